From an optimization exercise on the open Yosys and OpenROAD flow, aimed at small area, a short achievable clock period and few clock cycles per item; shortcuts taken in it are not production practice.
RTL that was checked went through simulation tests only; none was proved equivalent to the original.
Runs are listed by start time; runs that overlapped did not see each other's results, and the first one shown may already differ from the original design.
Some runs may be left out. An edit can pass the tests and still lose a function that they never use.
No functional check of the RTL was part of runs 1 to 6, 10 to 12, 15, 16 and 27.

## flow/constraint.sdc

```tcl
create_clock -name core_clock -period 10.0 [get_ports {CLOCK_50}]
set_input_delay 2.0000 -clock core_clock [delete_from_list [all_inputs] [get_ports {CLOCK_50}]]
set_output_delay 2.0000 -clock core_clock [all_outputs]
set_load 0.01 [all_outputs]
```

## flow/config.mk

```make
export PLATFORM = sky130hd
export DESIGN_NAME = SHA256_controller
export DESIGN_NICKNAME = SHA256_controller
export VERILOG_FILES = /design/flow/design.v
export SDC_FILE = /design/flow/constraint.sdc
export NUM_CORES = 4
export LEC_CHECK = 0
export CAP_MARGIN = 20
export CORE_MARGIN = 2
export CORE_UTILIZATION = 40
export SLEW_MARGIN = 20
```

## flow/run.sh

```bash
#!/bin/bash
# synth_recipe.tcl (not shown) runs the flow's synth.tcl, then flattens the netlist and writes it again
# the make line also repeats each setting of config.mk as NAME=value (left out here)
make -C /OpenROAD-flow-scripts/flow DESIGN_CONFIG=/design/flow/config.mk WORK_HOME=/design/flow/orfs CLKGATE_MAP_FILE= SYNTH_SCRIPT=/design/flow/synth_recipe.tcl finish
```

## flow/design.v

```verilog
module sigma0 (input [31:0] in, output [31:0] out);
	logic [31:0] shift_right;
	assign shift_right = in >> 3;
	assign out = {in[6:0], in[31:7]} ^ {in[17:0], in[31:18]} ^ shift_right;
endmodule
module sigma1 (input [31:0] in, output [31:0] out);
	logic [31:0] shift_right;
	assign shift_right = in >> 10;
	assign out = {in[16:0], in[31:17]} ^ {in[18:0], in[31:19]} ^ shift_right;
endmodule
module SIGMA0 (input [31:0] in, output [31:0] out);
	assign out = {in[1:0], in[31:2]} ^ {in[12:0], in[31:13]} ^ {in[21:0], in[31:22]};
endmodule
module SIGMA1 (input [31:0] in, output [31:0] out);
	assign out = {in[5:0], in[31:6]} ^ {in[10:0], in[31:11]} ^ {in[24:0], in[31:25]};
endmodule
module choice (input [31:0] in0, in1, in2, output [31:0] out);
	assign out = (~in0 & in2) | (in0 & in1);
endmodule
module majority (input [31:0] in0, in1, in2, output [31:0] out);
	assign out = in0 & (in1 | in2) | (in1 & in2);
endmodule
module SHA256_core (
	input clk,
	input [255:0] init,
	input [511:0] value,
	input start,
	output [255:0] result
);
	localparam SHA256_constants = {
		32'h428a2f98, 32'h71374491, 32'hb5c0fbcf, 32'he9b5dba5, 32'h3956c25b, 32'h59f111f1, 32'h923f82a4, 32'hab1c5ed5,
		32'hd807aa98, 32'h12835b01, 32'h243185be, 32'h550c7dc3, 32'h72be5d74, 32'h80deb1fe, 32'h9bdc06a7, 32'hc19bf174,
		32'he49b69c1, 32'hefbe4786, 32'h0fc19dc6, 32'h240ca1cc, 32'h2de92c6f, 32'h4a7484aa, 32'h5cb0a9dc, 32'h76f988da,
		32'h983e5152, 32'ha831c66d, 32'hb00327c8, 32'hbf597fc7, 32'hc6e00bf3, 32'hd5a79147, 32'h06ca6351, 32'h14292967,
		32'h27b70a85, 32'h2e1b2138, 32'h4d2c6dfc, 32'h53380d13, 32'h650a7354, 32'h766a0abb, 32'h81c2c92e, 32'h92722c85,
		32'ha2bfe8a1, 32'ha81a664b, 32'hc24b8b70, 32'hc76c51a3, 32'hd192e819, 32'hd6990624, 32'hf40e3585, 32'h106aa070,
		32'h19a4c116, 32'h1e376c08, 32'h2748774c, 32'h34b0bcb5, 32'h391c0cb3, 32'h4ed8aa4a, 32'h5b9cca4f, 32'h682e6ff3,
		32'h748f82ee, 32'h78a5636f, 32'h84c87814, 32'h8cc70208, 32'h90befffa, 32'ha4506ceb, 32'hbef9a3f7, 32'hc67178f2
	};
	logic [511:0] W_reg;
	logic [511:0] next_W;
	logic [255:0] hash_val_reg;
	logic [255:0] next_hash_val;
	logic [7:0] index;
	always_ff @(posedge clk) begin
		if (start) begin
			index <= 'd0;
			hash_val_reg <= init;
			W_reg <= value;
		end
		else if (index < 64) begin
			index <= index + 8'd1;
			W_reg <= next_W;
			hash_val_reg <= next_hash_val;
		end
	end
	logic [31:0] new_W_entry, s1, s0;
	sigma1 sig1(W_reg[511-14*32:512-(14+1)*32], s1);
	sigma0 sig0(W_reg[511-1*32:512-(1+1)*32], s0);
	assign new_W_entry = s1 + W_reg[511-9*32:512-(9+1)*32] + s0 + W_reg[511-0*32:512-(0+1)*32];
	assign next_W = {W_reg[479:0], new_W_entry};
	logic [31:0] T1, T2, S1, S0, ch, maj;
	SIGMA1 SIG1(hash_val_reg[255-4*32:256-(4+1)*32], S1);
	SIGMA0 SIG0(hash_val_reg[255-0*32:256-(0+1)*32], S0);
	majority maj0(hash_val_reg[255-0*32:256-(0+1)*32], hash_val_reg[255-1*32:256-(1+1)*32], hash_val_reg[255-2*32:256-(2+1)*32], maj);
	choice ch0(hash_val_reg[255-4*32:256-(4+1)*32], hash_val_reg[255-5*32:256-(5+1)*32], hash_val_reg[255-6*32:256-(6+1)*32], ch);
	assign T1 = S1 + ch + hash_val_reg[255-7*32:256-(7+1)*32] + SHA256_constants[2047-index*32-:32] + W_reg[511-0*32:512-(0+1)*32];
	assign T2 = S0 + maj;
	logic [31:0] new_hash_entry, modified_e_entry;
	assign new_hash_entry = T1 + T2;
	assign modified_e_entry = hash_val_reg[255-3*32:256-(3+1)*32] + T1;
	assign next_hash_val = {new_hash_entry, hash_val_reg[255:160], modified_e_entry, hash_val_reg[127:32]};
	genvar i;
	generate
		for (i = 0; i < 8; i++) begin : OUTPUT_LOOP
			assign result[32*(i+1)-1:32*i] = hash_val_reg[32*(i+1)-1:32*i] + init[32*(i+1)-1:32*i];
		end
	endgenerate
endmodule
module SHA256_controller
	#(parameter num_cores=1)	 
(
	input CLOCK_50,
	input calculate,
	input [95:0] data,
	input [255:0] midstate,
	input [255:0] target,
	output reg [31:0] good_nonce,
	output reg done
);
	localparam START = 4'd0, INIT = 4'd1, HASH1 = 4'd2, HASH1_READ = 4'd3, HASH2 = 4'd4, HASH2_READ=4'd5, SEND=4'd6;
	logic [4:0] next_state, current_state;
	logic [255:0] hash1;
	assign hash1 = 256'h8000000000000000000000000000000000000000000000000000000000000100;
	logic SHA256_start;
	logic [511:0] value_source [num_cores-1:0];
	logic [255:0] init_source [num_cores-1:0];
	logic [255:0] hash_result[num_cores-1:0];
	logic [255:0] hash_result_reversed[num_cores-1:0];
	logic [255:0] desired_target;
	logic [6:0] timer;
	logic timer_enable;
	always_ff @(posedge CLOCK_50) begin
		if (timer_enable && timer > 7'd0)
			timer <= timer - 7'd1;
		else
			timer <= 7'd64;
	end
	wire found_nonce;
	reg done_send;
	always_ff @(posedge CLOCK_50)
		if (current_state == START)
			done <= 1'b0;
		else if (done_send == 1'b1)
			done <= done_send;
	always_comb begin
		case (current_state)
			START:
				next_state = INIT;
			INIT:
				next_state = HASH1;
			HASH1:
				if (timer == 'd0)
					next_state = HASH1_READ;
				else
					next_state = HASH1;
			HASH1_READ:
				next_state = HASH2;
			HASH2:
				if (timer == 'd0)
					next_state = HASH2_READ;
				else
					next_state = HASH2;
			HASH2_READ:
				if (found_nonce)
					next_state = SEND;
				else
					next_state = INIT;
			SEND:
				if (done_send)
					next_state = INIT;
				else
					next_state = SEND;
			default:
				next_state = START;
		endcase
	end
	always_ff @(posedge CLOCK_50 or posedge calculate)
		if (calculate)
			current_state <= START;
		else
			current_state <= next_state;
	genvar i;
	generate
		for (i = 0; i < num_cores; i++) begin : SHA256_CORE_LOOP
			SHA256_core mycore1 (
				.clk(CLOCK_50),
				.init(init_source[i]),
				.value(value_source[i]),
				.start(SHA256_start),
				.result(hash_result[i])
			);
		end
	endgenerate
	assign SHA256_start = current_state != HASH2_READ && current_state != SEND &&
				(current_state == INIT || current_state == HASH1_READ || timer == 'd64);
	assign timer_enable = (current_state == HASH1 || current_state == HASH2);
	logic [31:0] nonce;
	always @(posedge CLOCK_50) begin
		if (current_state == HASH2_READ)
			nonce <= nonce + num_cores;
		else if (current_state == START)
			nonce <= 'h913914e3;
	end
	logic [31:0] nonce_values [num_cores-1:0];
	generate
		for (i = 0; i < num_cores; i++) begin : NONCE_LOOP
			assign nonce_values[i] = nonce + i;
		end
	endgenerate
	always_ff@(posedge CLOCK_50)
		if (current_state == INIT)
			desired_target <= target;
	generate
		for (i = 0; i < num_cores; i++) begin : SOURCES_LOOP
			always_ff@(posedge CLOCK_50) begin
				if (current_state == INIT) begin
					init_source[i] <= midstate;
					value_source[i] <= {data, nonce_values[i][7:0], nonce_values[i][15:8], nonce_values[i][23:16], nonce_values[i][31:24], 8'b10000000, 312'b0, 64'd640};
				end
				else if (current_state == HASH1_READ) begin
					init_source[i] <= 256'h6a09e667bb67ae853c6ef372a54ff53a510e527f9b05688c1f83d9ab5be0cd19;
					value_source[i] <= {hash_result[i], hash1};
				end
			end
		end
	endgenerate
	genvar j;
	generate
		for (i = 0; i < num_cores; i++) begin: REVERSR_RESULT_LOOP
			for (j = 0; j < 32; j++) begin: REVERSE_RESULT_PER_BIT_LOOP
				assign hash_result_reversed[i][8*j+:8] = hash_result[i][255-8*j-:8];
			end
		end
	endgenerate
	logic [num_cores-1:0] satisfactory_results;
	generate
		for (i = 0; i < num_cores; i++) begin: RESULT_LOOP
			always_comb begin
				satisfactory_results[i] <= 0;
				if (hash_result_reversed[i] < desired_target)
					satisfactory_results[i] <= 1;
			end
		end
	endgenerate
	assign found_nonce = |satisfactory_results;
	integer index;
	always_ff @(posedge CLOCK_50) begin
		if (current_state == SEND) begin
			if (satisfactory_results[index] == 'd1) begin
				good_nonce <= nonce - num_cores + index;
				done_send <= 'd1;
			end
			else begin
				index <= index + 1;
				done_send <= 'd0;
			end
		end
		else begin
			index <= 0;
			done_send <= 'd0;
		end
	end
endmodule
```

==> flow_summary.ini, run 1 <==
[worst_setup_path]
cp_common_cell = buf_4
r2r_cells = 36
critPathLaunchType = register
reg2reg_from = SHA256_CORE_LOOP[0].mycore1.index[3]
worstPathMaxFanout = 21
cp.required_ns = 10.57
ff2ff_setup_slack_ns = 0.78
crit_type = register to register
regToRegEndpoint = SHA256_CORE_LOOP[0].mycore1.hash_val_reg[252]
cpMaxStageDelayCell = fa_1
arrival_ns = 9.79
max_stage_delay_ns = 0.51
end_kind = register

[route]
dr_wl_met3_mm = 28.14
route.detailed.drc = 0
route.top_layer_used = met5
wl_per_cell_um = 28.35
initialDrtViolationCount = 8711
wl_met2_mm = 174.7
dr.pass1.iters = 6
vias_per_cell = 5.653
vias = 76100
wl_met1_mm = 159.3
ant_nets = 0
drt-total-wl_mm = 381.6

[synthesis]
synth_cells = 9437
syn-cell-area_um2 = 98060
synth_seq_cells = 1654
syn_area_per_cell_um2 = 10.39
ys_warn_count = 11
synth_flop_cell = edfxtp_1
synth-async-reset-ratio_pct = 0.1814
synth_edf_count = 1472
synth.distinct_cells = 91
synth_nets = 10940
ys_seq_area_share_pct = 48.81

[clock_network]
cts_root_buf = clkbuf_16
ctsResizeCount = 0
cts_tree = done
cts_setup_buffers = 0
clk_pin_slew_worst_paths_ns = 0.06
cts_hold_buffers = 0
htree_num_levels = 4
cts_buffers = 185
cts.path.max_buffers = 3
cts_num_sinks = 1654
clock_latency_ns = 0.89

[layout]
regArea_um2 = 47870
fillers = 22470
layout_commonest_cell = nand2_1
drive_gt1_share_pct = 5.919
most-common-layout-cells = nand2_1 (1668), edfxtp_1 (1472), ha_1 (694)
fin_area_um2 = 115200
multi_input_area_um2 = 46330
synthToLayoutAreaGrowth_pct = 17.52
largest_register_ffs = 512
nNetsFinal = 11600

[min_path]
hold_class = register to register
worstHoldEndpoint = value_source[0][321]
hold_start = value_source[0][321]
min_path_cells = 2

[place]
dpl_cell_area_um2 = 109100
gp_congestion = 0.9771
dp_slack_ns = 0.8141
portBuffers = 642
hpwl_mm = 296.9

[die]
coreArea_um2 = 243500
die_h_um = 499.1
num_rows = 181
ioPinCount = 643
initial_utilization_pct = 40.28
die_width_um = 499.1
dieArea_um2 = 249100

[sta]
setup_viol = 0
relSlewSlack_pct = 7.443
fin_skew_ns = 0.04993
drv_slew = 0
worst_slack_ns = 0.7849
grt_setup_unrepaired = false
min_period_ns = 9.215
tns_ns = 0
fmax_mhz = 108.5
finalHoldViolations = 0
finalCritPeriodShare_pct = 92.15
worst_slew_pin_slew_ns = 1.388

[grt]
grt_usage_pct = 29.88
grt_pass1_vias = 74370
grt_max_degree = 230
grt-ovfl-total = 0
grt_pass1_wl_mm = 535.3
antenna_found_initial = 16

[status]
status = no timing/DRC/antenna violations

[run]
drv_cap = 0
==> worst max path at each step <==
| stage | from | end | slack, ns | cells past startpoint |
|---|---|---|---|---|
| 3_5_place_dp | SHA256_CORE_LOOP[0].mycore1.index[3] | SHA256_CORE_LOOP[0].mycore1.hash_val_reg[252] | 0.81 | 35 |
| 6_report | SHA256_CORE_LOOP[0].mycore1.index[3] | SHA256_CORE_LOOP[0].mycore1.hash_val_reg[252] | 0.78 | 36 |
| 3_3_place_gp | SHA256_CORE_LOOP[0].mycore1.index[3] | SHA256_CORE_LOOP[0].mycore1.hash_val_reg[255] | 0.69 | 36 |
| 2_1_floorplan | current_state[2] | nonce[0] | 0.06 | 6 |
| 4_1_cts | SHA256_CORE_LOOP[0].mycore1.index[3] | SHA256_CORE_LOOP[0].mycore1.hash_val_reg[252] | 0.73 | 36 |
| 5_1_grt | SHA256_CORE_LOOP[0].mycore1.index[3] | SHA256_CORE_LOOP[0].mycore1.hash_val_reg[252] | 0.28 | 35 |
==> critical path: cells and delay by family (launching register included) <==
kind,cells,cell delay (ns)
buffers and inverters,9,1.26
adder cells (fa/ha/maj),6,2.54
XOR/XNOR,2,0.42
AO/OA/AOI/OAI,13,2.75
AND/OR/NAND/NOR,6,1.50
flip-flops,1,0.45
==> metal layers <==
layer,vias to the layer above,global-route usage [%]
li1,34520,-
met1,37570,40.29
met2,3433,47.64
met3,571,4.209
met4,2,13.72
met5,-,0
==> kinds of logic after synthesis <==
group | Yosys count | share of synthesized area [%]
and+or+nand+nor | 3318 | 15.35
AOI/OAI and AO/OA | 1696 | 11.35
DFF | 1654 | 48.81
buffers and inverters | 1050 | 4.022
adders and majority gates | 914 | 13.10
xor gates and xnor gates | 680 | 6.073
muxes | 125 | 1.303
==> Yosys cell counts (141+ instances only) <==
| master | instances | share of area (%) |
|---|---|---|
| a21o_1 | 231 | 1.8 |
| or3_1 | 171 | 1.1 |
| ha_1 | 694 | 8.9 |
| nand2_1 | 1669 | 6.4 |
| xnor2_1 | 521 | 4.7 |
| inv_1 | 634 | 2.4 |
| o21ai_0 | 296 | 1.5 |
| dfxtp_1 | 179 | 3.7 |
| nor2_1 | 532 | 2.0 |
| a21oi_1 | 490 | 2.5 |
| xor2_1 | 159 | 1.4 |
| edfxtp_1 | 1472 | 45 |
| fa_1 | 196 | 4.0 |
| clkbuf_1 | 389 | 1.5 |
| a22o_1 | 141 | 1.3 |
| and2_1 | 242 | 1.5 |
| and3_1 | 159 | 1.0 |
==> cell type report <==
| type | count | share of cell area, % |
|---|---|---|
| sequential | 1654 | 41.54 |
| timing repair buffer | 884 | 7.352 |
| clock buffer | 225 | 4.239 |
| antenna | 5 | 0.01086 |
| clock inverter | 121 | 1.091 |
| multi-input combinational | 6733 | 40.21 |
| inverter | 638 | 2.087 |
| tap | 3202 | 3.477 |
==> per-stage QoR <==
step	cells	hold slack, ns	util (%)
final	13460	0.4450	47.34
after global routing	13460	0.4524	47.33
after CTS	13460	0.4426	47.33
after detailed placement	13110	0.4341	44.81
after global placement	13110	0.4242	44.81
after floorplan	9437	0.4133	-
Power of run 1 is not shown: default switching activity piles up to over one toggle a cycle in this logic, so the estimate is an artifact.
==> run 2, diff against run 1 <==
==> flow/design.v (replaced) <==
module sigma0 (input [31:0] in, output [31:0] out);
	assign out = {in[6:0], in[31:7]} ^ {in[17:0], in[31:18]} ^ (in >> 3);
endmodule
module sigma1 (input [31:0] in, output [31:0] out);
	assign out = {in[16:0], in[31:17]} ^ {in[18:0], in[31:19]} ^ (in >> 10);
endmodule
module SIGMA0 (input [31:0] in, output [31:0] out);
	assign out = {in[1:0], in[31:2]} ^ {in[12:0], in[31:13]} ^ {in[21:0], in[31:22]};
endmodule
module SIGMA1 (input [31:0] in, output [31:0] out);
	assign out = {in[5:0], in[31:6]} ^ {in[10:0], in[31:11]} ^ {in[24:0], in[31:25]};
endmodule
module choice (input [31:0] in0, in1, in2, output [31:0] out);
	assign out = (in0 & in1) | (~in0 & in2);
endmodule
module majority (input [31:0] in0, in1, in2, output [31:0] out);
	assign out = (in0 & in1) | (in0 & in2) | (in1 & in2);
endmodule
module sha256_k (input [5:0] idx, output logic [31:0] k);
	always_comb
		case (idx)
			6'd0: k = 32'h428a2f98; 6'd1: k = 32'h71374491; 6'd2: k = 32'hb5c0fbcf; 6'd3: k = 32'he9b5dba5;
			6'd4: k = 32'h3956c25b; 6'd5: k = 32'h59f111f1; 6'd6: k = 32'h923f82a4; 6'd7: k = 32'hab1c5ed5;
			6'd8: k = 32'hd807aa98; 6'd9: k = 32'h12835b01; 6'd10: k = 32'h243185be; 6'd11: k = 32'h550c7dc3;
			6'd12: k = 32'h72be5d74; 6'd13: k = 32'h80deb1fe; 6'd14: k = 32'h9bdc06a7; 6'd15: k = 32'hc19bf174;
			6'd16: k = 32'he49b69c1; 6'd17: k = 32'hefbe4786; 6'd18: k = 32'h0fc19dc6; 6'd19: k = 32'h240ca1cc;
			6'd20: k = 32'h2de92c6f; 6'd21: k = 32'h4a7484aa; 6'd22: k = 32'h5cb0a9dc; 6'd23: k = 32'h76f988da;
			6'd24: k = 32'h983e5152; 6'd25: k = 32'ha831c66d; 6'd26: k = 32'hb00327c8; 6'd27: k = 32'hbf597fc7;
			6'd28: k = 32'hc6e00bf3; 6'd29: k = 32'hd5a79147; 6'd30: k = 32'h06ca6351; 6'd31: k = 32'h14292967;
			6'd32: k = 32'h27b70a85; 6'd33: k = 32'h2e1b2138; 6'd34: k = 32'h4d2c6dfc; 6'd35: k = 32'h53380d13;
			6'd36: k = 32'h650a7354; 6'd37: k = 32'h766a0abb; 6'd38: k = 32'h81c2c92e; 6'd39: k = 32'h92722c85;
			6'd40: k = 32'ha2bfe8a1; 6'd41: k = 32'ha81a664b; 6'd42: k = 32'hc24b8b70; 6'd43: k = 32'hc76c51a3;
			6'd44: k = 32'hd192e819; 6'd45: k = 32'hd6990624; 6'd46: k = 32'hf40e3585; 6'd47: k = 32'h106aa070;
			6'd48: k = 32'h19a4c116; 6'd49: k = 32'h1e376c08; 6'd50: k = 32'h2748774c; 6'd51: k = 32'h34b0bcb5;
			6'd52: k = 32'h391c0cb3; 6'd53: k = 32'h4ed8aa4a; 6'd54: k = 32'h5b9cca4f; 6'd55: k = 32'h682e6ff3;
			6'd56: k = 32'h748f82ee; 6'd57: k = 32'h78a5636f; 6'd58: k = 32'h84c87814; 6'd59: k = 32'h8cc70208;
			6'd60: k = 32'h90befffa; 6'd61: k = 32'ha4506ceb; 6'd62: k = 32'hbef9a3f7; default: k = 32'hc67178f2;
		endcase
endmodule
module SHA256_core (
	input clk,
	input ld1,
	input ld2,
	input [5:0] rnd,
	input [255:0] midstate,
	input [95:0] data,
	input [31:0] n,
	output [255:0] state
);
	localparam [255:0] IV = 256'h6a09e667bb67ae853c6ef372a54ff53a510e527f9b05688c1f83d9ab5be0cd19;
	logic [31:0] a, b, c, d, e, f, g, h;
	logic [31:0] w [0:15];
	assign state = {a, b, c, d, e, f, g, h};
	logic [31:0] k, s0w, s1w, S0, S1, ch, mj, t1, t2, wn;
	sha256_k kr(rnd, k);
	sigma0 sg0(w[1], s0w);
	sigma1 sg1(w[14], s1w);
	SIGMA0 SG0(a, S0);
	SIGMA1 SG1(e, S1);
	choice chs(e, f, g, ch);
	majority mjs(a, b, c, mj);
	assign wn = s1w + w[9] + s0w + w[0];
	assign t1 = h + S1 + ch + k + w[0];
	assign t2 = S0 + mj;
	always_ff @(posedge clk) begin
		if (ld1) begin
			{a, b, c, d, e, f, g, h} <= midstate;
			w[0] <= data[95:64];
			w[1] <= data[63:32];
			w[2] <= data[31:0];
			w[3] <= {n[7:0], n[15:8], n[23:16], n[31:24]};
			w[4] <= 32'h80000000;
			for (int j = 5; j < 15; j++) w[j] <= 32'd0;
			w[15] <= 32'd640;
		end else if (ld2) begin
			{a, b, c, d, e, f, g, h} <= IV;
			w[0] <= a + midstate[255:224];
			w[1] <= b + midstate[223:192];
			w[2] <= c + midstate[191:160];
			w[3] <= d + midstate[159:128];
			w[4] <= e + midstate[127:96];
			w[5] <= f + midstate[95:64];
			w[6] <= g + midstate[63:32];
			w[7] <= h + midstate[31:0];
			w[8] <= 32'h80000000;
			for (int j = 9; j < 15; j++) w[j] <= 32'd0;
			w[15] <= 32'd256;
		end else begin
			h <= g; g <= f; f <= e; e <= d + t1;
			d <= c; c <= b; b <= a; a <= t1 + t2;
			for (int j = 0; j < 15; j++) w[j] <= w[j+1];
			w[15] <= wn;
		end
	end
endmodule
module SHA256_controller (
	input CLOCK_50,
	input calculate,
	input [95:0] data,
	input [255:0] midstate,
	input [255:0] target,
	output [31:0] good_nonce,
	output reg done
);
	localparam [255:0] IV = 256'h6a09e667bb67ae853c6ef372a54ff53a510e527f9b05688c1f83d9ab5be0cd19;
	localparam [1:0] LD1 = 2'd0, RUN1 = 2'd1, LD2 = 2'd2, RUN2 = 2'd3;
	logic [1:0] st;
	logic first;        
	logic [5:0] rnd;
	logic [31:0] nonce;  
	logic [255:0] state;
	logic [31:0] nonce_next;
	assign nonce_next = nonce + 32'd1;
	SHA256_core core (
		.clk(CLOCK_50),
		.ld1(st == LD1),
		.ld2(st == LD2),
		.rnd(rnd),
		.midstate(midstate),
		.data(data),
		.n(nonce_next),
		.state(state)
	);
	logic [255:0] h2, v;
	logic found;
	always_comb begin
		for (int j = 0; j < 8; j++)
			h2[32*j +: 32] = state[32*j +: 32] + IV[32*j +: 32];
		for (int j = 0; j < 32; j++)
			v[8*j +: 8] = h2[255-8*j -: 8];
	end
	assign found = !first && (v < target);
	always_ff @(posedge CLOCK_50 or posedge calculate)
		if (calculate) begin
			st <= LD1;
			first <= 1'b1;
			rnd <= 6'd0;
			nonce <= 32'h913914e2;
			done <= 1'b0;
		end else if (!done) begin
			case (st)
				LD1: begin
					first <= 1'b0;
					if (found)
						done <= 1'b1;
					else begin
						nonce <= nonce_next;
						st <= RUN1;
					end
				end
				RUN1: begin
					rnd <= rnd + 6'd1;
					if (rnd == 6'd63) st <= LD2;
				end
				LD2: st <= RUN2;
				RUN2: begin
					rnd <= rnd + 6'd1;
					if (rnd == 6'd63) st <= LD1;
				end
			endcase
		end
	assign good_nonce = nonce;
endmodule
==> run 2 against run 1 <==
  * Largest cell class is now multi-input combinational cells
  * Synthesized cell count fell by 19%
  * Die area shrank 35%
  * Wire length fell by 21%
  * Hold slack got worse by 0.028 ns
  * Register-to-register slack improved by 0.54 ns
  * Clock skew is 0.031 ns higher
  * Still clean on timing, DRC and antenna
  * Sequential cell count is 844 lower
  * Design area fell by 33%
  * Final cell count fell by 23%
  * Critical path type unchanged
  * Worst setup slack improved by 0.54 ns
  * Maximum frequency grew 6.2%
  * Highest routed layer unchanged
==> flow_summary.ini, run 2 <==
[clock_network]
cts_hold_buffers = 0
clk_pin_slew_worst_paths_ns = 0.07
cts_tree = done
htree_num_levels = 3
ctsResizeCount = 0
cts.path.max_buffers = 3
cts_root_buf = clkbuf_16
cts_setup_buffers = 0
clock_latency_ns = 0.78
cts_num_sinks = 810
cts_buffers = 94

[worst_setup_path]
worstPathMaxFanout = 12
crit_type = register to register
cpMaxStageDelayCell = fa_1
max_stage_delay_ns = 0.52
critical_path_buf_inv_count = 3
arrival_ns = 9.27
cp_common_cell = fa_1
end_kind = register
cp.required_ns = 10.59
ff2ff_setup_slack_ns = 1.32
critPathTopFamily = compound AO/OA/AOI/OAI gates
critPathLaunchType = register

[sta]
min_period_ns = 8.677
drv_slew = 0
fin_skew_ns = 0.08093
finalCritPeriodShare_pct = 86.77
grt_setup_unrepaired = false
worst_slew_pin_slew_ns = 1.195
relSlewSlack_pct = 20.31
finalHoldViolations = 0
setup_viol = 0
fmax_mhz = 115.2
tns_ns = 0

[synthesis]
yosysTopAreaCell = dfxtp_1
synth_seq_cells = 810
synth_top_area_share_pct = 24.08
ys_seq_area_share_pct = 25.75
synth_cells = 7620
synth.distinct_cells = 91
synth_nets = 9086
synth_edf_count = 0
synth_area_leaders = dfxtp_1 (24%), ha_1 (13%), xnor2_1 (8.0%)
syn-cell-area_um2 = 63860
synth-async-reset-ratio_pct = 5.185
syn_area_per_cell_um2 = 8.380
ys_top_cells_by_count = dfxtp_1 (768), inv_1 (671), ha_1 (661), xnor2_1 (584), nand2_1 (550)
ys_warn_count = 5
yosysMostFrequentCell = dfxtp_1
synth_flop_cell = dfxtp_1

[route]
vias_per_cell = 5.822
dr.pass1.iters = 6
route.detailed.drc = 0
initialDrtViolationCount = 6197
wl_per_cell_um = 29.01
ant_nets = 0
vias = 60550
drt-total-wl_mm = 301.7

[layout]
largest_register_ffs = 512
drive_gt1_share_pct = 5.205
fillers = 15270
nNetsFinal = 9705
multi_input_area_um2 = 43760
synthToLayoutAreaGrowth_pct = 20.20
layout_commonest_cell = dfxtp_1
most-common-layout-cells = dfxtp_1 (768), inv_1 (670), ha_1 (659)
regArea_um2 = 16450
fin_util_pct = 48.47

[grt]
grt_pass1_vias = 58410
grt-ovfl-total = 0
antenna_found_initial = 10
grt_usage_pct = 35.96
grt_max_degree = 176
grt_pass1_wl_mm = 420.4

[min_path]
hold_class = register to register

[status]
status = no timing/DRC/antenna violations

[run]
drv_cap = 0

[place]
portBuffers = 642
hpwl_mm = 246.3
gp_congestion = 1.037

[die]
coreArea_um2 = 158400
ioPinCount = 643
dieArea_um2 = 162900
num_rows = 146
initial_utilization_pct = 40.32
die_width_um = 403.6
die_h_um = 403.6
-- run 2: cell types whose count changed after synthesis, moves of 89 or more --
cell      previous run  this run
nand2_1           1669       550
dfxtp_1            179       768
clkbuf_1           389       264
o21ai_0            296       435
and3_1             159        53
edfxtp_1          1472         0
xor2_1             159       248
o22a_1               2        93
or3_1              171        34
-- run 2: final timing paths --
path / startpoint / endpoint / depth (start not counted)
min: core.w[7][29] / core.w[6][29] / 2
min reg2reg: core.w[7][29] / core.w[6][29] / 2
max in group asynchronous: calculate / nonce[0] / 3
min in group asynchronous: calculate / nonce[27] / 3
max: rnd[2] / core.a[30] / 31
max reg2reg: rnd[2] / core.a[30] / 31
-- run 2: kinds of logic after synthesis --
| kind of cell | after synthesis | synth area share [%] |
|---|---|---|
| compound gates | 1957 | 20.04 |
| fa+ha+maj | 886 | 19.53 |
| simple gates | 2001 | 14.98 |
| mux | 152 | 2.441 |
| flops | 810 | 25.75 |
| buf+inv | 981 | 5.808 |
| xor+xnor | 833 | 11.45 |
-- run 2: through the flow --
step | hold WS (ns) | setup WS (ns) | std cells | area [um^2]
2_1_floorplan | 0.4014 | 1.839 | 7620 | 63860
6_report | 0.4169 | 1.323 | 10400 | 76760
4_1_cts | 0.4069 | 1.361 | 10390 | 76730
5_1_grt | 0.4290 | 0.6938 | 10400 | 76750
3_3_place_gp | 0.4064 | 1.573 | 10210 | 73250
3_5_place_dp | 0.4097 | 1.550 | 10220 | 73260
-- run 2: area by class of cell --
class	count	share of cell area, %
Antenna cell	10	0.03260
Clock buffer	119	3.384
Clock inverter	57	1.149
Inverter	674	3.306
Multi-Input combinational cell	5829	57.01
Sequential cell	810	21.43
Tap cell	2072	3.377
Timing Repair Buffer	830	10.30
-- run 2: worst min-delay path: stages, from the launching register on --
cell     delay, ns
dfxtp_1       0.30
nand2_1       0.04
o21ai_0       0.07
-- run 2: layer usage --
layer	vias to the layer above	GRT usage, %	share of wire (%)
met2	2951	55.28	43
met3	637	6.283	8.5
met4	2	22.51	7.1
met5	-	0	0.0043
met1	29290	46.71	41
li1	27670	-	-
Power of run 2 is left out for the same reason.
==> run 3, diff against run 2 <==
--- a/flow/design.v
+++ b/flow/design.v
@@ -39,2 +39,6 @@
 endmodule
+module csa (input [31:0] x, y, z, output [31:0] s, c);
+	assign s = x ^ y ^ z;
+	assign c = {(x[30:0] & y[30:0]) | (x[30:0] & z[30:0]) | (y[30:0] & z[30:0]), 1'b0};
+endmodule
 module SHA256_core (
@@ -43,3 +47,8 @@
 	input ld2,
+	input ffw,           
+	input ffc,           
+	input [1:0] cr,      
+	input ph2,           
 	input [5:0] rnd,
+	input [1:0] c,
 	input [255:0] midstate,
@@ -47,12 +56,13 @@
 	input [31:0] n,
-	output [255:0] state
+	input [255:0] target,
+	output e_lt, e_eq,    
+	output a_lt, a_eq     
 );
 	localparam [255:0] IV = 256'h6a09e667bb67ae853c6ef372a54ff53a510e527f9b05688c1f83d9ab5be0cd19;
-	logic [31:0] a, b, c, d, e, f, g, h;
+	localparam [31:0] K0 = 32'h428a2f98;
+	localparam [31:0] IV7K0 = 32'h5be0cd19 + 32'h428a2f98;
+	logic [31:0] a, b, cc, d, e, f, g, h;
 	logic [31:0] w [0:15];
-	assign state = {a, b, c, d, e, f, g, h};
-	logic [31:0] k, s0w, s1w, S0, S1, ch, mj, t1, t2, wn;
-	sha256_k kr(rnd, k);
-	sigma0 sg0(w[1], s0w);
-	sigma1 sg1(w[14], s1w);
+	logic [31:0] pre_s, pre_c;
+	logic [31:0] S0, S1, ch, mj;
 	SIGMA0 SG0(a, S0);
@@ -60,9 +70,64 @@
 	choice chs(e, f, g, ch);
-	majority mjs(a, b, c, mj);
-	assign wn = s1w + w[9] + s0w + w[0];
-	assign t1 = h + S1 + ch + k + w[0];
-	assign t2 = S0 + mj;
+	majority mjs(a, b, cc, mj);
+	logic [31:0] eu, ev, ep, eq, er, es, e_new;
+	csa ce1(pre_s, pre_c, d, eu, ev);
+	csa ce2(S1, ch, eu, ep, eq);
+	csa ce3(ep, eq, ev, er, es);
+	assign e_new = er + es;
+	logic [31:0] a1s, a1c, a2s, a2c, a3s, a3c, a4s, a4c, a_new;
+	csa ca1(S1, ch, pre_s, a1s, a1c);
+	csa ca2(S0, mj, pre_c, a2s, a2c);
+	csa ca3(a1s, a1c, a2s, a3s, a3c);
+	csa ca4(a3s, a3c, a2c, a4s, a4c);
+	assign a_new = a4s + a4c;
+	logic [31:0] s0w, s1w, wu, wv, wx, wy, wn;
+	sigma0 sg0(w[1], s0w);
+	sigma1 sg1(w[14], s1w);
+	csa cw1(s1w, w[9], s0w, wu, wv);
+	csa cw2(wu, wv, w[0], wx, wy);
+	assign wn = wx + wy;
+	logic [5:0] rnd1;
+	logic [31:0] kn, pn_s, pn_c;
+	assign rnd1 = rnd + 6'd1;
+	sha256_k kr(rnd1, kn);
+	csa cp(g, kn, w[1], pn_s, pn_c);
+	logic [31:0] opa, ope, ffa, ffe, ta, te, xa, xe;
+	always_comb begin
+		case (c)
+			2'd0: begin opa = ph2 ? IV[159:128] : midstate[159:128]; ope = ph2 ? IV[31:0]  : midstate[31:0]; end
+			2'd1: begin opa = ph2 ? IV[191:160] : midstate[191:160]; ope = ph2 ? IV[63:32] : midstate[63:32]; end
+			2'd2: begin opa = ph2 ? IV[223:192] : midstate[223:192]; ope = ph2 ? IV[95:64] : midstate[95:64]; end
+			default: begin opa = ph2 ? IV[255:224] : midstate[255:224]; ope = ph2 ? IV[127:96] : midstate[127:96]; end
+		endcase
+		case (cr)
+			2'd0: begin ta = target[127:96]; te = target[255:224]; end
+			2'd1: begin ta = target[95:64];  te = target[223:192]; end
+			2'd2: begin ta = target[63:32];  te = target[191:160]; end
+			default: begin ta = target[31:0]; te = target[159:128]; end
+		endcase
+	end
+	assign ffa = a + opa;
+	assign ffe = e + ope;
+	assign xa = {w[6][7:0], w[6][15:8], w[6][23:16], w[6][31:24]};
+	assign xe = {w[10][7:0], w[10][15:8], w[10][23:16], w[10][31:24]};
+	assign e_lt = xe < te;
+	assign e_eq = xe == te;
+	assign a_lt = xa < ta;
+	assign a_eq = xa == ta;
 	always_ff @(posedge clk) begin
 		if (ld1) begin
-			{a, b, c, d, e, f, g, h} <= midstate;
+			{a, b, cc, d, e, f, g, h} <= midstate;
+			{pre_s, pre_c} <= {midstate[31:0] ^ K0 ^ data[95:64],
+			                   ((midstate[30:0] & K0[30:0]) | (midstate[30:0] & data[94:64]) | (K0[30:0] & data[94:64])), 1'b0};
+		end else if (ld2) begin
+			{a, b, cc, d, e, f, g, h} <= IV;
+			{pre_s, pre_c} <= {ffa ^ IV7K0, (ffa[30:0] & IV7K0[30:0]), 1'b0};
+		end else begin
+			h <= g; g <= f; f <= e; e <= e_new;
+			d <= cc; cc <= b; b <= a; a <= a_new;
+			{pre_s, pre_c} <= {pn_s, pn_c};
+		end
+		for (int j = 0; j < 15; j++) w[j] <= w[j+1];
+		w[15] <= wn;
+		if (ld1) begin
 			w[0] <= data[95:64];
@@ -75,11 +140,2 @@
 		end else if (ld2) begin
-			{a, b, c, d, e, f, g, h} <= IV;
-			w[0] <= a + midstate[255:224];
-			w[1] <= b + midstate[223:192];
-			w[2] <= c + midstate[191:160];
-			w[3] <= d + midstate[159:128];
-			w[4] <= e + midstate[127:96];
-			w[5] <= f + midstate[95:64];
-			w[6] <= g + midstate[63:32];
-			w[7] <= h + midstate[31:0];
 			w[8] <= 32'h80000000;
@@ -87,7 +143,14 @@
 			w[15] <= 32'd256;
-		end else begin
-			h <= g; g <= f; f <= e; e <= d + t1;
-			d <= c; c <= b; b <= a; a <= t1 + t2;
-			for (int j = 0; j < 15; j++) w[j] <= w[j+1];
-			w[15] <= wn;
+		end
+		if (ffw) begin
+			case (c)
+				2'd0: begin w[6] <= ffa; w[10] <= ffe; end
+				2'd1: begin w[4] <= ffa; w[8]  <= ffe; end
+				2'd2: begin w[2] <= ffa; w[6]  <= ffe; end
+				default: begin w[0] <= ffa; w[4] <= ffe; end
+			endcase
+		end
+		if (ffc) begin
+			w[6] <= ffa;
+			w[10] <= ffe;
 		end
@@ -104,11 +167,15 @@
 );
-	localparam [255:0] IV = 256'h6a09e667bb67ae853c6ef372a54ff53a510e527f9b05688c1f83d9ab5be0cd19;
-	localparam [1:0] LD1 = 2'd0, RUN1 = 2'd1, LD2 = 2'd2, RUN2 = 2'd3;
-	logic [1:0] st;
-	logic first;        
+	localparam [2:0] LD1 = 3'd0, H1 = 3'd1, LD2 = 3'd2, H2 = 3'd3, CMP = 3'd4, FOUND = 3'd5;
+	logic [2:0] st;
 	logic [5:0] rnd;
-	logic [31:0] nonce;  
-	logic [255:0] state;
+	logic [31:0] nonce;   
 	logic [31:0] nonce_next;
+	logic [1:0] c, cr;
+	logic e_lt, e_eq, a_lt, a_eq;
+	logic adec, alt;      
+	logic chk;            
 	assign nonce_next = nonce + 32'd1;
+	assign c = rnd[1:0] - 2'd1;
+	assign cr = rnd[1:0] - 2'd2;
+	assign chk = (st == H2 && rnd >= 6'd62) || st == CMP;
 	SHA256_core core (
@@ -117,3 +184,8 @@
 		.ld2(st == LD2),
+		.ffw((st == H1 && rnd >= 6'd61) || st == LD2),
+		.ffc((st == H2 && rnd >= 6'd61) || (st == CMP && rnd[0] == 1'b0)),
+		.cr(cr),
+		.ph2(st == H2 || st == CMP),
 		.rnd(rnd),
+		.c(c),
 		.midstate(midstate),
@@ -121,13 +193,15 @@
 		.n(nonce_next),
-		.state(state)
+		.target(target),
+		.e_lt(e_lt), .e_eq(e_eq), .a_lt(a_lt), .a_eq(a_eq)
 	);
-	logic [255:0] h2, v;
-	logic found;
-	always_comb begin
-		for (int j = 0; j < 8; j++)
-			h2[32*j +: 32] = state[32*j +: 32] + IV[32*j +: 32];
-		for (int j = 0; j < 32; j++)
-			v[8*j +: 8] = h2[255-8*j -: 8];
-	end
-	assign found = !first && (v < target);
+	always_ff @(posedge CLOCK_50)
+		if (st == LD1 || st == LD2)
+			rnd <= 6'd0;
+		else
+			rnd <= rnd + 6'd1;
+	always_ff @(posedge CLOCK_50)
+		if (cr == 2'd0 || !adec) begin
+			adec <= !a_eq;
+			alt <= a_lt;
+		end
 	always_ff @(posedge CLOCK_50 or posedge calculate)
@@ -135,28 +209,24 @@
 			st <= LD1;
-			first <= 1'b1;
-			rnd <= 6'd0;
 			nonce <= 32'h913914e2;
 			done <= 1'b0;
-		end else if (!done) begin
+		end else
 			case (st)
 				LD1: begin
-					first <= 1'b0;
-					if (found)
-						done <= 1'b1;
-					else begin
-						nonce <= nonce_next;
-						st <= RUN1;
-					end
+					nonce <= nonce_next;
+					st <= H1;
 				end
-				RUN1: begin
-					rnd <= rnd + 6'd1;
-					if (rnd == 6'd63) st <= LD2;
+				H1: if (rnd == 6'd63) st <= LD2;
+				LD2: st <= H2;
+				H2, CMP: if (chk) begin
+					if (!e_eq || cr == 2'd3) begin
+						if (e_lt || (e_eq && (adec ? alt : a_lt))) begin
+							st <= FOUND;
+							done <= 1'b1;
+						end else
+							st <= LD1;
+					end else if (rnd == 6'd63)
+						st <= CMP;
 				end
-				LD2: st <= RUN2;
-				RUN2: begin
-					rnd <= rnd + 6'd1;
-					if (rnd == 6'd63) st <= LD1;
-				end
+				default: ;
 			endcase
-		end
 	assign good_nonce = nonce;
==> run 3 against run 2 <==
  * Core utilization increased by 0.33 points
  * Maximum frequency increased by 25%
  * Hold slack got worse by 0.0012 ns
  * Still clean on timing, DRC and antenna
  * Clock skew decreased by 0.046 ns
  * Synthesized cell count decreased by 18%
  * Die area decreased by 16%
  * Critical path type unchanged
  * Final cell count decreased by 18%
  * Via count decreased by 15%
==> flow_summary.ini, run 3 <==
[status]
status = no timing/DRC/antenna violations

[clock_network]
ctsResizeCount = 0
cts.path.max_buffers = 3
cts_tree = done
clk_pin_slew_worst_paths_ns = 0.07
htree_num_levels = 3
cts_root_buf = clkbuf_16
cts_setup_buffers = 0
cts_hold_buffers = 0
cts_num_sinks = 843
cts_buffers = 95
clock_latency_ns = 0.72

[grt]
grt_usage_pct = 38.50
grt_pass1_wl_mm = 373.0
antenna_found_initial = 23
grt-ovfl-total = 0
grt_max_degree = 250
grt_pass1_vias = 48960

[route]
vias_per_cell = 6.084
dr.pass1.iters = 9
drt-total-wl_mm = 273.2
route.detailed.drc = 0
ant_nets = 0
vias = 51730
wl_per_cell_um = 32.13
initialDrtViolationCount = 7264

[synthesis]
syn_area_per_cell_um2 = 8.579
synth_top_area_share_pct = 30.03
synth_edf_count = 2
ys_seq_area_share_pct = 31.85
yosysMostFrequentCell = dfxtp_1
synth_nets = 7420
synth_flop_cell = dfxtp_1
synth_cells = 6256
synth.distinct_cells = 84
ys_top_cells_by_count = dfxtp_1 (805), nand2_1 (646), o21ai_0 (535), clkbuf_1 (404), nor2_1 (386)
synth_seq_cells = 843
ys_warn_count = 5
yosysTopAreaCell = dfxtp_1
syn-cell-area_um2 = 53670
synth_area_leaders = dfxtp_1 (30%), fa_1 (10%), ha_1 (6.4%)
synth-async-reset-ratio_pct = 4.270

[sta]
min_period_ns = 6.941
drv_slew = 0
setup_viol = 0
worst_slew_pin_slew_ns = 1.410
finalCritPeriodShare_pct = 69.41
tns_ns = 0
relSlewSlack_pct = 6.009
fin_skew_ns = 0.03445
grt_setup_unrepaired = false
finalHoldViolations = 0
fmax_mhz = 144.1

[place]
gp_congestion = 1.055
portBuffers = 642
placed_cells = 8318
hpwl_mm = 216.5

[worst_setup_path]
crit_type = register to register
critPathLaunchType = register
r2r_cells = 18
arrival_ns = 7.57
worstPathMaxFanout = 40
cp.required_ns = 10.63
end_kind = register

[layout]
layout_commonest_cell = dfxtp_1
synthToLayoutAreaGrowth_pct = 21.18
largest_register_ffs = 512
layout.cells.non_filler = 8503
most-common-layout-cells = dfxtp_1 (804), nand2_1 (643), clkdlybuf4s50_1 (642)
fillers = 12830
nNetsFinal = 7811
drive_gt1_share_pct = 5.115

[die]
coreArea_um2 = 133300
die_width_um = 370.3
initial_utilization_pct = 40.26
num_rows = 134
ioPinCount = 643
dieArea_um2 = 137100
die_h_um = 370.3

[min_path]
min_path_cells = 1
hold_class = register to register

[run]
drv_cap = 0
-- run 3: cell types whose count changed after synthesis, sizes merged, moves of 131 or more --
cell	delta
xnor2	-260
a21oi	-131
inv	-312
clkbuf	+141
nor2	-157
ha	-386
-- run 3: cell type report --
type	instances	area (um^2)	share of cell area [%]
multi-input combinational	4602	33750	51.90
clock inverter	58	789.5	1.214
antenna	10	25.02	0.03848
timing repair buffer	744	7242	11.13
tap	1768	2212	3.401
clock buffer	117	2560	3.936
inverter	361	1358	2.087
sequential	843	17100	26.29
-- run 3: cells by family (layout without fill, tap and decap cells) --
kind of cell / after synthesis / in the layout / share of synthesized area [%]
AO/OA/AOI/OAI: 1809 / 1809 / 21.99
AND/OR/NAND/NOR: 1700 / 1700 / 14.70
flip-flops: 843 / 843 / 31.85
buffers and inverters: 811 / 1280 / 5.688
adder cells (fa/ha/maj): 566 / 566 / 17.04
XOR/XNOR: 485 / 485 / 7.915
multiplexers: 42 / 42 / 0.8183
other: 0 / 10 / 0
-- run 3: path summary, 6_finish.rpt --
kind	start	endpoint	slack [ns]
max	rnd[0]	core.w[4][23]	3.06
min	core.w[15][30]	core.w[14][30]	0.42
max reg2reg	rnd[0]	core.w[4][23]	3.06
min reg2reg	core.w[15][30]	core.w[14][30]	0.42
max in group asynchronous	calculate	st[1]	7.46
min in group asynchronous	calculate	nonce[13]	1.82
-- run 3: layer usage --
metal,GRT usage (%),share of wire (%)
met1,49.06,38
met2,57.76,42
met3,9.312,11
met4,25.61,8.1
met5,0,0.043
-- run 3: per-stage QoR --
stage | hold slack (ns) | cell area (um^2) | utilization (%) | worst slack, ns
2_1_floorplan | 0.3988 | 53670 | - | 4.686
3_3_place_gp | 0.4065 | 61640 | 46.25 | 3.253
3_5_place_dp | 0.4060 | 61650 | 46.25 | 3.122
4_1_cts | 0.4201 | 65000 | 48.76 | 3.077
5_1_grt | 0.4272 | 65020 | 48.78 | 3.091
6_report | 0.4157 | 65040 | 48.79 | 3.059
-- run 3: critical path, stage by stage, from the launching register on --
cell and delay, ns:
dfxtp_2 0.31, buf_4 0.27, inv_1 0.17, ha_4 0.52, clkinv_1 0.70, nor2_2 0.45
buf_4 0.43, a221oi_1 0.13, o21ai_0 0.32, ha_1 0.34, o21a_1 0.20, o2111ai_1 0.25
and3b_1 0.23, o2111ai_1 0.59, a41oi_1 0.32, a31oi_1 0.88, buf_4 0.28, a221oi_1 0.09
a211oi_1 0.27
Power of run 3 is left out for the same reason.
==> run 4, diff against run 3 <==
--- a/flow/config.mk
+++ b/flow/config.mk
@@ -9,3 +9,4 @@
 export CORE_MARGIN = 2
-export CORE_UTILIZATION = 40
+export CORE_UTILIZATION = 65
+export SETUP_SLACK_MARGIN = 4.5
 export SLEW_MARGIN = 20
==> run 4 against run 3 <==
  * Sequential share of layout area grew 0.19 points
  * Worst setup slack improved by 1.3 ns
  * Die area down 38%
  * First-iteration DRC count increased by 55%
  * Hold slack improved by 0.0077 ns
  * Global-route usage up 22 points
  * Critical path type unchanged
  * Highest routed layer unchanged
==> flow_summary.ini, run 4 <==
[synthesis]
synth-async-reset-ratio_pct = 4.270
synth_nets = 7420
synth_flop_cell = dfxtp_1
yosysTopAreaCell = dfxtp_1
synth_cells = 6256
syn_area_per_cell_um2 = 8.579
ys_top_cells_by_count = dfxtp_1 (805), nand2_1 (646), o21ai_0 (535), clkbuf_1 (404), nor2_1 (386)
synth_seq_cells = 843
synth_area_leaders = dfxtp_1 (30%), fa_1 (10%), ha_1 (6.4%)
ys_seq_area_share_pct = 31.85
ys_warn_count = 5
synth_top_area_share_pct = 30.03
syn-cell-area_um2 = 53670
synth_edf_count = 2
yosysMostFrequentCell = dfxtp_1
synth.distinct_cells = 84

[worst_setup_path]
worstPathMaxFanout = 87
critPathLaunchType = register
cp.required_ns = 10.61
end_kind = register
r2r_cells = 17
ff2ff_setup_slack_ns = 4.34
cp-startpoint = rnd[1]
crit_type = register to register
reg2reg_from = rnd[1]
arrival_ns = 6.27

[die]
coreArea_um2 = 81980
initial_utilization_pct = 65.47
die_h_um = 291.3
die_width_um = 291.3
dieArea_um2 = 84880
num_rows = 105
ioPinCount = 643

[clock_network]
htree_num_levels = 3
cts_root_buf = clkbuf_16
clock_latency_ns = 0.70
cts_tree = done
cts.path.max_buffers = 3
clk_pin_slew_worst_paths_ns = 0.08
cts_hold_buffers = 0
cts_num_sinks = 843
cts_buffers = 87

[sta]
fin_skew_ns = 0.05333
finalCritPeriodShare_pct = 56.64
finalHoldViolations = 0
tns_ns = 0
min_period_ns = 5.664
relSlewSlack_pct = 11.72
grt_setup_unrepaired = true
fmax_mhz = 176.6
drv_slew = 0
setup_viol = 0
worst_slew_pin_slew_ns = 1.319

[route]
dr.pass1.iters = 14
route.detailed.drc = 0
vias = 56450
wl_per_cell_um = 33.93
drt-total-wl_mm = 265.9
initialDrtViolationCount = 11230
ant_nets = 0
vias_per_cell = 7.204

[layout]
drive_gt1_share_pct = 6.292
nNetsFinal = 7816
synthToLayoutAreaGrowth_pct = 20.51
layout_commonest_cell = dfxtp_1
most-common-layout-cells = dfxtp_1 (782), clkdlybuf4s50_1 (641), nand2_1 (640)
largest_register_ffs = 512
layout.cells.non_filler = 7836
fin_util_pct = 78.89
fillers = 5280

[place]
hpwl_mm = 192.8
portBuffers = 642
gp_congestion = 1.136
placed_cells = 7608

[grt]
grt_pass1_vias = 52900
grt_usage_pct = 60.41
grt_max_degree = 256
grt-ovfl-total = 0
grt_pass1_wl_mm = 369.9
antenna_found_initial = 43

[min_path]
hold_start = core.w[13][16]
hold_class = register to register
min_path_cells = 1

[run]
drv_cap = 0

[status]
status = no timing/DRC/antenna violations
-- run 4: layer usage --
| metal | share of wire (%) | vias up | track usage (%) | wire (um) |
|---|---|---|---|---|
| met3 | 18 | 1936 | 30.95 | 47400 |
| met5 | 0.11 | - | 0.6807 | 294 |
| met2 | 38 | 5862 | 81.31 | 101100 |
| met4 | 14 | 16 | 60.37 | 35890 |
| li1 | - | 22570 | - | - |
| met1 | 31 | 26060 | 66.97 | 81190 |
-- run 4: what timing repair did --
item | 4_1_cts | 5_1_grt
hold endpoints to repair | 0 | 0
buffers inserted | 11 | 9
gates cloned | 0 | 1
pin swaps | 4 | 7
gates resized for setup | 50 | 84
endpoints found under the setup margin | 160 | 134
-- run 4: critical path, cell delays in order, from the launching register on --
cell and delay, ns:
dfxtp_2 0.48, buf_6 0.28, ha_4 0.19, buf_4 0.44, buf_12 0.40, a222oi_1 0.18, nand2_1 0.20, o21ai_0 0.34
ha_1 0.32, a21oi_1 0.15, nor2b_1 0.06, o21ai_0 0.14, a21oi_1 0.09, o31ai_1 0.55, a41oi_1 0.42, or4b_2 0.82
o31ai_1 0.14, o21bai_1 0.16
-- run 4: cells by family (layout without fill, tap and decap cells) --
family	Yosys count	in the layout	share of synthesized area, %
other	0	43	0
AND/OR/NAND/NOR	1700	1701	14.70
adder cells (fa/ha/maj)	566	566	17.04
AO/OA/AOI/OAI	1809	1809	21.99
buffers and inverters	811	1277	5.688
XOR/XNOR	485	485	7.915
flip-flops	843	843	31.85
multiplexers	42	42	0.8183
-- run 4: worst paths after layout --
| path | to |
|---|---|
| setup / recovery | st[0] |
| hold / removal | core.w[12][16] |
| setup reg to reg | st[0] |
| hold reg to reg | core.w[12][16] |
| max in group asynchronous | st[1] |
| min in group asynchronous | nonce[22] |
-- run 4: area by class of cell --
type                            instances  area, um^2  share of cell area (%)
Inverter                              361        1373                   2.122
Clock buffer                          122        2510                   3.881
Sequential cell                       843       17130                   26.48
Clock inverter                         38       536.8                  0.8299
Antenna cell                           43       107.6                  0.1664
Timing Repair Buffer                  756        7472                   11.55
Tap cell                             1070        1339                   2.070
Multi-Input combinational cell       4603       34210                   52.90
-- run 4: through the flow --
| stage | instance area (um^2) | hold WS, ns | setup WS (ns) |
|---|---|---|---|
| 5_1_grt | 64610 | 0.4253 | 4.400 |
| 4_1_cts | 64070 | 0.4147 | 4.448 |
| 3_3_place_gp | 60670 | 0.4032 | 3.579 |
| 2_1_floorplan | 53670 | 0.3988 | 4.686 |
| 6_report | 64680 | 0.4233 | 4.336 |
| 3_5_place_dp | 60670 | 0.4067 | 3.574 |
Power of run 4 is left out for the same reason.
==> run 5, diff against run 4 <==
--- a/flow/config.mk
+++ b/flow/config.mk
@@ -9,3 +9,3 @@
 export CORE_MARGIN = 2
-export CORE_UTILIZATION = 65
+export CORE_UTILIZATION = 40
 export SETUP_SLACK_MARGIN = 4.5
==> run 5 against run 4 <==
  * Synthesized cell count unchanged
  * Design area increased by 1.7%
  * Still clean on timing, DRC and antenna
  * Worst setup slack improved by 0.15 ns
  * Critical path type is now primary input to register
  * Final cell count increased by 8.8%
  * Non-clock buffer count increased by 12
  * Global-route usage decreased by 22 points
==> flow_summary.ini, run 5 <==
[layout]
layout_commonest_cell = dfxtp_1
most-common-layout-cells = dfxtp_1 (779), nand2_1 (642), clkdlybuf4s50_1 (642)
synthToLayoutAreaGrowth_pct = 22.60
drive_gt1_share_pct = 6.667
fin_util_pct = 49.36
fin_area_um2 = 65800
nNetsFinal = 7836
fillers = 12780
largest_register_ffs = 512

[route]
vias_per_cell = 6.111
route.detailed.drc = 0
wl_per_cell_um = 32.30
vias = 52120
route.top_layer_used = met5
ant_nets = 0
wl_met1_mm = 104.9
initialDrtViolationCount = 7301
drt-total-wl_mm = 275.5
dr_wl_met3_mm = 31.30
wl_met2_mm = 116.8
dr.pass1.iters = 8

[synthesis]
syn-cell-area_um2 = 53670
yosysMostFrequentCell = dfxtp_1
synth_seq_cells = 843
ys_warn_count = 5
yosysTopAreaCell = dfxtp_1
synth_top_area_share_pct = 30.03
synth_area_leaders = dfxtp_1 (30%), fa_1 (10%), ha_1 (6.4%)
synth_edf_count = 2
synth-async-reset-ratio_pct = 4.270
synth_flop_cell = dfxtp_1
ys_seq_area_share_pct = 31.85
ys_top_cells_by_count = dfxtp_1 (805), nand2_1 (646), o21ai_0 (535), clkbuf_1 (404), nor2_1 (386)
synth_cells = 6256
synth_nets = 7420
syn_area_per_cell_um2 = 8.579
synth.distinct_cells = 84

[worst_setup_path]
critPathLaunchType = primary input
cp_cell_sequence = clkdlybuf4s50_1, nor2_1, nor2_1, a221oi_1, a21oi_1, ha_1, nand2_1, or4_1, a21o_1, nand3_1, xor2_2, a221oi_1, nor3_1
end_kind = register
max_stage_delay_ns = 0.54
crit_type = primary input to register
cpMaxStageDelayCell = or4_1
arrival_ns = 6.16
worstPathMaxFanout = 6
cp.required_ns = 10.64

[sta]
worst_slew_pin_slew_ns = 1.406
drv_slew = 0
finalCritPeriodShare_pct = 55.15
finalHoldViolations = 0
fin_skew_ns = 0.04378
grt_setup_unrepaired = false
setup_viol = 0
fmax_mhz = 181.3
worst_slack_ns = 4.485
min_period_ns = 5.515
tns_ns = 0
relSlewSlack_pct = 6.274

[die]
die_h_um = 370.3
die_width_um = 370.3
coreArea_um2 = 133300
initial_utilization_pct = 40.26
ioPinCount = 643
num_rows = 134
dieArea_um2 = 137100

[grt]
grt-ovfl-total = 0
grt_max_degree = 250
antenna_found_initial = 27
grt_pass1_vias = 49240
grt_pass1_wl_mm = 375.0
grt_usage_pct = 38.74

[place]
dp_slack_ns = 3.122
dpl_cell_area_um2 = 61650
hpwl_mm = 216.5
portBuffers = 642
gp_congestion = 1.055

[clock_network]
cts_root_buf = clkbuf_16
cts_buffers = 95
cts.path.max_buffers = 3
cts_num_sinks = 843
clk_pin_slew_worst_paths_ns = 0.07
cts_tree = done
htree_num_levels = 3
clock_latency_ns = 0.73

[run]
drv_cap = 0

[min_path]
hold_class = register to register

[status]
status = no timing/DRC/antenna violations
## run 5: timing repair
action	in CTS	in global routing
hold buffers	0	0
gates resized for setup	78	38
endpoints found under the setup margin	219	143
pin swaps	5	2
buffers inserted	17	7
gates cloned	0	1
## run 5: cell families after synthesis
logic type	count (synthesis)	share of synthesized area (%)
AO/OA/AOI/OAI	1809	21.99
XOR/XNOR	485	7.915
adder cells (fa/ha/maj)	566	17.04
buffers and inverters	811	5.688
flip-flops	843	31.85
multiplexers	42	0.8183
AND/OR/NAND/NOR	1700	14.70
## run 5: area by class of cell
class	count	area [um^2]	area share, %
antenna	11	27.53	0.04184
clock buffer	117	2560	3.891
clock inverter	58	789.5	1.200
inverter	361	1369	2.080
multi-input combinational	4603	34180	51.95
sequential	843	17130	26.03
tap	1768	2212	3.362
timing repair buffer	768	7528	11.44
## run 5: worst paths after layout
path,from,to,slack (ns),cells after the start
min in group asynchronous,calculate,nonce[15],1.82,2
worst min-delay path,core.w[15][27],core.w[14][27],0.42,1
worst max-delay path,midstate[217],core.w[4][29],4.48,13
worst max register to register,rnd[0],core.w[0][1],4.51,15
worst min register to register,core.w[15][27],core.w[14][27],0.42,1
max in group asynchronous,calculate,st[1],7.45,2
## run 5: metal layers
| layer | global-route usage [%] | vias up |
|---|---|---|
| met1 | 49.42 | 25240 |
| li1 | - | 22570 |
| met2 | 57.93 | 3601 |
| met5 | 0 | - |
| met3 | 9.094 | 696 |
| met4 | 26.47 | 16 |
## run 5: worst max-delay path, delay by kind of cell
kind            cells  cell delay [ns]
fa+ha+maj           1             0.45
xor+xnor            1             0.54
compound gates      4             0.90
simple gates        6             1.78
buf+inv             1             0.47
## run 5: stage by stage
step / hold slack, ns / cells
final: 0.4169 / 8529
after detailed placement: 0.4060 / 8318
after global placement: 0.4065 / 8318
after global routing: 0.4272 / 8521
after CTS: 0.4201 / 8510
after floorplan: 0.3988 / 6256
Power of run 5 is left out for the same reason.
==> run 6, diff against run 5 <==
--- a/flow/design.v
+++ b/flow/design.v
@@ -48,7 +48,10 @@
 	input ffw,           
-	input ffc,           
+	input ffce,          
+	input ffca,          
+	input ph2,           
+	input [3:0] csel,    
 	input [1:0] cr,      
-	input ph2,           
+	input [1:0] wsel,    
+	input [3:0] k,
 	input [5:0] rnd,
-	input [1:0] c,
 	input [255:0] midstate,
@@ -88,2 +91,23 @@
 	assign wn = wx + wy;
+	logic [31:0] bw, w15;
+	always_comb begin
+		bw = 32'd0;
+		if (wsel[0])
+			case (k)
+				4'd0: bw = data[95:64];
+				4'd1: bw = data[63:32];
+				4'd2: bw = data[31:0];
+				4'd3: bw = {n[7:0], n[15:8], n[23:16], n[31:24]};
+				4'd4: bw = 32'h80000000;
+				4'd15: bw = 32'd640;
+				default: bw = 32'd0;
+			endcase
+		else
+			case (k)
+				4'd8: bw = 32'h80000000;
+				4'd15: bw = 32'd256;
+				default: bw = 32'd0;
+			endcase
+	end
+	assign w15 = (wsel == 2'd0) ? wn : bw;
 	logic [5:0] rnd1;
@@ -95,8 +119,10 @@
 	always_comb begin
-		case (c)
-			2'd0: begin opa = ph2 ? IV[159:128] : midstate[159:128]; ope = ph2 ? IV[31:0]  : midstate[31:0]; end
-			2'd1: begin opa = ph2 ? IV[191:160] : midstate[191:160]; ope = ph2 ? IV[63:32] : midstate[63:32]; end
-			2'd2: begin opa = ph2 ? IV[223:192] : midstate[223:192]; ope = ph2 ? IV[95:64] : midstate[95:64]; end
-			default: begin opa = ph2 ? IV[255:224] : midstate[255:224]; ope = ph2 ? IV[127:96] : midstate[127:96]; end
-		endcase
+		opa = ({32{csel[0]}} & (ph2 ? IV[159:128] : midstate[159:128]))
+		    | ({32{csel[1]}} & (ph2 ? IV[191:160] : midstate[191:160]))
+		    | ({32{csel[2]}} & (ph2 ? IV[223:192] : midstate[223:192]))
+		    | ({32{csel[3]}} & (ph2 ? IV[255:224] : midstate[255:224]));
+		ope = ({32{csel[0]}} & (ph2 ? IV[31:0]   : midstate[31:0]))
+		    | ({32{csel[1]}} & (ph2 ? IV[63:32]  : midstate[63:32]))
+		    | ({32{csel[2]}} & (ph2 ? IV[95:64]  : midstate[95:64]))
+		    | ({32{csel[3]}} & (ph2 ? IV[127:96] : midstate[127:96]));
 		case (cr)
@@ -111,3 +137,3 @@
 	assign xa = {w[6][7:0], w[6][15:8], w[6][23:16], w[6][31:24]};
-	assign xe = {w[10][7:0], w[10][15:8], w[10][23:16], w[10][31:24]};
+	assign xe = {w[0][7:0], w[0][15:8], w[0][23:16], w[0][31:24]};
 	assign e_lt = xe < te;
@@ -123,3 +149,4 @@
 			{a, b, cc, d, e, f, g, h} <= IV;
-			{pre_s, pre_c} <= {ffa ^ IV7K0, (ffa[30:0] & IV7K0[30:0]), 1'b0};
+			{pre_s, pre_c} <= {a ^ midstate[255:224] ^ IV7K0,
+			                   ((a[30:0] & midstate[254:224]) | (a[30:0] & IV7K0[30:0]) | (midstate[254:224] & IV7K0[30:0])), 1'b0};
 		end else begin
@@ -130,28 +157,11 @@
 		for (int j = 0; j < 15; j++) w[j] <= w[j+1];
-		w[15] <= wn;
-		if (ld1) begin
-			w[0] <= data[95:64];
-			w[1] <= data[63:32];
-			w[2] <= data[31:0];
-			w[3] <= {n[7:0], n[15:8], n[23:16], n[31:24]};
-			w[4] <= 32'h80000000;
-			for (int j = 5; j < 15; j++) w[j] <= 32'd0;
-			w[15] <= 32'd640;
-		end else if (ld2) begin
-			w[8] <= 32'h80000000;
-			for (int j = 9; j < 15; j++) w[j] <= 32'd0;
-			w[15] <= 32'd256;
-		end
+		w[15] <= w15;
 		if (ffw) begin
-			case (c)
-				2'd0: begin w[6] <= ffa; w[10] <= ffe; end
-				2'd1: begin w[4] <= ffa; w[8]  <= ffe; end
-				2'd2: begin w[2] <= ffa; w[6]  <= ffe; end
-				default: begin w[0] <= ffa; w[4] <= ffe; end
-			endcase
-		end
-		if (ffc) begin
-			w[6] <= ffa;
-			w[10] <= ffe;
-		end
+			if (csel[0]) begin w[6] <= ffa; w[10] <= ffe; end
+			if (csel[1]) begin w[4] <= ffa; w[8]  <= ffe; end
+			if (csel[2]) begin w[2] <= ffa; w[6]  <= ffe; end
+			if (csel[3]) begin w[0] <= ffa; w[4]  <= ffe; end
+		end
+		if (ffce) w[0] <= ffe;
+		if (ffca) w[6] <= ffa;
 	end
@@ -167,15 +177,32 @@
 );
-	localparam [2:0] LD1 = 3'd0, H1 = 3'd1, LD2 = 3'd2, H2 = 3'd3, CMP = 3'd4, FOUND = 3'd5;
-	logic [2:0] st;
-	logic [5:0] rnd;
-	logic [31:0] nonce;   
-	logic [31:0] nonce_next;
-	logic [1:0] c, cr;
+	localparam [2:0] RELOAD = 3'd0, LD1 = 3'd1, H1 = 3'd2, LD2 = 3'd3, H2 = 3'd4, CMP = 3'd5, FOUND = 3'd6;
+	logic [2:0] st, st_n;
+	logic [5:0] rnd, rnd_n;
+	logic [31:0] nonce;    
+	logic slow, slow_n;
+	logic done_n;
+	logic [1:0] cr;
 	logic e_lt, e_eq, a_lt, a_eq;
-	logic adec, alt;      
-	logic chk;            
-	assign nonce_next = nonce + 32'd1;
-	assign c = rnd[1:0] - 2'd1;
+	logic adec, alt;       
+	logic chk, fin, found;
+	logic [3:0] csel;      
+	logic ph2;             
+	logic [1:0] wsel;
+	logic [3:0] k;
 	assign cr = rnd[1:0] - 2'd2;
 	assign chk = (st == H2 && rnd >= 6'd62) || st == CMP;
+	assign fin = !e_eq || cr == 2'd3;
+	assign found = e_lt || (e_eq && (adec ? alt : a_lt));
+	always_comb begin
+		if (st == RELOAD || (st == H2 && !slow && rnd >= 6'd48) || st == LD1) begin
+			wsel = 2'd1;
+			k = rnd[3:0];
+		end else if ((st == H1 && rnd >= 6'd57) || st == LD2) begin
+			wsel = 2'd2;
+			k = (st == LD2) ? 4'd15 : rnd[3:0] - 4'd1;
+		end else begin
+			wsel = 2'd0;
+			k = rnd[3:0];
+		end
+	end
 	SHA256_core core (
@@ -185,10 +212,13 @@
 		.ffw((st == H1 && rnd >= 6'd61) || st == LD2),
-		.ffc((st == H2 && rnd >= 6'd61) || (st == CMP && rnd[0] == 1'b0)),
+		.ffce((st == H2 && rnd >= 6'd61) || (st == CMP && rnd == 6'd0)),
+		.ffca(slow && ((st == H2 && rnd >= 6'd61) || (st == CMP && rnd == 6'd0))),
+		.ph2(ph2),
+		.csel(csel),
 		.cr(cr),
-		.ph2(st == H2 || st == CMP),
+		.wsel(wsel),
+		.k(k),
 		.rnd(rnd),
-		.c(c),
 		.midstate(midstate),
 		.data(data),
-		.n(nonce_next),
+		.n(slow ? nonce : nonce + 32'd1),
 		.target(target),
@@ -196,8 +226,68 @@
 	);
-	always_ff @(posedge CLOCK_50)
-		if (st == LD1 || st == LD2)
-			rnd <= 6'd0;
-		else
-			rnd <= rnd + 6'd1;
-	always_ff @(posedge CLOCK_50)
+	always_comb begin
+		st_n = st;
+		slow_n = slow;
+		done_n = 1'b0;
+		rnd_n = rnd + 6'd1;
+		case (st)
+			RELOAD: if (rnd == 6'd62) st_n = LD1;
+			LD1: begin
+				st_n = H1;
+				rnd_n = 6'd0;
+			end
+			H1: if (rnd == 6'd63) st_n = LD2;
+			LD2: begin
+				st_n = H2;
+				rnd_n = 6'd0;
+			end
+			H2, CMP: if (chk) begin
+				if (!slow) begin
+					if (!e_eq) begin
+						if (e_lt) begin
+							st_n = FOUND;
+							done_n = 1'b1;
+						end else
+							st_n = LD1;
+					end else begin
+						st_n = RELOAD;
+						slow_n = 1'b1;
+						rnd_n = 6'd48;
+					end
+				end else if (fin) begin
+					if (found) begin
+						st_n = FOUND;
+						done_n = 1'b1;
+					end else begin
+						st_n = RELOAD;
+						slow_n = 1'b0;
+						rnd_n = 6'd48;
+					end
+				end else if (rnd == 6'd63)
+					st_n = CMP;
+			end
+			default: ;
+		endcase
+	end
+	always_ff @(posedge CLOCK_50 or posedge calculate)
+		if (calculate) begin
+			st <= RELOAD;
+			rnd <= 6'd48;
+			slow <= 1'b0;
+			nonce <= 32'h913914e2;
+			done <= 1'b0;
+		end else begin
+			st <= st_n;
+			rnd <= rnd_n;
+			slow <= slow_n;
+			if (done_n) done <= 1'b1;
+			if (st == LD1 && !slow) nonce <= nonce + 32'd1;
+		end
+	always_ff @(posedge CLOCK_50) begin
+		ph2 <= st_n == H2 || st_n == CMP;
+		case (rnd_n[1:0])
+			2'd1: csel <= 4'b0001;
+			2'd2: csel <= 4'b0010;
+			2'd3: csel <= 4'b0100;
+			default: csel <= 4'b1000;
+		endcase
 		if (cr == 2'd0 || !adec) begin
@@ -206,27 +296,3 @@
 		end
-	always_ff @(posedge CLOCK_50 or posedge calculate)
-		if (calculate) begin
-			st <= LD1;
-			nonce <= 32'h913914e2;
-			done <= 1'b0;
-		end else
-			case (st)
-				LD1: begin
-					nonce <= nonce_next;
-					st <= H1;
-				end
-				H1: if (rnd == 6'd63) st <= LD2;
-				LD2: st <= H2;
-				H2, CMP: if (chk) begin
-					if (!e_eq || cr == 2'd3) begin
-						if (e_lt || (e_eq && (adec ? alt : a_lt))) begin
-							st <= FOUND;
-							done <= 1'b1;
-						end else
-							st <= LD1;
-					end else if (rnd == 6'd63)
-						st <= CMP;
-				end
-				default: ;
-			endcase
+	end
 	assign good_nonce = nonce;
--- a/flow/config.mk
+++ b/flow/config.mk
@@ -10,3 +10,3 @@
 export CORE_UTILIZATION = 40
-export SETUP_SLACK_MARGIN = 4.5
+export SETUP_SLACK_MARGIN = 5.0
 export SLEW_MARGIN = 20
==> run 6 against run 5 <==
  * Worst setup slack improved by 0.29 ns
  * Non-clock buffer count up 120
  * Core utilization up 1.9 points
  * Area after synthesis is 0.35% higher
  * Maximum frequency rose by 5.6%
  * Still clean on timing, DRC and antenna
  * Wire length fell by 4.1%
  * Critical path depth up 4
  * First-iteration DRC count shrank 8.7%
  * Register-to-register slack gained 0.27 ns
  * Sequential cell count up 6
==> flow_summary.ini, run 6 <==
[status]
status = no timing/DRC/antenna violations

[min_path]
min_path_cells = 0
hold_class = register to register

[clock_network]
cts_buffers = 93
htree_num_levels = 3
cts.path.max_buffers = 3
cts_tree = done
cts_num_sinks = 849
clk_pin_slew_worst_paths_ns = 0.07
cts_root_buf = clkbuf_16
clock_latency_ns = 0.70
cts_hold_buffers = 0

[worst_setup_path]
worstPathMaxFanout = 7
cp-startpoint = core.e[12]
ff2ff_setup_slack_ns = 4.78
endpoint = core.a[30]
cpMaxStageDelayCell = dfxtp_2
arrival_ns = 5.77
end_kind = register
max_stage_delay_ns = 0.55
r2r_cells = 17
critPathLaunchType = register
cp_cell_sequence = o21a_1, inv_1, fa_1, inv_1, fa_1, inv_1, fa_1, ha_2, a21oi_1, o21bai_1, a311o_1, o41a_1, a41o_1, or4_4, a31oi_4, xor2_1, o21ai_1
cp.required_ns = 10.55
crit_type = register to register
reg2reg_from = core.e[12]
regToRegEndpoint = core.a[30]

[grt]
grt_pass1_wl_mm = 360.6
grt-ovfl-total = 0
antenna_found_initial = 14
grt_pass1_vias = 48410
grt_max_degree = 182
grt_usage_pct = 36.90

[die]
dieArea_um2 = 137600
ioPinCount = 643
num_rows = 134
die_h_um = 370.9
coreArea_um2 = 133600
die_width_um = 370.9
initial_utilization_pct = 40.31

[sta]
tns_ns = 0
setup_viol = 0
relSlewSlack_pct = 20.34
finalHoldViolations = 0
drv_slew = 0
min_period_ns = 5.222
finalCritPeriodShare_pct = 52.22
worst_slew_pin_slew_ns = 1.195
fmax_mhz = 191.5
worst_slack_ns = 4.778
fin_skew_ns = 0.02624
grt_setup_unrepaired = true

[place]
placed_cells = 8362
dp_slack_ns = 3.440
gp_congestion = 1.049
dpl_cell_area_um2 = 61970
hpwl_mm = 205.3
portBuffers = 642

[layout]
fin_area_um2 = 68560
layout_commonest_cell = nand2_1
regArea_um2 = 17380
fillers = 12570
synthToLayoutAreaGrowth_pct = 27.30
nNetsFinal = 8039
largest_register_ffs = 512
drive_gt1_share_pct = 12.06
most-common-layout-cells = nand2_1 (785), dfxtp_1 (755), clkdlybuf4s50_1 (583)
multi_input_area_um2 = 35270
layout.cells.non_filler = 8671

[synthesis]
synth_cells = 6281
syn-cell-area_um2 = 53860
synth_flop_cell = dfxtp_1
syn_area_per_cell_um2 = 8.575
ys_warn_count = 5
ys_seq_area_share_pct = 32.03
synth_nets = 7502
synth_top_area_share_pct = 29.89
synth_area_leaders = dfxtp_1 (30%), fa_1 (11%), ha_1 (7.0%)
ys_top_cells_by_count = dfxtp_1 (804), nand2_1 (791), o21ai_0 (545), inv_1 (494), clkbuf_1 (390)
yosysMostFrequentCell = dfxtp_1
synth.distinct_cells = 89
yosysTopAreaCell = dfxtp_1
synth_edf_count = 2
synth_seq_cells = 849
synth-async-reset-ratio_pct = 5.065

[route]
wl_per_cell_um = 30.45
ant_nets = 0
dr.pass1.iters = 9
vias = 51840
vias_per_cell = 5.978
drt-total-wl_mm = 264.1
route.detailed.drc = 0
initialDrtViolationCount = 6669

[run]
drv_cap = 0
[run 6: cell types whose count changed in the layout (fill, tap and decap cells not counted), sizes merged, moves of 59 or more]
cell,previous run,this run
and2,238,12
buf,126,247
a22o,87,2
o22a,98,1
clkdlybuf4s50,642,583
nand2,647,791
nand3b,26,95
inv,367,499
a31oi,107,41
o21ai,540,602
[run 6: cells by family (layout without fill, tap and decap cells)]
family          count (synthesis)  count (layout)  synth area share (%)
other cells                     0              10                     0
mux                            54              54                 1.113
simple gates                 1609            1609                 13.35
flops                         849             849                 32.03
compound gates               1717            1717                 20.20
buf+inv                       943            1555                 6.626
fa+ha+maj                     643             643                 19.10
xor+xnor                      466             466                 7.592
[run 6: worst max-delay path, delay by kind of cell, from the launching register on]
kind	cells	cell delay, ns
xor+xnor	1	0.16
flops	1	0.55
simple gates	1	0.44
fa+ha+maj	4	1.83
buf+inv	3	0.21
compound gates	8	1.91
[run 6: layout make-up]
type | count | share of cell area, %
inverters | 497 | 2.745
flip-flops and latches | 849 | 25.35
repair buffers | 888 | 12.53
clock buffers | 126 | 3.889
multi-input cells | 4489 | 51.45
clock inverters | 44 | 0.7756
well taps | 1768 | 3.227
diodes | 10 | 0.03650
[run 6: how the worst min path moves through the flow]
stage / startpoint / end / slack [ns]
global placement: core.w[15][27] / core.w[14][27] / 0.31
floorplan: core.w[12][0] / core.w[11][0] / 0.31
global route: core.w[2][16] / core.w[1][16] / 0.33
CTS: core.w[15][25] / core.w[14][25] / 0.32
finish: core.w[8][20] / core.w[7][20] / 0.32
detailed placement: core.w[13][21] / core.w[12][21] / 0.31
[run 6: per-layer routing]
metal	global-route usage, %	vias to the layer above	share of wire [%]
met5	0	-	0.025
met1	48.23	25250	39
met2	55.30	3203	43
li1	-	22720	-
met4	23.97	6	7.8
met3	7.498	655	11
[run 6: repair_timing]
item / CTS / global route
pin swaps: 82 / 154
endpoints found under the setup margin: 194 / 124
endpoints found under the hold margin: 0 / 0
gates cloned: 0 / 2
gates resized for setup: 296 / 299
buffers inserted: 53 / 74
[run 6: stage by stage]
stage / util [%] / hold WS, ns
5_1_grt: 51.30 / 0.3262
6_report: 51.31 / 0.3212
4_1_cts: 49.93 / 0.3236
3_5_place_dp: 46.38 / 0.3121
2_1_floorplan: - / 0.3096
3_3_place_gp: 46.36 / 0.3095
Power of run 6 is left out for the same reason.
==> run 7, diff against run 6 <==
==> flow/design.v (replaced) <==
module sigma0 (input [31:0] in, output [31:0] out);
	assign out = {in[6:0], in[31:7]} ^ {in[17:0], in[31:18]} ^ (in >> 3);
endmodule
module sigma1 (input [31:0] in, output [31:0] out);
	assign out = {in[16:0], in[31:17]} ^ {in[18:0], in[31:19]} ^ (in >> 10);
endmodule
module SIGMA0 (input [31:0] in, output [31:0] out);
	assign out = {in[1:0], in[31:2]} ^ {in[12:0], in[31:13]} ^ {in[21:0], in[31:22]};
endmodule
module SIGMA1 (input [31:0] in, output [31:0] out);
	assign out = {in[5:0], in[31:6]} ^ {in[10:0], in[31:11]} ^ {in[24:0], in[31:25]};
endmodule
module choice (input [31:0] in0, in1, in2, output [31:0] out);
	assign out = (in0 & in1) | (~in0 & in2);
endmodule
module majority (input [31:0] in0, in1, in2, output [31:0] out);
	assign out = (in0 & in1) | (in0 & in2) | (in1 & in2);
endmodule
module sha256_k_next (input [5:0] idx, output logic [31:0] k);
	always_comb
		case (idx)
			6'd0: k = 32'h71374491;
			6'd1: k = 32'hb5c0fbcf;
			6'd2: k = 32'he9b5dba5;
			6'd3: k = 32'h3956c25b;
			6'd4: k = 32'h59f111f1;
			6'd5: k = 32'h923f82a4;
			6'd6: k = 32'hab1c5ed5;
			6'd7: k = 32'hd807aa98;
			6'd8: k = 32'h12835b01;
			6'd9: k = 32'h243185be;
			6'd10: k = 32'h550c7dc3;
			6'd11: k = 32'h72be5d74;
			6'd12: k = 32'h80deb1fe;
			6'd13: k = 32'h9bdc06a7;
			6'd14: k = 32'hc19bf174;
			6'd15: k = 32'he49b69c1;
			6'd16: k = 32'hefbe4786;
			6'd17: k = 32'h0fc19dc6;
			6'd18: k = 32'h240ca1cc;
			6'd19: k = 32'h2de92c6f;
			6'd20: k = 32'h4a7484aa;
			6'd21: k = 32'h5cb0a9dc;
			6'd22: k = 32'h76f988da;
			6'd23: k = 32'h983e5152;
			6'd24: k = 32'ha831c66d;
			6'd25: k = 32'hb00327c8;
			6'd26: k = 32'hbf597fc7;
			6'd27: k = 32'hc6e00bf3;
			6'd28: k = 32'hd5a79147;
			6'd29: k = 32'h06ca6351;
			6'd30: k = 32'h14292967;
			6'd31: k = 32'h27b70a85;
			6'd32: k = 32'h2e1b2138;
			6'd33: k = 32'h4d2c6dfc;
			6'd34: k = 32'h53380d13;
			6'd35: k = 32'h650a7354;
			6'd36: k = 32'h766a0abb;
			6'd37: k = 32'h81c2c92e;
			6'd38: k = 32'h92722c85;
			6'd39: k = 32'ha2bfe8a1;
			6'd40: k = 32'ha81a664b;
			6'd41: k = 32'hc24b8b70;
			6'd42: k = 32'hc76c51a3;
			6'd43: k = 32'hd192e819;
			6'd44: k = 32'hd6990624;
			6'd45: k = 32'hf40e3585;
			6'd46: k = 32'h106aa070;
			6'd47: k = 32'h19a4c116;
			6'd48: k = 32'h1e376c08;
			6'd49: k = 32'h2748774c;
			6'd50: k = 32'h34b0bcb5;
			6'd51: k = 32'h391c0cb3;
			6'd52: k = 32'h4ed8aa4a;
			6'd53: k = 32'h5b9cca4f;
			6'd54: k = 32'h682e6ff3;
			6'd55: k = 32'h748f82ee;
			6'd56: k = 32'h78a5636f;
			6'd57: k = 32'h84c87814;
			6'd58: k = 32'h8cc70208;
			6'd59: k = 32'h90befffa;
			6'd60: k = 32'ha4506ceb;
			6'd61: k = 32'hbef9a3f7;
			6'd62: k = 32'hc67178f2;
			default: k = 32'h428a2f98;
		endcase
endmodule
module csa (input [31:0] x, y, z, output [31:0] s, c);
	assign s = x ^ y ^ z;
	assign c = {(x[30:0] & y[30:0]) | (x[30:0] & z[30:0]) | (y[30:0] & z[30:0]), 1'b0};
endmodule
module csa1 (input [31:0] x, y, z, output [31:0] s, c);
	assign s = x ^ y ^ z;
	assign c = {(x[30:0] & y[30:0]) | (x[30:0] & z[30:0]) | (y[30:0] & z[30:0]), 1'b1};
endmodule
module SHA256_core (
	input clk,
	input ld,
	input ld0,
	input ph2,            
	input lpre2,          
	input [3:0] ffe_w,    
	input [3:0] ffa_w,    
	input [3:0] esel,     
	input [3:0] asel,     
	input oph2,           
	input park_d,         
	input park_w,         
	input cmp_d,          
	input [1:0] cr,       
	input [1:0] ca,       
	input [1:0] wsel,     
	input [3:0] k,
	input [5:0] rnd,      
	input [255:0] midstate,
	input [95:0] data,
	input [31:0] n,
	input [255:0] target,
	output e_lt, e_eq,    
	output a_lt, a_eq     
);
	localparam [255:0] IV = 256'h6a09e667bb67ae853c6ef372a54ff53a510e527f9b05688c1f83d9ab5be0cd19;
	localparam [31:0] K0 = 32'h428a2f98;
	localparam [31:0] C2 = 32'h5be0cd19 + 32'h428a2f98 + 32'ha54ff53a;
	logic [31:0] a, b, c, d, e, f, g;
	logic [31:0] w [0:15];
	logic [31:0] pre_s, pre_c;
	logic [31:0] S0, S1, ch, mj;
	SIGMA0 SG0(a, S0);
	SIGMA1 SG1(e, S1);
	choice chs(e, f, g, ch);
	majority mjs(a, b, c, mj);
	logic [31:0] e1s, e1c, e2s, e2c, e_new;
	csa ce1(S1, ch, pre_s, e1s, e1c);
	csa ce2(e1s, e1c, pre_c, e2s, e2c);
	assign e_new = e2s + e2c;
	logic [31:0] a1s, a1c, a2s, a2c, a_new;
	csa  ca1(S0, mj, e, a1s, a1c);
	csa1 ca2(a1s, a1c, ~d, a2s, a2c);
	assign a_new = a2s + a2c;
	logic [31:0] s0w, s1w, wu, wv, wx, wy, wn;
	sigma0 sg0(w[1], s0w);
	sigma1 sg1(w[14], s1w);
	csa cw1(s1w, w[9], s0w, wu, wv);
	csa cw2(wu, wv, w[0], wx, wy);
	assign wn = wx + wy;
	logic [31:0] bw, w15;
	always_comb begin
		bw = 32'd0;
		if (wsel[0])
			case (k)
				4'd0: bw = data[95:64];
				4'd1: bw = data[63:32];
				4'd2: bw = data[31:0];
				4'd3: bw = {n[7:0], n[15:8], n[23:16], n[31:24]};
				4'd4: bw = 32'h80000000;
				4'd15: bw = 32'd640;
				default: bw = 32'd0;
			endcase
		else
			case (k)
				4'd8: bw = 32'h80000000;
				4'd15: bw = 32'd256;
				default: bw = 32'd0;
			endcase
	end
	assign w15 = (wsel == 2'd0) ? wn : bw;
	logic [31:0] kn, p1s, p1c, pn_s, pn_c;
	sha256_k_next kr(rnd, kn);
	csa cp1(g, kn, w[1], p1s, p1c);
	csa cp2(p1s, p1c, b, pn_s, pn_c);
	logic [31:0] l1s, l1c, q1s, q1c;
	csa cl1(midstate[31:0], K0, data[95:64], l1s, l1c);
	csa cl2(l1s, l1c, midstate[159:128], q1s, q1c);
	logic [31:0] opa, ope, opr_a, opr_e, ffa, ffe, ta, te, xa, xe, xd;
	always_comb begin
		ope = ({32{esel[0]}} & (oph2 ? IV[31:0]   : midstate[31:0]))
		    | ({32{esel[1]}} & (oph2 ? IV[63:32]  : midstate[63:32]))
		    | ({32{esel[2]}} & (oph2 ? IV[95:64]  : midstate[95:64]))
		    | ({32{esel[3]}} & (oph2 ? IV[127:96] : midstate[127:96]));
		opa = ({32{asel[0]}} & (oph2 ? IV[159:128] : midstate[159:128]))
		    | ({32{asel[1]}} & (oph2 ? IV[191:160] : midstate[191:160]))
		    | ({32{asel[2]}} & (oph2 ? IV[223:192] : midstate[223:192]))
		    | ({32{asel[3]}} & (oph2 ? IV[255:224] : midstate[255:224]));
		case (cr)
			2'd0: te = target[255:224];
			2'd1: te = target[223:192];
			2'd2: te = target[191:160];
			default: te = target[159:128];
		endcase
		case (ca)
			2'd0: ta = target[127:96];
			2'd1: ta = target[95:64];
			2'd2: ta = target[63:32];
			default: ta = target[31:0];
		endcase
	end
	always_ff @(posedge clk) begin
		opr_a <= opa;
		opr_e <= ope;
	end
	assign ffa = a + opr_a;
	assign ffe = e + opr_e;
	assign xd = cmp_d ? d : w[0];
	assign xe = {xd[7:0], xd[15:8], xd[23:16], xd[31:24]};
	assign xa = {w[6][7:0], w[6][15:8], w[6][23:16], w[6][31:24]};
	assign e_lt = xe < te;
	assign e_eq = xe == te;
	assign a_lt = xa < ta;
	assign a_eq = xa == ta;
	logic [255:0] lv;
	assign lv = ph2 ? IV : midstate;
	always_ff @(posedge clk) begin
		if (ld) begin
			{e, f, g} <= lv[127:32];
			{a, b, c} <= lv[223:128];
			if (lpre2)
				{pre_s, pre_c} <= {a ^ opr_a ^ C2, (a[30:0] & opr_a[30:0]) | (a[30:0] & C2[30:0]) | (opr_a[30:0] & C2[30:0]), 1'b0};
			else
				{pre_s, pre_c} <= {q1s, q1c};
		end else begin
			g <= f; f <= e; e <= e_new;
			c <= b; b <= a; a <= ld0 ? lv[255:224] : a_new;
			{pre_s, pre_c} <= {pn_s, pn_c};
		end
		d <= park_d ? ffe : c;
		for (int j = 0; j < 15; j++) w[j] <= w[j+1];
		w[15] <= w15;
		if (ffe_w[0]) w[11] <= ffe;
		if (ffe_w[1]) w[9]  <= ffe;
		if (ffe_w[2]) w[7]  <= ffe;
		if (ffe_w[3]) w[5]  <= ffe;
		if (ffa_w[0]) w[6]  <= ffa;
		if (ffa_w[1]) w[4]  <= ffa;
		if (ffa_w[2]) w[2]  <= ffa;
		if (ffa_w[3]) w[0]  <= ffa;
		if (park_w) begin
			w[0] <= ffe;
			w[6] <= ffa;
		end
	end
endmodule
module SHA256_controller (
	input CLOCK_50,
	input calculate,
	input [95:0] data,
	input [255:0] midstate,
	input [255:0] target,
	output [31:0] good_nonce,
	output reg done
);
	localparam [1:0] RELOAD = 2'd0, H1 = 2'd1, H2 = 2'd2, FOUND = 2'd3;
	logic [1:0] st;
	logic [6:0] rnd, rnd_n;
	logic [31:0] nonce;    
	logic slow;            
	logic e_lt, e_eq, a_lt, a_eq;
	logic edec, elt, adec, alt;
	logic dec;             
	logic acted;           
	logic r_lt, r_eq;
	logic [1:0] cr, ca;
	logic ld, ld0, ph2, lpre2, oph2, park_d, park_w;
	logic [3:0] ffe_w, ffa_w, esel, esel_n, asel_n, k;
	logic [1:0] wsel;
	logic [6:0] r60, r61, r62;
	assign r60 = rnd - 7'd60;
	assign r61 = rnd - 7'd61;
	assign r62 = rnd - 7'd62;
	always_comb begin
		rnd_n = rnd + 7'd1;
		case (st)
			RELOAD: if (rnd == 7'd61) rnd_n = 7'd0;
			H1: if (rnd == 7'd65) rnd_n = 7'd0;
			H2: if (!slow && rnd == 7'd61) rnd_n = 7'd0;
			    else if (slow && rnd == 7'd67) rnd_n = 7'd46;
			default: ;
		endcase
	end
	always_comb begin
		ld = 1'b0; ld0 = 1'b0; ph2 = 1'b0; lpre2 = 1'b0; oph2 = 1'b0;
		park_d = 1'b0; park_w = 1'b0;
		ffe_w = 4'd0; ffa_w = 4'd0;
		esel = 4'd0; esel_n = 4'd0; asel_n = 4'd0;
		wsel = 2'd0; k = rnd[3:0];
		if (rnd >= 7'd61 && rnd <= 7'd64) esel[r61[1:0]] = 1'b1;
		if (rnd >= 7'd60 && rnd <= 7'd63) esel_n[r60[1:0]] = 1'b1;
		if (rnd >= 7'd61 && rnd <= 7'd64) asel_n[r61[1:0]] = 1'b1;
		case (st)
			RELOAD: begin
				wsel = 2'd1;
				k = rnd[3:0] - 4'd14;
				if (rnd == 7'd61) ld = 1'b1;
			end
			H1: begin
				if (rnd == 7'd0) ld0 = 1'b1;
				if (rnd >= 7'd58) begin
					wsel = 2'd2;
					k = rnd[3:0] - 4'd2;
				end
				if (rnd >= 7'd61 && rnd <= 7'd64) ffe_w = esel;
				if (rnd >= 7'd62 && rnd <= 7'd65) ffa_w[r62[1:0]] = 1'b1;
				if (rnd == 7'd65) begin
					ld = 1'b1;
					ph2 = 1'b1;
					lpre2 = 1'b1;
				end
			end
			H2: begin
				oph2 = 1'b1;
				ph2 = 1'b1;
				if (rnd == 7'd0) ld0 = 1'b1;
				if (!slow) begin
					if (rnd >= 7'd46) begin
						wsel = 2'd1;
						k = rnd[3:0] - 4'd14;
					end
					if (rnd == 7'd61) begin
						park_d = 1'b1;
						ld = 1'b1;
						ph2 = 1'b0;
					end
				end else if (rnd >= 7'd61)
					park_w = 1'b1;
			end
			default: ;
		endcase
	end
	SHA256_core core (
		.clk(CLOCK_50),
		.ld(ld), .ld0(ld0), .ph2(ph2), .lpre2(lpre2),
		.ffe_w(ffe_w), .ffa_w(ffa_w), .esel(esel_n), .asel(asel_n), .oph2(oph2),
		.park_d(park_d), .park_w(park_w), .cmp_d(dec), .cr(cr), .ca(ca),
		.wsel(wsel), .k(k), .rnd(rnd[5:0]),
		.midstate(midstate), .data(data),
		.n(st == RELOAD ? nonce : nonce + 32'd1),
		.target(target),
		.e_lt(e_lt), .e_eq(e_eq), .a_lt(a_lt), .a_eq(a_eq)
	);
	always_ff @(posedge CLOCK_50) begin
		dec <= st == H2 && !slow && rnd == 7'd61;
		cr <= (st == H2 && !slow && rnd == 7'd61) ? 2'd0 : rnd_n[1:0] - 2'd2;   
		ca <= rnd_n[1:0] + 2'd1;                                               
		acted <= dec;
		r_lt <= e_lt;
		r_eq <= e_eq;
		if (rnd == 7'd62 || (!edec && rnd <= 7'd65)) begin
			edec <= !e_eq;
			elt <= e_lt;
		end
		if (rnd == 7'd63 || (!adec && rnd <= 7'd66)) begin
			adec <= !a_eq;
			alt <= a_lt;
		end
	end
	always_ff @(posedge CLOCK_50 or posedge calculate)
		if (calculate) begin
			st <= RELOAD;
			rnd <= 7'd46;
			slow <= 1'b0;
			nonce <= 32'h913914e3;
			done <= 1'b0;
		end else begin
			rnd <= rnd_n;
			case (st)
				RELOAD: if (rnd == 7'd61) st <= H1;
				H1: begin
					if (acted) begin
						if (!r_eq) begin
							if (r_lt) begin
								st <= FOUND;
								done <= 1'b1;
							end else
								nonce <= nonce + 32'd1;
						end else begin
							st <= RELOAD;
							slow <= 1'b1;
						end
					end
					if (rnd == 7'd65) st <= H2;
				end
				H2: begin
					if (!slow && rnd == 7'd61) st <= H1;
					if (slow && rnd == 7'd67) begin
						if (edec ? elt : alt) begin
							st <= FOUND;
							done <= 1'b1;
						end else begin
							st <= RELOAD;
							slow <= 1'b0;
							nonce <= nonce + 32'd1;
						end
					end
				end
				default: ;
			endcase
		end
	assign good_nonce = nonce;
endmodule
==> flow/flow/run.sh (new file) <==
#!/bin/bash
# The standard layout (standard.sh: standard synthesis, floorplan, place,
# CTS, route, finish), with the port buffers made from buf_1 cells instead of
# the default choice.  make's full output goes to make.log in this folder;
# ORFS keeps each step's own log under orfs/logs.
set -euo pipefail
bash standard.sh BUFFER_PORTS_ARGS="-buffer_cell sky130_fd_sc_hd__buf_1" finish > make.log 2>&1
==> flow/standard.sh (new file) <==
#!/bin/bash
# synth_recipe.tcl (not shown) runs the flow's synth.tcl, then flattens the netlist and writes it again
# the make line also repeats each setting of config.mk as NAME=value (left out here)
make -C /OpenROAD-flow-scripts/flow DESIGN_CONFIG=/design/flow/config.mk WORK_HOME=/design/flow/orfs CLKGATE_MAP_FILE= SYNTH_SCRIPT=/design/flow/synth_recipe.tcl "${@:-finish}"
removed: flow/run.sh
==> run 7 against run 6 <==
  * Via count shrank 3.4%
  * Area after synthesis rose by 2.8%
  * Register-to-register slack improved by 0.37 ns
  * Highest routed layer unchanged
==> flow_summary.ini, run 7 <==
[grt]
grt_pass1_vias = 47000
grt_max_degree = 167
grt_usage_pct = 35.58
grt_pass1_wl_mm = 355.7
antenna_found_initial = 15
grt-ovfl-total = 0

[sta]
worst_slack_ns = 5.153
drv_slew = 0
tns_ns = 0
fmax_mhz = 206.3
finalCritPeriodShare_pct = 48.47
worst_slew_pin_slew_ns = 1.272
relSlewSlack_pct = 14.56
finalHoldViolations = 0
grt_setup_unrepaired = true
setup_viol = 0
fin_skew_ns = 0.06581
whs_ns = 0.3027
min_period_ns = 4.847

[route]
vias_per_cell = 5.867
ant_nets = 0
dr.pass1.iters = 8
vias = 50070
wl_per_cell_um = 30.32
drt-total-wl_mm = 258.7
route.detailed.drc = 0
initialDrtViolationCount = 6674

[worst_setup_path]
crit_type = register to register
end_kind = register
cpMaxStageDelayCell = dfstp_4
arrival_ns = 5.48
cp_cell_sequence = ha_1, a21o_1, a311oi_4, or2_4, o311ai_4, nand2b_1, nor3_4, buf_16, a222oi_1, o21ai_0, a22o_1
worstPathMaxFanout = 25
max_stage_delay_ns = 0.84
cp.required_ns = 10.63
critPathLaunchType = register

[layout]
synthToLayoutAreaGrowth_pct = 13.84
drive_gt1_share_pct = 8.424
nNetsFinal = 7830
largest_register_ffs = 512
layout.cells.non_filler = 8534
regArea_um2 = 18720
multi_input_area_um2 = 33230
layout_commonest_cell = dfxtp_1
fillers = 13500
most-common-layout-cells = dfxtp_1 (833), o21ai_0 (665), buf_1 (642)

[synthesis]
synth_flop_cell = dfxtp_1
ys_seq_area_share_pct = 33.68
synth.distinct_cells = 109
syn-cell-area_um2 = 55380
synth_nets = 7406
synth_top_area_share_pct = 31.48
yosysTopAreaCell = dfxtp_1
synth_cells = 6222
ys_warn_count = 5
synth-async-reset-ratio_pct = 4.684
syn_area_per_cell_um2 = 8.901
ys_top_cells_by_count = dfxtp_1 (871), o21ai_0 (670), nand2_1 (636), inv_1 (582), clkbuf_1 (351)
yosysMostFrequentCell = dfxtp_1
synth_area_leaders = dfxtp_1 (31%), fa_1 (10%), ha_1 (6.7%)
synth_edf_count = 4
synth_seq_cells = 918

[die]
die_h_um = 376.1
num_rows = 136
dieArea_um2 = 141500
die_width_um = 376.1
initial_utilization_pct = 40.28
coreArea_um2 = 137500
ioPinCount = 643

[run]
drv_cap = 0

[clock_network]
cts_tree = done
cts_buffers = 102
cts_hold_buffers = 0
clk_pin_slew_worst_paths_ns = 0.07
cts.path.max_buffers = 3
cts_num_sinks = 918
htree_num_levels = 3
clock_latency_ns = 0.76
cts_root_buf = clkbuf_16

[place]
dp_slack_ns = 4.660
portBuffers = 642
placed_cells = 8331
hpwl_mm = 208.5
gp_congestion = 1.035

[min_path]
hold_class = register to register

[status]
status = no timing/DRC/antenna violations
## run 7: cell count changes in the layout (fill, tap and decap cells not counted), moves of 93 or more
cell,before,now
buf_1,0,642
buf_4,208,77
clkdlybuf4s50_1,583,0
inv_1,488,581
nand2_1,785,627
nand3b_1,95,2
o21ai_0,478,665
## run 7: final timing paths
kind,start,to,slack [ns],cells past startpoint
max,rnd[1],core.w[15][4],5.15,11
min in group asynchronous,calculate,nonce[3],1.40,3
max in group asynchronous,calculate,rnd[4],8.16,3
min,core.w[15][30],core.w[14][30],0.30,0
min reg2reg,core.w[15][30],core.w[14][30],0.30,0
max reg2reg,rnd[1],core.w[15][4],5.15,11
## run 7: metal layers
metal / share of wire, % / global-route usage, % / vias to the layer above
li1: - / - / 22100
met1: 41 / 47.81 / 24360
met2: 41 / 50.52 / 3028
met3: 11 / 9.429 / 566
met4: 7.3 / 22.35 / 12
met5: 0.033 / 0.03431 / -
## run 7: logic make-up after synthesis
family / Yosys count / share of synthesized area (%)
mux: 179 / 5.027
xor+xnor: 457 / 7.240
fa+ha+maj: 606 / 17.33
simple gates: 1430 / 11.47
buf+inv: 992 / 6.870
flops: 918 / 33.68
compound gates: 1640 / 18.38
## run 7: through the flow
stage | cell area, um^2 | util [%]
finish | 63050 | 45.86
global route | 63030 | 45.84
CTS | 62840 | 45.70
detailed placement | 59240 | 43.09
global placement | 59170 | 43.04
floorplan | 55380 | -
## run 7: area by class of cell
class | count | area share, %
inverters | 585 | 3.489
flip-flops and latches | 918 | 29.69
repair buffers | 726 | 4.925
diodes | 9 | 0.03572
clock inverters | 55 | 1.042
well taps | 1794 | 3.560
clock buffers | 134 | 4.558
multi-input cells | 4313 | 52.70
## run 7: timing repair
action / CTS / global route
cloned: 1 / 0
pin swaps: 1 / 4
resized for setup: 24 / 44
buffers inserted: 2 / 1
endpoints found under the setup margin: 33 / 70
## run 7: critical path: cells and delay by family, from the launching register on
kind	cells	cell delay [ns]
AO/OA/AOI/OAI	6	2.06
adder cells (fa/ha/maj)	1	0.63
buffers and inverters	1	0.21
flip-flops	1	0.84
AND/OR/NAND/NOR	3	0.97
Testbench counts for the RTL of run 7, summed over its fixed seeds: cycles 1,043,776, nonces 8,126.
Power of run 7 is not shown: the default activity estimate is doubtful for this run.
==> run 8, diff against run 7 <==
==> flow/run.sh (new file) <==
#!/bin/bash
# synth_recipe.tcl (not shown) runs the flow's synth.tcl, then flattens the netlist and writes it again
# the make line also repeats each setting of config.mk as NAME=value (left out here)
make -C /OpenROAD-flow-scripts/flow DESIGN_CONFIG=/design/flow/config.mk WORK_HOME=/design/flow/orfs CLKGATE_MAP_FILE= SYNTH_SCRIPT=/design/flow/synth_recipe.tcl finish
removed: flow/flow/run.sh
removed: flow/standard.sh
==> run 8 against run 7 <==
  * Core utilization up 2.9 points
  * Non-clock buffer count up 2
  * Sequential share of layout area down 1.8 points
  * Highest routed layer unchanged
  * Maximum frequency down 1.1%
  * Sequential cell count unchanged
  * Count of clock-buffer cells in the layout down 6
  * Clock skew up 0.013 ns
  * Final cell count down 0.14%
  * Worst setup slack worse by 0.054 ns
==> flow_summary.ini, run 8 <==
[sta]
drv_slew = 0
worst_slew_pin_slew_ns = 1.253
fmax_mhz = 204.0
grt_setup_unrepaired = false
min_period_ns = 4.901
fin_skew_ns = 0.07859
setup_viol = 0
relSlewSlack_pct = 15.85
tns_ns = 0
finalHoldViolations = 0
finalCritPeriodShare_pct = 49.01

[synthesis]
yosysMostFrequentCell = dfxtp_1
synth_nets = 7406
ys_top_cells_by_count = dfxtp_1 (871), o21ai_0 (670), nand2_1 (636), inv_1 (582), clkbuf_1 (351)
synth.distinct_cells = 109
synth_seq_cells = 918
syn_area_per_cell_um2 = 8.901
synth_top_area_share_pct = 31.48
ys_seq_area_share_pct = 33.68
synth-async-reset-ratio_pct = 4.684
yosysTopAreaCell = dfxtp_1
synth_edf_count = 4
syn-cell-area_um2 = 55380
synth_cells = 6222
synth_flop_cell = dfxtp_1
synth_area_leaders = dfxtp_1 (31%), fa_1 (10%), ha_1 (6.7%)
ys_warn_count = 5

[route]
ant_nets = 0
initialDrtViolationCount = 6462
route.detailed.drc = 0
dr.pass1.iters = 8
drt-total-wl_mm = 261.4
wl_per_cell_um = 30.68
vias = 50330
vias_per_cell = 5.906

[place]
portBuffers = 642
dpl_cell_area_um2 = 63310
gp_congestion = 1.030
hpwl_mm = 210.8

[worst_setup_path]
reg2reg_from = core.a[27]
worstPathMaxFanout = 6
regToRegEndpoint = core.a[29]
arrival_ns = 5.49
crit_type = register to register
r2r_cells = 16
cp.required_ns = 10.59
critical_path_buf_inv_count = 2
cp_cell_sequence = xnor2_1, xnor2_1, fa_1, inv_1, fa_1, inv_1, ha_1, o21ai_0, or4b_4, a21oi_2, a31oi_1, o311ai_2, nand2_1, o21ai_1, xnor2_1, a22oi_1
cpMaxStageDelayCell = dfxtp_1
cp_common_cell = xnor2_1
max_stage_delay_ns = 0.63
critPathLaunchType = register
ff2ff_setup_slack_ns = 5.10
critPathTopFamily = adder cells
end_kind = register

[die]
initial_utilization_pct = 40.28
num_rows = 136
die_width_um = 376.1
dieArea_um2 = 141500
ioPinCount = 643
die_h_um = 376.1
coreArea_um2 = 137500

[clock_network]
cts_num_sinks = 918
cts_buffers = 98
htree_num_levels = 3
cts_hold_buffers = 0
cts_root_buf = clkbuf_16
cts_tree = done
clk_pin_slew_worst_paths_ns = 0.06
cts.path.max_buffers = 3
clock_latency_ns = 0.75

[layout]
layout_commonest_cell = dfxtp_1
nNetsFinal = 7827
fin_area_um2 = 67070
fin_util_pct = 48.78
synthToLayoutAreaGrowth_pct = 21.10
largest_register_ffs = 512
drive_gt1_share_pct = 8.018
most-common-layout-cells = dfxtp_1 (844), o21ai_0 (664), clkdlybuf4s50_1 (642)

[min_path]
hold_start = core.w[4][15]
hold_class = register to register
worstHoldEndpoint = core.w[3][15]
min_path_cells = 0

[status]
status = no timing/DRC/antenna violations

[grt]
grt_max_degree = 175
grt-ovfl-total = 0
grt_pass1_vias = 47500
antenna_found_initial = 17
grt_pass1_wl_mm = 359.2
grt_usage_pct = 35.83

[run]
drv_cap = 0
## run 8: cell counts after synthesis
No cell type changed its count.
## run 8: metal layers
| layer | GRT usage, % | vias up | part of all wire (%) |
|---|---|---|---|
| li1 | - | 22070 | - |
| met1 | 47.88 | 24390 | 40 |
| met2 | 51.17 | 3250 | 41 |
| met3 | 9.657 | 605 | 11 |
| met4 | 22.29 | 16 | 7.4 |
| met5 | 0 | - | 0.050 |
## run 8: area by class of cell
type | count | area (um^2)
antenna | 6 | 15.01
clock buffer | 128 | 2766
clock inverter | 51 | 810.8
fill | 13040 | 70420
inverter | 585 | 2196
multi-input combinational | 4312 | 33160
sequential | 918 | 18710
tap | 1794 | 2245
timing repair buffer | 728 | 7169
## run 8: logic make-up after synthesis
group | Yosys count | share of synthesized area [%]
buffers and inverters | 992 | 6.870
multiplexers | 179 | 5.027
flip-flops | 918 | 33.68
AO/OA/AOI/OAI | 1640 | 18.38
adder cells (fa/ha/maj) | 606 | 17.33
XOR/XNOR | 457 | 7.240
AND/OR/NAND/NOR | 1430 | 11.47
## run 8: timing repair
item / in CTS / in global routing
gates resized for setup: 19 / 26
setup buffers: 0 / 1
endpoints found under the setup margin: 5 / 35
gates cloned: 0 / 1
pin swaps: 0 / 2
## run 8: worst max-delay path by stage
stage	from	endpoint	slack [ns]	depth (start not counted)
global placement	target[177]	edec	3.53	7
detailed placement	core.e[10]	core.e[31]	4.78	14
global route	core.w[1][8]	core.w[15][31]	4.97	18
floorplan	core.a[2]	core.a[29]	5.78	17
finish	core.a[27]	core.a[29]	5.10	16
CTS	core.e[14]	core.e[31]	5.00	17
## run 8: worst register-to-register path, stage by stage (launching register included)
cell,delay (ns)
dfxtp_1,0.63
xnor2_1,0.16
xnor2_1,0.24
fa_1,0.53
inv_1,0.05
fa_1,0.47
inv_1,0.04
ha_1,0.35
o21ai_0,0.18
or4b_4,0.60
a21oi_2,0.24
a31oi_1,0.25
o311ai_2,0.38
nand2_1,0.14
o21ai_1,0.18
xnor2_1,0.20
a22oi_1,0.11
## run 8: per-stage QoR
step           std cells  hold WS (ns)  setup slack, ns
3_3_place_gp        8329        0.3096            3.532
2_1_floorplan       6222        0.3096            5.778
3_5_place_dp        8334        0.3121            4.781
6_report            8522        0.3106            5.099
5_1_grt             8516        0.3278            4.975
4_1_cts             8513        0.3042            4.999
Power of run 8 is not shown: the default activity estimate is doubtful for this run.
==> run 9, diff against run 8 <==
==> flow/flow/run.sh (new file) <==
#!/bin/bash
# The standard layout (standard.sh: standard synthesis, floorplan, place,
# CTS, route, finish), with the port buffers made from buf_1 cells instead of
# the default choice.  make's full output goes to make.log in this folder;
# ORFS keeps each step's own log under orfs/logs.
set -euo pipefail
bash standard.sh BUFFER_PORTS_ARGS="-buffer_cell sky130_fd_sc_hd__buf_1" finish > make.log 2>&1
==> flow/standard.sh (new file) <==
#!/bin/bash
# synth_recipe.tcl (not shown) runs the flow's synth.tcl, then flattens the netlist and writes it again
# the make line also repeats each setting of config.mk as NAME=value (left out here)
make -C /OpenROAD-flow-scripts/flow DESIGN_CONFIG=/design/flow/config.mk WORK_HOME=/design/flow/orfs CLKGATE_MAP_FILE= SYNTH_SCRIPT=/design/flow/synth_recipe.tcl "${@:-finish}"
--- a/flow/config.mk
+++ b/flow/config.mk
@@ -10,2 +10,4 @@
 export CORE_UTILIZATION = 40
+export CTS_BUF_LIST = sky130_fd_sc_hd__clkbuf_8
+export CTS_CLUSTER_SIZE = 40
 export SETUP_SLACK_MARGIN = 5.0
removed: flow/run.sh
==> run 9 against run 8 <==
  * Still clean
  * Core utilization fell by 3.1 points
  * Clock skew rose by 0.0080 ns
  * Highest routed layer unchanged
  * Area after synthesis did not move
  * Global-route usage barely moved
  * Largest cell class unchanged
  * Final cell count rose by 1.2%
  * Wire length fell by 0.55%
  * Non-clock buffer count rose by 1
  * Sequential cell count did not move
  * Die area did not move
==> flow_summary.ini, run 9 <==
[worst_setup_path]
cp.required_ns = 10.79
cp_cell_sequence = inv_1, ha_1, inv_1, nor2_1, o21ai_0, nand2_1, a221oi_1, a21oi_1, fa_1, inv_1, fa_1, nand2_1, o21ai_0
critPathTopFamily = adder cells
arrival_ns = 5.67
end_kind = register
critPathLaunchType = register
critical_path_buf_inv_count = 3
max_stage_delay_ns = 0.77
cpMaxStageDelayCell = a21oi_1
crit_type = register to register
cp_common_cell = inv_1
worstPathMaxFanout = 25

[synthesis]
ys_seq_area_share_pct = 33.68
synth_cells = 6222
synth_area_leaders = dfxtp_1 (31%), fa_1 (10%), ha_1 (6.7%)
syn_area_per_cell_um2 = 8.901
synth_edf_count = 4
synth_flop_cell = dfxtp_1
synth_nets = 7406
ys_warn_count = 5
synth_seq_cells = 918
synth_top_area_share_pct = 31.48
syn-cell-area_um2 = 55380
yosysTopAreaCell = dfxtp_1
synth.distinct_cells = 109
yosysMostFrequentCell = dfxtp_1
ys_top_cells_by_count = dfxtp_1 (871), o21ai_0 (670), nand2_1 (636), inv_1 (582), clkbuf_1 (351)
synth-async-reset-ratio_pct = 4.684

[clock_network]
clk_pin_slew_worst_paths_ns = 0.07
cts_tree = done
htree_num_levels = 4
cts_root_buf = clkbuf_8
cts.path.max_buffers = 3
cts_num_sinks = 918
cts_buffers = 162
clock_latency_ns = 0.96

[layout]
regArea_um2 = 18720
drive_gt1_share_pct = 9.146
largest_register_ffs = 512
nNetsFinal = 7893
synthToLayoutAreaGrowth_pct = 13.43
multi_input_area_um2 = 33210
most-common-layout-cells = dfxtp_1 (833), o21ai_0 (665), buf_1 (642)
layout_commonest_cell = dfxtp_1
fillers = 13620

[sta]
tns_ns = 0
fin_skew_ns = 0.08655
grt_setup_unrepaired = true
finalCritPeriodShare_pct = 48.83
fmax_mhz = 204.8
finalHoldViolations = 0
relSlewSlack_pct = 18.07
min_period_ns = 4.883
setup_viol = 0
drv_slew = 0
worst_slew_pin_slew_ns = 1.220

[grt]
antenna_found_initial = 21
grt_usage_pct = 35.82
grt_pass1_vias = 47560
grt_max_degree = 167
grt_pass1_wl_mm = 357.3
grt-ovfl-total = 0

[place]
hpwl_mm = 208.5
gp_congestion = 1.035
portBuffers = 642

[die]
dieArea_um2 = 141500
die_width_um = 376.1
coreArea_um2 = 137500
die_h_um = 376.1
num_rows = 136
ioPinCount = 643
initial_utilization_pct = 40.28

[min_path]
hold_class = register to register

[route]
vias = 50640
initialDrtViolationCount = 6578
dr.pass1.iters = 7
route.detailed.drc = 0
vias_per_cell = 5.871
ant_nets = 0
drt-total-wl_mm = 260.0
wl_per_cell_um = 30.14

[run]
drv_cap = 0

[status]
status = no timing/DRC/antenna violations
run 9: worst paths after layout:
check | slack, ns | end | cells after the start | from
max | 5.12 | core.pre_s[19] | 13 | rnd[1]
min | 0.30 | core.w[14][31] | 0 | core.w[15][31]
max reg2reg | 5.12 | core.pre_s[19] | 13 | rnd[1]
min reg2reg | 0.30 | core.w[14][31] | 0 | core.w[15][31]
max in group asynchronous | 8.33 | slow | 3 | calculate
min in group asynchronous | 1.21 | nonce[13] | 3 | calculate
run 9: kinds of logic after synthesis:
family | synth area share, %
buffers and inverters | 6.870
and+or+nand+nor | 11.47
adders and majority gates | 17.33
AOI/OAI and AO/OA | 18.38
xor gates and xnor gates | 7.240
DFF | 33.68
muxes | 5.027
run 9: layout make-up:
cell class              instances  share of cell area, %
multi-input cells            4313                  52.86
flip-flops and latches        918                  29.80
repair buffers                729                  4.979
clock buffers                 201                  4.403
well taps                    1794                  3.573
inverters                     585                  3.501
clock inverters                77                 0.8405
diodes                          9                0.03585
run 9: worst register-to-register path, delay by kind of cell (launching register included):
kind,cells,cell delay (ns)
fa+ha+maj,3,1.65
simple gates,3,0.79
compound gates,4,1.11
flops,1,0.58
buf+inv,3,0.64
run 9: timing repair:
item | in CTS | in global routing
hold endpoints to repair | 0 | 0
pin swaps | 1 | 3
cloned | 1 | 0
hold buffers | 0 | 0
setup buffers | 2 | 4
endpoints found under the setup margin | 31 | 65
gates resized for setup | 25 | 39
run 9: metal layers:
metal / wire (um) / vias up / share of wire, % / track usage, %
met5: 65 / - / 0.025 / 0
met4: 18900 / 10 / 7.3 / 22.56
met3: 30290 / 561 / 12 / 10.18
met2: 105800 / 3210 / 41 / 50.86
met1: 105000 / 24620 / 40 / 47.66
li1: - / 22240 / - / -
run 9: per-stage QoR:
stage | std cells | setup WS (ns) | cell area (um^2) | hold WS, ns | util, %
2_1_floorplan | 6222 | 5.778 | 55380 | 0.3096 | -
3_3_place_gp | 8328 | 4.312 | 59170 | 0.3098 | 43.04
4_1_cts | 8612 | 4.962 | 62610 | 0.2989 | 45.53
6_report | 8626 | 5.117 | 62820 | 0.3039 | 45.69
5_1_grt | 8619 | 4.984 | 62810 | 0.2997 | 45.68
3_5_place_dp | 8331 | 4.660 | 59240 | 0.3121 | 43.09
Power of run 9 is not shown: the default activity estimate is doubtful for this run.
==> run 10, diff against run 9 <==
--- a/flow/design.v
+++ b/flow/design.v
@@ -263,8 +263,4 @@
 	logic ld, ld0, ph2, lpre2, oph2, park_d, park_w;
-	logic [3:0] ffe_w, ffa_w, esel, esel_n, asel_n, k;
+	logic [3:0] ffe_w, ffa_w, esel_n, asel_n, k;
 	logic [1:0] wsel;
-	logic [6:0] r60, r61, r62;
-	assign r60 = rnd - 7'd60;
-	assign r61 = rnd - 7'd61;
-	assign r62 = rnd - 7'd62;
 	always_comb begin
@@ -279,29 +275,47 @@
 	end
+	logic [1:0] st_nn;
 	always_comb begin
-		ld = 1'b0; ld0 = 1'b0; ph2 = 1'b0; lpre2 = 1'b0; oph2 = 1'b0;
-		park_d = 1'b0; park_w = 1'b0;
-		ffe_w = 4'd0; ffa_w = 4'd0;
-		esel = 4'd0; esel_n = 4'd0; asel_n = 4'd0;
-		wsel = 2'd0; k = rnd[3:0];
-		if (rnd >= 7'd61 && rnd <= 7'd64) esel[r61[1:0]] = 1'b1;
-		if (rnd >= 7'd60 && rnd <= 7'd63) esel_n[r60[1:0]] = 1'b1;
-		if (rnd >= 7'd61 && rnd <= 7'd64) asel_n[r61[1:0]] = 1'b1;
+		st_nn = st;
 		case (st)
+			RELOAD: if (rnd == 7'd61) st_nn = H1;
+			H1: if (rnd == 7'd65) st_nn = H2;
+			H2: if (!slow && rnd == 7'd61) st_nn = H1;
+			    else if (slow && rnd == 7'd67) st_nn = RELOAD;
+			default: ;
+		endcase
+	end
+	logic ld_d, ld0_d, ph2_d, lpre2_d, oph2_d, park_d_d, park_w_d;
+	logic [3:0] ffe_w_d, ffa_w_d, esel_d, asel_d, k_d;
+	logic [1:0] wsel_d;
+	logic [6:0] r, r60, r61, r62;
+	assign r = rnd_n;
+	assign r60 = r - 7'd60;
+	assign r61 = r - 7'd61;
+	assign r62 = r - 7'd62;
+	always_comb begin
+		ld_d = 1'b0; ld0_d = 1'b0; ph2_d = 1'b0; lpre2_d = 1'b0; oph2_d = 1'b0;
+		park_d_d = 1'b0; park_w_d = 1'b0;
+		ffe_w_d = 4'd0; ffa_w_d = 4'd0;
+		esel_d = 4'd0; asel_d = 4'd0;
+		wsel_d = 2'd0; k_d = r[3:0];
+		if (r >= 7'd60 && r <= 7'd63) esel_d[r60[1:0]] = 1'b1;
+		if (r >= 7'd61 && r <= 7'd64) asel_d[r61[1:0]] = 1'b1;
+		case (st_nn)
 			RELOAD: begin
-				wsel = 2'd1;
-				k = rnd[3:0] - 4'd14;
-				if (rnd == 7'd61) ld = 1'b1;
+				wsel_d = 2'd1;
+				k_d = r[3:0] - 4'd14;
+				if (r == 7'd61) ld_d = 1'b1;
 			end
 			H1: begin
-				if (rnd == 7'd0) ld0 = 1'b1;
-				if (rnd >= 7'd58) begin
-					wsel = 2'd2;
-					k = rnd[3:0] - 4'd2;
+				if (r == 7'd0) ld0_d = 1'b1;
+				if (r >= 7'd58) begin
+					wsel_d = 2'd2;
+					k_d = r[3:0] - 4'd2;
 				end
-				if (rnd >= 7'd61 && rnd <= 7'd64) ffe_w = esel;
-				if (rnd >= 7'd62 && rnd <= 7'd65) ffa_w[r62[1:0]] = 1'b1;
-				if (rnd == 7'd65) begin
-					ld = 1'b1;
-					ph2 = 1'b1;
-					lpre2 = 1'b1;
+				if (r >= 7'd61 && r <= 7'd64) ffe_w_d[r61[1:0]] = 1'b1;
+				if (r >= 7'd62 && r <= 7'd65) ffa_w_d[r62[1:0]] = 1'b1;
+				if (r == 7'd65) begin
+					ld_d = 1'b1;
+					ph2_d = 1'b1;
+					lpre2_d = 1'b1;
 				end
@@ -309,17 +323,17 @@
 			H2: begin
-				oph2 = 1'b1;
-				ph2 = 1'b1;
-				if (rnd == 7'd0) ld0 = 1'b1;
+				oph2_d = 1'b1;
+				ph2_d = 1'b1;
+				if (r == 7'd0) ld0_d = 1'b1;
 				if (!slow) begin
-					if (rnd >= 7'd46) begin
-						wsel = 2'd1;
-						k = rnd[3:0] - 4'd14;
+					if (r >= 7'd46) begin
+						wsel_d = 2'd1;
+						k_d = r[3:0] - 4'd14;
 					end
-					if (rnd == 7'd61) begin
-						park_d = 1'b1;
-						ld = 1'b1;
-						ph2 = 1'b0;
+					if (r == 7'd61) begin
+						park_d_d = 1'b1;
+						ld_d = 1'b1;
+						ph2_d = 1'b0;
 					end
-				end else if (rnd >= 7'd61)
-					park_w = 1'b1;
+				end else if (r >= 7'd61)
+					park_w_d = 1'b1;
 			end
@@ -328,2 +342,9 @@
 	end
+	always_ff @(posedge CLOCK_50) begin
+		ld <= ld_d; ld0 <= ld0_d; ph2 <= ph2_d; lpre2 <= lpre2_d; oph2 <= oph2_d;
+		park_d <= park_d_d; park_w <= park_w_d;
+		ffe_w <= ffe_w_d; ffa_w <= ffa_w_d;
+		esel_n <= esel_d; asel_n <= asel_d;
+		wsel <= wsel_d; k <= k_d;
+	end
 	SHA256_core core (
@@ -358,3 +379,3 @@
 			st <= RELOAD;
-			rnd <= 7'd46;
+			rnd <= 7'd45;    
 			slow <= 1'b0;
==> flow/flow/run.sh (replaced) <==
#!/bin/bash
# The standard layout (standard.sh: standard synthesis, floorplan, place,
# CTS, route, finish), with the port buffers made from buf_1 cells instead of
# the default choice, and timing repair aiming at 6.5 ns of setup slack.  make's full output goes to make.log in this folder;
# ORFS keeps each step's own log under orfs/logs.
set -euo pipefail
bash standard.sh BUFFER_PORTS_ARGS="-buffer_cell sky130_fd_sc_hd__buf_1" SETUP_SLACK_MARGIN=6.5 finish > make.log 2>&1
--- a/flow/config.mk
+++ b/flow/config.mk
@@ -10,4 +10,2 @@
 export CORE_UTILIZATION = 40
-export CTS_BUF_LIST = sky130_fd_sc_hd__clkbuf_8
-export CTS_CLUSTER_SIZE = 40
 export SETUP_SLACK_MARGIN = 5.0
==> run 10 against run 9 <==
  * First-iteration DRC count is 18% higher
  * Core utilization is 5.7 points higher
  * Synthesized cell count is 4.3% lower
  * Wire length is 7.0% higher
  * Via count is 2.0% higher
  * Register-to-register slack better by 0.62 ns
==> flow_summary.ini, run 10 <==
[status]
status = no timing/DRC/antenna violations

[route]
ant_nets = 0
dr.pass1.iters = 9
drt-total-wl_mm = 278.2
initialDrtViolationCount = 7741
vias = 51670
wl_per_cell_um = 31.87
vias_per_cell = 5.920
route.detailed.drc = 0

[die]
die_h_um = 380.5
num_rows = 138
coreArea_um2 = 141100
initial_utilization_pct = 40.19
ioPinCount = 643
die_width_um = 380.5
dieArea_um2 = 144800

[clock_network]
htree_num_levels = 3
cts.path.max_buffers = 3
clk_pin_slew_worst_paths_ns = 0.07
cts_buffers = 99
cts_hold_buffers = 0
cts_num_sinks = 947
clock_latency_ns = 0.74
cts_tree = done
cts_root_buf = clkbuf_16

[sta]
fin_skew_ns = 0.05798
finalHoldViolations = 0
grt_setup_unrepaired = true
drv_slew = 0
fmax_mhz = 234.6
relSlewSlack_pct = 18.77
min_period_ns = 4.262
worst_slack_ns = 5.738
setup_viol = 0
tns_ns = 0
worst_slew_pin_slew_ns = 1.218
finalCritPeriodShare_pct = 42.62

[synthesis]
ys_warn_count = 5
ys_seq_area_share_pct = 33.93
synth_edf_count = 4
syn-cell-area_um2 = 56700
yosysTopAreaCell = dfxtp_1
synth_area_leaders = dfxtp_1 (32%), fa_1 (9.9%), ha_1 (6.9%)
synth-async-reset-ratio_pct = 4.541
synth_flop_cell = dfxtp_1
synth_cells = 5955
ys_top_cells_by_count = dfxtp_1 (900), inv_1 (650), a21oi_1 (406), o21ai_0 (397), nor2_1 (390)
synth_seq_cells = 947
syn_area_per_cell_um2 = 9.521
synth_nets = 7156
synth.distinct_cells = 86
synth_top_area_share_pct = 31.78
yosysMostFrequentCell = dfxtp_1

[min_path]
min_path_cells = 0
hold_start = core.w[2][29]
worstHoldEndpoint = core.w[1][29]
hold_class = register to register

[worst_setup_path]
cp-startpoint = core.a[7]
critical_path_buf_inv_count = 3
worstPathMaxFanout = 4
end_kind = register
ff2ff_setup_slack_ns = 5.74
arrival_ns = 4.91
regToRegEndpoint = core.a[30]
r2r_cells = 18
cp.required_ns = 10.65
cp_cell_sequence = buf_4, xnor2_2, xnor2_1, fa_1, inv_1, fa_1, inv_1, ha_4, and2_4, nand3_1, nor3_2, o31ai_4, a21boi_2, a311o_1, a21oi_2, o21ai_2, mux2i_1, a22o_1
critPathTopFamily = adder cells
crit_type = register to register
cpMaxStageDelayCell = fa_1
max_stage_delay_ns = 0.61
reg2reg_from = core.a[7]
critPathLaunchType = register

[layout]
fillers = 12890
layout.cells.non_filler = 8728
most-common-layout-cells = dfxtp_1 (761), buf_1 (629), inv_1 (603)
drive_gt1_share_pct = 26.89
nNetsFinal = 7948
largest_register_ffs = 512
synthToLayoutAreaGrowth_pct = 27.86
layout_commonest_cell = dfxtp_1

[run]
drv_cap = 0

[place]
hpwl_mm = 216.9
placed_cells = 8209
dp_slack_ns = 4.829
gp_congestion = 1.048
portBuffers = 642

[grt]
grt_max_degree = 171
grt_pass1_wl_mm = 374.2
grt-ovfl-total = 0
antenna_found_initial = 31
grt_pass1_vias = 48210
grt_usage_pct = 36.72
## run 10: cell types whose count changed after synthesis, sizes merged, moves of 25 or more
cell and delta:
o21ai -290, a222oi +25, clkbuf -62, a221oi -39, mux2i +69, nor3 -67
dfxtp +29, inv +71, nor2 +58, nand3b +65, nand2 -355, mux2 +227
a21oi +102, a22oi -25
## run 10: cells by family after synthesis
| logic type | after synthesis | share of synthesized area, % |
|---|---|---|
| XOR/XNOR | 460 | 7.106 |
| adder cells (fa/ha/maj) | 613 | 17.12 |
| AO/OA/AOI/OAI | 1308 | 14.15 |
| flip-flops | 947 | 33.93 |
| buffers and inverters | 1005 | 6.691 |
| multiplexers | 499 | 11.59 |
| AND/OR/NAND/NOR | 1123 | 9.414 |
## run 10: per-layer routing
metal | global-route usage (%) | share of wire (%)
met3 | 10.25 | 13
met5 | 0 | 0.067
met2 | 52.17 | 40
met4 | 23.87 | 8.3
met1 | 48.66 | 39
## run 10: worst max-delay path by stage
stage | slack, ns | endpoint | depth (start not counted)
after global placement | 4.85 | k[3] | 17
after CTS | 5.78 | core.a[30] | 18
after floorplan | 5.77 | elt | 13
after global routing | 5.65 | core.e[28] | 16
final | 5.74 | core.a[30] | 18
after detailed placement | 4.83 | k[3] | 17
## run 10: through the flow
| step | utilization, % | instance area, um^2 | hold WS (ns) |
|---|---|---|---|
| after floorplan | - | 57500 | 0.3096 |
| after global placement | 43.48 | 61340 | 0.3096 |
| after detailed placement | 43.48 | 61340 | 0.3121 |
| after CTS | 49.50 | 69830 | 0.2798 |
| after global routing | 51.38 | 72480 | 0.2847 |
| final | 51.39 | 72490 | 0.2943 |
## run 10: cell type report
type | instances | area, um^2 | share of cell area [%]
multi-input cells | 4003 | 38290 | 52.82
flip-flops and latches | 947 | 19650 | 27.11
repair buffers | 1043 | 6051 | 8.347
clock buffers | 126 | 2773 | 3.825
inverters | 653 | 2495 | 3.442
well taps | 1890 | 2365 | 3.262
clock inverters | 56 | 838.3 | 1.156
diodes | 10 | 25.02 | 0.03452
## run 10: what timing repair did
item / 4_1_cts / 5_1_grt
gates resized for setup: 785 / 400
endpoints found under the setup margin: 364 / 250
setup buffers: 228 / 96
cloned: 0 / 2
pin swaps: 265 / 274
Power of run 10 is left out: the tool's default activity adds up to more than one toggle a clock period on the data nets, which glitch-free logic cannot reach.
==> run 11, diff against run 10 <==
--- a/flow/design.v
+++ b/flow/design.v
@@ -95,2 +95,24 @@
 endmodule
+module sk_add (input [31:0] a, b, output [31:0] s);
+	logic [31:0] g [0:5];
+	logic [31:0] p [0:5];
+	assign g[0] = a & b;
+	assign p[0] = a | b;
+	genvar l, i;
+	generate
+		for (l = 0; l < 5; l++) begin : lv
+			for (i = 0; i < 32; i++) begin : bt
+				if ((i >> l) & 1) begin
+					localparam int j = ((i >> l) << l) - 1;
+					assign g[l+1][i] = g[l][i] | (p[l][i] & g[l][j]);
+					assign p[l+1][i] = p[l][i] & p[l][j];
+				end else begin
+					assign g[l+1][i] = g[l][i];
+					assign p[l+1][i] = p[l][i];
+				end
+			end
+		end
+	endgenerate
+	assign s = a ^ b ^ {g[5][30:0], 1'b0};
+endmodule
 module SHA256_core (
@@ -127,15 +149,19 @@
 	logic [31:0] pre_s, pre_c;
-	logic [31:0] S0, S1, ch, mj;
+	logic [31:0] S0, S1;
 	SIGMA0 SG0(a, S0);
 	SIGMA1 SG1(e, S1);
-	choice chs(e, f, g, ch);
-	majority mjs(a, b, c, mj);
-	logic [31:0] e1s, e1c, e2s, e2c, e_new;
-	csa ce1(S1, ch, pre_s, e1s, e1c);
-	csa ce2(e1s, e1c, pre_c, e2s, e2c);
-	assign e_new = e2s + e2c;
-	logic [31:0] a1s, a1c, a2s, a2c, a_new;
-	csa  ca1(S0, mj, e, a1s, a1c);
-	csa1 ca2(a1s, a1c, ~d, a2s, a2c);
-	assign a_new = a2s + a2c;
+	logic [31:0] ef_s, ef_c, eg_s, eg_c, ex_s, ex_c, e2s, e2c, e_new;
+	csa cef(f, pre_s, pre_c, ef_s, ef_c);
+	csa ceg(g, pre_s, pre_c, eg_s, eg_c);
+	assign ex_s = (e & ef_s) | (~e & eg_s);
+	assign ex_c = {(e[30:0] & ef_c[31:1]) | (~e[30:0] & eg_c[31:1]), 1'b0};
+	csa ce2(S1, ex_s, ex_c, e2s, e2c);
+	sk_add ae(e2s, e2c, e_new);
+	logic [31:0] bo_s, bo_c, ba_s, ba_c, ax_s, ax_c, a2s, a2c, a_new;
+	csa1 cao(b | c, e, ~d, bo_s, bo_c);
+	csa1 caa(b & c, e, ~d, ba_s, ba_c);
+	assign ax_s = (a & bo_s) | (~a & ba_s);
+	assign ax_c = {(a[30:0] & bo_c[31:1]) | (~a[30:0] & ba_c[31:1]), 1'b1};
+	csa ca2(S0, ax_s, ax_c, a2s, a2c);
+	sk_add aa(a2s, a2c, a_new);
 	logic [31:0] s0w, s1w, wu, wv, wx, wy, wn;
@@ -145,3 +171,3 @@
 	csa cw2(wu, wv, w[0], wx, wy);
-	assign wn = wx + wy;
+	sk_add aw(wx, wy, wn);
 	logic [31:0] bw, w15;
==> run 11 against run 10 <==
  * Still clean on timing, DRC and antenna
  * Design area increased by 2.8%
  * Non-clock buffer count decreased by 42
  * Hold slack improved by 0.0075 ns
  * Global-route usage decreased by 0.14 points
  * Area after synthesis increased by 5.8%
  * Via count increased by 2.0%
  * Critical path depth decreased by 2
  * Core utilization decreased by 1.5 points
  * Maximum frequency decreased by 1.6%
  * Register-to-register slack got worse by 0.07 ns
  * Critical path type unchanged
  * Critical endpoint is now core.a[28]
==> flow_summary.ini, run 11 <==
[die]
ioPinCount = 643
num_rows = 142
die_width_um = 391.2
dieArea_um2 = 153000
coreArea_um2 = 149400
initial_utilization_pct = 40.13
die_h_um = 391.2

[clock_network]
cts_num_sinks = 947
cts_tree = done
cts.path.max_buffers = 3
clock_latency_ns = 0.78
cts_hold_buffers = 0
htree_num_levels = 3
cts_root_buf = clkbuf_16
cts_buffers = 104
clk_pin_slew_worst_paths_ns = 0.06

[synthesis]
synth_top_area_share_pct = 30.05
yosysMostFrequentCell = dfxtp_1
synth_flop_cell = dfxtp_1
ys_seq_area_share_pct = 32.08
synth_area_leaders = dfxtp_1 (30%), fa_1 (12%), ha_1 (8.4%)
synth_seq_cells = 947
syn-cell-area_um2 = 59970
synth-async-reset-ratio_pct = 4.541
synth.distinct_cells = 102
synth_edf_count = 4
yosysTopAreaCell = dfxtp_1
synth_nets = 7659
ys_warn_count = 8
ys_top_cells_by_count = dfxtp_1 (900), inv_1 (723), nor2_1 (459), ha_1 (403)
synth_cells = 6298
syn_area_per_cell_um2 = 9.521

[grt]
grt_busiest_layer = met2
grt_usage_pct = 36.58
grt_max_degree = 140
grt_pass1_wl_mm = 389.0
antenna_found_initial = 23
grt_use_met1_pct = 47.84
gr-usage-met2_pct = 51.72
grt-ovfl-total = 0
met3_usage_pct = 10.71
grt_pass1_vias = 49980

[sta]
grt_setup_unrepaired = true
relSlewSlack_pct = 14.70
worst_slew_pin_slew_ns = 1.270
tns_ns = 0
finalHoldViolations = 0
min_period_ns = 4.330
setup_viol = 0
fin_skew_ns = 0.07996
finalCritPeriodShare_pct = 43.30
drv_slew = 0
fmax_mhz = 230.9
whs_ns = 0.3018

[layout]
largest_register_ffs = 512
drive_gt1_share_pct = 23.25
nNetsFinal = 8396
most-common-layout-cells = dfxtp_1 (785), inv_1 (683), buf_1 (629)
fillers = 13900
synthToLayoutAreaGrowth_pct = 24.24
layout_commonest_cell = dfxtp_1

[worst_setup_path]
max_stage_delay_ns = 0.75
critical_path_buf_inv_count = 1
critPathTopFamily = compound AO/OA/AOI/OAI gates
cp.required_ns = 10.59
cp_cell_sequence = xor2_1, xnor2_1, fa_1, ha_2, nor2_2, o21ai_2, o211a_4, o211ai_1, buf_4, a31oi_4, or3_4, a21oi_4, nor2_2, xor2_1, o21ai_1, a21boi_1
critPathLaunchType = register
cpMaxStageDelayCell = dfxtp_1
crit_type = register to register
arrival_ns = 4.92
end_kind = register
worstPathMaxFanout = 7

[route]
drt-total-wl_mm = 289.5
wl_per_cell_um = 31.65
vias = 52710
vias_per_cell = 5.764
initialDrtViolationCount = 6999
ant_nets = 0
route.detailed.drc = 0
dr.pass1.iters = 12

[place]
portBuffers = 642
hpwl_mm = 227.8
gp_congestion = 1.039

[min_path]
hold_class = register to register

[status]
status = no timing/DRC/antenna violations

[run]
drv_cap = 0
-- run 11: changes by cell type after synthesis, sizes merged, moves of 14 or more --
cell    delta
a21oi     -15
nand3b    +14
a21o      -31
inv       +72
nand3     -29
nor2      +69
or2       +31
fa        +69
maj3      -21
nand2     +41
mux2i     +57
ha        +91
and2      +26
-- run 11: stage by stage --
| stage | instance area [um^2] | setup WS [ns] | utilization [%] | instances |
|---|---|---|---|---|
| floorplan | 60210 | 5.951 | - | 6298 |
| global placement | 64440 | 4.955 | 43.13 | 8668 |
| detailed placement | 64470 | 5.142 | 43.15 | 8669 |
| CTS | 71570 | 5.700 | 47.90 | 9001 |
| global route | 74490 | 5.523 | 49.85 | 9139 |
| finish | 74500 | 5.670 | 49.86 | 9145 |
-- run 11: cell families after synthesis --
group,after synthesis,synth area share (%)
AO/OA/AOI/OAI,1222,12.57
XOR/XNOR,461,6.733
adder cells (fa/ha/maj),752,20.04
buffers and inverters,1101,6.911
flip-flops,947,32.08
multiplexers,542,11.63
AND/OR/NAND/NOR,1273,10.03
-- run 11: path summary, 6_finish.rpt --
check | from | end | slack, ns | depth (start not counted)
max | core.a[27] | core.a[28] | 5.67 | 16
min | core.w[13][17] | core.w[12][17] | 0.30 | 0
max reg2reg | core.a[27] | core.a[28] | 5.67 | 16
min reg2reg | core.w[13][17] | core.w[12][17] | 0.30 | 0
max in group asynchronous | calculate | rnd[4] | 7.78 | 2
min in group asynchronous | calculate | nonce[18] | 1.45 | 2
-- run 11: final cells by class --
cell class	instances	area, um^2	area share (%)
repair buffers	1001	5876	7.886
diodes	11	27.53	0.03695
well taps	2016	2522	3.386
repair inverters	1	16.27	0.02183
multi-input cells	4250	40120	53.86
clock inverters	42	571.8	0.7675
clock buffers	147	2984	4.005
flip-flops and latches	947	19540	26.23
inverters	730	2838	3.809
-- run 11: repair_timing --
| item | 4_1_cts | 5_1_grt |
|---|---|---|
| gates resized for setup | 576 | 460 |
| setup endpoints to repair | 351 | 223 |
| pin swaps | 147 | 235 |
| setup buffers | 136 | 129 |
| cloned | 7 | 2 |
-- run 11: per-layer routing --
metal  wire length, um  share of wire [%]  vias up
met5                72              0.025        -
met4             24170                8.4       12
met3             35290                 12      756
met2            117600                 41     3312
met1            112300                 39    26020
li1                  -                  -    22620
Power of run 11 is not shown: the default activity estimate is doubtful for this run.
==> run 12, diff against run 11 <==
--- a/flow/design.v
+++ b/flow/design.v
@@ -195,4 +195,4 @@
 	sha256_k_next kr(rnd, kn);
-	csa cp1(g, kn, w[1], p1s, p1c);
-	csa cp2(p1s, p1c, b, pn_s, pn_c);
+	csa cp1(g, b, w[1], p1s, p1c);
+	csa cp2(p1s, p1c, kn, pn_s, pn_c);
 	logic [31:0] l1s, l1c, q1s, q1c;
@@ -241,3 +241,3 @@
 			{e, f, g} <= lv[127:32];
-			{a, b, c} <= lv[223:128];
+			{b, c} <= lv[191:128];
 			if (lpre2)
@@ -248,3 +248,3 @@
 			g <= f; f <= e; e <= e_new;
-			c <= b; b <= a; a <= ld0 ? lv[255:224] : a_new;
+			c <= b; b <= a;
 			{pre_s, pre_c} <= {pn_s, pn_c};
@@ -252,2 +252,3 @@
 		d <= park_d ? ffe : c;
+		a <= (ld | ld0) ? (ld ? lv[223:192] : lv[255:224]) : a_new;
 		for (int j = 0; j < 15; j++) w[j] <= w[j+1];
==> flow/flow/run.sh (replaced) <==
#!/bin/bash
# The standard layout (standard.sh: standard synthesis, floorplan, place,
# CTS, route, finish), with the port buffers made from buf_1 cells instead of
# the default choice, and timing repair aiming at 5.7 ns of setup slack.  make's full output goes to make.log in this folder;
# ORFS keeps each step's own log under orfs/logs.
set -euo pipefail
bash standard.sh BUFFER_PORTS_ARGS="-buffer_cell sky130_fd_sc_hd__buf_1" SETUP_SLACK_MARGIN=5.7 finish > make.log 2>&1
==> run 12 against run 11 <==
  * Wire length is 2.9% lower
  * Final cell count down 4.7%
  * Sequential cell count stayed put
  * Clock skew shrank 0.0026 ns
  * Sequential share of layout area grew 1.8 points
  * Worst setup slack worse by 0.14 ns
  * Maximum frequency shrank 3.2%
  * Via count shrank 3.2%
  * Non-clock buffer count fell by 197
  * Synthesized cell count is 2.5% lower
  * Highest routed layer unchanged
==> flow_summary.ini, run 12 <==
[route]
vias = 51010
drt-total-wl_mm = 281.0
wl_per_cell_um = 32.25
dr.pass1.iters = 10
route.detailed.drc = 0
ant_nets = 0
vias_per_cell = 5.855
initialDrtViolationCount = 7337

[die]
die_h_um = 389.6
ioPinCount = 643
initial_utilization_pct = 40.27
num_rows = 141
dieArea_um2 = 151800
coreArea_um2 = 147700
die_width_um = 389.6

[clock_network]
clock_latency_ns = 0.77
htree_num_levels = 3
cts_num_sinks = 947
cts_tree = done
cts_root_buf = clkbuf_16
cts.path.max_buffers = 3
cts_hold_buffers = 0
cts_buffers = 103
clk_pin_slew_worst_paths_ns = 0.07

[place]
hpwl_mm = 227.4
dp_slack_ns = 4.633
gp_congestion = 1.066
portBuffers = 642

[sta]
grt_setup_unrepaired = true
whs_ns = 0.3020
worst_slew_pin_slew_ns = 1.266
finalCritPeriodShare_pct = 44.74
fin_skew_ns = 0.07736
setup_viol = 0
finalHoldViolations = 0
worst_slack_ns = 5.526
min_period_ns = 4.474
relSlewSlack_pct = 14.69
fmax_mhz = 223.5
tns_ns = 0
drv_slew = 0

[synthesis]
syn-cell-area_um2 = 59470
synth.mux.area_fraction_pct = 12.66
synth_flop_cell = dfxtp_1
ys_seq_area_share_pct = 32.35
syn_area_per_cell_um2 = 9.685
synth_top_area_share_pct = 30.30
synth_seq_cells = 947
synth_cells = 6140
synthAdderAreaFrac_pct = 20.21
ys_warn_count = 8
synth_nets = 7501
yosysMostFrequentCell = dfxtp_1
yosysTopAreaCell = dfxtp_1
synth_compound_area_share_pct = 12.45
synth_edf_count = 4
synth-simple-area-share_pct = 8.485
yosys.area_share.xor_xnor_pct = 6.848
synth_area_leaders = dfxtp_1 (30%), fa_1 (12%), ha_1 (8.5%)
synth.distinct_cells = 92
ys_top_cells_by_count = dfxtp_1 (900), inv_1 (742), ha_1 (403), nor2_1 (363), xnor2_1 (358)
synth-async-reset-ratio_pct = 4.541
synth_top_family_by_area = adder cells

[worst_setup_path]
cpMaxStageDelayCell = dfxtp_1
critPathLaunchType = register
end_kind = register
critical_path_buf_inv_count = 1
max_stage_delay_ns = 0.53
crit_type = register to register
worstPathMaxFanout = 5
cp.required_ns = 10.65
cp_cell_sequence = inv_1, fa_1, mux2i_1, fa_1, ha_1, or4_4, nor3_4, o311ai_4, a211oi_2, nor3_4, or3_1, a222oi_1, xnor2_1, o22ai_1
critPathTopFamily = adder cells
arrival_ns = 5.12

[grt]
grt_pass1_vias = 47960
antenna_found_initial = 24
grt_usage_pct = 35.78
grt_pass1_wl_mm = 377.9
grt_max_degree = 103
grt-ovfl-total = 0

[min_path]
hold_class = register to register

[layout]
largest_register_ffs = 512
layout_commonest_cell = dfxtp_1
most-common-layout-cells = dfxtp_1 (806), inv_1 (732), buf_1 (642)
synthToLayoutAreaGrowth_pct = 16.42
fillers = 13990
drive_gt1_share_pct = 16.44
nNetsFinal = 8048

[status]
status = no timing/DRC/antenna violations

[run]
drv_cap = 0
-- run 12: path summary, 6_finish.rpt --
kind | end | slack [ns] | depth (start not counted) | start
setup / recovery | core.a[31] | 5.53 | 14 | core.d[18]
max in group asynchronous | rnd[4] | 7.87 | 2 | calculate
hold reg to reg | core.w[10][1] | 0.30 | 0 | core.w[11][1]
min in group asynchronous | nonce[29] | 1.43 | 2 | calculate
hold / removal | core.w[10][1] | 0.30 | 0 | core.w[11][1]
setup reg to reg | core.a[31] | 5.53 | 14 | core.d[18]
-- run 12: routing by layer --
metal	track usage (%)	share of wire, %	up-vias
met3	9.056	12	672
met1	47.59	40	25340
met5	0.5104	0.040	-
met2	51.35	41	3212
met4	23.20	8.0	18
li1	-	-	21770
-- run 12: logic make-up after synthesis --
kind of cell    count (synthesis)
compound gates               1183
xor+xnor                      465
mux                           588
fa+ha+maj                     752
simple gates                 1097
flops                         947
buf+inv                      1108
-- run 12: area by class of cell --
| cell class | instances | area, um^2 | share of cell area [%] |
|---|---|---|---|
| repair buffers | 804 | 3716 | 5.368 |
| flip-flops and latches | 947 | 19420 | 28.05 |
| well taps | 1930 | 2415 | 3.488 |
| clock inverters | 42 | 544.3 | 0.7862 |
| diodes | 13 | 32.53 | 0.04699 |
| inverters | 746 | 2806 | 4.054 |
| multi-input cells | 4085 | 37270 | 53.84 |
| clock buffers | 146 | 3023 | 4.366 |
-- run 12: timing repair --
action	4_1_cts	5_1_grt
endpoints found under the setup margin	131	92
gates resized for setup	164	167
endpoints found under the hold margin	0	0
pin swaps	44	91
setup buffers	24	39
-- run 12: through the flow --
step | std cells | utilization, % | area, um^2
floorplan | 6140 | - | 59470
global placement | 8449 | 43.21 | 63810
detailed placement | 8449 | 43.24 | 63850
CTS | 8661 | 46.18 | 68190
global route | 8705 | 46.87 | 69210
finish | 8713 | 46.88 | 69230
Power of run 12 is not shown: the default activity estimate is doubtful for this run.
==> run 13, diff against run 12 <==
==> flow/design.v: back to that of run 7 <==
==> run 13 against run 12 <==
  * First-iteration DRC count fell by 8.9%
  * Maximum frequency fell by 0.55%
  * Via count barely moved
  * Design area fell by 5.7%
  * Sequential cell count fell by 29
  * Hold slack improved by 0.0031 ns
  * Die area fell by 6.8%
  * Worst setup slack got worse by 0.025 ns
  * Area after synthesis fell by 6.9%
  * Wire length fell by 6.4%
  * Synthesized cell count rose by 1.3%
  * Critical path type unchanged
  * Critical endpoint is now core.a[29]
==> flow_summary.ini, run 13 <==
[status]
status = no timing/DRC/antenna violations

[sta]
fmax_mhz = 222.3
finalCritPeriodShare_pct = 44.98
fin_skew_ns = 0.06844
setup_viol = 0
min_period_ns = 4.498
drv_slew = 0
grt_setup_unrepaired = true
finalHoldViolations = 0
relSlewSlack_pct = 15.04
worst_slew_pin_slew_ns = 1.270
tns_ns = 0

[synthesis]
synth_nets = 7406
synth-async-reset-ratio_pct = 4.684
syn-cell-area_um2 = 55380
yosysMostFrequentCell = dfxtp_1
synth_area_leaders = dfxtp_1 (31%), fa_1 (10%), ha_1 (6.7%)
syn_area_per_cell_um2 = 8.901
synth_top_area_share_pct = 31.48
ys_warn_count = 5
synth_flop_cell = dfxtp_1
ys_seq_area_share_pct = 33.68
synth_cells = 6222
yosysTopAreaCell = dfxtp_1
synth.distinct_cells = 109
synth_seq_cells = 918
synth_edf_count = 4
ys_top_cells_by_count = dfxtp_1 (871), o21ai_0 (670), nand2_1 (636), inv_1 (582), clkbuf_1 (351)

[die]
die_width_um = 376.1
initial_utilization_pct = 40.28
dieArea_um2 = 141500
die_h_um = 376.1
coreArea_um2 = 137500
num_rows = 136
ioPinCount = 643

[layout]
layout_commonest_cell = dfxtp_1
synthToLayoutAreaGrowth_pct = 17.83
fillers = 13290
largest_register_ffs = 512
most-common-layout-cells = dfxtp_1 (782), o21ai_0 (645), buf_1 (642)
nNetsFinal = 7929
drive_gt1_share_pct = 12.55

[clock_network]
clk_pin_slew_worst_paths_ns = 0.07
cts_root_buf = clkbuf_16
cts.path.max_buffers = 3
cts_buffers = 102
cts_hold_buffers = 0
htree_num_levels = 3
cts_num_sinks = 918
clock_latency_ns = 0.76
cts_tree = done

[route]
vias = 51060
initialDrtViolationCount = 6682
vias_per_cell = 5.913
drt-total-wl_mm = 263.0
wl_per_cell_um = 30.46
route.detailed.drc = 0
ant_nets = 0
dr.pass1.iters = 9

[place]
portBuffers = 642
gp_congestion = 1.035
hpwl_mm = 208.5

[worst_setup_path]
crit_type = register to register
critPathLaunchType = register
cp.required_ns = 10.53
worstPathMaxFanout = 4
end_kind = register
arrival_ns = 5.02

[grt]
grt_pass1_vias = 47410
antenna_found_initial = 24
grt_pass1_wl_mm = 359.9
grt_usage_pct = 36.01
grt_max_degree = 167
grt-ovfl-total = 0

[min_path]
hold_class = register to register

[run]
drv_cap = 0
-- run 13: cell types whose count changed after synthesis, sizes merged, moves of 42 or more --
| cell | previous run | this run |
|---|---|---|
| nand3 | 75 | 117 |
| nand2 | 322 | 636 |
| nor3 | 56 | 126 |
| mux2 | 323 | 63 |
| ha | 403 | 295 |
| fa | 348 | 279 |
| clkbuf | 298 | 351 |
| inv | 742 | 582 |
| mux2i | 166 | 43 |
| o21ai | 354 | 687 |
| a21o | 36 | 94 |
-- run 13: final timing paths --
| kind | from | to | slack [ns] | depth (start not counted) |
|---|---|---|---|---|
| worst min-delay path | core.w[15][30] | core.w[14][30] | 0.31 | 0 |
| worst min register to register | core.w[15][30] | core.w[14][30] | 0.31 | 0 |
| worst max register to register | core.a[3] | core.a[29] | 5.50 | 17 |
| max in group asynchronous | calculate | rnd[4] | 8.14 | 3 |
| worst max-delay path | core.a[3] | core.a[29] | 5.50 | 17 |
| min in group asynchronous | calculate | nonce[3] | 1.41 | 3 |
-- run 13: layout make-up --
class	count	area, um^2	share of cell area [%]
inverters	585	2203	3.376
diodes	10	25.02	0.03835
clock inverters	55	656.9	1.007
multi-input cells	4314	34290	52.54
clock buffers	134	2874	4.404
well taps	1794	2245	3.440
flip-flops and latches	918	18880	28.93
repair buffers	824	4088	6.264
-- run 13: layer usage --
layer | wire length [um] | global-route usage (%) | share of wire [%]
met5 | 85 | 0 | 0.032
met4 | 19050 | 22.21 | 7.2
met3 | 30310 | 9.360 | 12
met2 | 107700 | 51.40 | 41
met1 | 105800 | 48.44 | 40
-- run 13: metrics by stage --
stage | instance area, um^2 | util (%) | setup slack [ns] | hold WS (ns) | instances
after global routing | 65240 | 47.45 | 5.413 | 0.3194 | 8626
after floorplan | 55380 | - | 5.778 | 0.3096 | 6222
final | 65260 | 47.46 | 5.502 | 0.3051 | 8634
after CTS | 63980 | 46.53 | 5.604 | 0.3037 | 8569
after global placement | 59170 | 43.04 | 4.312 | 0.3098 | 8328
after detailed placement | 59240 | 43.09 | 4.660 | 0.3121 | 8331
-- run 13: what timing repair did --
action,4_1_cts,5_1_grt
pin swaps,42,100
setup endpoints to repair,436,223
cloned,2,0
setup buffers,47,54
gates resized for setup,224,144
endpoints found under the hold margin,0,0
-- run 13: cell families (layout without fill, tap and decap cells) --
family,Yosys count,count (layout),synth area share [%]
other cells,0,10,0
mux,179,179,5.027
buf+inv,992,1598,6.870
flops,918,918,33.68
simple gates,1430,1431,11.47
compound gates,1640,1641,18.38
fa+ha+maj,606,606,17.33
xor+xnor,457,457,7.240
-- run 13: critical path, cell delays in order, from the launching register on --
cell and delay, ns:
dfxtp_4 0.38, xnor2_4 0.14, xnor2_2 0.20, fa_1 0.54
inv_1 0.05, fa_1 0.52, inv_2 0.06, ha_4 0.27
a211oi_4 0.06, o21a_1 0.22, or4b_4 0.57, a21oi_4 0.21
a31oi_4 0.14, o311ai_4 0.33, nand2_1 0.14, o21ai_2 0.15
xnor2_1 0.17, a22oi_1 0.10
Testbench counts for the RTL of run 13, summed over its fixed seeds: cycles 1,043,776, nonces 8,126.
Power of run 13 is not shown: default switching activity piles up to over one toggle a cycle in this logic, so the estimate is an artifact.
==> run 14, diff against run 13 <==
==> flow/flow/run.sh (replaced) <==
#!/bin/bash
# The standard layout (standard.sh: standard synthesis, floorplan, place,
# CTS, route, finish), with the port buffers made from buf_1 cells instead of
# the default choice, and timing repair aiming at 6.2 ns of setup slack.  make's full output goes to make.log in this folder;
# ORFS keeps each step's own log under orfs/logs.
set -euo pipefail
bash standard.sh BUFFER_PORTS_ARGS="-buffer_cell sky130_fd_sc_hd__buf_1" SETUP_SLACK_MARGIN=6.2 finish > make.log 2>&1
--- a/flow/config.mk
+++ b/flow/config.mk
@@ -12 +12,2 @@
 export SLEW_MARGIN = 20
+export TNS_END_PERCENT = 5
==> run 14 against run 13 <==
  * Hold slack lost 0.014 ns
  * Area after synthesis unchanged
  * Still clean
  * Critical path depth shrank 2
  * Highest routed layer unchanged
==> flow_summary.ini, run 14 <==
[synthesis]
synth_flop_cell = dfxtp_1
yosysMostFrequentCell = dfxtp_1
yosys.area_share.xor_xnor_pct = 7.240
ys_warn_count = 5
yosysTopAreaCell = dfxtp_1
synth_top_family_by_area = compound AO/OA/AOI/OAI gates
synth_seq_cells = 918
ys_top_cells_by_count = dfxtp_1 (871), o21ai_0 (670), nand2_1 (636), inv_1 (582), clkbuf_1 (351)
synth.mux.area_fraction_pct = 5.027
synth.distinct_cells = 109
synth_compound_area_share_pct = 18.38
syn_area_per_cell_um2 = 8.901
synth_top_area_share_pct = 31.48
synth-async-reset-ratio_pct = 4.684
synth_edf_count = 4
synth_cells = 6222
synth_nets = 7406
ys_seq_area_share_pct = 33.68
synthAdderAreaFrac_pct = 17.33
synth-simple-area-share_pct = 11.47
synth_area_leaders = dfxtp_1 (31%), fa_1 (10%), ha_1 (6.7%)
syn-cell-area_um2 = 55380

[die]
ioPinCount = 643
initial_utilization_pct = 40.28
coreArea_um2 = 137500
dieArea_um2 = 141500
num_rows = 136
die_width_um = 376.1
die_h_um = 376.1

[grt]
gr-usage-met2_pct = 51.95
met3_usage_pct = 10.80
antenna_found_initial = 16
grt_pass1_vias = 47390
grt_busiest_layer = met2
grt_max_degree = 141
grt_usage_pct = 36.60
grt-ovfl-total = 0
grt_use_met1_pct = 49.86
grt_pass1_wl_mm = 364.2

[sta]
grt_setup_unrepaired = true
drv_slew = 0
finalCritPeriodShare_pct = 43.72
fin_skew_ns = 0.07955
tns_ns = 0
fmax_mhz = 228.7
finalHoldViolations = 0
setup_viol = 0
worst_slew_pin_slew_ns = 1.163
relSlewSlack_pct = 22.24
min_period_ns = 4.372

[min_path]
worstHoldEndpoint = core.w[1][31]
min_path_cells = 0
hold_class = register to register
hold_start = core.w[2][31]

[route]
ant_nets = 0
drt-total-wl_mm = 266.7
wl_per_cell_um = 30.90
vias = 51010
initialDrtViolationCount = 6581
dr.pass1.iters = 6
route.detailed.drc = 0
vias_per_cell = 5.911

[place]
gp_congestion = 1.032
dpl_cell_area_um2 = 59180
hpwl_mm = 209.9
portBuffers = 642

[clock_network]
cts_tree = done
htree_num_levels = 3
clk_pin_slew_worst_paths_ns = 0.06
cts.path.max_buffers = 3
cts_buffers = 101
cts_num_sinks = 918
clock_latency_ns = 0.77
cts_root_buf = clkbuf_16
cts_hold_buffers = 0

[layout]
fillers = 13230
layout_commonest_cell = dfxtp_1
most-common-layout-cells = dfxtp_1 (761), buf_1 (642), o21ai_0 (631)
nNetsFinal = 7931
synthToLayoutAreaGrowth_pct = 18.41
multi_input_area_um2 = 34630
regArea_um2 = 18940
largest_register_ffs = 512
drive_gt1_share_pct = 13.51
fin_area_um2 = 65580

[worst_setup_path]
critPathLaunchType = register
arrival_ns = 4.99
cp.required_ns = 10.61
ff2ff_setup_slack_ns = 5.63
end_kind = register
crit_type = register to register
regToRegEndpoint = core.pre_s[18]
reg2reg_from = rnd[1]
worstPathMaxFanout = 11
r2r_cells = 15

[run]
drv_cap = 0

[status]
status = no timing/DRC/antenna violations
run 14: cell counts after synthesis:
Identical to the previous run, type by type.
run 14: layout make-up:
| class | instances | share of cell area (%) |
|---|---|---|
| multi-input combinational | 4316 | 52.80 |
| sequential | 918 | 28.88 |
| timing repair buffer | 825 | 6.128 |
| clock buffer | 140 | 4.415 |
| tap | 1794 | 3.423 |
| inverter | 585 | 3.371 |
| clock inverter | 46 | 0.9558 |
| antenna | 6 | 0.02289 |
run 14: worst max-delay path, cell delays in order, from the launching register on:
cell and delay (ns):
dfstp_4 0.52, clkinvlp_4 0.10, buf_4 0.12, buf_4 0.13, ha_2 0.45, inv_1 0.18
nor2_2 0.48, a211oi_1 0.10, a211oi_1 0.45, a211oi_1 0.13, a31oi_2 0.47, fa_1 0.50
inv_1 0.08, fa_1 0.40, nand2_1 0.06, o21ai_0 0.08
run 14: per-stage QoR:
stage	setup slack, ns	std cells	hold WS (ns)	util (%)
2_1_floorplan	5.834	6222	0.3096	-
3_3_place_gp	4.355	8320	0.3101	43.03
3_5_place_dp	4.443	8321	0.3121	43.05
4_1_cts	5.528	8568	0.2917	46.77
5_1_grt	5.567	8625	0.3031	47.69
6_report	5.628	8630	0.2914	47.70
run 14: metal layers:
metal | vias to the layer above | part of all wire (%)
met5 | - | 0.024
met1 | 24910 | 41
li1 | 22310 | -
met4 | 10 | 6.4
met2 | 3253 | 41
met3 | 532 | 12
run 14: how the worst max path moves through the flow:
stage / start / end / slack [ns] / cells after the start
2_1_floorplan: target[1] / alt / 5.83 / 13
3_3_place_gp: rnd[2] / core.w[15][4] / 4.35 / 10
3_5_place_dp: rnd[1] / core.pre_s[23] / 4.44 / 12
4_1_cts: core.a[1] / core.a[31] / 5.53 / 16
5_1_grt: core.a[2] / core.a[31] / 5.57 / 16
6_report: rnd[1] / core.pre_s[18] / 5.63 / 15
run 14: what timing repair did:
item,4_1_cts,5_1_grt
setup endpoints to repair,601,388
cloned,5,0
hold endpoints to repair,0,0
gates resized for setup,311,177
pin swaps,59,87
buffers inserted,56,56
run 14: cells by family after synthesis:
family,count (synthesis)
mux,179
flops,918
fa+ha+maj,606
xor+xnor,457
simple gates,1430
compound gates,1640
buf+inv,992
Power of run 14 is left out for the same reason.
==> run 15, diff against run 14 <==
==> flow/design.v: back to that of run 10 <==
==> flow/flow/run.sh (replaced) <==
#!/bin/bash
# The standard layout (standard.sh: standard synthesis, floorplan, place,
# CTS, route, finish), with the port buffers made from buf_1 cells instead of
# the default choice, and timing repair aiming at 5.7 ns of setup slack.  make's full output goes to make.log in this folder;
# ORFS keeps each step's own log under orfs/logs.
set -euo pipefail
bash standard.sh BUFFER_PORTS_ARGS="-buffer_cell sky130_fd_sc_hd__buf_1" SETUP_SLACK_MARGIN=5.7 finish > make.log 2>&1
--- a/flow/config.mk
+++ b/flow/config.mk
@@ -12,2 +12 @@
 export SLEW_MARGIN = 20
-export TNS_END_PERCENT = 5
==> run 15 against run 14 <==
  * Still clean on timing, DRC and antenna
  * Count of clock-buffer cells in the layout fell by 2
  * Sequential share of layout area rose by 0.16 points
  * Register-to-register slack got worse by 0.06 ns
  * Final cell count decreased by 1.3%
  * Hold slack gained 0.023 ns
  * Critical path type unchanged
==> flow_summary.ini, run 15 <==
[layout]
regArea_um2 = 19560
multi_input_area_um2 = 35300
fillers = 13500
drive_gt1_share_pct = 17.67
fin_area_um2 = 67360
most-common-layout-cells = dfxtp_1 (772), buf_1 (642), inv_1 (638)
largest_register_ffs = 512
layout_commonest_cell = dfxtp_1
nNetsFinal = 7728
synthToLayoutAreaGrowth_pct = 18.81
fin_util_pct = 47.75

[sta]
finalCritPeriodShare_pct = 44.28
fin_skew_ns = 0.06323
tns_ns = 0
worst_slew_pin_slew_ns = 1.230
setup_viol = 0
worst_slack_ns = 5.572
relSlewSlack_pct = 17.98
fmax_mhz = 225.8
finalHoldViolations = 0
min_period_ns = 4.428
grt_setup_unrepaired = true
drv_slew = 0

[worst_setup_path]
r2r_cells = 12
cp.required_ns = 10.70
endpoint = core.w[0][27]
crit_type = register to register
critical_path_buf_inv_count = 1
max_stage_delay_ns = 0.73
regToRegEndpoint = core.w[0][27]
ff2ff_setup_slack_ns = 5.57
cpMaxStageDelayCell = xnor2_1
cp_cell_sequence = inv_1, ha_1, a211oi_1, o21bai_1, a21oi_2, o21ai_0, a31oi_1, a31oi_1, a21oi_1, xnor2_1, mux2i_1, o21ai_0
critPathLaunchType = register
cp.depth = 12
reg2reg_from = core.a[1]
arrival_ns = 5.13
critPathTopFamily = compound AO/OA/AOI/OAI gates
worstPathMaxFanout = 5
cp-startpoint = core.a[1]
end_kind = register

[synthesis]
ys_warn_count = 5
synth_area_leaders = dfxtp_1 (32%), fa_1 (9.9%), ha_1 (6.9%)
yosysTopAreaCell = dfxtp_1
ys_seq_area_share_pct = 33.93
synth_top_area_share_pct = 31.78
syn_area_per_cell_um2 = 9.521
synth_cells = 5955
ys_top_cells_by_count = dfxtp_1 (900), inv_1 (650), a21oi_1 (406), o21ai_0 (397), nor2_1 (390)
synth_seq_cells = 947
synth_flop_cell = dfxtp_1
synth_edf_count = 4
synth-async-reset-ratio_pct = 4.541
yosysMostFrequentCell = dfxtp_1
syn-cell-area_um2 = 56700
synth_nets = 7156
synth.distinct_cells = 86

[route]
dr.pass1.iters = 9
initialDrtViolationCount = 6666
vias = 50270
ant_nets = 0
vias_per_cell = 5.902
drt-total-wl_mm = 287.7
route.detailed.drc = 0
wl_per_cell_um = 33.78

[grt]
grt_pass1_vias = 47540
grt_usage_pct = 38.37
grt_max_degree = 83
grt_pass1_wl_mm = 385.9
grt-ovfl-total = 0
antenna_found_initial = 20

[die]
ioPinCount = 643
coreArea_um2 = 141100
die_h_um = 380.5
initial_utilization_pct = 40.19
num_rows = 138
dieArea_um2 = 144800
die_width_um = 380.5

[min_path]
hold_class = register to register
hold_start = core.w[4][2]

[run]
drv_cap = 0

[clock_network]
cts.path.max_buffers = 3
cts_buffers = 106
cts_num_sinks = 947
htree_num_levels = 3
cts_tree = done
clock_latency_ns = 0.78
cts_root_buf = clkbuf_16
cts_hold_buffers = 0
clk_pin_slew_worst_paths_ns = 0.06

[place]
portBuffers = 642
gp_congestion = 1.061
hpwl_mm = 231.9
dpl_cell_area_um2 = 60960
dp_slack_ns = 4.541

[status]
status = no timing/DRC/antenna violations
## run 15: cell types whose count changed after synthesis, sizes merged, moves of 29 or more
cell	delta
nand2	-355
o21ai	-290
mux2	+227
a21oi	+102
inv	+71
mux2i	+69
nor3	-67
nand3b	+65
clkbuf	-62
nor2	+58
a221oi	-39
dfxtp	+29
## run 15: area by class of cell
class                   instances  area share, %
diodes                         11        0.04086
clock buffers                 138          4.460
clock inverters                60          1.170
inverters                     653          3.676
multi-input cells            4003          52.41
flip-flops and latches        947          29.04
well taps                    1890          3.510
repair buffers                815          5.687
repair inverters                1       0.007430
## run 15: logic make-up (layout without fill, tap and decap cells)
kind of cell             Yosys count  after routing  share of synthesized area, %
XOR/XNOR                         460            460                         7.106
AO/OA/AOI/OAI                   1308           1308                         14.15
flip-flops                       947            947                         33.93
buffers and inverters           1005           1667                         6.691
adder cells (fa/ha/maj)          613            613                         17.12
other                              0             11                             0
multiplexers                     499            499                         11.59
AND/OR/NAND/NOR                 1123           1123                         9.414
## run 15: worst min-delay path by stage
stage                endpoint  slack [ns]  cells after the start
2_1_floorplan   core.w[10][0]        0.31                      0
3_3_place_gp   core.w[10][30]        0.31                      0
3_5_place_dp   core.w[10][30]        0.31                      0
4_1_cts          core.w[3][2]        0.30                      0
5_1_grt         core.w[1][18]        0.32                      0
6_report         core.w[3][2]        0.31                      0
## run 15: per-layer routing
metal / wire, um / track usage [%]
met1: 116400 / 51.54
met2: 116600 / 54.21
met3: 34490 / 11.76
met4: 20170 / 22.09
met5: 57 / 0
## run 15: timing repair
| action | CTS | global route |
|---|---|---|
| setup endpoints to repair | 168 | 97 |
| gates resized for setup | 267 | 196 |
| gates cloned | 0 | 2 |
| pin swaps | 43 | 77 |
| setup buffers | 39 | 53 |
## run 15: stage by stage
step / hold slack, ns / instances
after floorplan: 0.3096 / 5955
after global placement: 0.3095 / 8215
after detailed placement: 0.3121 / 8215
after CTS: 0.3006 / 8452
after global routing: 0.3214 / 8508
final: 0.3143 / 8518
Power of run 15 is left out for the same reason.
==> run 16, diff against run 15 <==
--- a/flow/design.v
+++ b/flow/design.v
@@ -133,8 +133,8 @@
 	logic [31:0] e1s, e1c, e2s, e2c, e_new;
-	csa ce1(S1, ch, pre_s, e1s, e1c);
-	csa ce2(e1s, e1c, pre_c, e2s, e2c);
+	csa ce1(ch, pre_s, pre_c, e1s, e1c);
+	csa ce2(e1s, e1c, S1, e2s, e2c);
 	assign e_new = e2s + e2c;
 	logic [31:0] a1s, a1c, a2s, a2c, a_new;
-	csa  ca1(S0, mj, e, a1s, a1c);
-	csa1 ca2(a1s, a1c, ~d, a2s, a2c);
+	csa1 ca1(mj, e, ~d, a1s, a1c);
+	csa  ca2(a1s, a1c, S0, a2s, a2c);
 	assign a_new = a2s + a2c;
@@ -143,4 +143,4 @@
 	sigma1 sg1(w[14], s1w);
-	csa cw1(s1w, w[9], s0w, wu, wv);
-	csa cw2(wu, wv, w[0], wx, wy);
+	csa cw1(w[9], w[0], s0w, wu, wv);
+	csa cw2(wu, wv, s1w, wx, wy);
 	assign wn = wx + wy;
@@ -169,4 +169,4 @@
 	sha256_k_next kr(rnd, kn);
-	csa cp1(g, kn, w[1], p1s, p1c);
-	csa cp2(p1s, p1c, b, pn_s, pn_c);
+	csa cp1(g, b, w[1], p1s, p1c);
+	csa cp2(p1s, p1c, kn, pn_s, pn_c);
 	logic [31:0] l1s, l1c, q1s, q1c;
@@ -215,3 +215,3 @@
 			{e, f, g} <= lv[127:32];
-			{a, b, c} <= lv[223:128];
+			{b, c} <= lv[191:128];
 			if (lpre2)
@@ -222,3 +222,3 @@
 			g <= f; f <= e; e <= e_new;
-			c <= b; b <= a; a <= ld0 ? lv[255:224] : a_new;
+			c <= b; b <= a;
 			{pre_s, pre_c} <= {pn_s, pn_c};
@@ -226,2 +226,3 @@
 		d <= park_d ? ffe : c;
+		a <= (ld | ld0) ? (ld ? lv[223:192] : lv[255:224]) : a_new;
 		for (int j = 0; j < 15; j++) w[j] <= w[j+1];
==> flow/flow/run.sh (replaced) <==
#!/bin/bash
# The standard layout (standard.sh: standard synthesis, floorplan, place,
# CTS, route, finish), with the port buffers made from buf_1 cells instead of
# the default choice, and timing repair aiming at 6.2 ns of setup slack.  make's full output goes to make.log in this folder;
# ORFS keeps each step's own log under orfs/logs.
set -euo pipefail
bash standard.sh BUFFER_PORTS_ARGS="-buffer_cell sky130_fd_sc_hd__buf_1" SETUP_SLACK_MARGIN=6.2 finish > make.log 2>&1
--- a/flow/config.mk
+++ b/flow/config.mk
@@ -12 +12,2 @@
 export SLEW_MARGIN = 20
+export TNS_END_PERCENT = 5
==> run 16 against run 15 <==
  * Final cell count increased by 2.2%
  * Core utilization decreased by 0.54 points
  * Non-clock buffer count increased by 6
  * Clock skew decreased by 0.0081 ns
  * Register-to-register slack improved by 0.13 ns
  * Still clean on timing, DRC and antenna
  * Via count increased by 1.4%
  * Count of clock-buffer cells in the layout increased by 4
  * Worst setup slack improved by 0.13 ns
==> flow_summary.ini, run 16 <==
[status]
status = no timing/DRC/antenna violations

[sta]
finalCritPeriodShare_pct = 42.96
finalHoldViolations = 0
worst_slew_pin_slew_ns = 1.239
relSlewSlack_pct = 16.54
setup_viol = 0
fmax_mhz = 232.8
min_period_ns = 4.296
grt_setup_unrepaired = true
drv_slew = 0
tns_ns = 0
whs_ns = 0.2845
fin_skew_ns = 0.05518

[synthesis]
ys_top_cells_by_count = dfxtp_1 (900), inv_1 (652), o21ai_0 (438), nand2_1 (411), a21oi_1 (382)
yosysTopAreaCell = dfxtp_1
synth_flop_cell = dfxtp_1
ys_seq_area_share_pct = 33.51
synth-async-reset-ratio_pct = 4.541
synth_top_area_share_pct = 31.39
synth_cells = 6148
yosysMostFrequentCell = dfxtp_1
synth_seq_cells = 947
syn_area_per_cell_um2 = 9.336
synth_nets = 7351
synth.distinct_cells = 95
synth_area_leaders = dfxtp_1 (31%), fa_1 (9.7%), ha_1 (6.9%)
ys_warn_count = 5
synth_edf_count = 4
syn-cell-area_um2 = 57400

[min_path]
hold_class = register to register

[worst_setup_path]
end_kind = register
cpMaxStageDelayCell = a21oi_1
max_stage_delay_ns = 0.88
cp.required_ns = 10.63
cp_cell_sequence = buf_4, clkinv_2, ha_1, inv_1, mux2i_1, nor2_1, a211oi_1, a21oi_1, fa_1, mux2_2
worstPathMaxFanout = 26
arrival_ns = 4.93
crit_type = register to register
critPathLaunchType = register

[die]
dieArea_um2 = 146500
initial_utilization_pct = 40.15
die_width_um = 382.8
coreArea_um2 = 143000
num_rows = 139
die_h_um = 382.8
ioPinCount = 643

[place]
portBuffers = 642
placed_cells = 8410
hpwl_mm = 219.7
gp_congestion = 1.066

[layout]
synthToLayoutAreaGrowth_pct = 17.60
layout_commonest_cell = dfxtp_1
fillers = 13890
regArea_um2 = 19500
layout.cells.non_filler = 8707
fin_util_pct = 47.22
largest_register_ffs = 512
drive_gt1_share_pct = 15.75
multi_input_area_um2 = 35530
most-common-layout-cells = dfxtp_1 (809), buf_1 (642), inv_1 (622)
nNetsFinal = 7912

[route]
initialDrtViolationCount = 6104
drt-total-wl_mm = 272.0
dr.pass1.iters = 9
dr_wl_met3_mm = 26.79
vias = 50970
wl_met2_mm = 117.8
ant_nets = 0
route.detailed.drc = 0
route.top_layer_used = met5
vias_per_cell = 5.854
wl_met1_mm = 107.2
wl_per_cell_um = 31.24

[clock_network]
cts_num_sinks = 947
clk_pin_slew_worst_paths_ns = 0.07
cts.path.max_buffers = 3
cts_hold_buffers = 0
cts_root_buf = clkbuf_16
cts_tree = done
cts_buffers = 105
htree_num_levels = 3
clock_latency_ns = 0.79

[grt]
grt_max_degree = 196
grt-ovfl-total = 0
grt_usage_pct = 36.07
grt_pass1_wl_mm = 370.5
grt_pass1_vias = 48440
antenna_found_initial = 42

[run]
drv_cap = 0
-- run 16: critical path: cells and delay by family, from the launching register on --
kind                     cells  cell delay (ns)
AO/OA/AOI/OAI                2             0.94
adder cells (fa/ha/maj)      2             1.02
buffers and inverters        3             1.09
flip-flops                   1             0.51
multiplexers                 2             0.47
AND/OR/NAND/NOR              1             0.12
-- run 16: per-stage QoR --
| stage | setup slack [ns] | area, um^2 |
|---|---|---|
| finish | 5.704 | 67500 |
| global route | 5.639 | 67490 |
| CTS | 5.675 | 66060 |
| detailed placement | 4.375 | 61580 |
| global placement | 4.377 | 61540 |
| floorplan | 5.746 | 57410 |
-- run 16: final cells by class --
cell class	count	area share, %
timing repair buffer	821	5.722
inverter	660	3.728
antenna	9	0.03337
sequential	947	28.89
clock inverter	51	1.001
multi-input combinational	4174	52.64
clock buffer	142	4.460
tap	1903	3.528
-- run 16: cells by family after synthesis --
family / count (synthesis) / synth area share (%)
adders and majority gates: 594 / 16.58
and+or+nand+nor: 1198 / 9.465
DFF: 947 / 33.51
buffers and inverters: 1027 / 6.764
muxes: 455 / 10.65
xor gates and xnor gates: 440 / 6.714
AOI/OAI and AO/OA: 1487 / 16.31
-- run 16: worst paths after layout --
path | start | to | slack [ns] | depth (start not counted)
max | rnd[0] | core.pre_s[6] | 5.70 | 10
min | core.w[2][16] | core.w[1][16] | 0.28 | 0
max reg2reg | rnd[0] | core.pre_s[6] | 5.70 | 10
min reg2reg | core.w[2][16] | core.w[1][16] | 0.28 | 0
max in group asynchronous | calculate | rnd[4] | 7.94 | 2
min in group asynchronous | calculate | nonce[11] | 1.41 | 2
-- run 16: per-layer routing --
metal / vias to the layer above / GRT usage (%)
met5: - / 0
met4: 22 / 22.35
met3: 625 / 7.927
met2: 2946 / 54.95
met1: 25160 / 46.47
li1: 22220 / -
-- run 16: repair_timing --
| item | in CTS | in global routing |
|---|---|---|
| hold endpoints to repair | 0 | 0 |
| pin swaps | 29 | 87 |
| setup endpoints to repair | 222 | 216 |
| buffers inserted | 33 | 62 |
| cloned | 0 | 0 |
| resized for setup | 172 | 239 |
Power of run 16 is not shown: the default activity estimate is doubtful for this run.
==> run 17, diff against run 16 <==
==> flow/design.v: back to that of run 7 <==
--- a/flow/config.mk
+++ b/flow/config.mk
@@ -10,2 +10,3 @@
 export CORE_UTILIZATION = 40
+export PLACE_DENSITY = 0.75
 export SETUP_SLACK_MARGIN = 5.0
==> run 17 against run 16 <==
  * Largest cell class unchanged
  * Core utilization up 0.61 points
  * Hold slack better by 0.016 ns
  * Design area down 2.6%
  * Wire length down 2.1%
  * Worst setup slack worse by 0.13 ns
  * Sequential cell count down 29
  * Still clean
  * Critical path depth up 7
  * Via count up 1.6%
  * Area after synthesis down 3.5%
  * Clock skew up 0.019 ns
  * Sequential share of layout area about the same
==> flow_summary.ini, run 17 <==
[status]
status = no timing/DRC/antenna violations

[sta]
fin_skew_ns = 0.07410
grt_setup_unrepaired = true
finalHoldViolations = 0
relSlewSlack_pct = 10.20
setup_viol = 0
tns_ns = 0
fmax_mhz = 226.0
finalCritPeriodShare_pct = 44.24
worst_slew_pin_slew_ns = 1.333
drv_slew = 0
min_period_ns = 4.424

[layout]
synthToLayoutAreaGrowth_pct = 18.72
nNetsFinal = 7968
regArea_um2 = 18990
most-common-layout-cells = dfxtp_1 (749), buf_1 (642), o21ai_0 (639)
fillers = 12940
layout_commonest_cell = dfxtp_1
multi_input_area_um2 = 34570
largest_register_ffs = 512
fin_util_pct = 47.82
drive_gt1_share_pct = 13.94

[synthesis]
synth_flop_cell = dfxtp_1
synth-async-reset-ratio_pct = 4.684
ys_seq_area_share_pct = 33.68
synth_area_leaders = dfxtp_1 (31%), fa_1 (10%), ha_1 (6.7%)
ys_warn_count = 5
synth_seq_cells = 918
synth.distinct_cells = 109
syn-cell-area_um2 = 55380
synth_top_area_share_pct = 31.48
yosysTopAreaCell = dfxtp_1
yosysMostFrequentCell = dfxtp_1
syn_area_per_cell_um2 = 8.901
ys_top_cells_by_count = dfxtp_1 (871), o21ai_0 (670), nand2_1 (636), inv_1 (582), clkbuf_1 (351)
synth_cells = 6222
synth_nets = 7406
synth_edf_count = 4

[clock_network]
cts_hold_buffers = 0
cts.path.max_buffers = 3
cts_root_buf = clkbuf_16
htree_num_levels = 3
clk_pin_slew_worst_paths_ns = 0.06
cts_num_sinks = 918
clock_latency_ns = 0.74
cts_tree = done
cts_buffers = 95

[grt]
grt_pass1_wl_mm = 364.0
antenna_found_initial = 20
grt_usage_pct = 36.37
grt-ovfl-total = 0
grt_pass1_vias = 48970
grt_max_degree = 150

[place]
gp_congestion = 1.074
hpwl_mm = 206.5
portBuffers = 642

[die]
ioPinCount = 643
dieArea_um2 = 141500
die_h_um = 376.1
die_width_um = 376.1
num_rows = 136
initial_utilization_pct = 40.28
coreArea_um2 = 137500

[route]
vias_per_cell = 5.981
vias = 51810
dr.pass1.iters = 7
drt-total-wl_mm = 266.2
route.detailed.drc = 0
initialDrtViolationCount = 7159
ant_nets = 0
wl_per_cell_um = 30.74

[worst_setup_path]
crit_type = register to register
end_kind = register
critPathLaunchType = register
cp.required_ns = 10.55
arrival_ns = 4.98
worstPathMaxFanout = 6

[min_path]
hold_class = register to register

[run]
drv_cap = 0
-- run 17: worst paths after layout --
path	cells after the start	start	slack, ns	endpoint
setup / recovery	17	core.a[5]	5.58	core.a[20]
hold / removal	0	core.w[2][20]	0.30	core.w[1][20]
setup reg to reg	17	core.a[5]	5.58	core.a[20]
hold reg to reg	0	core.w[2][20]	0.30	core.w[1][20]
max in group asynchronous	2	calculate	7.76	rnd[4]
min in group asynchronous	2	calculate	1.49	nonce[14]
-- run 17: area by class of cell --
type | instances | area share [%]
Multi-Input combinational cell | 4313 | 52.58
Sequential cell | 918 | 28.87
Timing Repair Buffer | 871 | 6.763
Clock buffer | 126 | 4.087
Tap cell | 1794 | 3.414
Inverter | 585 | 3.372
Clock inverter | 47 | 0.8791
Antenna cell | 8 | 0.03045
-- run 17: cell families (layout without fill, tap and decap cells) --
| logic type | Yosys count | in the layout | share of synthesized area [%] |
|---|---|---|---|
| simple gates | 1430 | 1431 | 11.47 |
| xor+xnor | 457 | 457 | 7.240 |
| mux | 179 | 179 | 5.027 |
| other cells | 0 | 8 | 0 |
| flops | 918 | 918 | 33.68 |
| fa+ha+maj | 606 | 606 | 17.33 |
| compound gates | 1640 | 1640 | 18.38 |
| buf+inv | 992 | 1629 | 6.870 |
-- run 17: per-layer routing --
| layer | share of wire [%] | track usage (%) | vias to the layer above |
|---|---|---|---|
| met1 | 37 | 46.39 | 24960 |
| met2 | 40 | 50.90 | 3793 |
| li1 | - | - | 22360 |
| met4 | 8.9 | 25.80 | 16 |
| met5 | 0.084 | 0.8233 | - |
| met3 | 14 | 12.64 | 685 |
-- run 17: stage by stage --
step | hold slack, ns | area, um^2 | setup WS [ns] | std cells
final | 0.3007 | 65750 | 5.576 | 8662
after global routing | 0.2986 | 65750 | 5.460 | 8659
after CTS | 0.3026 | 65000 | 5.628 | 8622
after detailed placement | 0.3121 | 59210 | 4.678 | 8324
after global placement | 0.3099 | 59170 | 4.728 | 8322
after floorplan | 0.3096 | 55400 | 5.834 | 6222
-- run 17: critical path: stages, from the launching register on --
cell and delay (ns):
dfxtp_4 0.41, maj3_1 0.37, fa_1 0.52, inv_1 0.06
fa_1 0.49, inv_1 0.07, ha_4 0.26, a21o_1 0.16
a21oi_1 0.18, nor2b_1 0.11, o31ai_4 0.35, o211ai_1 0.15
buf_4 0.18, buf_4 0.13, a31o_2 0.22, a21oi_1 0.16
xor2_1 0.25, o22ai_1 0.16
-- run 17: repair_timing --
action	in CTS	in global routing
pin swaps	98	62
setup endpoints to repair	607	262
gates cloned	2	0
endpoints found under the hold margin	0	0
gates resized for setup	399	94
buffers inserted	123	32
Testbench counts for the RTL of run 17, summed over its fixed seeds: cycles 1,043,776, nonces 8,126.
Power of run 17 is not shown: default switching activity piles up to over one toggle a cycle in this logic, so the estimate is an artifact.
==> run 18, diff against run 17 <==
--- a/flow/config.mk
+++ b/flow/config.mk
@@ -10,3 +10,4 @@
 export CORE_UTILIZATION = 40
-export PLACE_DENSITY = 0.75
+export CTS_BUF_LIST = sky130_fd_sc_hd__clkbuf_8
+export CTS_CLUSTER_SIZE = 40
 export SETUP_SLACK_MARGIN = 5.0
==> run 18 against run 17 <==
  * Still clean
  * Critical path depth shrank 7
  * Area after synthesis is the same
  * Synthesized cell count is the same
  * Core utilization shrank 0.074 points
  * Critical path type unchanged
  * Highest routed layer unchanged
==> flow_summary.ini, run 18 <==
[route]
route.detailed.drc = 0
vias = 51320
dr.pass1.iters = 6
wl_per_cell_um = 30.70
ant_nets = 0
initialDrtViolationCount = 6711
drt-total-wl_mm = 268.4
vias_per_cell = 5.870

[layout]
layout.cells.non_filler = 8742
nNetsFinal = 8000
largest_register_ffs = 512
most-common-layout-cells = dfxtp_1 (765), buf_1 (642), o21ai_0 (634)
synthToLayoutAreaGrowth_pct = 18.54
drive_gt1_share_pct = 14.36
fillers = 13260
layout_commonest_cell = dfxtp_1

[worst_setup_path]
end_kind = register
cp.required_ns = 10.81
crit_type = register to register
worstPathMaxFanout = 89
arrival_ns = 5.20
critPathLaunchType = register

[clock_network]
cts_num_sinks = 918
clk_pin_slew_worst_paths_ns = 0.06
clock_latency_ns = 0.96
cts_root_buf = clkbuf_8
cts.path.max_buffers = 3
cts_buffers = 161
cts_tree = done
htree_num_levels = 4
cts_hold_buffers = 0

[synthesis]
synth-async-reset-ratio_pct = 4.684
synth_cells = 6222
synth_edf_count = 4
synth.distinct_cells = 109
synth-simple-area-share_pct = 11.47
yosys.area_share.xor_xnor_pct = 7.240
synth.mux.area_fraction_pct = 5.027
ys_seq_area_share_pct = 33.68
yosysTopAreaCell = dfxtp_1
synth_nets = 7406
synthAdderAreaFrac_pct = 17.33
synth_flop_cell = dfxtp_1
ys_top_cells_by_count = dfxtp_1 (871), o21ai_0 (670), nand2_1 (636), inv_1 (582), clkbuf_1 (351)
syn_area_per_cell_um2 = 8.901
synth_compound_area_share_pct = 18.38
yosysMostFrequentCell = dfxtp_1
synth_top_family_by_area = compound AO/OA/AOI/OAI gates
syn-cell-area_um2 = 55380
synth_seq_cells = 918
synth_top_area_share_pct = 31.48
ys_warn_count = 5
synth_area_leaders = dfxtp_1 (31%), fa_1 (10%), ha_1 (6.7%)

[sta]
relSlewSlack_pct = 21.62
grt_setup_unrepaired = true
finalCritPeriodShare_pct = 43.91
fin_skew_ns = 0.06083
tns_ns = 0
setup_viol = 0
worst_slew_pin_slew_ns = 1.172
finalHoldViolations = 0
drv_slew = 0
fmax_mhz = 227.8
min_period_ns = 4.391

[die]
ioPinCount = 643
coreArea_um2 = 137500
initial_utilization_pct = 40.28
num_rows = 136
die_h_um = 376.1
die_width_um = 376.1
dieArea_um2 = 141500

[run]
drv_cap = 0

[place]
portBuffers = 642
gp_congestion = 1.032
placed_cells = 8321
hpwl_mm = 209.9

[grt]
grt_pass1_vias = 48220
antenna_found_initial = 18
grt_pass1_wl_mm = 366.6
grt_usage_pct = 36.88
grt_max_degree = 141
grt-ovfl-total = 0

[status]
status = no timing/DRC/antenna violations

[min_path]
hold_class = register to register
[run 18: cell counts after synthesis]
Identical to the previous run, type by type.
[run 18: metal layers]
| metal | wire [um] | global-route usage (%) | part of all wire [%] |
|---|---|---|---|
| met5 | 90 | 0 | 0.034 |
| met4 | 17900 | 21.32 | 6.7 |
| met3 | 32900 | 11.42 | 12 |
| met2 | 108100 | 51.56 | 40 |
| met1 | 109400 | 49.89 | 41 |
[run 18: worst max-delay path: stages, from the launching register on]
cell     delay, ns
dfrtp_2       0.64
buf_4         0.85
nand2_1       0.45
a31oi_1       0.29
o21ai_0       0.11
o21ai_0       0.66
fa_1          0.54
inv_1         0.08
fa_1          0.40
nand2_1       0.07
o21ai_0       0.10
[run 18: path summary, 6_finish.rpt]
check                                    start             end  slack, ns  cells after the start
max in group asynchronous            calculate          rnd[4]       8.24                      2
worst max register to register          rnd[4]  core.pre_s[15]       5.61                     10
min in group asynchronous            calculate        nonce[8]       1.18                      2
worst min register to register  core.w[15][26]  core.w[14][26]       0.28                      0
worst max-delay path                    rnd[4]  core.pre_s[15]       5.61                     10
worst min-delay path            core.w[15][26]  core.w[14][26]       0.28                      0
[run 18: cells by family after synthesis]
logic type,Yosys count
XOR/XNOR,457
adder cells (fa/ha/maj),606
flip-flops,918
buffers and inverters,992
multiplexers,179
AND/OR/NAND/NOR,1430
AO/OA/AOI/OAI,1640
[run 18: final cells by class]
class	count	area (um^2)	share of cell area (%)
clock buffer	198	2725	4.151
sequential	918	18940	28.84
multi-input combinational	4317	34610	52.71
antenna	6	15.01	0.02287
timing repair buffer	833	4073	6.203
clock inverter	91	844.6	1.286
inverter	585	2210	3.366
tap	1794	2245	3.419
[run 18: through the flow]
stage	setup slack (ns)	utilization, %	hold slack [ns]	cell area [um^2]
2_1_floorplan	5.834	-	0.3096	55400
3_3_place_gp	4.355	43.03	0.3101	59170
3_5_place_dp	4.443	43.05	0.3121	59180
4_1_cts	5.561	46.94	0.2796	64540
5_1_grt	5.559	47.74	0.2960	65640
6_report	5.609	47.75	0.2824	65650
[run 18: timing repair]
item	4_1_cts	5_1_grt
hold endpoints to repair	0	0
gates cloned	6	0
resized for setup	331	141
buffers inserted	68	52
pin swaps	77	78
endpoints found under the setup margin	605	348
Power of run 18 is left out for the same reason.
==> run 19, diff against run 18 <==
==> flow/flow/run.sh (replaced) <==
#!/bin/bash
# The standard layout (standard.sh: standard synthesis, floorplan, place,
# CTS, route, finish), with the port buffers made from buf_1 cells instead of
# the default choice, and timing repair aiming at 6.8 ns of setup slack.  make's full output goes to make.log in this folder;
# ORFS keeps each step's own log under orfs/logs.
set -euo pipefail
bash standard.sh BUFFER_PORTS_ARGS="-buffer_cell sky130_fd_sc_hd__buf_1" SETUP_SLACK_MARGIN=6.8 finish > make.log 2>&1
--- a/flow/config.mk
+++ b/flow/config.mk
@@ -10,4 +10,2 @@
 export CORE_UTILIZATION = 40
-export CTS_BUF_LIST = sky130_fd_sc_hd__clkbuf_8
-export CTS_CLUSTER_SIZE = 40
 export SETUP_SLACK_MARGIN = 5.0
==> run 19 against run 18 <==
  * Via count up 1.8%
  * Maximum frequency down 2.3%
  * Critical path type unchanged
  * Non-clock buffer count up 89
  * Critical path depth up 8
  * Final cell count down 0.14%
  * First-iteration DRC count up 6.3%
  * Hold slack better by 0.027 ns
==> flow_summary.ini, run 19 <==
[route]
vias_per_cell = 5.986
wl_per_cell_um = 30.86
vias = 52260
initialDrtViolationCount = 7137
ant_nets = 0
route.detailed.drc = 0
drt-total-wl_mm = 269.4
dr.pass1.iters = 8

[layout]
largest_register_ffs = 512
nNetsFinal = 8024
layout_commonest_cell = dfxtp_1
fillers = 12970
drive_gt1_share_pct = 16.08
most-common-layout-cells = dfxtp_1 (772), buf_1 (642), nand2_1 (613)
synthToLayoutAreaGrowth_pct = 21.57

[worst_setup_path]
ff2ff_setup_slack_ns = 5.51
crit_type = register to register
end_kind = register
worstPathMaxFanout = 5
arrival_ns = 5.08
cp.required_ns = 10.58
critPathLaunchType = register
r2r_cells = 18
reg2reg_from = core.a[3]
regToRegEndpoint = core.a[31]

[synthesis]
synth-async-reset-ratio_pct = 4.684
synth_top_area_share_pct = 31.48
synth_nets = 7406
ys_top_cells_by_count = dfxtp_1 (871), o21ai_0 (670), nand2_1 (636), inv_1 (582), clkbuf_1 (351)
synth_seq_cells = 918
synth.distinct_cells = 109
yosysTopAreaCell = dfxtp_1
synth_edf_count = 4
syn_area_per_cell_um2 = 8.901
syn-cell-area_um2 = 55380
yosysMostFrequentCell = dfxtp_1
synth_area_leaders = dfxtp_1 (31%), fa_1 (10%), ha_1 (6.7%)
ys_seq_area_share_pct = 33.68
synth_cells = 6222
synth_flop_cell = dfxtp_1
ys_warn_count = 5

[sta]
finalCritPeriodShare_pct = 44.94
min_period_ns = 4.494
tns_ns = 0
grt_setup_unrepaired = true
relSlewSlack_pct = 15.93
setup_viol = 0
drv_slew = 0
finalHoldViolations = 0
fin_skew_ns = 0.06421
fmax_mhz = 222.5
worst_slew_pin_slew_ns = 1.248

[clock_network]
htree_num_levels = 3
clock_latency_ns = 0.76
cts_tree = done
cts_root_buf = clkbuf_16
clk_pin_slew_worst_paths_ns = 0.06
cts_hold_buffers = 0
cts.path.max_buffers = 3
cts_buffers = 97
cts_num_sinks = 918

[grt]
grt-ovfl-total = 0
grt_max_degree = 196
grt_pass1_wl_mm = 366.5
grt_pass1_vias = 48330
grt_usage_pct = 36.66
antenna_found_initial = 32

[min_path]
hold_class = register to register
worstHoldEndpoint = core.w[3][14]
hold_start = core.w[4][14]
min_path_cells = 0

[die]
num_rows = 136
die_width_um = 376.1
coreArea_um2 = 137500
initial_utilization_pct = 40.28
dieArea_um2 = 141500
die_h_um = 376.1
ioPinCount = 643

[place]
portBuffers = 642
gp_congestion = 1.077
hpwl_mm = 208.9

[run]
drv_cap = 0

[status]
status = no timing/DRC/antenna violations
[run 19: cell counts after synthesis]
Identical to the previous run, type by type.
[run 19: cell families after synthesis]
family	Yosys count	share of synthesized area (%)
multiplexers	179	5.027
adder cells (fa/ha/maj)	606	17.33
AND/OR/NAND/NOR	1430	11.47
AO/OA/AOI/OAI	1640	18.38
flip-flops	918	33.68
XOR/XNOR	457	7.240
buffers and inverters	992	6.870
[run 19: through the flow]
stage	worst slack (ns)	instances	hold slack (ns)	instance area, um^2	utilization, %
after floorplan	5.834	6222	0.3096	55730	-
after global placement	4.607	8323	0.3102	59370	43.18
after detailed placement	4.523	8324	0.3121	59390	43.19
after CTS	5.491	8616	0.3068	65440	47.60
after global routing	5.443	8719	0.3253	67310	48.95
final	5.506	8730	0.3098	67330	48.97
[run 19: how the worst max path moves through the flow]
stage,slack [ns],to,cells after the start,from
5_1_grt,5.44,core.a[29],18,core.a[3]
3_5_place_dp,4.52,core.pre_s[23],13,rnd[1]
3_3_place_gp,4.61,core.pre_s[23],13,rnd[1]
2_1_floorplan,5.83,alt,13,target[1]
6_report,5.51,core.a[31],18,core.a[3]
4_1_cts,5.49,core.w[15][31],17,core.w[1][8]
[run 19: critical path, stage by stage (launching register included)]
cell and delay, ns:
dfxtp_4 0.39, buf_4 0.15, xnor2_2 0.14, xnor2_2 0.15, fa_1 0.54, inv_1 0.06, fa_1 0.48, inv_1 0.06
ha_4 0.29, nand3_4 0.08, nor2_4 0.09, or4b_4 0.51, a21oi_4 0.23, a31oi_4 0.15, o311ai_4 0.38, a311oi_2 0.18
o21bai_2 0.21, xnor2_1 0.15, o21ai_1 0.07
[run 19: per-layer routing]
metal / share of wire (%) / track usage [%] / vias up
met4: 8.2 / 25.12 / 16
met3: 13 / 11.30 / 738
met5: 0.039 / 0 / -
met1: 38 / 47.83 / 25310
li1: - / - / 22520
met2: 40 / 51.60 / 3676
[run 19: final cells by class]
type / instances / area, um^2 / area share (%)
sequential: 918 / 18910 / 28.08
antenna: 19 / 47.55 / 0.07061
tap: 1794 / 2245 / 3.334
clock inverter: 43 / 523.0 / 0.7767
inverter: 585 / 2218 / 3.295
multi-input combinational: 4316 / 35470 / 52.68
clock buffer: 133 / 2814 / 4.179
timing repair buffer: 922 / 5110 / 7.589
[run 19: timing repair]
item	in CTS	in global routing
cloned	6	3
hold endpoints to repair	0	0
gates resized for setup	424	231
buffers inserted	110	92
endpoints found under the setup margin	691	657
pin swaps	91	119
Power of run 19 is left out for the same reason.
==> run 20, diff against run 19 <==
==> flow/flow/run.sh (replaced) <==
#!/bin/bash
# The standard layout (standard.sh: standard synthesis, floorplan, place,
# CTS, route, finish), with the port buffers made from buf_1 cells instead of
# the default choice, and timing repair aiming at 6.2 ns of setup slack.  make's full output goes to make.log in this folder;
# ORFS keeps each step's own log under orfs/logs.
set -euo pipefail
bash standard.sh BUFFER_PORTS_ARGS="-buffer_cell sky130_fd_sc_hd__buf_1" SETUP_SLACK_MARGIN=6.2 finish > make.log 2>&1
--- a/flow/config.mk
+++ b/flow/config.mk
@@ -7,2 +7,3 @@
 export LEC_CHECK = 0
+export ABC_AREA = 1
 export CAP_MARGIN = 20
==> run 20 against run 19 <==
  * Sequential share of layout area fell by 0.27 points
  * Count of clock-buffer cells in the layout rose by 14
  * Clock skew shrank 0.0021 ns
  * Critical path type unchanged
  * Highest routed layer unchanged
==> flow_summary.ini, run 20 <==
[status]
status = no timing/DRC/antenna violations

[sta]
drv_slew = 0
worst_slew_pin_slew_ns = 1.353
relSlewSlack_pct = 9.558
fin_skew_ns = 0.06206
finalCritPeriodShare_pct = 40.86
min_period_ns = 4.086
finalHoldViolations = 0
whs_ns = 0.3082
fmax_mhz = 244.7
tns_ns = 0
setup_viol = 0
grt_setup_unrepaired = true

[die]
dieArea_um2 = 145500
die_h_um = 381.5
die_width_um = 381.5
ioPinCount = 643
coreArea_um2 = 141400
num_rows = 138
initial_utilization_pct = 40.30

[worst_setup_path]
cp_cell_sequence = inv_1, buf_6, ha_2, nor2_1, inv_1, nor2_4, a221oi_1, o211ai_1, fa_1, inv_1, fa_1, nand2_1, o21ai_0
max_stage_delay_ns = 0.60
ff2ff_setup_slack_ns = 5.91
critPathLaunchType = register
cp.required_ns = 10.60
crit_type = register to register
cp-startpoint = rnd[0]
r2r_cells = 13
arrival_ns = 4.68
cpMaxStageDelayCell = fa_1
reg2reg_from = rnd[0]
end_kind = register
critical_path_buf_inv_count = 4
cp_common_cell = inv_1
worstPathMaxFanout = 16
regToRegEndpoint = core.pre_c[22]
critPathTopFamily = adder cells

[synthesis]
synth_nets = 8727
synth_top_area_share_pct = 30.59
synth_flop_cell = dfxtp_1
synth-async-reset-ratio_pct = 4.684
synth_seq_cells = 918
synth_area_leaders = dfxtp_1 (31%), nand2_1 (10%), fa_1 (9.8%)
synth_cells = 7543
syn-cell-area_um2 = 56990
yosysTopAreaCell = dfxtp_1
ys_seq_area_share_pct = 32.73
synth_edf_count = 4
ys_warn_count = 5
yosysMostFrequentCell = nand2_1
ys_top_cells_by_count = nand2_1 (1559), inv_1 (1006), o21ai_0 (874), dfxtp_1 (871), nor2_1 (468)
syn_area_per_cell_um2 = 7.556
synth.distinct_cells = 72

[layout]
most-common-layout-cells = nand2_1 (1520), inv_1 (989), o21ai_0 (832)
largest_register_ffs = 512
drive_gt1_share_pct = 11.20
layout_commonest_cell = nand2_1
synthToLayoutAreaGrowth_pct = 19.49
regArea_um2 = 18940
multi_input_area_um2 = 34910
nNetsFinal = 9321
fin_area_um2 = 68100
fillers = 14250

[route]
vias = 59060
wl_per_cell_um = 32.93
dr.pass1.iters = 6
initialDrtViolationCount = 7729
drt-total-wl_mm = 333.5
ant_nets = 0
vias_per_cell = 5.832
route.detailed.drc = 0

[clock_network]
cts_tree = done
cts_buffers = 103
cts_hold_buffers = 0
clk_pin_slew_worst_paths_ns = 0.06
cts_num_sinks = 918
htree_num_levels = 3
cts_root_buf = clkbuf_16
clock_latency_ns = 0.75
cts.path.max_buffers = 3

[grt]
grt_pass1_vias = 54820
grt_usage_pct = 44.00
grt_max_degree = 140
grt-ovfl-total = 0
grt_pass1_wl_mm = 443.5
antenna_found_initial = 26

[min_path]
min_path_cells = 0
worstHoldEndpoint = core.w[12][16]
hold_class = register to register
hold_start = core.w[13][16]

[run]
drv_cap = 0

[place]
gp_congestion = 1.072
hpwl_mm = 267.8
dpl_cell_area_um2 = 61150
portBuffers = 642
## run 20: cell types whose count changed in the layout (fill, tap and decap cells not counted), sizes merged, moves of 74 or more
| cell | before | now |
|---|---|---|
| inv | 591 | 1034 |
| o21ai | 687 | 917 |
| nor2 | 332 | 480 |
| nand3 | 117 | 377 |
| xnor2 | 334 | 162 |
| a21o | 94 | 20 |
| buf | 916 | 829 |
| a22oi | 85 | 10 |
| nand2 | 636 | 1567 |
## run 20: layer usage
metal  global-route usage (%)  vias up  wire (um)
li1                         -    25730          -
met1                    58.12    28600     134100
met3                    14.53      801      41320
met5                   0.7275        -         62
met2                    61.07     3932     132500
met4                    28.14        8      25580
## run 20: worst max path at each step
stage                           to  slack [ns]  cells past startpoint
floorplan           core.w[15][21]        6.24                     21
global route            core.e[26]        5.88                     18
global placement         core.e[1]        4.22                     16
detailed placement      core.a[11]        4.09                     15
finish              core.pre_c[22]        5.91                     13
CTS                  core.w[5][29]        5.92                     15
## run 20: cell families (layout without fill, tap and decap cells)
family	Yosys count	in the layout	synth area share (%)
xor+xnor	350	350	5.378
buf+inv	1387	2066	9.376
simple gates	2632	2636	19.18
compound gates	1623	1623	15.96
mux	31	31	0.6059
fa+ha+maj	602	602	16.77
flops	918	918	32.73
other cells	0	12	0
## run 20: worst reg2reg max path: stages, from the launching register on
cell and delay (ns):
dfrtp_4 0.53, inv_1 0.15, buf_6 0.25, ha_2 0.37, nor2_1 0.12, inv_1 0.23, nor2_4 0.11, a221oi_1 0.58
o211ai_1 0.43, fa_1 0.60, inv_1 0.05, fa_1 0.36, nand2_1 0.08, o21ai_0 0.11
## run 20: area by class of cell
| cell class | instances | area share, % |
|---|---|---|
| Multi-Input combinational cell | 5242 | 51.27 |
| Sequential cell | 918 | 27.81 |
| Timing Repair Buffer | 833 | 6.166 |
| Inverter | 1037 | 5.889 |
| Clock buffer | 147 | 4.457 |
| Tap cell | 1890 | 3.472 |
| Clock inverter | 47 | 0.8801 |
| Antenna cell | 12 | 0.04409 |
| Timing Repair inverter | 2 | 0.02021 |
## run 20: per-stage QoR
step / utilization, % / worst slack, ns / instances
2_1_floorplan: - / 6.242 / 7543
3_3_place_gp: 43.23 / 4.222 / 9822
3_5_place_dp: 43.24 / 4.095 / 9823
4_1_cts: 46.76 / 5.917 / 10050
5_1_grt: 48.14 / 5.881 / 10120
6_report: 48.16 / 5.914 / 10130
## run 20: repair_timing
action	4_1_cts	5_1_grt
setup endpoints to repair	549	478
gates cloned	4	5
gates resized for setup	328	358
pin swaps	21	77
setup buffers	27	63
Power of run 20 is left out for the same reason.
==> run 21, diff against run 20 <==
==> flow/flow/run.sh (replaced) <==
#!/bin/bash
# The standard layout (standard.sh: standard synthesis, floorplan, place,
# CTS, route, finish), with the port buffers made from buf_1 cells instead of
# the default choice, and timing repair aiming at 6.8 ns of setup slack.  make's full output goes to make.log in this folder;
# ORFS keeps each step's own log under orfs/logs.
set -euo pipefail
bash standard.sh BUFFER_PORTS_ARGS="-buffer_cell sky130_fd_sc_hd__buf_1" SETUP_SLACK_MARGIN=6.8 finish > make.log 2>&1
==> run 21 against run 20 <==
  * Worst setup slack improved by 0.091 ns
  * Sequential cell count did not move
  * Wire length fell by 2.2%
  * Design area grew 5.4%
  * Maximum frequency grew 2.3%
  * Hold slack better by 0.0064 ns
  * Clock skew fell by 0.022 ns
  * Count of clock-buffer cells in the layout is 3 lower
  * Sequential share of layout area shrank 1.3 points
  * Via count rose by 2.1%
  * Die area is the same
  * Area after synthesis stayed put
  * Largest cell class unchanged
==> flow_summary.ini, run 21 <==
[status]
status = no timing/DRC/antenna violations

[clock_network]
clk_pin_slew_worst_paths_ns = 0.07
cts.path.max_buffers = 3
htree_num_levels = 3
cts_hold_buffers = 0
cts_num_sinks = 918
cts_root_buf = clkbuf_16
cts_buffers = 104
cts_tree = done
clock_latency_ns = 0.77

[synthesis]
ys_warn_count = 5
synth_edf_count = 4
ys_top_cells_by_count = nand2_1 (1559), inv_1 (1006), o21ai_0 (874), dfxtp_1 (871), nor2_1 (468)
synth-async-reset-ratio_pct = 4.684
synth_seq_cells = 918
synth_top_area_share_pct = 30.59
synth_cells = 7543
syn_area_per_cell_um2 = 7.556
ys_seq_area_share_pct = 32.73
synth.distinct_cells = 72
syn-cell-area_um2 = 56990
synth_nets = 8727
synth_flop_cell = dfxtp_1
yosysMostFrequentCell = nand2_1
synth_area_leaders = dfxtp_1 (31%), nand2_1 (10%), fa_1 (9.8%)
yosysTopAreaCell = dfxtp_1

[layout]
layout_commonest_cell = nand2_1
nNetsFinal = 9471
largest_register_ffs = 512
drive_gt1_share_pct = 15.90
most-common-layout-cells = nand2_1 (1473), inv_1 (965), o21ai_0 (791)
synthToLayoutAreaGrowth_pct = 25.89
fillers = 13790

[worst_setup_path]
critPathTopFamily = compound AO/OA/AOI/OAI gates
end_kind = register
cp_cell_sequence = buf_4, ha_1, o2bb2ai_1, o21ai_0, nand3_1, nand3_1, or2_2, nand2_1, o21ai_1
worstPathMaxFanout = 6
cp.required_ns = 10.57
cpMaxStageDelayCell = o2bb2ai_1
arrival_ns = 4.56
crit_type = register to register
max_stage_delay_ns = 0.73
critical_path_buf_inv_count = 1
cp_common_cell = nand3_1
critPathLaunchType = register

[sta]
drv_slew = 0
relSlewSlack_pct = 20.41
fmax_mhz = 250.3
grt_setup_unrepaired = true
setup_viol = 0
tns_ns = 0
finalHoldViolations = 0
finalCritPeriodShare_pct = 39.95
min_period_ns = 3.995
fin_skew_ns = 0.04023
worst_slew_pin_slew_ns = 1.190

[route]
vias = 60330
route.detailed.drc = 0
initialDrtViolationCount = 8177
wl_per_cell_um = 31.76
vias_per_cell = 5.871
ant_nets = 0
drt-total-wl_mm = 326.3
dr.pass1.iters = 6

[place]
gp_congestion = 1.092
portBuffers = 642
hpwl_mm = 254.4

[die]
dieArea_um2 = 145500
num_rows = 138
die_width_um = 381.5
ioPinCount = 643
initial_utilization_pct = 40.30
die_h_um = 381.5
coreArea_um2 = 141400

[grt]
antenna_found_initial = 23
grt_pass1_vias = 55750
grt_usage_pct = 43.16
grt-ovfl-total = 0
grt_max_degree = 77
grt_pass1_wl_mm = 439.3

[run]
drv_cap = 0

[min_path]
hold_class = register to register
## run 21: cell counts after synthesis
No cell type changed its count.
## run 21: path summary, 6_finish.rpt
path | start | end | depth (start not counted) | slack, ns
max | core.e[2] | core.w[7][23] | 9 | 6.00
min reg2reg | core.w[15][21] | core.w[14][21] | 0 | 0.31
min in group asynchronous | calculate | nonce[13] | 3 | 1.40
max reg2reg | core.e[2] | core.w[7][23] | 9 | 6.00
min | core.w[15][21] | core.w[14][21] | 0 | 0.31
max in group asynchronous | calculate | rnd[0] | 3 | 7.95
## run 21: cells by family after synthesis
| family | share of synthesized area [%] |
|---|---|
| AOI/OAI and AO/OA | 15.96 |
| xor gates and xnor gates | 5.378 |
| adders and majority gates | 16.77 |
| buffers and inverters | 9.376 |
| DFF | 32.73 |
| muxes | 0.6059 |
| and+or+nand+nor | 19.18 |
## run 21: metal layers
metal  vias to the layer above  global-route usage [%]  share of wire [%]
met1                     29100                   56.45                 39
li1                      26020                       -                  -
met5                         -                       0              0.030
met2                      4273                   60.67                 40
met4                        12                   27.65                8.1
met3                       923                   14.21                 13
## run 21: worst reg2reg max path, stage by stage, from the launching register on
cell and delay, ns:
dfxtp_4 0.39, buf_4 0.19, ha_1 0.35, o2bb2ai_1 0.73, o21ai_0 0.52, nand3_1 0.18
nand3_1 0.20, or2_2 0.33, nand2_1 0.63, o21ai_1 0.28
## run 21: final cells by class
class / instances / area [um^2] / area share [%]
antenna: 8 / 20.02 / 0.02790
tap: 1890 / 2365 / 3.296
timing repair inverter: 4 / 35.03 / 0.04883
sequential: 918 / 18990 / 26.47
clock inverter: 53 / 614.3 / 0.8562
multi-input combinational: 5240 / 36660 / 51.09
inverter: 1037 / 4045 / 5.638
clock buffer: 144 / 3024 / 4.215
timing repair buffer: 982 / 5997 / 8.358
## run 21: repair_timing
item / 4_1_cts / 5_1_grt
pin swaps: 97 / 180
setup endpoints to repair: 700 / 671
cloned: 17 / 4
gates resized for setup: 582 / 550
setup buffers: 117 / 114
## run 21: per-stage QoR
step / cells / utilization [%] / setup WS (ns) / hold WS (ns) / instance area [um^2]
2_1_floorplan: 7543 / - / 6.514 / 0.3089 / 57260
3_3_place_gp: 9819 / 43.32 / 4.518 / 0.3096 / 61260
3_5_place_dp: 9819 / 43.32 / 4.362 / 0.3121 / 61260
4_1_cts: 10150 / 48.39 / 6.162 / 0.3198 / 68420
5_1_grt: 10270 / 50.73 / 6.096 / 0.3219 / 71730
6_report: 10280 / 50.74 / 6.005 / 0.3147 / 71750
Power of run 21 is left out for the same reason.
==> run 22, diff against run 21 <==
--- a/flow/design.v
+++ b/flow/design.v
@@ -108,5 +108,5 @@
 	input park_w,         
+	input park_a,         
 	input cmp_d,          
-	input [1:0] cr,       
-	input [1:0] ca,       
+	input [2:0] cr,       
 	input [1:0] wsel,     
@@ -118,4 +118,3 @@
 	input [255:0] target,
-	output e_lt, e_eq,    
-	output a_lt, a_eq     
+	output e_lt, e_eq     
 );
@@ -133,8 +132,8 @@
 	logic [31:0] e1s, e1c, e2s, e2c, e_new;
-	csa ce1(S1, ch, pre_s, e1s, e1c);
-	csa ce2(e1s, e1c, pre_c, e2s, e2c);
+	csa ce1(ch, pre_s, pre_c, e1s, e1c);
+	csa ce2(e1s, e1c, S1, e2s, e2c);
 	assign e_new = e2s + e2c;
 	logic [31:0] a1s, a1c, a2s, a2c, a_new;
-	csa  ca1(S0, mj, e, a1s, a1c);
-	csa1 ca2(a1s, a1c, ~d, a2s, a2c);
+	csa1 ca1(mj, e, ~d, a1s, a1c);
+	csa  ca2(a1s, a1c, S0, a2s, a2c);
 	assign a_new = a2s + a2c;
@@ -143,4 +142,4 @@
 	sigma1 sg1(w[14], s1w);
-	csa cw1(s1w, w[9], s0w, wu, wv);
-	csa cw2(wu, wv, w[0], wx, wy);
+	csa cw1(w[9], w[0], s0w, wu, wv);
+	csa cw2(wu, wv, s1w, wx, wy);
 	assign wn = wx + wy;
@@ -169,4 +168,4 @@
 	sha256_k_next kr(rnd, kn);
-	csa cp1(g, kn, w[1], p1s, p1c);
-	csa cp2(p1s, p1c, b, pn_s, pn_c);
+	csa cp1(g, b, w[1], p1s, p1c);
+	csa cp2(p1s, p1c, kn, pn_s, pn_c);
 	logic [31:0] l1s, l1c, q1s, q1c;
@@ -174,3 +173,3 @@
 	csa cl2(l1s, l1c, midstate[159:128], q1s, q1c);
-	logic [31:0] opa, ope, opr_a, opr_e, ffa, ffe, ta, te, xa, xe, xd;
+	logic [31:0] opa, ope, opr_a, opr_e, ffa, ffe, te, xe, xd;
 	always_comb begin
@@ -185,12 +184,10 @@
 		case (cr)
-			2'd0: te = target[255:224];
-			2'd1: te = target[223:192];
-			2'd2: te = target[191:160];
-			default: te = target[159:128];
-		endcase
-		case (ca)
-			2'd0: ta = target[127:96];
-			2'd1: ta = target[95:64];
-			2'd2: ta = target[63:32];
-			default: ta = target[31:0];
+			3'd0: te = target[255:224];
+			3'd1: te = target[223:192];
+			3'd2: te = target[191:160];
+			3'd3: te = target[159:128];
+			3'd4: te = target[127:96];
+			3'd5: te = target[95:64];
+			3'd6: te = target[63:32];
+			default: te = target[31:0];
 		endcase
@@ -205,7 +202,4 @@
 	assign xe = {xd[7:0], xd[15:8], xd[23:16], xd[31:24]};
-	assign xa = {w[6][7:0], w[6][15:8], w[6][23:16], w[6][31:24]};
 	assign e_lt = xe < te;
 	assign e_eq = xe == te;
-	assign a_lt = xa < ta;
-	assign a_eq = xa == ta;
 	logic [255:0] lv;
@@ -215,3 +209,3 @@
 			{e, f, g} <= lv[127:32];
-			{a, b, c} <= lv[223:128];
+			{b, c} <= lv[191:128];
 			if (lpre2)
@@ -222,3 +216,3 @@
 			g <= f; f <= e; e <= e_new;
-			c <= b; b <= a; a <= ld0 ? lv[255:224] : a_new;
+			c <= b; b <= a;
 			{pre_s, pre_c} <= {pn_s, pn_c};
@@ -226,2 +220,3 @@
 		d <= park_d ? ffe : c;
+		a <= (ld | ld0) ? (ld ? lv[223:192] : lv[255:224]) : a_new;
 		for (int j = 0; j < 15; j++) w[j] <= w[j+1];
@@ -236,6 +231,3 @@
 		if (ffa_w[3]) w[0]  <= ffa;
-		if (park_w) begin
-			w[0] <= ffe;
-			w[6] <= ffa;
-		end
+		if (park_w) w[0] <= park_a ? ffa : ffe;
 	end
@@ -256,4 +248,5 @@
 	logic slow;            
-	logic e_lt, e_eq, a_lt, a_eq;
-	logic edec, elt, adec, alt;
+	logic pass2;           
+	logic e_lt, e_eq;
+	logic edec, elt;
 	logic dec;             
@@ -261,3 +254,3 @@
 	logic r_lt, r_eq;
-	logic [1:0] cr, ca;
+	logic [1:0] cr;
 	logic ld, ld0, ph2, lpre2, oph2, park_d, park_w;
@@ -322,3 +315,3 @@
 					end
-				end else if (rnd >= 7'd61)
+				end else if (pass2 ? rnd >= 7'd62 : rnd >= 7'd61)
 					park_w = 1'b1;
@@ -332,3 +325,3 @@
 		.ffe_w(ffe_w), .ffa_w(ffa_w), .esel(esel_n), .asel(asel_n), .oph2(oph2),
-		.park_d(park_d), .park_w(park_w), .cmp_d(dec), .cr(cr), .ca(ca),
+		.park_d(park_d), .park_w(park_w), .park_a(pass2), .cmp_d(dec), .cr({pass2, cr}),
 		.wsel(wsel), .k(k), .rnd(rnd[5:0]),
@@ -337,3 +330,3 @@
 		.target(target),
-		.e_lt(e_lt), .e_eq(e_eq), .a_lt(a_lt), .a_eq(a_eq)
+		.e_lt(e_lt), .e_eq(e_eq)
 	);
@@ -341,4 +334,3 @@
 		dec <= st == H2 && !slow && rnd == 7'd61;
-		cr <= (st == H2 && !slow && rnd == 7'd61) ? 2'd0 : rnd_n[1:0] - 2'd2;   
-		ca <= rnd_n[1:0] + 2'd1;                                               
+		cr <= (st == H2 && !slow && rnd == 7'd61) ? 2'd0 : rnd_n[1:0] - (pass2 ? 2'd3 : 2'd2);
 		acted <= dec;
@@ -346,3 +338,4 @@
 		r_eq <= e_eq;
-		if (rnd == 7'd62 || (!edec && rnd <= 7'd65)) begin
+		if (pass2 ? (rnd == 7'd63 || (!edec && rnd <= 7'd66))
+		          : (rnd == 7'd62 || (!edec && rnd <= 7'd65))) begin
 			edec <= !e_eq;
@@ -350,6 +343,2 @@
 		end
-		if (rnd == 7'd63 || (!adec && rnd <= 7'd66)) begin
-			adec <= !a_eq;
-			alt <= a_lt;
-		end
 	end
@@ -360,2 +349,3 @@
 			slow <= 1'b0;
+			pass2 <= 1'b0;
 			nonce <= 32'h913914e3;
@@ -384,8 +374,11 @@
 					if (slow && rnd == 7'd67) begin
-						if (edec ? elt : alt) begin
+						st <= RELOAD;
+						if (edec && elt) begin
 							st <= FOUND;
 							done <= 1'b1;
-						end else begin
-							st <= RELOAD;
+						end else if (!edec && !pass2)
+							pass2 <= 1'b1;
+						else begin
 							slow <= 1'b0;
+							pass2 <= 1'b0;
 							nonce <= nonce + 32'd1;
==> flow/flow/run.sh (replaced) <==
#!/bin/bash
# The standard layout (standard.sh: standard synthesis, floorplan, place,
# CTS, route, finish), with the port buffers made from buf_1 cells instead of
# the default choice, and timing repair aiming at 5.8 ns of setup slack.  make's full output goes to make.log in this folder;
# ORFS keeps each step's own log under orfs/logs.
set -euo pipefail
bash standard.sh BUFFER_PORTS_ARGS="-buffer_cell sky130_fd_sc_hd__buf_1" SETUP_SLACK_MARGIN=5.8 finish > make.log 2>&1
==> run 22 against run 21 <==
  * Still clean
  * Critical path type unchanged
  * Global-route usage increased by 3.8 points
  * Via count increased by 0.60%
  * Final cell count fell by 2.6%
  * Maximum frequency down 9.6%
  * Worst setup slack worse by 0.42 ns
==> flow_summary.ini, run 22 <==
[clock_network]
htree_num_levels = 3
cts.path.max_buffers = 3
clock_latency_ns = 0.74
cts_num_sinks = 915
clk_pin_slew_worst_paths_ns = 0.07
cts_hold_buffers = 0
cts_tree = done
cts_buffers = 100
cts_root_buf = clkbuf_16

[synthesis]
synth.mux.area_fraction_pct = 0.5938
synth_top_family_by_area = simple AND/OR/NAND/NOR gates
yosysTopAreaCell = dfxtp_1
ys_seq_area_share_pct = 32.78
synth-simple-area-share_pct = 18.58
synth_flop_cell = dfxtp_1
synth_seq_cells = 915
ys_warn_count = 5
synth_edf_count = 2
synth_compound_area_share_pct = 17.19
syn_area_per_cell_um2 = 7.584
syn-cell-area_um2 = 56680
synth-async-reset-ratio_pct = 4.809
ys_top_cells_by_count = nand2_1 (1578), inv_1 (1020), dfxtp_1 (869), o21ai_0 (788), nor2_1 (430)
synth_area_leaders = dfxtp_1 (31%), nand2_1 (10%), fa_1 (9.8%)
synth_nets = 8629
synth_cells = 7474
synth.distinct_cells = 70
yosys.area_share.xor_xnor_pct = 5.701
synthAdderAreaFrac_pct = 15.71
synth_top_area_share_pct = 30.69
yosysMostFrequentCell = nand2_1

[place]
hpwl_mm = 292.0
dp_slack_ns = 4.788
placed_cells = 9772
portBuffers = 642
gp_congestion = 1.106

[sta]
finalCritPeriodShare_pct = 44.18
worst_slew_pin_slew_ns = 1.260
worst_slack_ns = 5.582
fmax_mhz = 226.4
setup_viol = 0
tns_ns = 0
relSlewSlack_pct = 15.68
min_period_ns = 4.418
grt_setup_unrepaired = true
fin_skew_ns = 0.03095
drv_slew = 0
finalHoldViolations = 0

[route]
initialDrtViolationCount = 10190
dr.pass1.iters = 7
vias = 60690
route.detailed.drc = 0
wl_per_cell_um = 35.36
drt-total-wl_mm = 354.0
ant_nets = 0
vias_per_cell = 6.063

[run]
drv_cap = 0

[min_path]
hold_class = register to register

[grt]
grt-ovfl-total = 0
grt_max_degree = 153
grt_pass1_wl_mm = 469.4
antenna_found_initial = 79
grt_pass1_vias = 55950
grt_usage_pct = 46.97

[die]
dieArea_um2 = 144700
initial_utilization_pct = 40.18
die_h_um = 380.4
coreArea_um2 = 141100
num_rows = 138
ioPinCount = 643
die_width_um = 380.4

[worst_setup_path]
worstPathMaxFanout = 44
end_kind = register
ff2ff_setup_slack_ns = 5.58
crit_type = register to register
critPathTopFamily = simple AND/OR/NAND/NOR gates
cp_cell_sequence = clkbuf_8, clkinv_1, buf_4, nor2_1, inv_1, nand2_1, nor2_1, nor2_1, a221oi_1, a221oi_2, fa_1, nor2_1, a31oi_1
critical_path_buf_inv_count = 4
arrival_ns = 5.01
cp_common_cell = nor2_1
cpMaxStageDelayCell = a221oi_2
cp.required_ns = 10.59
critPathLaunchType = register
max_stage_delay_ns = 0.78

[layout]
layout_commonest_cell = nand2_1
most-common-layout-cells = nand2_1 (1569), inv_1 (1004), dfxtp_1 (814)
nNetsFinal = 9157
synthToLayoutAreaGrowth_pct = 15.61
largest_register_ffs = 512
drive_gt1_share_pct = 7.355
fillers = 14210
layout.cells.non_filler = 10010

[status]
status = no timing/DRC/antenna violations
[run 22: cell types whose count changed in the layout (fill, tap and decap cells not counted), sizes merged, moves of 30 or more]
cell    previous run  this run
nand3            377       288
o21ai            917       833
nor2             476       443
buf              970       764
a221oi            14        56
nand4             92       122
[run 22: cell families (layout without fill, tap and decap cells)]
kind of cell,count (synthesis),after routing
and+or+nand+nor,2545,2547
adders and majority gates,545,545
xor gates and xnor gates,369,369
DFF,915,915
other,0,31
buffers and inverters,1392,2006
muxes,30,30
AOI/OAI and AO/OA,1678,1678
[run 22: timing repair]
item / in CTS / in global routing
buffers inserted: 0 / 16
hold endpoints to repair: 0 / 0
pin swaps: 1 / 23
gates resized for setup: 23 / 185
cloned: 0 / 2
setup endpoints to repair: 360 / 258
[run 22: path summary, 6_finish.rpt]
path                              startpoint              to  cells past startpoint
worst max register to register        rnd[2]  core.pre_s[11]                     13
min in group asynchronous          calculate       nonce[14]                      2
worst min register to register  core.w[2][5]    core.w[1][5]                      0
worst max-delay path                  rnd[2]  core.pre_s[11]                     13
worst min-delay path            core.w[2][5]    core.w[1][5]                      0
max in group asynchronous          calculate            slow                      2
[run 22: layout make-up]
| cell class | instances | area, um^2 | area share, % |
|---|---|---|---|
| multi-input cells | 5169 | 33380 | 50.94 |
| flip-flops and latches | 915 | 18690 | 28.53 |
| inverters | 1051 | 3981 | 6.075 |
| repair buffers | 765 | 3397 | 5.184 |
| clock buffers | 126 | 2781 | 4.244 |
| well taps | 1890 | 2365 | 3.609 |
| clock inverters | 64 | 852.1 | 1.300 |
| diodes | 31 | 77.57 | 0.1184 |
[run 22: metrics by stage]
stage	util [%]	hold WS (ns)	instance area (um^2)
2_1_floorplan	-	0.3096	56680
3_3_place_gp	43.32	0.3096	61100
3_5_place_dp	43.32	0.3121	61110
4_1_cts	45.94	0.3048	64810
5_1_grt	46.41	0.3121	65470
6_report	46.45	0.3094	65530
[run 22: worst register-to-register path, stage by stage (launching register included)]
cell	delay, ns
dfstp_2	0.52
clkbuf_8	0.37
clkinv_1	0.18
buf_4	0.28
nor2_1	0.54
inv_1	0.24
nand2_1	0.27
nor2_1	0.10
nor2_1	0.12
a221oi_1	0.18
a221oi_2	0.79
fa_1	0.55
nor2_1	0.11
a31oi_1	0.05
[run 22: layer usage]
layer | routed length, um | vias to the layer above | GRT usage [%] | part of all wire [%]
met5 | 555 | - | 1.091 | 0.16
met1 | 143200 | 29520 | 65.01 | 40
met2 | 134700 | 4794 | 61.82 | 38
li1 | - | 25440 | - | -
met4 | 22470 | 52 | 24.65 | 6.3
met3 | 53060 | 886 | 18.46 | 15
Testbench counts for the RTL of run 22, summed over its fixed seeds: cycles 1,043,776, nonces 8,126.
Power of run 22 is left out for the same reason.
==> run 23, diff against run 22 <==
==> flow/flow/run.sh (replaced) <==
#!/bin/bash
# The standard layout (standard.sh: standard synthesis, floorplan, place,
# CTS, route, finish), with the port buffers made from buf_1 cells instead of
# the default choice, and timing repair aiming at 6.2 ns of setup slack.  make's full output goes to make.log in this folder;
# ORFS keeps each step's own log under orfs/logs.
set -euo pipefail
bash standard.sh BUFFER_PORTS_ARGS="-buffer_cell sky130_fd_sc_hd__buf_1" SETUP_SLACK_MARGIN=6.2 finish > make.log 2>&1
==> run 23 against run 22 <==
  * Still clean on timing, DRC and antenna
  * Final cell count up 0.33%
  * Largest cell class unchanged
  * Critical path type unchanged
  * Design area up 3.2%
  * First-iteration DRC count down 5.6%
  * Via count about the same
  * Core utilization up 1.5 points
  * Maximum frequency up 11%
==> flow_summary.ini, run 23 <==
[grt]
grt_max_degree = 84
grt_usage_pct = 46.93
antenna_found_initial = 55
grt_pass1_vias = 55340
grt_pass1_wl_mm = 467.8
grt-ovfl-total = 0

[synthesis]
synth_top_area_share_pct = 30.69
synth_area_leaders = dfxtp_1 (31%), nand2_1 (10%), fa_1 (9.8%)
synth_edf_count = 2
ys_warn_count = 5
synth-async-reset-ratio_pct = 4.809
ys_top_cells_by_count = nand2_1 (1578), inv_1 (1020), dfxtp_1 (869), o21ai_0 (788), nor2_1 (430)
yosys.area_share.xor_xnor_pct = 5.701
synthAdderAreaFrac_pct = 15.71
syn_area_per_cell_um2 = 7.584
synth_seq_cells = 915
synth_compound_area_share_pct = 17.19
synth.mux.area_fraction_pct = 0.5938
synth_nets = 8629
syn-cell-area_um2 = 56680
synth-simple-area-share_pct = 18.58
synth_flop_cell = dfxtp_1
yosysMostFrequentCell = nand2_1
synth_cells = 7474
synth.distinct_cells = 70
ys_seq_area_share_pct = 32.78
synth_top_family_by_area = simple AND/OR/NAND/NOR gates
yosysTopAreaCell = dfxtp_1

[layout]
synthToLayoutAreaGrowth_pct = 19.36
drive_gt1_share_pct = 10.79
fin_area_um2 = 67660
layout_commonest_cell = nand2_1
layout.cells.non_filler = 10040
largest_register_ffs = 512
nNetsFinal = 9210
fillers = 14120
most-common-layout-cells = nand2_1 (1549), inv_1 (995), dfxtp_1 (781)

[sta]
setup_viol = 0
tns_ns = 0
worst_slew_pin_slew_ns = 1.163
grt_setup_unrepaired = true
drv_slew = 0
finalHoldViolations = 0
min_period_ns = 3.978
fmax_mhz = 251.4
relSlewSlack_pct = 22.40
finalCritPeriodShare_pct = 39.78
fin_skew_ns = 0.04142

[min_path]
hold_class = register to register

[clock_network]
cts_root_buf = clkbuf_16
clk_pin_slew_worst_paths_ns = 0.07
cts_buffers = 101
cts_tree = done
clock_latency_ns = 0.76
htree_num_levels = 3
cts_num_sinks = 915
cts.path.max_buffers = 3
cts_hold_buffers = 0

[worst_setup_path]
crit_type = register to register
end_kind = register
ff2ff_setup_slack_ns = 6.02
critPathLaunchType = register
cp.required_ns = 10.65
arrival_ns = 4.62
worstPathMaxFanout = 6

[die]
num_rows = 138
coreArea_um2 = 141100
initial_utilization_pct = 40.18
die_width_um = 380.4
die_h_um = 380.4
dieArea_um2 = 144700
ioPinCount = 643

[route]
vias_per_cell = 6.037
initialDrtViolationCount = 9615
ant_nets = 0
drt-total-wl_mm = 353.6
wl_per_cell_um = 35.21
vias = 60640
route.detailed.drc = 0
dr.pass1.iters = 7

[place]
hpwl_mm = 287.5
placed_cells = 9761
portBuffers = 642
dpl_cell_area_um2 = 61050
gp_congestion = 1.135

[run]
drv_cap = 0

[status]
status = no timing/DRC/antenna violations
[run 23: cell counts after synthesis]
No cell type changed its count.
[run 23: through the flow]
stage                     utilization, %  setup WS (ns)  hold WS, ns
final                              47.96          6.022       0.3086
after global routing               47.93          5.966       0.3125
after CTS                          46.37          5.915       0.3163
after detailed placement           43.28          3.920       0.3121
after global placement             43.27          4.205       0.3099
after floorplan                        -          6.210       0.3096
[run 23: layout make-up]
class | instances | area (um^2) | share of cell area, %
clock inverter | 43 | 608.1 | 0.8988
multi-input combinational | 5170 | 34720 | 51.32
timing repair inverter | 1 | 7.507 | 0.01110
clock buffer | 142 | 2892 | 4.274
antenna | 17 | 42.54 | 0.06288
sequential | 915 | 18860 | 27.87
inverter | 1051 | 4025 | 5.949
tap | 1890 | 2365 | 3.495
timing repair buffer | 815 | 4138 | 6.116
[run 23: cell families after synthesis]
kind of cell	Yosys count
fa+ha+maj	545
flops	915
simple gates	2545
mux	30
compound gates	1678
xor+xnor	369
buf+inv	1392
[run 23: per-layer routing]
metal  vias to the layer above  share of wire, %  GRT usage (%)
met3                       894                15          20.24
met1                     29500                40          64.13
li1                      25550                 -              -
met2                      4676                38          61.45
met4                        22               6.8          24.78
met5                         -             0.040              0
[run 23: timing repair]
| item | in CTS | in global routing |
|---|---|---|
| gates resized for setup | 184 | 470 |
| endpoints found under the setup margin | 522 | 431 |
| cloned | 7 | 4 |
| pin swaps | 18 | 75 |
| buffers inserted | 19 | 51 |
[run 23: path summary, 6_finish.rpt]
check	start	to	depth (start not counted)
max	core.e[2]	core.w[0][14]	11
min	core.w[2][4]	core.w[1][4]	0
max reg2reg	core.e[2]	core.w[0][14]	11
min reg2reg	core.w[2][4]	core.w[1][4]	0
max in group asynchronous	calculate	st[0]	2
min in group asynchronous	calculate	nonce[22]	2
[run 23: critical path: stages, from the launching register on]
cell and delay (ns):
dfxtp_4 0.34, buf_4 0.13, buf_4 0.20, ha_1 0.37, nand3b_1 0.13, nand2_1 0.11, a21oi_2 0.77, inv_1 0.14
a21oi_1 0.34, xor2_2 0.92, o21ai_0 0.19, o21a_1 0.21
Power of run 23 is left out for the same reason.
==> run 24, diff against run 23 <==
--- a/flow/design.v
+++ b/flow/design.v
@@ -95,2 +95,24 @@
 endmodule
+module sk_add (input [31:0] a, b, output [31:0] s);
+	logic [31:0] g [0:5];
+	logic [31:0] p [0:5];
+	assign g[0] = a & b;
+	assign p[0] = a | b;
+	genvar l, i;
+	generate
+		for (l = 0; l < 5; l++) begin : lv
+			for (i = 0; i < 32; i++) begin : bt
+				if ((i >> l) & 1) begin
+					localparam int j = ((i >> l) << l) - 1;
+					assign g[l+1][i] = g[l][i] | (p[l][i] & g[l][j]);
+					assign p[l+1][i] = p[l][i] & p[l][j];
+				end else begin
+					assign g[l+1][i] = g[l][i];
+					assign p[l+1][i] = p[l][i];
+				end
+			end
+		end
+	endgenerate
+	assign s = a ^ b ^ {g[5][30:0], 1'b0};
+endmodule
 module SHA256_core (
@@ -134,3 +156,3 @@
 	csa ce2(e1s, e1c, S1, e2s, e2c);
-	assign e_new = e2s + e2c;
+	sk_add ae(e2s, e2c, e_new);
 	logic [31:0] a1s, a1c, a2s, a2c, a_new;
@@ -138,3 +160,3 @@
 	csa  ca2(a1s, a1c, S0, a2s, a2c);
-	assign a_new = a2s + a2c;
+	sk_add aa(a2s, a2c, a_new);
 	logic [31:0] s0w, s1w, wu, wv, wx, wy, wn;
==> run 24 against run 23 <==
  * Largest cell class unchanged
  * Still clean on timing, DRC and antenna
  * Via count is 4.2% lower
  * Global-route usage down 2.9 points
  * Maximum frequency decreased by 0.56%
  * Clock skew is 0.030 ns higher
  * First-iteration DRC count down 17%
==> flow_summary.ini, run 24 <==
[clock_network]
cts.path.max_buffers = 3
clk_pin_slew_worst_paths_ns = 0.07
cts_buffers = 103
cts_root_buf = clkbuf_16
clock_latency_ns = 0.79
cts_hold_buffers = 0
htree_num_levels = 3
cts_tree = done
cts_num_sinks = 915

[sta]
fmax_mhz = 250.0
min_period_ns = 4.001
relSlewSlack_pct = 22.86
grt_setup_unrepaired = true
whs_ns = 0.3003
fin_skew_ns = 0.07092
finalCritPeriodShare_pct = 40.01
setup_viol = 0
finalHoldViolations = 0
worst_slack_ns = 5.999
drv_slew = 0
worst_slew_pin_slew_ns = 1.156
tns_ns = 0

[die]
ioPinCount = 643
initial_utilization_pct = 40.31
die_width_um = 381.5
num_rows = 138
coreArea_um2 = 141400
die_h_um = 381.5
dieArea_um2 = 145500

[layout]
multi_input_area_um2 = 34020
synthToLayoutAreaGrowth_pct = 16.81
fillers = 14370
most-common-layout-cells = nand2_1 (1463), inv_1 (998), dfxtp_1 (787)
regArea_um2 = 18800
layout_commonest_cell = nand2_1
largest_register_ffs = 512
nNetsFinal = 9167
drive_gt1_share_pct = 9.394
fin_util_pct = 47.08

[route]
wl_met2_mm = 136.8
vias_per_cell = 5.842
initialDrtViolationCount = 8026
wl_met1_mm = 123.4
route.top_layer_used = met5
dr.pass1.iters = 6
dr_wl_met3_mm = 38.03
wl_per_cell_um = 33.26
route.detailed.drc = 0
vias = 58090
ant_nets = 0
drt-total-wl_mm = 330.7

[synthesis]
yosysMostFrequentCell = nand2_1
synth_top_area_share_pct = 30.52
ys_seq_area_share_pct = 32.60
synthAdderAreaFrac_pct = 17.11
synth_area_leaders = dfxtp_1 (31%), fa_1 (10%), nand2_1 (9.8%)
synth_compound_area_share_pct = 16.50
synth_edf_count = 2
synth_flop_cell = dfxtp_1
ys_top_cells_by_count = nand2_1 (1488), inv_1 (1029), dfxtp_1 (869), o21ai_0 (772), nor2_1 (399)
syn-cell-area_um2 = 57000
synth_seq_cells = 915
synth-async-reset-ratio_pct = 4.809
synth_top_family_by_area = simple AND/OR/NAND/NOR gates
synth_nets = 8628
ys_warn_count = 8
synth_cells = 7409
yosys.area_share.xor_xnor_pct = 5.593
yosysTopAreaCell = dfxtp_1
synth.distinct_cells = 71
synth-simple-area-share_pct = 17.94
synth.mux.area_fraction_pct = 0.5905
syn_area_per_cell_um2 = 7.693

[place]
hpwl_mm = 265.2
dp_slack_ns = 5.181
gp_congestion = 1.113
portBuffers = 642

[min_path]
hold_class = register to register

[worst_setup_path]
end_kind = register
critPathLaunchType = register
cp.required_ns = 10.56
worstPathMaxFanout = 21
crit_type = register to register
arrival_ns = 4.57

[grt]
grt_pass1_vias = 54150
grt_max_degree = 97
grt-ovfl-total = 0
antenna_found_initial = 34
grt_usage_pct = 43.99
grt_pass1_wl_mm = 443.1

[run]
drv_cap = 0

[status]
status = no timing/DRC/antenna violations
[run 24: kinds of logic after synthesis]
group                      count (synthesis)
and+or+nand+nor                         2456
AOI/OAI and AO/OA                       1631
buffers and inverters                   1404
DFF                                      915
adders and majority gates                609
xor gates and xnor gates                 364
muxes                                     30
[run 24: timing repair]
action / CTS / global route
pin swaps: 8 / 67
setup endpoints to repair: 306 / 346
cloned: 2 / 2
gates resized for setup: 150 / 288
endpoints found under the hold margin: 0 / 0
buffers inserted: 8 / 48
[run 24: path summary, 6_finish.rpt]
kind                              start             end  slack [ns]  depth (start not counted)
min reg2reg                core.w[2][2]    core.w[1][2]        0.30                          0
max in group asynchronous     calculate          rnd[4]        8.12                          3
max                              rnd[0]  core.pre_s[18]        6.00                         14
max reg2reg                      rnd[0]  core.pre_s[18]        6.00                         14
min                        core.w[2][2]    core.w[1][2]        0.30                          0
min in group asynchronous     calculate        nonce[8]        1.39                          3
[run 24: final cells by class]
class / instances / share of cell area [%]
Antenna cell: 15 / 0.05637
Clock buffer: 139 / 4.437
Clock inverter: 55 / 1.116
Inverter: 1054 / 6.036
Multi-Input combinational cell: 5092 / 51.10
Sequential cell: 915 / 28.23
Tap cell: 1890 / 3.552
Timing Repair Buffer: 781 / 5.466
Timing Repair inverter: 1 / 0.007517
[run 24: critical path: stages (launching register included)]
cell	delay (ns)
dfrtp_1	0.34
buf_4	0.30
clkinv_1	0.15
buf_4	0.25
ha_1	0.21
inv_1	0.36
nor2_1	0.18
nor2_2	0.41
inv_1	0.17
a21oi_1	0.17
a221oi_1	0.15
a21oi_2	0.44
fa_1	0.48
nor2_1	0.11
a31oi_1	0.07
[run 24: routing by layer]
layer | vias up | global-route usage [%]
met5 | - | 0
met4 | 22 | 35.25
met3 | 924 | 12.11
met2 | 4061 | 64.25
met1 | 27930 | 54.36
li1 | 25150 | -
[run 24: through the flow]
step / std cells / area, um^2
final: 9942 / 66580
after global routing: 9931 / 66560
after CTS: 9877 / 65290
after detailed placement: 9673 / 61150
after global placement: 9672 / 61110
after floorplan: 7409 / 57090
Testbench counts for the RTL of run 24, summed over its fixed seeds: cycles 1,043,776, nonces 8,126.
Power of run 24 is not shown: the default activity estimate is doubtful for this run.
==> run 25, diff against run 24 <==
==> flow/flow/run.sh (replaced) <==
#!/bin/bash
# The standard layout (standard.sh: standard synthesis, floorplan, place,
# CTS, route, finish), with the port buffers made from buf_1 cells instead of
# the default choice, and timing repair aiming at 6.5 ns of setup slack.  make's full output goes to make.log in this folder;
# ORFS keeps each step's own log under orfs/logs.
set -euo pipefail
bash standard.sh BUFFER_PORTS_ARGS="-buffer_cell sky130_fd_sc_hd__buf_1" SETUP_SLACK_MARGIN=6.5 finish > make.log 2>&1
==> run 25 against run 24 <==
  * Worst setup slack gained 0.13 ns
  * First-iteration DRC count grew 0.96%
  * Critical path depth shrank 4
  * Register-to-register slack gained 0.13 ns
  * Clock skew shrank 0.0059 ns
==> flow_summary.ini, run 25 <==
[die]
dieArea_um2 = 145500
die_width_um = 381.5
num_rows = 138
ioPinCount = 643
initial_utilization_pct = 40.31
coreArea_um2 = 141400
die_h_um = 381.5

[sta]
min_period_ns = 3.866
grt_setup_unrepaired = true
setup_viol = 0
fin_skew_ns = 0.06498
fmax_mhz = 258.7
drv_slew = 0
finalCritPeriodShare_pct = 38.66
finalHoldViolations = 0
worst_slew_pin_slew_ns = 1.158
tns_ns = 0
relSlewSlack_pct = 22.72

[clock_network]
cts_num_sinks = 915
clk_pin_slew_worst_paths_ns = 0.07
htree_num_levels = 3
cts.path.max_buffers = 3
clock_latency_ns = 0.78
cts_hold_buffers = 0
cts_tree = done
cts_buffers = 103
cts_root_buf = clkbuf_16

[synthesis]
yosysTopAreaCell = dfxtp_1
synth_top_area_share_pct = 30.52
synth_seq_cells = 915
ys_seq_area_share_pct = 32.60
synth_compound_area_share_pct = 16.50
synth.mux.area_fraction_pct = 0.5905
syn-cell-area_um2 = 57000
synth-simple-area-share_pct = 17.94
synth-async-reset-ratio_pct = 4.809
synthAdderAreaFrac_pct = 17.11
synth_flop_cell = dfxtp_1
synth_cells = 7409
yosysMostFrequentCell = nand2_1
ys_warn_count = 8
synth_edf_count = 2
synth_area_leaders = dfxtp_1 (31%), fa_1 (10%), nand2_1 (9.8%)
synth_top_family_by_area = simple AND/OR/NAND/NOR gates
yosys.area_share.xor_xnor_pct = 5.593
syn_area_per_cell_um2 = 7.693
synth.distinct_cells = 71
synth_nets = 8628
ys_top_cells_by_count = nand2_1 (1488), inv_1 (1029), dfxtp_1 (869), o21ai_0 (772), nor2_1 (399)

[worst_setup_path]
critPathLaunchType = register
cp_cell_sequence = inv_2, ha_1, nand2_1, inv_1, o21ai_0, a31oi_1, a211oi_1, fa_1, nor2_1, a31oi_1
cpMaxStageDelayCell = a211oi_1
max_stage_delay_ns = 0.78
arrival_ns = 4.45
cp.required_ns = 10.58
cp_common_cell = a31oi_1
crit_type = register to register
r2r_cells = 10
end_kind = register
worstPathMaxFanout = 15

[layout]
nNetsFinal = 9205
synthToLayoutAreaGrowth_pct = 18.87
largest_register_ffs = 512
most-common-layout-cells = nand2_1 (1458), inv_1 (981), dfxtp_1 (779)
drive_gt1_share_pct = 11.27
layout_commonest_cell = nand2_1

[route]
wl_per_cell_um = 33.37
route.detailed.drc = 0
vias = 58400
initialDrtViolationCount = 8103
drt-total-wl_mm = 333.0
ant_nets = 0
dr.pass1.iters = 6
vias_per_cell = 5.852

[status]
status = no timing/DRC/antenna violations

[grt]
grt_usage_pct = 44.14
grt_pass1_vias = 54480
grt_max_degree = 97
grt_pass1_wl_mm = 444.6
grt-ovfl-total = 0
antenna_found_initial = 31

[min_path]
hold_class = register to register
min_path_cells = 0

[run]
drv_cap = 0

[place]
portBuffers = 642
hpwl_mm = 265.2
gp_congestion = 1.113
## run 25: cell type report
class,count,area [um^2]
flip-flops and latches,915,18840
multi-input cells,5092,34760
clock inverters,55,743.2
repair inverters,2,15.01
fillers,14270,73660
clock buffers,139,2954
diodes,15,37.54
well taps,1890,2365
inverters,1054,4040
repair buffers,818,4006
## run 25: per-layer routing
metal	routed length (um)	track usage [%]	vias to the layer above	part of all wire, %
li1	-	-	25230	-
met1	123400	54.79	27950	37
met2	137600	64.39	4216	41
met3	38700	11.66	993	12
met4	33180	35.63	14	10
met5	85	0	-	0.026
## run 25: cells by family (layout without fill, tap and decap cells)
family | count (synthesis) | count (layout)
AOI/OAI and AO/OA | 1631 | 1631
xor gates and xnor gates | 364 | 364
adders and majority gates | 609 | 609
buffers and inverters | 1404 | 2068
and+or+nand+nor | 2456 | 2458
DFF | 915 | 915
other | 0 | 15
muxes | 30 | 30
## run 25: final timing paths
path | end | startpoint | slack [ns]
min in group asynchronous | nonce[8] | calculate | 1.38
max in group asynchronous | rnd[4] | calculate | 8.11
worst max-delay path | core.pre_s[11] | rnd[1] | 6.13
worst max register to register | core.pre_s[11] | rnd[1] | 6.13
worst min-delay path | core.w[1][2] | core.w[2][2] | 0.31
worst min register to register | core.w[1][2] | core.w[2][2] | 0.31
## run 25: worst max-delay path, delay by kind of cell (launching register included)
kind                       cells  cell delay, ns
buffers and inverters          2            0.35
AOI/OAI and AO/OA              4            1.14
and+or+nand+nor                2            0.49
DFF                            1            0.74
adders and majority gates      2            0.96
## run 25: what timing repair did
| action | in CTS | in global routing |
|---|---|---|
| resized for setup | 285 | 375 |
| endpoints found under the hold margin | 0 | 0 |
| buffers inserted | 41 | 52 |
| pin swaps | 43 | 86 |
| setup endpoints to repair | 552 | 524 |
| gates cloned | 2 | 3 |
## run 25: through the flow
step / cells / hold slack, ns / worst slack, ns / area [um^2] / utilization (%)
2_1_floorplan: 7409 / 0.3096 / 6.134 / 57090 / -
3_3_place_gp: 9672 / 0.3097 / 5.197 / 61110 / 43.22
3_5_place_dp: 9673 / 0.3121 / 5.181 / 61150 / 43.24
4_1_cts: 9910 / 0.3143 / 6.126 / 65930 / 46.62
5_1_grt: 9968 / 0.3225 / 6.044 / 67730 / 47.89
6_report: 9980 / 0.3065 / 6.134 / 67760 / 47.91
Power of run 25 is not shown: the default activity estimate is doubtful for this run.
==> run 26, diff against run 25 <==
==> flow/flow/run.sh (replaced) <==
#!/bin/bash
# The standard layout (standard.sh: standard synthesis, floorplan, place,
# CTS, route, finish), with the port buffers made from buf_1 cells instead of
# the default choice, and timing repair aiming at 6.8 ns of setup slack.  make's full output goes to make.log in this folder;
# ORFS keeps each step's own log under orfs/logs.
set -euo pipefail
bash standard.sh BUFFER_PORTS_ARGS="-buffer_cell sky130_fd_sc_hd__buf_1" SETUP_SLACK_MARGIN=6.8 finish > make.log 2>&1
==> run 26 against run 25 <==
  * Sequential share of layout area fell by 0.15 points
  * Register-to-register slack lost 0.12 ns
  * Core utilization grew 0.22 points
  * Count of clock-buffer cells in the layout fell by 3
  * Wire length is 1.6% lower
  * Maximum frequency is 3.1% lower
  * Synthesized cell count is the same
  * Hold slack better by 0.014 ns
  * Via count is 1.5% higher
==> flow_summary.ini, run 26 <==
[sta]
setup_viol = 0
worst_slew_pin_slew_ns = 1.250
fmax_mhz = 250.7
fin_skew_ns = 0.07785
min_period_ns = 3.989
tns_ns = 0
finalHoldViolations = 0
grt_setup_unrepaired = true
finalCritPeriodShare_pct = 39.89
drv_slew = 0
relSlewSlack_pct = 16.58

[worst_setup_path]
regToRegEndpoint = core.pre_s[13]
critPathLaunchType = register
r2r_cells = 15
worstPathMaxFanout = 21
reg2reg_from = rnd[0]
cp.required_ns = 10.57
crit_type = register to register
arrival_ns = 4.56
end_kind = register
ff2ff_setup_slack_ns = 6.01

[route]
initialDrtViolationCount = 8587
vias = 59300
route.detailed.drc = 0
vias_per_cell = 5.913
wl_per_cell_um = 32.68
dr.pass1.iters = 9
drt-total-wl_mm = 327.8
ant_nets = 0

[grt]
grt_pass1_vias = 55240
antenna_found_initial = 50
grt_usage_pct = 43.25
grt_pass1_wl_mm = 438.5
grt-ovfl-total = 0
grt_max_degree = 142

[layout]
most-common-layout-cells = nand2_1 (1458), inv_1 (980), dfxtp_1 (783)
layout_commonest_cell = nand2_1
regArea_um2 = 18820
largest_register_ffs = 512
multi_input_area_um2 = 34600
synthToLayoutAreaGrowth_pct = 19.43
fillers = 14230
drive_gt1_share_pct = 11.31
nNetsFinal = 9239

[place]
portBuffers = 642
hpwl_mm = 259.7
gp_congestion = 1.147

[synthesis]
yosysTopAreaCell = dfxtp_1
syn_area_per_cell_um2 = 7.693
yosysMostFrequentCell = nand2_1
synth_seq_cells = 915
synth_nets = 8628
ys_warn_count = 8
synth-async-reset-ratio_pct = 4.809
ys_top_cells_by_count = nand2_1 (1488), inv_1 (1029), dfxtp_1 (869), o21ai_0 (772), nor2_1 (399)
synth_flop_cell = dfxtp_1
synth_cells = 7409
synth_edf_count = 2
ys_seq_area_share_pct = 32.60
synth_area_leaders = dfxtp_1 (31%), fa_1 (10%), nand2_1 (9.8%)
synth_top_area_share_pct = 30.52
synth.distinct_cells = 71
syn-cell-area_um2 = 57000

[die]
num_rows = 138
initial_utilization_pct = 40.31
ioPinCount = 643
dieArea_um2 = 145500
die_width_um = 381.5
die_h_um = 381.5
coreArea_um2 = 141400

[clock_network]
cts_tree = done
cts.path.max_buffers = 3
clock_latency_ns = 0.78
clk_pin_slew_worst_paths_ns = 0.07
cts_root_buf = clkbuf_16
cts_buffers = 102
cts_num_sinks = 915
htree_num_levels = 3

[run]
drv_cap = 0

[min_path]
hold_start = core.w[11][26]
min_path_cells = 0
worstHoldEndpoint = core.w[10][26]
hold_class = register to register

[status]
status = no timing/DRC/antenna violations
## run 26: metal layers
metal	vias to the layer above	global-route usage, %	part of all wire (%)
li1	25320	-	-
met4	14	35.63	10
met1	28440	53.39	37
met5	-	0	0.025
met2	4420	62.00	41
met3	1109	12.89	13
## run 26: cells by family (layout without fill, tap and decap cells)
group	count (synthesis)	count (layout)	synth area share, %
compound gates	1631	1631	16.50
mux	30	30	0.5905
xor+xnor	364	364	5.593
simple gates	2456	2458	17.94
other cells	0	31	0
flops	915	915	32.60
buf+inv	1404	2102	9.667
fa+ha+maj	609	609	17.11
## run 26: through the flow
stage / instances / cell area [um^2] / utilization (%) / hold slack [ns] / setup slack [ns]
final: 10030 / 68080 / 48.14 / 0.3202 / 6.011
after global routing: 10020 / 68040 / 48.11 / 0.3225 / 5.975
after CTS: 9930 / 66220 / 46.83 / 0.3209 / 6.029
after detailed placement: 9665 / 61080 / 43.19 / 0.3121 / 4.962
after global placement: 9664 / 61070 / 43.18 / 0.3097 / 5.101
after floorplan: 7409 / 57090 / - / 0.3096 / 6.153
## run 26: worst max-delay path: stages (launching register included)
cell      delay, ns
dfrtp_1        0.38
buf_8          0.18
clkinv_1       0.10
buf_4          0.26
ha_2           0.41
nor2_4         0.10
inv_2          0.20
o21ai_0        0.12
a21oi_1        0.39
a21oi_1        0.21
a21oi_1        0.23
o21ai_0        0.12
a21oi_1        0.44
fa_1           0.48
nand2_1        0.07
o21ai_0        0.09
## run 26: how the worst max path moves through the flow
stage / endpoint / from / cells past startpoint / slack, ns
floorplan: core.e[17] / core.e[2] / 20 / 6.15
global placement: core.a[6] / rnd[5] / 18 / 5.10
detailed placement: core.a[9] / st[0] / 15 / 4.96
CTS: core.w[15][31] / core.w[1][19] / 22 / 6.03
global route: core.w[15][31] / core.w[1][19] / 22 / 5.98
finish: core.pre_s[13] / rnd[0] / 15 / 6.01
## run 26: layout make-up
type	count	share of cell area [%]
Multi-Input combinational cell	5092	50.83
Sequential cell	915	27.65
Timing Repair Buffer	851	6.567
Inverter	1054	6.001
Clock buffer	136	4.203
Tap cell	1890	3.474
Clock inverter	57	1.119
Antenna cell	31	0.1140
Timing Repair inverter	4	0.04595
## run 26: timing repair
item | in CTS | in global routing
pin swaps | 44 | 75
hold buffers | 0 | 0
gates resized for setup | 309 | 320
gates cloned | 7 | 6
buffers inserted | 65 | 63
endpoints found under the setup margin | 683 | 668
Power of run 26 is not shown: the default activity estimate is doubtful for this run.
==> run 27, diff against run 26 <==
--- a/flow/design.v
+++ b/flow/design.v
@@ -148,14 +148,18 @@
 	logic [31:0] pre_s, pre_c;
-	logic [31:0] S0, S1, ch, mj;
+	logic [31:0] S0, S1;
 	SIGMA0 SG0(a, S0);
 	SIGMA1 SG1(e, S1);
-	choice chs(e, f, g, ch);
-	majority mjs(a, b, c, mj);
-	logic [31:0] e1s, e1c, e2s, e2c, e_new;
-	csa ce1(ch, pre_s, pre_c, e1s, e1c);
-	csa ce2(e1s, e1c, S1, e2s, e2c);
+	logic [31:0] ef_s, ef_c, eg_s, eg_c, ex_s, ex_c, e2s, e2c, e_new;
+	csa cef(f, pre_s, pre_c, ef_s, ef_c);
+	csa ceg(g, pre_s, pre_c, eg_s, eg_c);
+	assign ex_s = (e & ef_s) | (~e & eg_s);
+	assign ex_c = {(e[30:0] & ef_c[31:1]) | (~e[30:0] & eg_c[31:1]), 1'b0};
+	csa ce2(ex_s, ex_c, S1, e2s, e2c);
 	sk_add ae(e2s, e2c, e_new);
-	logic [31:0] a1s, a1c, a2s, a2c, a_new;
-	csa1 ca1(mj, e, ~d, a1s, a1c);
-	csa  ca2(a1s, a1c, S0, a2s, a2c);
+	logic [31:0] bo_s, bo_c, ba_s, ba_c, ax_s, ax_c, a2s, a2c, a_new;
+	csa1 cao(b | c, e, ~d, bo_s, bo_c);
+	csa1 caa(b & c, e, ~d, ba_s, ba_c);
+	assign ax_s = (a & bo_s) | (~a & ba_s);
+	assign ax_c = {(a[30:0] & bo_c[31:1]) | (~a[30:0] & ba_c[31:1]), 1'b1};
+	csa ca2(ax_s, ax_c, S0, a2s, a2c);
 	sk_add aa(a2s, a2c, a_new);
==> flow/flow/run.sh (replaced) <==
#!/bin/bash
# The standard layout (standard.sh: standard synthesis, floorplan, place,
# CTS, route, finish), with the port buffers made from buf_1 cells instead of
# the default choice, and timing repair aiming at 6.5 ns of setup slack.  make's full output goes to make.log in this folder;
# ORFS keeps each step's own log under orfs/logs.
set -euo pipefail
bash standard.sh BUFFER_PORTS_ARGS="-buffer_cell sky130_fd_sc_hd__buf_1" SETUP_SLACK_MARGIN=6.5 finish > make.log 2>&1
==> run 27 against run 26 <==
  * Count of clock-buffer cells in the layout is 12 lower
  * Design area is 3.4% higher
  * Critical path depth is 5 lower
  * Global-route usage is 1.4 points lower
  * Highest routed layer unchanged
  * Hold slack worse by 0.031 ns
  * Die area is 2.9% higher
  * Register-to-register slack hardly changed
  * Critical path type unchanged
  * Largest cell class unchanged
  * Non-clock buffer count is 82 higher
  * First-iteration DRC count is 13% lower
==> flow_summary.ini, run 27 <==
[status]
status = no timing/DRC/antenna violations

[worst_setup_path]
cp_cell_sequence = buf_4, ha_1, inv_1, nor2_1, nand2_1, nand2_1, nand2_1, clkinv_2, o21ai_0, nand3_1
cpMaxStageDelayCell = ha_1
critPathLaunchType = register
critical_path_buf_inv_count = 3
cp_common_cell = nand2_1
max_stage_delay_ns = 0.61
reg2reg_from = rnd[0]
crit_type = register to register
cp.required_ns = 10.67
arrival_ns = 4.66
end_kind = register
critPathTopFamily = simple AND/OR/NAND/NOR gates
worstPathMaxFanout = 27
cp-startpoint = rnd[0]

[die]
num_rows = 140
ioPinCount = 643
initial_utilization_pct = 40.28
die_h_um = 387.1
dieArea_um2 = 149800
coreArea_um2 = 145700
die_width_um = 387.1

[clock_network]
clock_latency_ns = 0.77
htree_num_levels = 3
clk_pin_slew_worst_paths_ns = 0.07
cts.path.max_buffers = 3
cts_tree = done
cts_num_sinks = 915
cts_buffers = 98
cts_root_buf = clkbuf_16

[layout]
most-common-layout-cells = nand2_1 (1718), inv_1 (924), dfxtp_1 (782)
nNetsFinal = 9611
largest_register_ffs = 512
drive_gt1_share_pct = 12.06
synthToLayoutAreaGrowth_pct = 19.90
layout.cells.non_filler = 10340
layout_commonest_cell = nand2_1

[synthesis]
synth_top_area_share_pct = 29.64
ys_warn_count = 8
yosysTopAreaCell = dfxtp_1
synth_area_leaders = dfxtp_1 (30%), fa_1 (12%), nand2_1 (11%)
synth.distinct_cells = 69
syn_area_per_cell_um2 = 7.668
synth_edf_count = 2
ys_seq_area_share_pct = 31.65
syn-cell-area_um2 = 58700
ys_top_cells_by_count = nand2_1 (1755), inv_1 (986), dfxtp_1 (869), o21ai_0 (712), nor2_1 (478)
synth_flop_cell = dfxtp_1
synth-async-reset-ratio_pct = 4.809
yosysMostFrequentCell = nand2_1
synth_cells = 7655
synth_nets = 8938
synth_seq_cells = 915

[grt]
grt_pass1_wl_mm = 441.2
grt_usage_pct = 41.89
grt_pass1_vias = 56110
antenna_found_initial = 40
grt-ovfl-total = 0
grt_max_degree = 101

[route]
route.detailed.drc = 0
ant_nets = 0
vias = 59460
dr.pass1.iters = 7
drt-total-wl_mm = 324.6
initialDrtViolationCount = 7434
vias_per_cell = 5.750
wl_per_cell_um = 31.39

[sta]
min_period_ns = 3.986
drv_slew = 0
fmax_mhz = 250.9
worst_slew_pin_slew_ns = 1.247
fin_skew_ns = 0.06202
setup_viol = 0
tns_ns = 0
finalHoldViolations = 0
relSlewSlack_pct = 16.29
grt_setup_unrepaired = true
finalCritPeriodShare_pct = 39.86

[min_path]
hold_start = core.w[13][8]
hold_class = register to register

[run]
drv_cap = 0

[place]
placed_cells = 9945
portBuffers = 642
gp_congestion = 1.082
hpwl_mm = 263.7
[run 27: cell families (layout without fill, tap and decap cells)]
family | count (synthesis) | in the layout | share of synthesized area [%]
flops | 915 | 915 | 31.65
fa+ha+maj | 674 | 674 | 18.78
compound gates | 1481 | 1481 | 14.35
buf+inv | 1377 | 2126 | 9.004
xor+xnor | 357 | 357 | 5.327
simple gates | 2759 | 2762 | 19.26
other cells | 0 | 17 | 0
mux | 92 | 92 | 1.631
[run 27: repair_timing]
item,CTS,global route
resized for setup,357,247
cloned,10,2
setup endpoints to repair,590,495
hold buffers,0,0
pin swaps,89,86
setup buffers,124,64
hold endpoints to repair,0,0
[run 27: final cells by class]
type / count / area, um^2
Clock buffer: 124 / 2754
Clock inverter: 55 / 809.5
Sequential cell: 915 / 18810
Fill cell: 14670 / 75360
Antenna cell: 17 / 42.54
Tap cell: 1917 / 2399
Inverter: 1010 / 3965
Timing Repair inverter: 4 / 28.78
Timing Repair Buffer: 933 / 5047
Multi-Input combinational cell: 5366 / 36520
[run 27: path summary, 6_finish.rpt]
check	endpoint	slack (ns)	depth (start not counted)
max in group asynchronous	pass2	7.78	2
setup reg to reg	core.opr_e[30]	6.01	10
min in group asynchronous	nonce[8]	1.50	2
setup / recovery	core.opr_e[30]	6.01	10
hold / removal	core.w[12][8]	0.29	0
hold reg to reg	core.w[12][8]	0.29	0
[run 27: per-stage QoR]
stage	area [um^2]	util, %	hold slack [ns]	worst slack (ns)
2_1_floorplan	58800	-	0.3096	6.286
3_3_place_gp	62960	43.20	0.3096	4.933
3_5_place_dp	62980	43.21	0.3121	4.858
4_1_cts	68850	47.24	0.2776	6.108
5_1_grt	70360	48.27	0.2821	5.919
6_report	70380	48.29	0.2890	6.014
[run 27: metal layers]
layer / part of all wire, % / track usage, % / wire, um
met4: 7.1 / 23.77 / 22900
met1: 42 / 58.48 / 135200
met5: 0.043 / 0.1914 / 138
met3: 11 / 9.619 / 35710
met2: 40 / 59.11 / 130600
Power of run 27 is not shown: the default activity estimate is doubtful for this run.

-- separate check: timing with driven ports --
Ports are ideal in the flow. The routed layouts listed here were re-timed in OpenROAD.
Step 1 (the two cells are an assumption about what drives the block):
set clk [get_ports {CLOCK_50}]
set_driving_cell -lib_cell sky130_fd_sc_hd__clkbuf_16 $clk
set_driving_cell -lib_cell sky130_fd_sc_hd__buf_2 [delete_from_list [all_inputs] $clk]
Step 2 also shifts input and output timing later by t, the mid clock arrival at the registers, as if the neighbouring blocks saw the same clock.
a / b / c = ideal / step 1 / step 2; a / b = the first two.
| run | t, ns | slack for setup (ns) | worst setup path at the end | slew at the worst register clock pin (ns) | cell pins on the clock port's net |
|---|---|---|---|---|---|
| run 1 | 0.972 | 0.785 / 0.785 / 0.785 | register to register | 0.07 / 0.07 | 1 |
| run 2 | 0.811 | 1.323 / 1.323 / 1.323 | register to register | 0.07 / 0.07 | 1 |
| run 3 | 0.783 | 3.059 / 3.059 / 3.059 | register to register | 0.07 / 0.07 | 1 |
| run 4 | 0.762 | 4.336 / 4.336 / 3.746 | input to register | 0.08 / 0.08 | 1 |
| run 5 | 0.791 | 4.485 / 4.513 / 3.732 | input to register | 0.07 / 0.07 | 1 |
| run 6 | 0.764 | 4.778 / 4.778 / 4.079 | input to register | 0.07 / 0.07 | 1 |
| run 7 | 0.815 | 5.153 / 5.153 / 5.086 | input to register | 0.07 / 0.07 | 1 |
| run 8 | 0.795 | 5.099 / 5.099 / 4.764 | input to register | 0.08 / 0.08 | 1 |
| run 9 | 0.995 | 5.117 / 5.117 / 5.074 | input to register | 0.07 / 0.07 | 1 |
| run 10 | 0.789 | 5.738 / 5.738 / 5.595 | input to register | 0.07 / 0.07 | 1 |
| run 11 | 0.812 | 5.670 / 5.670 / 5.580 | input to register | 0.07 / 0.07 | 1 |
| run 12 | 0.824 | 5.526 / 5.526 / 5.154 | input to register | 0.07 / 0.07 | 1 |
| run 13 | 0.814 | 5.502 / 5.502 / 5.220 | input to register | 0.07 / 0.07 | 1 |
| run 14 | 0.817 | 5.628 / 5.628 / 5.043 | input to register | 0.07 / 0.07 | 1 |
| run 15 | 0.826 | 5.572 / 5.572 / 5.082 | input to register | 0.08 / 0.08 | 1 |
| run 16 | 0.843 | 5.704 / 5.704 / 4.959 | input to register | 0.07 / 0.07 | 1 |
| run 17 | 0.792 | 5.576 / 5.576 / 4.938 | input to register | 0.07 / 0.07 | 1 |
| run 18 | 1.016 | 5.609 / 5.609 / 5.004 | input to register | 0.07 / 0.07 | 1 |
| run 19 | 0.808 | 5.506 / 5.506 / 5.095 | input to register | 0.07 / 0.07 | 1 |
| run 20 | 0.807 | 5.914 / 5.914 / 5.480 | input to register | 0.07 / 0.07 | 1 |
| run 21 | 0.841 | 6.005 / 6.005 / 5.582 | input to register | 0.07 / 0.07 | 1 |
| run 22 | 0.806 | 5.582 / 5.582 / 5.009 | input to register | 0.07 / 0.07 | 1 |
| run 23 | 0.821 | 6.022 / 6.022 / 5.378 | input to register | 0.07 / 0.07 | 1 |
| run 24 | 0.826 | 5.999 / 5.999 / 5.503 | input to register | 0.07 / 0.07 | 1 |
| run 25 | 0.828 | 6.134 / 6.134 / 5.599 | input to register | 0.07 / 0.07 | 1 |
| run 26 | 0.825 | 6.011 / 6.011 / 5.460 | input to register | 0.07 / 0.07 | 1 |
| run 27 | 0.820 | 6.014 / 6.014 / 5.271 | input to register | 0.07 / 0.07 | 1 |
After both steps setup and hold are still met in every run listed. The setup slack of run 5, which loses most, moves by +0.028 ns with the drivers and by -0.753 ns with both steps.
